What follows belongs to an exercise in optimizing a design on an open flow for small area; a production flow would make more cautious choices.
Function was checked by simulation only, so behaviour that the tests miss may differ from the original.
Order is by start time. A run may have started before the one above it ended, and the first run may already hold edits.
The series may have gaps, and a smaller design here may also do less where the tests do not look.

File: design.v
`timescale 1ns / 1ps
module matCalc(clk, reset,sel,c, MatrixIn,MatrixIn1,MatrixOut, determinant);
input clk, reset; 
input [2:0] sel; 
input [31:0] c; 
input [287:0] MatrixIn, MatrixIn1; 
output reg [31:0] determinant; 
output reg [287:0] MatrixOut; 
reg [31:0] X; 
reg [31:0] Y; 
reg [31:0] Z; 
always @(posedge reset, posedge clk) begin 
    if (reset) begin 
        determinant <= 16'b0;
        MatrixOut <= 288'b0; 
        X <= 32'b0;
        Y <= 32'b0;
        Z <= 32'b0;
    end 
    else begin 
        if (sel == 0) begin 
            MatrixOut[287:256] <= MatrixIn[287:256];  
            MatrixOut[255:224] <=  MatrixIn[191:160];  
            MatrixOut[223:192] <= MatrixIn[95:64];  
            MatrixOut[191:160] <= MatrixIn[255:224];  
            MatrixOut[159:128] <= MatrixIn[159:128];  
            MatrixOut[127:96] <= MatrixIn[63:32];  
            MatrixOut[95:64] <= MatrixIn[223:192];  
            MatrixOut[63:32] <= MatrixIn[127:96];   
            MatrixOut[31:0] <= MatrixIn[31:0];    
        end 
        else if (sel == 1) begin 
            MatrixOut[287:256] <= MatrixIn[287:256]+MatrixIn1[287:256]; 
            MatrixOut[255:224] <=  MatrixIn[255:224]+MatrixIn1[255:224]; 
            MatrixOut[223:192] <= MatrixIn[223:192]+MatrixIn1[223:192]; 
            MatrixOut[191:160] <= MatrixIn[191:160]+MatrixIn1[191:160]; 
            MatrixOut[159:128] <= MatrixIn[159:128]+MatrixIn1[159:128]; 
            MatrixOut[127:96] <= MatrixIn[127:96]+MatrixIn1[127:96]; 
            MatrixOut[95:64] <= MatrixIn[95:64]+MatrixIn1[95:64]; 
            MatrixOut[63:32] <= MatrixIn[63:32]+MatrixIn1[63:32];  
            MatrixOut[31:0] <= MatrixIn[31:0]+MatrixIn1[31:0];   
        end 
        else if (sel == 2) begin 
            MatrixOut[287:256] <= MatrixIn[287:256]-MatrixIn1[287:256]; 
            MatrixOut[255:224] <=  MatrixIn[255:224]-MatrixIn1[255:224]; 
            MatrixOut[223:192] <= MatrixIn[223:192]-MatrixIn1[223:192]; 
            MatrixOut[191:160] <= MatrixIn[191:160]-MatrixIn1[191:160]; 
            MatrixOut[159:128] <= MatrixIn[159:128]-MatrixIn1[159:128]; 
            MatrixOut[127:96] <= MatrixIn[127:96]-MatrixIn1[127:96]; 
            MatrixOut[95:64] <= MatrixIn[95:64]-MatrixIn1[95:64]; 
            MatrixOut[63:32] <= MatrixIn[63:32]-MatrixIn1[63:32];  
            MatrixOut[31:0] <= MatrixIn[31:0]-MatrixIn1[31:0]; 
        end 
        else if (sel == 3) begin 
            MatrixOut[287:256] <= c*MatrixIn[287:256]; 
            MatrixOut[255:224] <= c*MatrixIn[255:224]; 
            MatrixOut[223:192] <= c*MatrixIn[223:192]; 
            MatrixOut[191:160] <= c*MatrixIn[191:160]; 
            MatrixOut[159:128] <= c*MatrixIn[159:128]; 
            MatrixOut[127:96] <= c*MatrixIn[127:96]; 
            MatrixOut[95:64] <= c*MatrixIn[95:64]; 
            MatrixOut[63:32] <= c*MatrixIn[63:32];  
            MatrixOut[31:0] <= c*MatrixIn[31:0]; 
        end 
        else begin 
            X <= MatrixIn[287:256]*((MatrixIn[159:128]*MatrixIn[31:0])- (MatrixIn[63:32]*MatrixIn[127:96]));
            Y <= MatrixIn[255:224]*((MatrixIn[191:160]*MatrixIn[31:0])-(MatrixIn[95:64]*MatrixIn[127:96]));
            Z <= MatrixIn[223:192]*((MatrixIn[191:160]*MatrixIn[63:32])-(MatrixIn[95:64]*MatrixIn[159:128]));
            determinant <= X-Y+Z;
        end 
    end
 end 
endmodule
`timescale 1ns / 1ps
module DeterminantTopModule(clk, reset, SW, LED,sel,
                             c, 
                             E00, E01, E02, 
                             E10, E11, E12, 
                             E20, E21, E22, 
                             F00, F01, F02, 
                             F10, F11, F12, 
                             F20, F21, F22, 
                             G00, G01, G02, 
                             G10, G11, G12, 
                             G20, G21, G22, 
                             determinant);
input clk, reset; 
input [2:0] sel;
input [2:0] SW; 
input [31:0] c;
input [31:0] E00, E01, E02, 
             E10, E11, E12, 
             E20, E21, E22;
input [31:0]  F00, F01, F02, 
              F10, F11, F12, 
              F20, F21, F22; 
output [31:0] G00, G01, G02, 
              G10, G11, G12, 
              G20, G21, G22; 
output  wire  [15:0] LED;
output wire [31:0] determinant;
matCalc one (.clk (clk), .reset(reset), .c(c),.sel(sel),
             .MatrixIn({E00, E01, E02, E10, E11, E12, E20, E21,E22}), 
             .MatrixIn1({F00, F01, F02, F10, F11, F12, F20, F21,F22}),
             .MatrixOut({G00, G01, G02, G10, G11, G12, G20, G21,G22}),
             .determinant(determinant));
assign LED = E02[15:0];
endmodule
File: run.sh
#!/bin/bash
# synth_recipe.tcl (not shown) runs the flow's synth.tcl, then flattens the netlist and writes it again
# the make line also repeats each setting of config.mk as NAME=value (left out here)
make -C /OpenROAD-flow-scripts/flow DESIGN_CONFIG=/design/flow/config.mk WORK_HOME=/design/flow/orfs CLKGATE_MAP_FILE= SYNTH_SCRIPT=/design/flow/synth_recipe.tcl finish
File: config.mk
export PLATFORM = sky130hd
export DESIGN_NAME = DeterminantTopModule
export DESIGN_NICKNAME = DeterminantTopModule
export VERILOG_FILES = /design/flow/design.v
export SDC_FILE = /design/flow/constraint.sdc
export NUM_CORES = 8
export LEC_CHECK = 0
export CAP_MARGIN = 20
export CORE_MARGIN = 2
export CORE_UTILIZATION = 40
export SLEW_MARGIN = 20
File: constraint.sdc
create_clock -name core_clock -period 23.0 [get_ports {clk}]
set_input_delay 4.6000 -clock core_clock [delete_from_list [all_inputs] [get_ports {clk}]]
set_output_delay 4.6000 -clock core_clock [all_outputs]
set_load 0.01 [all_outputs]
==> results of run 1 <==
[worst max-delay path: cells and delay by family]
family	cells	cell delay [ps]
adders and majority gates	19	8180
AOI/OAI and AO/OA	19	3240
xor gates and xnor gates	14	3440
buffers and inverters	8	1120
and+or+nand+nor	13	1810
[path summary, 6_finish.rpt]
check	slack, ps	to	start
max	1240	one.X[31]	E12[0]
min	470	one.MatrixOut[13]	one.MatrixOut[13]
max reg2reg	15800	one.determinant[31]	one.Z[1]
min reg2reg	470	one.MatrixOut[13]	one.MatrixOut[13]
max in group asynchronous	15260	one.MatrixOut[49]	reset
min in group asynchronous	4190	one.determinant[4]	reset
[sequential cells by signal (all words and copies together) (netlist names)]
name	flops
one.determinant	32
one.X	32
one.Z	32
one.MatrixOut	288
one.Y	32
[cell type report]
cell class | count | area [um^2] | area share [%]
repair buffers | 1885 | 16230 | 4.589
clock inverters | 33 | 446.7 | 0.1263
flip-flops and latches | 416 | 10410 | 2.943
clock buffers | 90 | 1949 | 0.5511
well taps | 10890 | 13620 | 3.851
multi-input cells | 26560 | 275000 | 77.75
inverters | 9393 | 35280 | 9.974
diodes | 306 | 765.7 | 0.2165
[kinds of logic (layout without fill, tap and decap cells)]
family,count (synthesis),after routing,synth area share (%)
buffers and inverters,11720,11400,13.39
adder cells (fa/ha/maj),10480,10480,57.13
XOR/XNOR,1605,1605,4.275
AO/OA/AOI/OAI,3194,3194,6.048
flip-flops,416,416,3.164
multiplexers,80,80,0.2677
AND/OR/NAND/NOR,11200,11200,15.73
other,0,306,0
[stage by stage]
stage | std cells | cell area [um^2]
after global routing | 49430 | 353400
after global placement | 49130 | 350400
after CTS | 49260 | 352900
final | 49570 | 353700
after floorplan | 38690 | 329000
after detailed placement | 49130 | 350500
[cell usage in the layout (no fill, tap or decap), types with 595 or more instances in the layout]
cell                              netlist  final
sky130_fd_sc_hd__inv_1               9391   9389
sky130_fd_sc_hd__fa_1                7576   7576
sky130_fd_sc_hd__nand2_1             6649   6637
sky130_fd_sc_hd__and2_1              3309   3309
sky130_fd_sc_hd__ha_1                2900   2900
sky130_fd_sc_hd__xnor2_1             1301   1281
sky130_fd_sc_hd__a21oi_1             1002    998
sky130_fd_sc_hd__buf_4                 18    973
sky130_fd_sc_hd__clkdlybuf4s50_1        0    700
sky130_fd_sc_hd__o21ai_0              664    651
sky130_fd_sc_hd__nor2_1               607    595
[metal layers]
metal  part of all wire, %  global-route usage [%]
met1                    36                   40.12
met2                    43                   49.74
met3                    11                   10.37
met4                    10                   26.83
met5                 0.069                       0
==> flow_summary.yaml, run 1 <==
status:
  outcome: "finished clean"
timing:
  fin_tns_setup_ps: 0
  hold_slack_ps: 474.7
  slew_headroom_pct: 9.172
  timing.final.hold_violations: 0
  finalSetupViolCount: 0
  finalCritPeriodShare_pct: 94.60
  grt_setup_unrepaired: "false"
  period_needed_ps: 21760
  timing.final.ws_setup_ps: 1241
  worst_slew_pin_slew_ps: 1353
  finalClockSkew_ps: 95.29
  final_max_slew_violation_count: 0
  fmax_ghz: 0.04596
cts:
  cts_tree: "done"
  clock_tree.root_cell: "sky130_fd_sc_hd__clkbuf_16"
  ctsResizeCount: 0
  htree_num_levels: 3
  tritoncts.num_buffers: 72
  cts.sinks: 416
  clk_pin_slew_worst_paths_ps: 80
  post_cts_buffers: 0
  insertion_delay_to_the_later_sink_of_the_worst_skew_pair_ps: 960
  clk_path_buf_depth: 4
  cts_hold_buf: 0
floorplanning:
  dieWidth_um: 910.9
  die_outline_area_mm2: 0.8298
  io_pins: 952
  start_util_pct: 40.08
  floorplan.rows: 333
  core_mm2: 0.8208
  die-height_um: 910.9
placed_design:
  place.port_buffers: 948
  gpl.final_weighted_congestion: 0.9848
  place_hpwl_um: 1110000
  detailedPlace.worstSlack_ps: 594.5
finish:
  total_nets_final: 49420
  layout-area-overhead-vs-synth_pct: 7.504
  layout-drive-gt1-share_pct: 3.891
  final_util_pct: 43.09
  layout.filler_cells: 81270
worst_setup_path:
  critPathMaxStageDelay_ps: 900
  worstSetupStartpointType: "input pin"
  setup.worst_path.end_class: "flip-flop"
  critPathArrivalTime_ps: 22570
  cp_max_fanout: 32
  crit_type: "input pin to flip-flop"
  worst-r2r-cell-count: 34
  cp_slowest_cell: "sky130_fd_sc_hd__xnor2_1"
  worstPathRequired_ps: 23810
min_path:
  worstHoldPathCells: 2
  holdCritPathClass: "flip-flop to flip-flop"
run:
  max_cap_viol_count: 0
yosys:
  netlist_area_mm2: 0.3290
  avgSynthCellArea_um2: 8.504
  synth.area.top_cells: "sky130_fd_sc_hd__fa_1 (46%), sky130_fd_sc_hd__ha_1 (11%), sky130_fd_sc_hd__inv_1 (11%)"
  yosys.cell_count.top_type: "sky130_fd_sc_hd__inv_1"
  post-synth-top-area-cell: "sky130_fd_sc_hd__fa_1"
  sequential_element_share_of_the_synthesized_area_pct: 3.164
  synth_edf_count: 0
  yosysTopAreaCellShare_pct: 46.10
  synthArstFlopShare_pct: 100.0
  postSynthRegisterBits: 416
  synthFlopType: "sky130_fd_sc_hd__dfrtp_1"
  synth_commonest_cells: "sky130_fd_sc_hd__inv_1 (9391), sky130_fd_sc_hd__fa_1 (7576), sky130_fd_sc_hd__nand2_1 (6649)"
  synthDistinctLibCells: 88
  syn_nets: 49780
  synth.yosys.warnings: 1
  cells_after_synthesis: 38690
global_routing:
  number_of_global_route_vias_before_repair: 283800
  grt_pass1_wl_um: 2009000
  grt_usage_pct: 33.45
  grt_max_degree: 151
  gr-total-overflow: 0
  grt_antenna_before_repair: 307
routing:
  drt_wl_total_um: 1389000
  drt-vias-per-instance: 5.444
  drt-pass1-iter-count: 14
  drt-wirelength-per-cell_um: 28.03
  drcViolationCount: 0
  route.vias.total: 269800
  detail-route-antenna-nets: 0
  drtIter0Drc: 25160
Power of run 1 is not shown: default switching activity piles up to over one toggle a cycle in this logic, so the estimate is an artifact.
==> run 2: changes to the inputs <==
==> design.v (replaced) <==
`timescale 1ns / 1ps
module matCalc(clk, reset,sel,c, MatrixIn,MatrixIn1,MatrixOut, determinant);
input clk, reset;
input [2:0] sel;
input [31:0] c;
input [287:0] MatrixIn, MatrixIn1;
output reg [31:0] determinant;
output reg [287:0] MatrixOut;
reg [31:0] D;
wire [31:0] E00 = MatrixIn[287:256], E01 = MatrixIn[255:224], E02 = MatrixIn[223:192];
wire [31:0] E10 = MatrixIn[191:160], E11 = MatrixIn[159:128], E12 = MatrixIn[127:96];
wire [31:0] E20 = MatrixIn[95:64],   E21 = MatrixIn[63:32],   E22 = MatrixIn[31:0];
wire det = sel[2];
wire [31:0] p11 = E11 * (det ? E22 : c);
wire [31:0] p21 = E21 * (det ? E12 : c);
wire [31:0] p12 = E12 * (det ? E20 : c);
wire [31:0] p22 = E22 * (det ? E10 : c);
wire [31:0] p10 = E10 * (det ? E21 : c);
wire [31:0] p20 = E20 * (det ? E11 : c);
wire [31:0] m0 = p11 - p21;    
wire [31:0] m1 = p12 - p22;    
wire [31:0] m2 = p10 - p20;    
wire [31:0] p00 = E00 * (det ? m0 : c);
wire [31:0] p01 = E01 * (det ? m1 : c);
wire [31:0] p02 = E02 * (det ? m2 : c);
wire [31:0] dnew = p00 + p01 + p02;
wire [287:0] prod = {p00, p01, p02, p10, p11, p12, p20, p21, p22};
wire [287:0] trans = {E00, E10, E20, E01, E11, E21, E02, E12, E22};
reg [287:0] gnext;
integer i;
always @* begin
    for (i = 0; i < 9; i = i + 1) begin
        case (sel[1:0])
            2'd0: gnext[32*i +: 32] = trans[32*i +: 32];
            2'd1: gnext[32*i +: 32] = MatrixIn[32*i +: 32] + MatrixIn1[32*i +: 32];
            2'd2: gnext[32*i +: 32] = MatrixIn[32*i +: 32] - MatrixIn1[32*i +: 32];
            default: gnext[32*i +: 32] = prod[32*i +: 32];
        endcase
    end
end
always @(posedge reset, posedge clk) begin
    if (reset) begin
        determinant <= 32'b0;
        MatrixOut <= 288'b0;
        D <= 32'b0;
    end
    else if (det) begin
        determinant <= D;
        D <= dnew;
    end
    else begin
        MatrixOut <= gnext;
    end
end
endmodule
`timescale 1ns / 1ps
module DeterminantTopModule(clk, reset, SW, LED,sel,
                             c, 
                             E00, E01, E02, 
                             E10, E11, E12, 
                             E20, E21, E22, 
                             F00, F01, F02, 
                             F10, F11, F12, 
                             F20, F21, F22, 
                             G00, G01, G02, 
                             G10, G11, G12, 
                             G20, G21, G22, 
                             determinant);
input clk, reset; 
input [2:0] sel;
input [2:0] SW; 
input [31:0] c;
input [31:0] E00, E01, E02, 
             E10, E11, E12, 
             E20, E21, E22;
input [31:0]  F00, F01, F02, 
              F10, F11, F12, 
              F20, F21, F22; 
output [31:0] G00, G01, G02, 
              G10, G11, G12, 
              G20, G21, G22; 
output  wire  [15:0] LED;
output wire [31:0] determinant;
matCalc one (.clk (clk), .reset(reset), .c(c),.sel(sel),
             .MatrixIn({E00, E01, E02, E10, E11, E12, E20, E21,E22}), 
             .MatrixIn1({F00, F01, F02, F10, F11, F12, F20, F21,F22}),
             .MatrixOut({G00, G01, G02, G10, G11, G12, G20, G21,G22}),
             .determinant(determinant));
assign LED = E02[15:0];
endmodule
==> run 2 against run 1 <==
Against the previous run: still clean; first-iteration DRC count fell by 35%; via count fell by 39%; critical path depth rose by 8; sequential cell count fell by 64; cell count fell by 39%; sequential share of layout area rose by 1.1 points; clock skew fell by 23 ps; synthesized area fell by 44%; routed wire length fell by 35%; non-clock buffer count rose by 1214; critical path type unchanged.
==> flow_summary.yaml, run 2 <==
yosys:
  synthFlopType: "sky130_fd_sc_hd__dfrtp_1"
  synthSimpleGateAreaFrac_pct: 16.43
  synth_compound_area_share_pct: 9.137
  yosys.cell_count.top_type: "sky130_fd_sc_hd__inv_1"
  synthDistinctLibCells: 86
  syn_nets: 27550
  synthArstFlopShare_pct: 100.0
  post-synth-top-area-cell: "sky130_fd_sc_hd__fa_1"
  post_synth_xor_area_fraction_pct: 6.540
  postSynthRegisterBits: 352
  synth_commonest_cells: "sky130_fd_sc_hd__inv_1 (4549), sky130_fd_sc_hd__fa_1 (3716), sky130_fd_sc_hd__nand2_1 (3598)"
  synthMuxAreaShare_pct: 0.4735
  yosysTopAreaCellShare_pct: 40.57
  netlist_area_mm2: 0.1834
  sequential_element_share_of_the_synthesized_area_pct: 4.804
  avgSynthCellArea_um2: 8.448
  synth_edf_count: 0
  cells_after_synthesis: 21710
  adder_and_majority_gate_portion_of_the_synthesized_area_pct: 50.92
  synth.yosys.warnings: 1
  combinational_family_with_the_most_area_after_synthesis: "adder cells"
  synth.area.top_cells: "sky130_fd_sc_hd__fa_1 (41%), sky130_fd_sc_hd__ha_1 (10%), sky130_fd_sc_hd__inv_1 (9.3%)"
timing:
  timing.final.ws_setup_ps: 354.1
  period_needed_ps: 22650
  finalSetupViolCount: 0
  fmax_ghz: 0.04416
  timing.final.hold_violations: 0
  finalClockSkew_ps: 72.59
  finalCritPeriodShare_pct: 98.46
  slew_headroom_pct: 3.091
  grt_setup_unrepaired: "true"
  final_max_slew_violation_count: 0
  worst_slew_pin_slew_ps: 1444
worst_setup_path:
  cp_max_fanout: 19
  setup.worst_path.end_class: "flip-flop"
  worstPathRequired_ps: 23690
  worstSetupStartpointType: "input pin"
  critPathArrivalTime_ps: 23330
  crit_type: "input pin to flip-flop"
  cp_slowest_cell: "sky130_fd_sc_hd__fa_1"
  crit_top_cell: "sky130_fd_sc_hd__fa_1"
  reg2reg_slack_ps: 22030
  critPathMaxStageDelay_ps: 590
cts:
  tritoncts.num_buffers: 52
  cts.sinks: 352
  insertion_delay_to_the_later_sink_of_the_worst_skew_pair_ps: 870
  clk_pin_slew_worst_paths_ps: 70
  clk_path_buf_depth: 3
  clock_tree.root_cell: "sky130_fd_sc_hd__clkbuf_16"
  htree_num_levels: 2
  cts_tree: "done"
finish:
  layout.filler_cells: 44600
  registers_with_the_most_flip_flops: "one.MatrixOut: 288 flops, one.D: 32 flops, one.determinant: 32 flops"
  postLayoutCellArea_mm2: 0.2181
  most_common_cell_after_layout_fill_and_taps_aside: "sky130_fd_sc_hd__inv_1"
  largest_register_ff_count: 288
  commonest_non_fill_non_tap_cells_in_the_layout: "sky130_fd_sc_hd__inv_1 (4539), sky130_fd_sc_hd__fa_1 (3710), sky130_fd_sc_hd__nand2_1 (3597)"
  total_nets_final: 29560
  layout-area-overhead-vs-synth_pct: 18.92
  registers.top_by_ff_count: "one.MatrixOut"
  final_util_pct: 47.78
  instances_no_fill: 30020
  layout-drive-gt1-share_pct: 11.07
floorplanning:
  core_mm2: 0.4564
  die-height_um: 681.1
  io_pins: 952
  dieWidth_um: 681.1
  floorplan.rows: 248
  start_util_pct: 40.17
  die_outline_area_mm2: 0.4639
placed_design:
  detailedPlace.worstSlack_ps: -1696
  place_hpwl_um: 760600
  placedInstanceArea_mm2: 0.2148
  place.port_buffers: 948
  placed_cells_incl_taps: 29760
  gpl.final_weighted_congestion: 1.092
global_routing:
  gr-total-overflow: 0
  grt_antenna_before_repair: 195
  grt_pass1_wl_um: 1267000
  grt_max_degree: 101
  number_of_global_route_vias_before_repair: 166300
  grt_usage_pct: 38.95
routing:
  drtIter0Drc: 16310
  route.vias.total: 164400
  drt_wl_total_um: 901200
  drt-vias-per-instance: 5.476
  drt-wirelength-per-cell_um: 30.02
  detail-route-antenna-nets: 0
  drcViolationCount: 0
  drt-pass1-iter-count: 6
min_path:
  holdCritPathClass: "flip-flop to flip-flop"
status:
  outcome: "finished clean"
run:
  max_cap_viol_count: 0
[run 2: changes by cell type after synthesis, sizes merged, moves of 370 or more]
cell    delta
ha      -1389
clkbuf  -1122
inv     -4842
nand2   -3051
and2    -1784
fa      -3860
a21oi    -370
[run 2: metal layers]
metal  track usage, %  share of wire (%)  vias up
li1                 -                  -    69930
met1            46.24                 36    83450
met2            56.95                 42     8604
met3            9.847                9.4     2341
met4            37.81                 12       66
met5                0              0.052        -
[run 2: what timing repair did]
item	in CTS	in global routing
setup buffers	3	22
setup endpoints to repair	2	4
gates resized for setup	29	175
hold buffers	0	0
pin swaps	17	127
[run 2: final cells by class]
cell class                 count  area, um^2  area share, %
multi-input combinational  15660      154500          70.83
timing repair buffer        3099       27920          12.80
inverter                    4552       17110          7.845
sequential                   352        8808          4.039
tap                         6125        7664          3.514
clock buffer                  71        1443         0.6615
antenna                      133       332.8         0.1526
clock inverter                27       329.1         0.1509
[run 2: cell families after synthesis]
family                     count (synthesis)
AOI/OAI and AO/OA                       2484
xor gates and xnor gates                1341
adders and majority gates               5235
buffers and inverters                   5693
DFF                                      352
muxes                                     79
and+or+nand+nor                         6522
[run 2: critical path: cells and delay by family]
kind | cells | cell delay, ps
xor+xnor | 24 | 4560
buf+inv | 14 | 1480
mux | 1 | 260
simple gates | 7 | 1530
fa+ha+maj | 18 | 7540
compound gates | 17 | 3280
[run 2: through the flow]
stage,TNS (ps),hold WS [ps]
2_1_floorplan,0,446.2
3_3_place_gp,-4666,462.4
3_5_place_dp,-5066,467.4
4_1_cts,0,480.8
5_1_grt,-465.6,493.8
6_report,0,479.3
[run 2: final timing paths]
check	startpoint	to	cells after the start
max reg2reg	one.D[28]	one.determinant[28]	1
min reg2reg	one.MatrixOut[73]	one.MatrixOut[73]	1
max	sel[2]	one.D[31]	81
max in group asynchronous	reset	one.MatrixOut[96]	4
min in group asynchronous	reset	one.MatrixOut[68]	2
min	one.MatrixOut[73]	one.MatrixOut[73]	1
Power of run 2 is left out for the same reason.
==> run 3: changes to the inputs <==
==> design.v (replaced) <==
`timescale 1ns / 1ps
module matCalc(clk, reset,sel,c, MatrixIn,MatrixIn1,MatrixOut, determinant);
input clk, reset;
input [2:0] sel;
input [31:0] c;
input [287:0] MatrixIn, MatrixIn1;
output reg [31:0] determinant;
output reg [287:0] MatrixOut;
reg [31:0] ep0, ep1, ep2;
reg [31:0] mn0, mn1, mn2;
wire [31:0] E00 = MatrixIn[287:256], E01 = MatrixIn[255:224], E02 = MatrixIn[223:192];
wire [31:0] E10 = MatrixIn[191:160], E11 = MatrixIn[159:128], E12 = MatrixIn[127:96];
wire [31:0] E20 = MatrixIn[95:64],   E21 = MatrixIn[63:32],   E22 = MatrixIn[31:0];
wire [31:0] F00 = MatrixIn1[287:256], F01 = MatrixIn1[255:224], F02 = MatrixIn1[223:192];
wire [31:0] F10 = MatrixIn1[191:160], F11 = MatrixIn1[159:128], F12 = MatrixIn1[127:96];
wire [31:0] F20 = MatrixIn1[95:64],   F21 = MatrixIn1[63:32],   F22 = MatrixIn1[31:0];
wire det = sel[2];
wire op0 = (sel == 3'd0);
wire op1 = (sel == 3'd1);
wire op2 = (sel == 3'd2);
wire op3 = (sel == 3'd3);
wire [15:0] c1, c2, c3;
rdec dc (.B(c), .s1(c1), .s2(c2), .s3(c3));
wire [15:0] g1o = {c1[15:1] & {15{op3}}, (c1[0] & op3) | op1 | op2};
wire [15:0] g1d = {c1[15:1] & {15{op3}}, (c1[0] & op3) | op1 | op2 | op0};
wire [15:0] g2 = c2 & {16{op3}};
wire [15:0] g3 = c3 & {16{op3}};
wire [31:0] vop0 = {32{op0}}, vop1 = {32{op1}}, vop2 = {32{op2}};
wire [31:0] r00 = (vop1 & F00) | (vop2 & ~F00);
wire [31:0] r01 = (vop1 & F01) | (vop2 & ~F01) | (vop0 & E10);
wire [31:0] r02 = (vop1 & F02) | (vop2 & ~F02) | (vop0 & E20);
wire [31:0] r10 = (vop1 & F10) | (vop2 & ~F10) | (vop0 & E01);
wire [31:0] r11 = (vop1 & F11) | (vop2 & ~F11);
wire [31:0] r12 = (vop1 & F12) | (vop2 & ~F12) | (vop0 & E21);
wire [31:0] r20 = (vop1 & F20) | (vop2 & ~F20) | (vop0 & E02);
wire [31:0] r21 = (vop1 & F21) | (vop2 & ~F21) | (vop0 & E12);
wire [31:0] r22 = (vop1 & F22) | (vop2 & ~F22);
wire [31:0] p00, p01, p02, p10, p11, p12, p20, p21, p22;
unitE u11 (.det(det), .A(E11), .Bd(E22), .g1(g1d), .g2(g2), .g3(g3), .R(r11), .cin(op2), .P(p11));
unitE u21 (.det(det), .A(E21), .Bd(E12), .g1(g1o), .g2(g2), .g3(g3), .R(r21), .cin(op2), .P(p21));
unitE u12 (.det(det), .A(E12), .Bd(E20), .g1(g1o), .g2(g2), .g3(g3), .R(r12), .cin(op2), .P(p12));
unitE u22 (.det(det), .A(E22), .Bd(E10), .g1(g1d), .g2(g2), .g3(g3), .R(r22), .cin(op2), .P(p22));
unitE u10 (.det(det), .A(E10), .Bd(E21), .g1(g1o), .g2(g2), .g3(g3), .R(r10), .cin(op2), .P(p10));
unitE u20 (.det(det), .A(E20), .Bd(E11), .g1(g1o), .g2(g2), .g3(g3), .R(r20), .cin(op2), .P(p20));
wire [31:0] m0, m1, m2;
add2 s0 (.X0(p11), .X1(~p21), .cin(1'b1), .Y(m0));    
add2 s1 (.X0(p12), .X1(~p22), .cin(1'b1), .Y(m1));    
add2 s2 (.X0(p10), .X1(~p20), .cin(1'b1), .Y(m2));    
unitE u00 (.det(det), .A(det ? ep0 : E00), .Bd(mn0), .g1(g1d), .g2(g2), .g3(g3), .R(r00), .cin(op2), .P(p00));
unitE u01 (.det(det), .A(det ? ep1 : E01), .Bd(mn1), .g1(g1o), .g2(g2), .g3(g3), .R(r01), .cin(op2), .P(p01));
unitE u02 (.det(det), .A(det ? ep2 : E02), .Bd(mn2), .g1(g1o), .g2(g2), .g3(g3), .R(r02), .cin(op2), .P(p02));
wire [31:0] dsum;
add3 s3 (.X0(p00), .X1(p01), .X2(p02), .cin(1'b0), .Y(dsum));
always @(posedge reset, posedge clk) begin
    if (reset) begin
        determinant <= 32'b0;
        MatrixOut <= 288'b0;
        ep0 <= 32'b0; ep1 <= 32'b0; ep2 <= 32'b0;
        mn0 <= 32'b0; mn1 <= 32'b0; mn2 <= 32'b0;
    end
    else if (det) begin
        determinant <= dsum;
        ep0 <= E00; ep1 <= E01; ep2 <= E02;
        mn0 <= m0; mn1 <= m1; mn2 <= m2;
    end
    else begin
        MatrixOut <= {p00, p01, p02, p10, p11, p12, p20, p21, p22};
    end
end
endmodule
module rdec(B, s1, s2, s3);
input [31:0] B;
output [15:0] s1, s2, s3;
genvar k;
generate for (k = 0; k < 16; k = k + 1) begin : d
    assign s1[k] = ~B[2*k+1] & B[2*k];
    assign s2[k] = B[2*k+1] & ~B[2*k];
    assign s3[k] = B[2*k+1] & B[2*k];
end endgenerate
endmodule
module unitE(det, A, Bd, g1, g2, g3, R, cin, P);
input det;
input [31:0] A, Bd;
input [15:0] g1, g2, g3;
input [31:0] R;
input cin;
output [31:0] P;
wire [15:0] d1, d2, d3;
rdec db (.B(Bd), .s1(d1), .s2(d2), .s3(d3));
mulunit mu (.A(A), .s1(det ? d1 : g1), .s2(det ? d2 : g2), .s3(det ? d3 : g3),
            .R(R), .cin(cin), .P(P));
endmodule
module mulunit(A, s1, s2, s3, R, cin, P);
input [31:0] A;
input [15:0] s1, s2, s3;
input [31:0] R;
input cin;
output [31:0] P;
    wire ts1 = A[1] ^ A[0];
    wire tc2 = A[1] & A[0];
    wire ts3 = A[2] ^ A[1] ^ tc2;
    wire tc4 = (A[2] & A[1]) | (tc2 & (A[2] | A[1]));
    wire ts5 = A[3] ^ A[2] ^ tc4;
    wire tc6 = (A[3] & A[2]) | (tc4 & (A[3] | A[2]));
    wire ts7 = A[4] ^ A[3] ^ tc6;
    wire tc8 = (A[4] & A[3]) | (tc6 & (A[4] | A[3]));
    wire ts9 = A[5] ^ A[4] ^ tc8;
    wire tc10 = (A[5] & A[4]) | (tc8 & (A[5] | A[4]));
    wire ts11 = A[6] ^ A[5] ^ tc10;
    wire tc12 = (A[6] & A[5]) | (tc10 & (A[6] | A[5]));
    wire ts13 = A[7] ^ A[6] ^ tc12;
    wire tc14 = (A[7] & A[6]) | (tc12 & (A[7] | A[6]));
    wire ts15 = A[8] ^ A[7] ^ tc14;
    wire tc16 = (A[8] & A[7]) | (tc14 & (A[8] | A[7]));
    wire ts17 = A[9] ^ A[8] ^ tc16;
    wire tc18 = (A[9] & A[8]) | (tc16 & (A[9] | A[8]));
    wire ts19 = A[10] ^ A[9] ^ tc18;
    wire tc20 = (A[10] & A[9]) | (tc18 & (A[10] | A[9]));
    wire ts21 = A[11] ^ A[10] ^ tc20;
    wire tc22 = (A[11] & A[10]) | (tc20 & (A[11] | A[10]));
    wire ts23 = A[12] ^ A[11] ^ tc22;
    wire tc24 = (A[12] & A[11]) | (tc22 & (A[12] | A[11]));
    wire ts25 = A[13] ^ A[12] ^ tc24;
    wire tc26 = (A[13] & A[12]) | (tc24 & (A[13] | A[12]));
    wire ts27 = A[14] ^ A[13] ^ tc26;
    wire tc28 = (A[14] & A[13]) | (tc26 & (A[14] | A[13]));
    wire ts29 = A[15] ^ A[14] ^ tc28;
    wire tc30 = (A[15] & A[14]) | (tc28 & (A[15] | A[14]));
    wire ts31 = A[16] ^ A[15] ^ tc30;
    wire tc32 = (A[16] & A[15]) | (tc30 & (A[16] | A[15]));
    wire ts33 = A[17] ^ A[16] ^ tc32;
    wire tc34 = (A[17] & A[16]) | (tc32 & (A[17] | A[16]));
    wire ts35 = A[18] ^ A[17] ^ tc34;
    wire tc36 = (A[18] & A[17]) | (tc34 & (A[18] | A[17]));
    wire ts37 = A[19] ^ A[18] ^ tc36;
    wire tc38 = (A[19] & A[18]) | (tc36 & (A[19] | A[18]));
    wire ts39 = A[20] ^ A[19] ^ tc38;
    wire tc40 = (A[20] & A[19]) | (tc38 & (A[20] | A[19]));
    wire ts41 = A[21] ^ A[20] ^ tc40;
    wire tc42 = (A[21] & A[20]) | (tc40 & (A[21] | A[20]));
    wire ts43 = A[22] ^ A[21] ^ tc42;
    wire tc44 = (A[22] & A[21]) | (tc42 & (A[22] | A[21]));
    wire ts45 = A[23] ^ A[22] ^ tc44;
    wire tc46 = (A[23] & A[22]) | (tc44 & (A[23] | A[22]));
    wire ts47 = A[24] ^ A[23] ^ tc46;
    wire tc48 = (A[24] & A[23]) | (tc46 & (A[24] | A[23]));
    wire ts49 = A[25] ^ A[24] ^ tc48;
    wire tc50 = (A[25] & A[24]) | (tc48 & (A[25] | A[24]));
    wire ts51 = A[26] ^ A[25] ^ tc50;
    wire tc52 = (A[26] & A[25]) | (tc50 & (A[26] | A[25]));
    wire ts53 = A[27] ^ A[26] ^ tc52;
    wire tc54 = (A[27] & A[26]) | (tc52 & (A[27] | A[26]));
    wire ts55 = A[28] ^ A[27] ^ tc54;
    wire tc56 = (A[28] & A[27]) | (tc54 & (A[28] | A[27]));
    wire ts57 = A[29] ^ A[28] ^ tc56;
    wire tc58 = (A[29] & A[28]) | (tc56 & (A[29] | A[28]));
    wire ts59 = A[30] ^ A[29] ^ tc58;
    wire tc60 = (A[30] & A[29]) | (tc58 & (A[30] | A[29]));
    wire ts61 = A[31] ^ A[30] ^ tc60;
    wire [31:0] A3 = {ts61, ts59, ts57, ts55, ts53, ts51, ts49, ts47, ts45, ts43, ts41, ts39, ts37, ts35, ts33, ts31, ts29, ts27, ts25, ts23, ts21, ts19, ts17, ts15, ts13, ts11, ts9, ts7, ts5, ts3, ts1, A[0]};
    wire pp0_0 = (s1[0] & A[0]) | (s3[0] & A3[0]);
    wire pp0_1 = (s1[0] & A[1]) | (s2[0] & A[0]) | (s3[0] & A3[1]);
    wire pp0_2 = (s1[0] & A[2]) | (s2[0] & A[1]) | (s3[0] & A3[2]);
    wire pp0_3 = (s1[0] & A[3]) | (s2[0] & A[2]) | (s3[0] & A3[3]);
    wire pp0_4 = (s1[0] & A[4]) | (s2[0] & A[3]) | (s3[0] & A3[4]);
    wire pp0_5 = (s1[0] & A[5]) | (s2[0] & A[4]) | (s3[0] & A3[5]);
    wire pp0_6 = (s1[0] & A[6]) | (s2[0] & A[5]) | (s3[0] & A3[6]);
    wire pp0_7 = (s1[0] & A[7]) | (s2[0] & A[6]) | (s3[0] & A3[7]);
    wire pp0_8 = (s1[0] & A[8]) | (s2[0] & A[7]) | (s3[0] & A3[8]);
    wire pp0_9 = (s1[0] & A[9]) | (s2[0] & A[8]) | (s3[0] & A3[9]);
    wire pp0_10 = (s1[0] & A[10]) | (s2[0] & A[9]) | (s3[0] & A3[10]);
    wire pp0_11 = (s1[0] & A[11]) | (s2[0] & A[10]) | (s3[0] & A3[11]);
    wire pp0_12 = (s1[0] & A[12]) | (s2[0] & A[11]) | (s3[0] & A3[12]);
    wire pp0_13 = (s1[0] & A[13]) | (s2[0] & A[12]) | (s3[0] & A3[13]);
    wire pp0_14 = (s1[0] & A[14]) | (s2[0] & A[13]) | (s3[0] & A3[14]);
    wire pp0_15 = (s1[0] & A[15]) | (s2[0] & A[14]) | (s3[0] & A3[15]);
    wire pp0_16 = (s1[0] & A[16]) | (s2[0] & A[15]) | (s3[0] & A3[16]);
    wire pp0_17 = (s1[0] & A[17]) | (s2[0] & A[16]) | (s3[0] & A3[17]);
    wire pp0_18 = (s1[0] & A[18]) | (s2[0] & A[17]) | (s3[0] & A3[18]);
    wire pp0_19 = (s1[0] & A[19]) | (s2[0] & A[18]) | (s3[0] & A3[19]);
    wire pp0_20 = (s1[0] & A[20]) | (s2[0] & A[19]) | (s3[0] & A3[20]);
    wire pp0_21 = (s1[0] & A[21]) | (s2[0] & A[20]) | (s3[0] & A3[21]);
    wire pp0_22 = (s1[0] & A[22]) | (s2[0] & A[21]) | (s3[0] & A3[22]);
    wire pp0_23 = (s1[0] & A[23]) | (s2[0] & A[22]) | (s3[0] & A3[23]);
    wire pp0_24 = (s1[0] & A[24]) | (s2[0] & A[23]) | (s3[0] & A3[24]);
    wire pp0_25 = (s1[0] & A[25]) | (s2[0] & A[24]) | (s3[0] & A3[25]);
    wire pp0_26 = (s1[0] & A[26]) | (s2[0] & A[25]) | (s3[0] & A3[26]);
    wire pp0_27 = (s1[0] & A[27]) | (s2[0] & A[26]) | (s3[0] & A3[27]);
    wire pp0_28 = (s1[0] & A[28]) | (s2[0] & A[27]) | (s3[0] & A3[28]);
    wire pp0_29 = (s1[0] & A[29]) | (s2[0] & A[28]) | (s3[0] & A3[29]);
    wire pp0_30 = (s1[0] & A[30]) | (s2[0] & A[29]) | (s3[0] & A3[30]);
    wire pp0_31 = (s1[0] & A[31]) | (s2[0] & A[30]) | (s3[0] & A3[31]);
    wire pp1_2 = (s1[1] & A[0]) | (s3[1] & A3[0]);
    wire pp1_3 = (s1[1] & A[1]) | (s2[1] & A[0]) | (s3[1] & A3[1]);
    wire pp1_4 = (s1[1] & A[2]) | (s2[1] & A[1]) | (s3[1] & A3[2]);
    wire pp1_5 = (s1[1] & A[3]) | (s2[1] & A[2]) | (s3[1] & A3[3]);
    wire pp1_6 = (s1[1] & A[4]) | (s2[1] & A[3]) | (s3[1] & A3[4]);
    wire pp1_7 = (s1[1] & A[5]) | (s2[1] & A[4]) | (s3[1] & A3[5]);
    wire pp1_8 = (s1[1] & A[6]) | (s2[1] & A[5]) | (s3[1] & A3[6]);
    wire pp1_9 = (s1[1] & A[7]) | (s2[1] & A[6]) | (s3[1] & A3[7]);
    wire pp1_10 = (s1[1] & A[8]) | (s2[1] & A[7]) | (s3[1] & A3[8]);
    wire pp1_11 = (s1[1] & A[9]) | (s2[1] & A[8]) | (s3[1] & A3[9]);
    wire pp1_12 = (s1[1] & A[10]) | (s2[1] & A[9]) | (s3[1] & A3[10]);
    wire pp1_13 = (s1[1] & A[11]) | (s2[1] & A[10]) | (s3[1] & A3[11]);
    wire pp1_14 = (s1[1] & A[12]) | (s2[1] & A[11]) | (s3[1] & A3[12]);
    wire pp1_15 = (s1[1] & A[13]) | (s2[1] & A[12]) | (s3[1] & A3[13]);
    wire pp1_16 = (s1[1] & A[14]) | (s2[1] & A[13]) | (s3[1] & A3[14]);
    wire pp1_17 = (s1[1] & A[15]) | (s2[1] & A[14]) | (s3[1] & A3[15]);
    wire pp1_18 = (s1[1] & A[16]) | (s2[1] & A[15]) | (s3[1] & A3[16]);
    wire pp1_19 = (s1[1] & A[17]) | (s2[1] & A[16]) | (s3[1] & A3[17]);
    wire pp1_20 = (s1[1] & A[18]) | (s2[1] & A[17]) | (s3[1] & A3[18]);
    wire pp1_21 = (s1[1] & A[19]) | (s2[1] & A[18]) | (s3[1] & A3[19]);
    wire pp1_22 = (s1[1] & A[20]) | (s2[1] & A[19]) | (s3[1] & A3[20]);
    wire pp1_23 = (s1[1] & A[21]) | (s2[1] & A[20]) | (s3[1] & A3[21]);
    wire pp1_24 = (s1[1] & A[22]) | (s2[1] & A[21]) | (s3[1] & A3[22]);
    wire pp1_25 = (s1[1] & A[23]) | (s2[1] & A[22]) | (s3[1] & A3[23]);
    wire pp1_26 = (s1[1] & A[24]) | (s2[1] & A[23]) | (s3[1] & A3[24]);
    wire pp1_27 = (s1[1] & A[25]) | (s2[1] & A[24]) | (s3[1] & A3[25]);
    wire pp1_28 = (s1[1] & A[26]) | (s2[1] & A[25]) | (s3[1] & A3[26]);
    wire pp1_29 = (s1[1] & A[27]) | (s2[1] & A[26]) | (s3[1] & A3[27]);
    wire pp1_30 = (s1[1] & A[28]) | (s2[1] & A[27]) | (s3[1] & A3[28]);
    wire pp1_31 = (s1[1] & A[29]) | (s2[1] & A[28]) | (s3[1] & A3[29]);
    wire pp2_4 = (s1[2] & A[0]) | (s3[2] & A3[0]);
    wire pp2_5 = (s1[2] & A[1]) | (s2[2] & A[0]) | (s3[2] & A3[1]);
    wire pp2_6 = (s1[2] & A[2]) | (s2[2] & A[1]) | (s3[2] & A3[2]);
    wire pp2_7 = (s1[2] & A[3]) | (s2[2] & A[2]) | (s3[2] & A3[3]);
    wire pp2_8 = (s1[2] & A[4]) | (s2[2] & A[3]) | (s3[2] & A3[4]);
    wire pp2_9 = (s1[2] & A[5]) | (s2[2] & A[4]) | (s3[2] & A3[5]);
    wire pp2_10 = (s1[2] & A[6]) | (s2[2] & A[5]) | (s3[2] & A3[6]);
    wire pp2_11 = (s1[2] & A[7]) | (s2[2] & A[6]) | (s3[2] & A3[7]);
    wire pp2_12 = (s1[2] & A[8]) | (s2[2] & A[7]) | (s3[2] & A3[8]);
    wire pp2_13 = (s1[2] & A[9]) | (s2[2] & A[8]) | (s3[2] & A3[9]);
    wire pp2_14 = (s1[2] & A[10]) | (s2[2] & A[9]) | (s3[2] & A3[10]);
    wire pp2_15 = (s1[2] & A[11]) | (s2[2] & A[10]) | (s3[2] & A3[11]);
    wire pp2_16 = (s1[2] & A[12]) | (s2[2] & A[11]) | (s3[2] & A3[12]);
    wire pp2_17 = (s1[2] & A[13]) | (s2[2] & A[12]) | (s3[2] & A3[13]);
    wire pp2_18 = (s1[2] & A[14]) | (s2[2] & A[13]) | (s3[2] & A3[14]);
    wire pp2_19 = (s1[2] & A[15]) | (s2[2] & A[14]) | (s3[2] & A3[15]);
    wire pp2_20 = (s1[2] & A[16]) | (s2[2] & A[15]) | (s3[2] & A3[16]);
    wire pp2_21 = (s1[2] & A[17]) | (s2[2] & A[16]) | (s3[2] & A3[17]);
    wire pp2_22 = (s1[2] & A[18]) | (s2[2] & A[17]) | (s3[2] & A3[18]);
    wire pp2_23 = (s1[2] & A[19]) | (s2[2] & A[18]) | (s3[2] & A3[19]);
    wire pp2_24 = (s1[2] & A[20]) | (s2[2] & A[19]) | (s3[2] & A3[20]);
    wire pp2_25 = (s1[2] & A[21]) | (s2[2] & A[20]) | (s3[2] & A3[21]);
    wire pp2_26 = (s1[2] & A[22]) | (s2[2] & A[21]) | (s3[2] & A3[22]);
    wire pp2_27 = (s1[2] & A[23]) | (s2[2] & A[22]) | (s3[2] & A3[23]);
    wire pp2_28 = (s1[2] & A[24]) | (s2[2] & A[23]) | (s3[2] & A3[24]);
    wire pp2_29 = (s1[2] & A[25]) | (s2[2] & A[24]) | (s3[2] & A3[25]);
    wire pp2_30 = (s1[2] & A[26]) | (s2[2] & A[25]) | (s3[2] & A3[26]);
    wire pp2_31 = (s1[2] & A[27]) | (s2[2] & A[26]) | (s3[2] & A3[27]);
    wire pp3_6 = (s1[3] & A[0]) | (s3[3] & A3[0]);
    wire pp3_7 = (s1[3] & A[1]) | (s2[3] & A[0]) | (s3[3] & A3[1]);
    wire pp3_8 = (s1[3] & A[2]) | (s2[3] & A[1]) | (s3[3] & A3[2]);
    wire pp3_9 = (s1[3] & A[3]) | (s2[3] & A[2]) | (s3[3] & A3[3]);
    wire pp3_10 = (s1[3] & A[4]) | (s2[3] & A[3]) | (s3[3] & A3[4]);
    wire pp3_11 = (s1[3] & A[5]) | (s2[3] & A[4]) | (s3[3] & A3[5]);
    wire pp3_12 = (s1[3] & A[6]) | (s2[3] & A[5]) | (s3[3] & A3[6]);
    wire pp3_13 = (s1[3] & A[7]) | (s2[3] & A[6]) | (s3[3] & A3[7]);
    wire pp3_14 = (s1[3] & A[8]) | (s2[3] & A[7]) | (s3[3] & A3[8]);
    wire pp3_15 = (s1[3] & A[9]) | (s2[3] & A[8]) | (s3[3] & A3[9]);
    wire pp3_16 = (s1[3] & A[10]) | (s2[3] & A[9]) | (s3[3] & A3[10]);
    wire pp3_17 = (s1[3] & A[11]) | (s2[3] & A[10]) | (s3[3] & A3[11]);
    wire pp3_18 = (s1[3] & A[12]) | (s2[3] & A[11]) | (s3[3] & A3[12]);
    wire pp3_19 = (s1[3] & A[13]) | (s2[3] & A[12]) | (s3[3] & A3[13]);
    wire pp3_20 = (s1[3] & A[14]) | (s2[3] & A[13]) | (s3[3] & A3[14]);
    wire pp3_21 = (s1[3] & A[15]) | (s2[3] & A[14]) | (s3[3] & A3[15]);
    wire pp3_22 = (s1[3] & A[16]) | (s2[3] & A[15]) | (s3[3] & A3[16]);
    wire pp3_23 = (s1[3] & A[17]) | (s2[3] & A[16]) | (s3[3] & A3[17]);
    wire pp3_24 = (s1[3] & A[18]) | (s2[3] & A[17]) | (s3[3] & A3[18]);
    wire pp3_25 = (s1[3] & A[19]) | (s2[3] & A[18]) | (s3[3] & A3[19]);
    wire pp3_26 = (s1[3] & A[20]) | (s2[3] & A[19]) | (s3[3] & A3[20]);
    wire pp3_27 = (s1[3] & A[21]) | (s2[3] & A[20]) | (s3[3] & A3[21]);
    wire pp3_28 = (s1[3] & A[22]) | (s2[3] & A[21]) | (s3[3] & A3[22]);
    wire pp3_29 = (s1[3] & A[23]) | (s2[3] & A[22]) | (s3[3] & A3[23]);
    wire pp3_30 = (s1[3] & A[24]) | (s2[3] & A[23]) | (s3[3] & A3[24]);
    wire pp3_31 = (s1[3] & A[25]) | (s2[3] & A[24]) | (s3[3] & A3[25]);
    wire pp4_8 = (s1[4] & A[0]) | (s3[4] & A3[0]);
    wire pp4_9 = (s1[4] & A[1]) | (s2[4] & A[0]) | (s3[4] & A3[1]);
    wire pp4_10 = (s1[4] & A[2]) | (s2[4] & A[1]) | (s3[4] & A3[2]);
    wire pp4_11 = (s1[4] & A[3]) | (s2[4] & A[2]) | (s3[4] & A3[3]);
    wire pp4_12 = (s1[4] & A[4]) | (s2[4] & A[3]) | (s3[4] & A3[4]);
    wire pp4_13 = (s1[4] & A[5]) | (s2[4] & A[4]) | (s3[4] & A3[5]);
    wire pp4_14 = (s1[4] & A[6]) | (s2[4] & A[5]) | (s3[4] & A3[6]);
    wire pp4_15 = (s1[4] & A[7]) | (s2[4] & A[6]) | (s3[4] & A3[7]);
    wire pp4_16 = (s1[4] & A[8]) | (s2[4] & A[7]) | (s3[4] & A3[8]);
    wire pp4_17 = (s1[4] & A[9]) | (s2[4] & A[8]) | (s3[4] & A3[9]);
    wire pp4_18 = (s1[4] & A[10]) | (s2[4] & A[9]) | (s3[4] & A3[10]);
    wire pp4_19 = (s1[4] & A[11]) | (s2[4] & A[10]) | (s3[4] & A3[11]);
    wire pp4_20 = (s1[4] & A[12]) | (s2[4] & A[11]) | (s3[4] & A3[12]);
    wire pp4_21 = (s1[4] & A[13]) | (s2[4] & A[12]) | (s3[4] & A3[13]);
    wire pp4_22 = (s1[4] & A[14]) | (s2[4] & A[13]) | (s3[4] & A3[14]);
    wire pp4_23 = (s1[4] & A[15]) | (s2[4] & A[14]) | (s3[4] & A3[15]);
    wire pp4_24 = (s1[4] & A[16]) | (s2[4] & A[15]) | (s3[4] & A3[16]);
    wire pp4_25 = (s1[4] & A[17]) | (s2[4] & A[16]) | (s3[4] & A3[17]);
    wire pp4_26 = (s1[4] & A[18]) | (s2[4] & A[17]) | (s3[4] & A3[18]);
    wire pp4_27 = (s1[4] & A[19]) | (s2[4] & A[18]) | (s3[4] & A3[19]);
    wire pp4_28 = (s1[4] & A[20]) | (s2[4] & A[19]) | (s3[4] & A3[20]);
    wire pp4_29 = (s1[4] & A[21]) | (s2[4] & A[20]) | (s3[4] & A3[21]);
    wire pp4_30 = (s1[4] & A[22]) | (s2[4] & A[21]) | (s3[4] & A3[22]);
    wire pp4_31 = (s1[4] & A[23]) | (s2[4] & A[22]) | (s3[4] & A3[23]);
    wire pp5_10 = (s1[5] & A[0]) | (s3[5] & A3[0]);
    wire pp5_11 = (s1[5] & A[1]) | (s2[5] & A[0]) | (s3[5] & A3[1]);
    wire pp5_12 = (s1[5] & A[2]) | (s2[5] & A[1]) | (s3[5] & A3[2]);
    wire pp5_13 = (s1[5] & A[3]) | (s2[5] & A[2]) | (s3[5] & A3[3]);
    wire pp5_14 = (s1[5] & A[4]) | (s2[5] & A[3]) | (s3[5] & A3[4]);
    wire pp5_15 = (s1[5] & A[5]) | (s2[5] & A[4]) | (s3[5] & A3[5]);
    wire pp5_16 = (s1[5] & A[6]) | (s2[5] & A[5]) | (s3[5] & A3[6]);
    wire pp5_17 = (s1[5] & A[7]) | (s2[5] & A[6]) | (s3[5] & A3[7]);
    wire pp5_18 = (s1[5] & A[8]) | (s2[5] & A[7]) | (s3[5] & A3[8]);
    wire pp5_19 = (s1[5] & A[9]) | (s2[5] & A[8]) | (s3[5] & A3[9]);
    wire pp5_20 = (s1[5] & A[10]) | (s2[5] & A[9]) | (s3[5] & A3[10]);
    wire pp5_21 = (s1[5] & A[11]) | (s2[5] & A[10]) | (s3[5] & A3[11]);
    wire pp5_22 = (s1[5] & A[12]) | (s2[5] & A[11]) | (s3[5] & A3[12]);
    wire pp5_23 = (s1[5] & A[13]) | (s2[5] & A[12]) | (s3[5] & A3[13]);
    wire pp5_24 = (s1[5] & A[14]) | (s2[5] & A[13]) | (s3[5] & A3[14]);
    wire pp5_25 = (s1[5] & A[15]) | (s2[5] & A[14]) | (s3[5] & A3[15]);
    wire pp5_26 = (s1[5] & A[16]) | (s2[5] & A[15]) | (s3[5] & A3[16]);
    wire pp5_27 = (s1[5] & A[17]) | (s2[5] & A[16]) | (s3[5] & A3[17]);
    wire pp5_28 = (s1[5] & A[18]) | (s2[5] & A[17]) | (s3[5] & A3[18]);
    wire pp5_29 = (s1[5] & A[19]) | (s2[5] & A[18]) | (s3[5] & A3[19]);
    wire pp5_30 = (s1[5] & A[20]) | (s2[5] & A[19]) | (s3[5] & A3[20]);
    wire pp5_31 = (s1[5] & A[21]) | (s2[5] & A[20]) | (s3[5] & A3[21]);
    wire pp6_12 = (s1[6] & A[0]) | (s3[6] & A3[0]);
    wire pp6_13 = (s1[6] & A[1]) | (s2[6] & A[0]) | (s3[6] & A3[1]);
    wire pp6_14 = (s1[6] & A[2]) | (s2[6] & A[1]) | (s3[6] & A3[2]);
    wire pp6_15 = (s1[6] & A[3]) | (s2[6] & A[2]) | (s3[6] & A3[3]);
    wire pp6_16 = (s1[6] & A[4]) | (s2[6] & A[3]) | (s3[6] & A3[4]);
    wire pp6_17 = (s1[6] & A[5]) | (s2[6] & A[4]) | (s3[6] & A3[5]);
    wire pp6_18 = (s1[6] & A[6]) | (s2[6] & A[5]) | (s3[6] & A3[6]);
    wire pp6_19 = (s1[6] & A[7]) | (s2[6] & A[6]) | (s3[6] & A3[7]);
    wire pp6_20 = (s1[6] & A[8]) | (s2[6] & A[7]) | (s3[6] & A3[8]);
    wire pp6_21 = (s1[6] & A[9]) | (s2[6] & A[8]) | (s3[6] & A3[9]);
    wire pp6_22 = (s1[6] & A[10]) | (s2[6] & A[9]) | (s3[6] & A3[10]);
    wire pp6_23 = (s1[6] & A[11]) | (s2[6] & A[10]) | (s3[6] & A3[11]);
    wire pp6_24 = (s1[6] & A[12]) | (s2[6] & A[11]) | (s3[6] & A3[12]);
    wire pp6_25 = (s1[6] & A[13]) | (s2[6] & A[12]) | (s3[6] & A3[13]);
    wire pp6_26 = (s1[6] & A[14]) | (s2[6] & A[13]) | (s3[6] & A3[14]);
    wire pp6_27 = (s1[6] & A[15]) | (s2[6] & A[14]) | (s3[6] & A3[15]);
    wire pp6_28 = (s1[6] & A[16]) | (s2[6] & A[15]) | (s3[6] & A3[16]);
    wire pp6_29 = (s1[6] & A[17]) | (s2[6] & A[16]) | (s3[6] & A3[17]);
    wire pp6_30 = (s1[6] & A[18]) | (s2[6] & A[17]) | (s3[6] & A3[18]);
    wire pp6_31 = (s1[6] & A[19]) | (s2[6] & A[18]) | (s3[6] & A3[19]);
    wire pp7_14 = (s1[7] & A[0]) | (s3[7] & A3[0]);
    wire pp7_15 = (s1[7] & A[1]) | (s2[7] & A[0]) | (s3[7] & A3[1]);
    wire pp7_16 = (s1[7] & A[2]) | (s2[7] & A[1]) | (s3[7] & A3[2]);
    wire pp7_17 = (s1[7] & A[3]) | (s2[7] & A[2]) | (s3[7] & A3[3]);
    wire pp7_18 = (s1[7] & A[4]) | (s2[7] & A[3]) | (s3[7] & A3[4]);
    wire pp7_19 = (s1[7] & A[5]) | (s2[7] & A[4]) | (s3[7] & A3[5]);
    wire pp7_20 = (s1[7] & A[6]) | (s2[7] & A[5]) | (s3[7] & A3[6]);
    wire pp7_21 = (s1[7] & A[7]) | (s2[7] & A[6]) | (s3[7] & A3[7]);
    wire pp7_22 = (s1[7] & A[8]) | (s2[7] & A[7]) | (s3[7] & A3[8]);
    wire pp7_23 = (s1[7] & A[9]) | (s2[7] & A[8]) | (s3[7] & A3[9]);
    wire pp7_24 = (s1[7] & A[10]) | (s2[7] & A[9]) | (s3[7] & A3[10]);
    wire pp7_25 = (s1[7] & A[11]) | (s2[7] & A[10]) | (s3[7] & A3[11]);
    wire pp7_26 = (s1[7] & A[12]) | (s2[7] & A[11]) | (s3[7] & A3[12]);
    wire pp7_27 = (s1[7] & A[13]) | (s2[7] & A[12]) | (s3[7] & A3[13]);
    wire pp7_28 = (s1[7] & A[14]) | (s2[7] & A[13]) | (s3[7] & A3[14]);
    wire pp7_29 = (s1[7] & A[15]) | (s2[7] & A[14]) | (s3[7] & A3[15]);
    wire pp7_30 = (s1[7] & A[16]) | (s2[7] & A[15]) | (s3[7] & A3[16]);
    wire pp7_31 = (s1[7] & A[17]) | (s2[7] & A[16]) | (s3[7] & A3[17]);
    wire pp8_16 = (s1[8] & A[0]) | (s3[8] & A3[0]);
    wire pp8_17 = (s1[8] & A[1]) | (s2[8] & A[0]) | (s3[8] & A3[1]);
    wire pp8_18 = (s1[8] & A[2]) | (s2[8] & A[1]) | (s3[8] & A3[2]);
    wire pp8_19 = (s1[8] & A[3]) | (s2[8] & A[2]) | (s3[8] & A3[3]);
    wire pp8_20 = (s1[8] & A[4]) | (s2[8] & A[3]) | (s3[8] & A3[4]);
    wire pp8_21 = (s1[8] & A[5]) | (s2[8] & A[4]) | (s3[8] & A3[5]);
    wire pp8_22 = (s1[8] & A[6]) | (s2[8] & A[5]) | (s3[8] & A3[6]);
    wire pp8_23 = (s1[8] & A[7]) | (s2[8] & A[6]) | (s3[8] & A3[7]);
    wire pp8_24 = (s1[8] & A[8]) | (s2[8] & A[7]) | (s3[8] & A3[8]);
    wire pp8_25 = (s1[8] & A[9]) | (s2[8] & A[8]) | (s3[8] & A3[9]);
    wire pp8_26 = (s1[8] & A[10]) | (s2[8] & A[9]) | (s3[8] & A3[10]);
    wire pp8_27 = (s1[8] & A[11]) | (s2[8] & A[10]) | (s3[8] & A3[11]);
    wire pp8_28 = (s1[8] & A[12]) | (s2[8] & A[11]) | (s3[8] & A3[12]);
    wire pp8_29 = (s1[8] & A[13]) | (s2[8] & A[12]) | (s3[8] & A3[13]);
    wire pp8_30 = (s1[8] & A[14]) | (s2[8] & A[13]) | (s3[8] & A3[14]);
    wire pp8_31 = (s1[8] & A[15]) | (s2[8] & A[14]) | (s3[8] & A3[15]);
    wire pp9_18 = (s1[9] & A[0]) | (s3[9] & A3[0]);
    wire pp9_19 = (s1[9] & A[1]) | (s2[9] & A[0]) | (s3[9] & A3[1]);
    wire pp9_20 = (s1[9] & A[2]) | (s2[9] & A[1]) | (s3[9] & A3[2]);
    wire pp9_21 = (s1[9] & A[3]) | (s2[9] & A[2]) | (s3[9] & A3[3]);
    wire pp9_22 = (s1[9] & A[4]) | (s2[9] & A[3]) | (s3[9] & A3[4]);
    wire pp9_23 = (s1[9] & A[5]) | (s2[9] & A[4]) | (s3[9] & A3[5]);
    wire pp9_24 = (s1[9] & A[6]) | (s2[9] & A[5]) | (s3[9] & A3[6]);
    wire pp9_25 = (s1[9] & A[7]) | (s2[9] & A[6]) | (s3[9] & A3[7]);
    wire pp9_26 = (s1[9] & A[8]) | (s2[9] & A[7]) | (s3[9] & A3[8]);
    wire pp9_27 = (s1[9] & A[9]) | (s2[9] & A[8]) | (s3[9] & A3[9]);
    wire pp9_28 = (s1[9] & A[10]) | (s2[9] & A[9]) | (s3[9] & A3[10]);
    wire pp9_29 = (s1[9] & A[11]) | (s2[9] & A[10]) | (s3[9] & A3[11]);
    wire pp9_30 = (s1[9] & A[12]) | (s2[9] & A[11]) | (s3[9] & A3[12]);
    wire pp9_31 = (s1[9] & A[13]) | (s2[9] & A[12]) | (s3[9] & A3[13]);
    wire pp10_20 = (s1[10] & A[0]) | (s3[10] & A3[0]);
    wire pp10_21 = (s1[10] & A[1]) | (s2[10] & A[0]) | (s3[10] & A3[1]);
    wire pp10_22 = (s1[10] & A[2]) | (s2[10] & A[1]) | (s3[10] & A3[2]);
    wire pp10_23 = (s1[10] & A[3]) | (s2[10] & A[2]) | (s3[10] & A3[3]);
    wire pp10_24 = (s1[10] & A[4]) | (s2[10] & A[3]) | (s3[10] & A3[4]);
    wire pp10_25 = (s1[10] & A[5]) | (s2[10] & A[4]) | (s3[10] & A3[5]);
    wire pp10_26 = (s1[10] & A[6]) | (s2[10] & A[5]) | (s3[10] & A3[6]);
    wire pp10_27 = (s1[10] & A[7]) | (s2[10] & A[6]) | (s3[10] & A3[7]);
    wire pp10_28 = (s1[10] & A[8]) | (s2[10] & A[7]) | (s3[10] & A3[8]);
    wire pp10_29 = (s1[10] & A[9]) | (s2[10] & A[8]) | (s3[10] & A3[9]);
    wire pp10_30 = (s1[10] & A[10]) | (s2[10] & A[9]) | (s3[10] & A3[10]);
    wire pp10_31 = (s1[10] & A[11]) | (s2[10] & A[10]) | (s3[10] & A3[11]);
    wire pp11_22 = (s1[11] & A[0]) | (s3[11] & A3[0]);
    wire pp11_23 = (s1[11] & A[1]) | (s2[11] & A[0]) | (s3[11] & A3[1]);
    wire pp11_24 = (s1[11] & A[2]) | (s2[11] & A[1]) | (s3[11] & A3[2]);
    wire pp11_25 = (s1[11] & A[3]) | (s2[11] & A[2]) | (s3[11] & A3[3]);
    wire pp11_26 = (s1[11] & A[4]) | (s2[11] & A[3]) | (s3[11] & A3[4]);
    wire pp11_27 = (s1[11] & A[5]) | (s2[11] & A[4]) | (s3[11] & A3[5]);
    wire pp11_28 = (s1[11] & A[6]) | (s2[11] & A[5]) | (s3[11] & A3[6]);
    wire pp11_29 = (s1[11] & A[7]) | (s2[11] & A[6]) | (s3[11] & A3[7]);
    wire pp11_30 = (s1[11] & A[8]) | (s2[11] & A[7]) | (s3[11] & A3[8]);
    wire pp11_31 = (s1[11] & A[9]) | (s2[11] & A[8]) | (s3[11] & A3[9]);
    wire pp12_24 = (s1[12] & A[0]) | (s3[12] & A3[0]);
    wire pp12_25 = (s1[12] & A[1]) | (s2[12] & A[0]) | (s3[12] & A3[1]);
    wire pp12_26 = (s1[12] & A[2]) | (s2[12] & A[1]) | (s3[12] & A3[2]);
    wire pp12_27 = (s1[12] & A[3]) | (s2[12] & A[2]) | (s3[12] & A3[3]);
    wire pp12_28 = (s1[12] & A[4]) | (s2[12] & A[3]) | (s3[12] & A3[4]);
    wire pp12_29 = (s1[12] & A[5]) | (s2[12] & A[4]) | (s3[12] & A3[5]);
    wire pp12_30 = (s1[12] & A[6]) | (s2[12] & A[5]) | (s3[12] & A3[6]);
    wire pp12_31 = (s1[12] & A[7]) | (s2[12] & A[6]) | (s3[12] & A3[7]);
    wire pp13_26 = (s1[13] & A[0]) | (s3[13] & A3[0]);
    wire pp13_27 = (s1[13] & A[1]) | (s2[13] & A[0]) | (s3[13] & A3[1]);
    wire pp13_28 = (s1[13] & A[2]) | (s2[13] & A[1]) | (s3[13] & A3[2]);
    wire pp13_29 = (s1[13] & A[3]) | (s2[13] & A[2]) | (s3[13] & A3[3]);
    wire pp13_30 = (s1[13] & A[4]) | (s2[13] & A[3]) | (s3[13] & A3[4]);
    wire pp13_31 = (s1[13] & A[5]) | (s2[13] & A[4]) | (s3[13] & A3[5]);
    wire pp14_28 = (s1[14] & A[0]) | (s3[14] & A3[0]);
    wire pp14_29 = (s1[14] & A[1]) | (s2[14] & A[0]) | (s3[14] & A3[1]);
    wire pp14_30 = (s1[14] & A[2]) | (s2[14] & A[1]) | (s3[14] & A3[2]);
    wire pp14_31 = (s1[14] & A[3]) | (s2[14] & A[2]) | (s3[14] & A3[3]);
    wire pp15_30 = (s1[15] & A[0]) | (s3[15] & A3[0]);
    wire pp15_31 = (s1[15] & A[1]) | (s2[15] & A[0]) | (s3[15] & A3[1]);
    wire ms62 = R[0] ^ cin ^ pp0_0;
    wire mc63 = (R[0] & cin) | (pp0_0 & (R[0] | cin));
    wire ms64 = R[1] ^ pp0_1 ^ mc63;
    wire mc65 = (R[1] & pp0_1) | (mc63 & (R[1] | pp0_1));
    wire ms66 = R[2] ^ pp1_2 ^ pp0_2;
    wire mc67 = (R[2] & pp1_2) | (pp0_2 & (R[2] | pp1_2));
    wire ms68 = mc65 ^ ms66;
    wire mc69 = mc65 & ms66;
    wire ms70 = R[3] ^ pp1_3 ^ pp0_3;
    wire mc71 = (R[3] & pp1_3) | (pp0_3 & (R[3] | pp1_3));
    wire ms72 = mc67 ^ mc69 ^ ms70;
    wire mc73 = (mc67 & mc69) | (ms70 & (mc67 | mc69));
    wire ms74 = R[4] ^ pp2_4 ^ pp1_4;
    wire mc75 = (R[4] & pp2_4) | (pp1_4 & (R[4] | pp2_4));
    wire ms76 = ms74 ^ pp0_4 ^ mc71;
    wire mc77 = (ms74 & pp0_4) | (mc71 & (ms74 | pp0_4));
    wire ms78 = mc73 ^ ms76;
    wire mc79 = mc73 & ms76;
    wire ms80 = R[5] ^ pp2_5 ^ pp1_5;
    wire mc81 = (R[5] & pp2_5) | (pp1_5 & (R[5] | pp2_5));
    wire ms82 = mc75 ^ ms80 ^ pp0_5;
    wire mc83 = (mc75 & ms80) | (pp0_5 & (mc75 | ms80));
    wire ms84 = mc77 ^ mc79 ^ ms82;
    wire mc85 = (mc77 & mc79) | (ms82 & (mc77 | mc79));
    wire ms86 = R[6] ^ pp3_6 ^ pp2_6;
    wire mc87 = (R[6] & pp3_6) | (pp2_6 & (R[6] | pp3_6));
    wire ms88 = ms86 ^ pp1_6 ^ mc81;
    wire mc89 = (ms86 & pp1_6) | (mc81 & (ms86 | pp1_6));
    wire ms90 = ms88 ^ mc83 ^ pp0_6;
    wire mc91 = (ms88 & mc83) | (pp0_6 & (ms88 | mc83));
    wire ms92 = mc85 ^ ms90;
    wire mc93 = mc85 & ms90;
    wire ms94 = R[7] ^ pp3_7 ^ pp2_7;
    wire mc95 = (R[7] & pp3_7) | (pp2_7 & (R[7] | pp3_7));
    wire ms96 = mc87 ^ ms94 ^ pp1_7;
    wire mc97 = (mc87 & ms94) | (pp1_7 & (mc87 | ms94));
    wire ms98 = mc89 ^ ms96 ^ pp0_7;
    wire mc99 = (mc89 & ms96) | (pp0_7 & (mc89 | ms96));
    wire ms100 = mc91 ^ mc93 ^ ms98;
    wire mc101 = (mc91 & mc93) | (ms98 & (mc91 | mc93));
    wire ms102 = R[8] ^ pp4_8 ^ pp3_8;
    wire mc103 = (R[8] & pp4_8) | (pp3_8 & (R[8] | pp4_8));
    wire ms104 = ms102 ^ pp2_8 ^ mc95;
    wire mc105 = (ms102 & pp2_8) | (mc95 & (ms102 | pp2_8));
    wire ms106 = ms104 ^ mc97 ^ pp1_8;
    wire mc107 = (ms104 & mc97) | (pp1_8 & (ms104 | mc97));
    wire ms108 = ms106 ^ pp0_8 ^ mc99;
    wire mc109 = (ms106 & pp0_8) | (mc99 & (ms106 | pp0_8));
    wire ms110 = mc101 ^ ms108;
    wire mc111 = mc101 & ms108;
    wire ms112 = R[9] ^ pp4_9 ^ pp3_9;
    wire mc113 = (R[9] & pp4_9) | (pp3_9 & (R[9] | pp4_9));
    wire ms114 = mc103 ^ ms112 ^ pp2_9;
    wire mc115 = (mc103 & ms112) | (pp2_9 & (mc103 | ms112));
    wire ms116 = mc105 ^ ms114 ^ pp1_9;
    wire mc117 = (mc105 & ms114) | (pp1_9 & (mc105 | ms114));
    wire ms118 = mc107 ^ ms116 ^ pp0_9;
    wire mc119 = (mc107 & ms116) | (pp0_9 & (mc107 | ms116));
    wire ms120 = mc109 ^ mc111 ^ ms118;
    wire mc121 = (mc109 & mc111) | (ms118 & (mc109 | mc111));
    wire ms122 = R[10] ^ pp5_10 ^ pp4_10;
    wire mc123 = (R[10] & pp5_10) | (pp4_10 & (R[10] | pp5_10));
    wire ms124 = ms122 ^ pp3_10 ^ mc113;
    wire mc125 = (ms122 & pp3_10) | (mc113 & (ms122 | pp3_10));
    wire ms126 = ms124 ^ mc115 ^ pp2_10;
    wire mc127 = (ms124 & mc115) | (pp2_10 & (ms124 | mc115));
    wire ms128 = ms126 ^ pp1_10 ^ mc117;
    wire mc129 = (ms126 & pp1_10) | (mc117 & (ms126 | pp1_10));
    wire ms130 = ms128 ^ pp0_10 ^ mc119;
    wire mc131 = (ms128 & pp0_10) | (mc119 & (ms128 | pp0_10));
    wire ms132 = mc121 ^ ms130;
    wire mc133 = mc121 & ms130;
    wire ms134 = R[11] ^ pp5_11 ^ pp4_11;
    wire mc135 = (R[11] & pp5_11) | (pp4_11 & (R[11] | pp5_11));
    wire ms136 = mc123 ^ ms134 ^ pp3_11;
    wire mc137 = (mc123 & ms134) | (pp3_11 & (mc123 | ms134));
    wire ms138 = mc125 ^ ms136 ^ pp2_11;
    wire mc139 = (mc125 & ms136) | (pp2_11 & (mc125 | ms136));
    wire ms140 = mc127 ^ ms138 ^ pp1_11;
    wire mc141 = (mc127 & ms138) | (pp1_11 & (mc127 | ms138));
    wire ms142 = mc129 ^ ms140 ^ pp0_11;
    wire mc143 = (mc129 & ms140) | (pp0_11 & (mc129 | ms140));
    wire ms144 = mc131 ^ mc133 ^ ms142;
    wire mc145 = (mc131 & mc133) | (ms142 & (mc131 | mc133));
    wire ms146 = R[12] ^ pp6_12 ^ pp5_12;
    wire mc147 = (R[12] & pp6_12) | (pp5_12 & (R[12] | pp6_12));
    wire ms148 = ms146 ^ pp4_12 ^ mc135;
    wire mc149 = (ms146 & pp4_12) | (mc135 & (ms146 | pp4_12));
    wire ms150 = ms148 ^ mc137 ^ pp3_12;
    wire mc151 = (ms148 & mc137) | (pp3_12 & (ms148 | mc137));
    wire ms152 = ms150 ^ pp2_12 ^ mc139;
    wire mc153 = (ms150 & pp2_12) | (mc139 & (ms150 | pp2_12));
    wire ms154 = ms152 ^ pp1_12 ^ mc141;
    wire mc155 = (ms152 & pp1_12) | (mc141 & (ms152 | pp1_12));
    wire ms156 = ms154 ^ pp0_12 ^ mc143;
    wire mc157 = (ms154 & pp0_12) | (mc143 & (ms154 | pp0_12));
    wire ms158 = mc145 ^ ms156;
    wire mc159 = mc145 & ms156;
    wire ms160 = R[13] ^ pp6_13 ^ pp5_13;
    wire mc161 = (R[13] & pp6_13) | (pp5_13 & (R[13] | pp6_13));
    wire ms162 = mc147 ^ ms160 ^ pp4_13;
    wire mc163 = (mc147 & ms160) | (pp4_13 & (mc147 | ms160));
    wire ms164 = mc149 ^ ms162 ^ pp3_13;
    wire mc165 = (mc149 & ms162) | (pp3_13 & (mc149 | ms162));
    wire ms166 = mc151 ^ ms164 ^ pp2_13;
    wire mc167 = (mc151 & ms164) | (pp2_13 & (mc151 | ms164));
    wire ms168 = mc153 ^ ms166 ^ pp1_13;
    wire mc169 = (mc153 & ms166) | (pp1_13 & (mc153 | ms166));
    wire ms170 = mc155 ^ ms168 ^ pp0_13;
    wire mc171 = (mc155 & ms168) | (pp0_13 & (mc155 | ms168));
    wire ms172 = mc157 ^ mc159 ^ ms170;
    wire mc173 = (mc157 & mc159) | (ms170 & (mc157 | mc159));
    wire ms174 = R[14] ^ pp7_14 ^ pp6_14;
    wire mc175 = (R[14] & pp7_14) | (pp6_14 & (R[14] | pp7_14));
    wire ms176 = ms174 ^ pp5_14 ^ mc161;
    wire mc177 = (ms174 & pp5_14) | (mc161 & (ms174 | pp5_14));
    wire ms178 = ms176 ^ mc163 ^ pp4_14;
    wire mc179 = (ms176 & mc163) | (pp4_14 & (ms176 | mc163));
    wire ms180 = ms178 ^ pp3_14 ^ mc165;
    wire mc181 = (ms178 & pp3_14) | (mc165 & (ms178 | pp3_14));
    wire ms182 = ms180 ^ pp2_14 ^ mc167;
    wire mc183 = (ms180 & pp2_14) | (mc167 & (ms180 | pp2_14));
    wire ms184 = ms182 ^ pp1_14 ^ mc169;
    wire mc185 = (ms182 & pp1_14) | (mc169 & (ms182 | pp1_14));
    wire ms186 = ms184 ^ pp0_14 ^ mc171;
    wire mc187 = (ms184 & pp0_14) | (mc171 & (ms184 | pp0_14));
    wire ms188 = mc173 ^ ms186;
    wire mc189 = mc173 & ms186;
    wire ms190 = R[15] ^ pp7_15 ^ pp6_15;
    wire mc191 = (R[15] & pp7_15) | (pp6_15 & (R[15] | pp7_15));
    wire ms192 = mc175 ^ ms190 ^ pp5_15;
    wire mc193 = (mc175 & ms190) | (pp5_15 & (mc175 | ms190));
    wire ms194 = mc177 ^ ms192 ^ pp4_15;
    wire mc195 = (mc177 & ms192) | (pp4_15 & (mc177 | ms192));
    wire ms196 = mc179 ^ ms194 ^ pp3_15;
    wire mc197 = (mc179 & ms194) | (pp3_15 & (mc179 | ms194));
    wire ms198 = mc181 ^ ms196 ^ pp2_15;
    wire mc199 = (mc181 & ms196) | (pp2_15 & (mc181 | ms196));
    wire ms200 = mc183 ^ ms198 ^ pp1_15;
    wire mc201 = (mc183 & ms198) | (pp1_15 & (mc183 | ms198));
    wire ms202 = mc185 ^ ms200 ^ pp0_15;
    wire mc203 = (mc185 & ms200) | (pp0_15 & (mc185 | ms200));
    wire ms204 = mc187 ^ mc189 ^ ms202;
    wire mc205 = (mc187 & mc189) | (ms202 & (mc187 | mc189));
    wire ms206 = R[16] ^ pp8_16 ^ pp7_16;
    wire mc207 = (R[16] & pp8_16) | (pp7_16 & (R[16] | pp8_16));
    wire ms208 = ms206 ^ pp6_16 ^ mc191;
    wire mc209 = (ms206 & pp6_16) | (mc191 & (ms206 | pp6_16));
    wire ms210 = ms208 ^ mc193 ^ pp5_16;
    wire mc211 = (ms208 & mc193) | (pp5_16 & (ms208 | mc193));
    wire ms212 = ms210 ^ pp4_16 ^ mc195;
    wire mc213 = (ms210 & pp4_16) | (mc195 & (ms210 | pp4_16));
    wire ms214 = ms212 ^ pp3_16 ^ mc197;
    wire mc215 = (ms212 & pp3_16) | (mc197 & (ms212 | pp3_16));
    wire ms216 = ms214 ^ pp2_16 ^ mc199;
    wire mc217 = (ms214 & pp2_16) | (mc199 & (ms214 | pp2_16));
    wire ms218 = ms216 ^ pp1_16 ^ mc201;
    wire mc219 = (ms216 & pp1_16) | (mc201 & (ms216 | pp1_16));
    wire ms220 = ms218 ^ pp0_16 ^ mc203;
    wire mc221 = (ms218 & pp0_16) | (mc203 & (ms218 | pp0_16));
    wire ms222 = mc205 ^ ms220;
    wire mc223 = mc205 & ms220;
    wire ms224 = R[17] ^ pp8_17 ^ pp7_17;
    wire mc225 = (R[17] & pp8_17) | (pp7_17 & (R[17] | pp8_17));
    wire ms226 = mc207 ^ ms224 ^ pp6_17;
    wire mc227 = (mc207 & ms224) | (pp6_17 & (mc207 | ms224));
    wire ms228 = mc209 ^ ms226 ^ pp5_17;
    wire mc229 = (mc209 & ms226) | (pp5_17 & (mc209 | ms226));
    wire ms230 = mc211 ^ ms228 ^ pp4_17;
    wire mc231 = (mc211 & ms228) | (pp4_17 & (mc211 | ms228));
    wire ms232 = mc213 ^ ms230 ^ pp3_17;
    wire mc233 = (mc213 & ms230) | (pp3_17 & (mc213 | ms230));
    wire ms234 = mc215 ^ ms232 ^ pp2_17;
    wire mc235 = (mc215 & ms232) | (pp2_17 & (mc215 | ms232));
    wire ms236 = mc217 ^ ms234 ^ pp1_17;
    wire mc237 = (mc217 & ms234) | (pp1_17 & (mc217 | ms234));
    wire ms238 = mc219 ^ ms236 ^ pp0_17;
    wire mc239 = (mc219 & ms236) | (pp0_17 & (mc219 | ms236));
    wire ms240 = mc221 ^ mc223 ^ ms238;
    wire mc241 = (mc221 & mc223) | (ms238 & (mc221 | mc223));
    wire ms242 = R[18] ^ pp9_18 ^ pp8_18;
    wire mc243 = (R[18] & pp9_18) | (pp8_18 & (R[18] | pp9_18));
    wire ms244 = ms242 ^ pp7_18 ^ mc225;
    wire mc245 = (ms242 & pp7_18) | (mc225 & (ms242 | pp7_18));
    wire ms246 = ms244 ^ mc227 ^ pp6_18;
    wire mc247 = (ms244 & mc227) | (pp6_18 & (ms244 | mc227));
    wire ms248 = ms246 ^ pp5_18 ^ mc229;
    wire mc249 = (ms246 & pp5_18) | (mc229 & (ms246 | pp5_18));
    wire ms250 = ms248 ^ pp4_18 ^ mc231;
    wire mc251 = (ms248 & pp4_18) | (mc231 & (ms248 | pp4_18));
    wire ms252 = ms250 ^ pp3_18 ^ mc233;
    wire mc253 = (ms250 & pp3_18) | (mc233 & (ms250 | pp3_18));
    wire ms254 = ms252 ^ pp2_18 ^ mc235;
    wire mc255 = (ms252 & pp2_18) | (mc235 & (ms252 | pp2_18));
    wire ms256 = ms254 ^ pp1_18 ^ mc237;
    wire mc257 = (ms254 & pp1_18) | (mc237 & (ms254 | pp1_18));
    wire ms258 = ms256 ^ pp0_18 ^ mc239;
    wire mc259 = (ms256 & pp0_18) | (mc239 & (ms256 | pp0_18));
    wire ms260 = mc241 ^ ms258;
    wire mc261 = mc241 & ms258;
    wire ms262 = R[19] ^ pp9_19 ^ pp8_19;
    wire mc263 = (R[19] & pp9_19) | (pp8_19 & (R[19] | pp9_19));
    wire ms264 = mc243 ^ ms262 ^ pp7_19;
    wire mc265 = (mc243 & ms262) | (pp7_19 & (mc243 | ms262));
    wire ms266 = mc245 ^ ms264 ^ pp6_19;
    wire mc267 = (mc245 & ms264) | (pp6_19 & (mc245 | ms264));
    wire ms268 = mc247 ^ ms266 ^ pp5_19;
    wire mc269 = (mc247 & ms266) | (pp5_19 & (mc247 | ms266));
    wire ms270 = mc249 ^ ms268 ^ pp4_19;
    wire mc271 = (mc249 & ms268) | (pp4_19 & (mc249 | ms268));
    wire ms272 = mc251 ^ ms270 ^ pp3_19;
    wire mc273 = (mc251 & ms270) | (pp3_19 & (mc251 | ms270));
    wire ms274 = mc253 ^ ms272 ^ pp2_19;
    wire mc275 = (mc253 & ms272) | (pp2_19 & (mc253 | ms272));
    wire ms276 = mc255 ^ ms274 ^ pp1_19;
    wire mc277 = (mc255 & ms274) | (pp1_19 & (mc255 | ms274));
    wire ms278 = mc257 ^ ms276 ^ pp0_19;
    wire mc279 = (mc257 & ms276) | (pp0_19 & (mc257 | ms276));
    wire ms280 = mc259 ^ mc261 ^ ms278;
    wire mc281 = (mc259 & mc261) | (ms278 & (mc259 | mc261));
    wire ms282 = R[20] ^ pp10_20 ^ pp9_20;
    wire mc283 = (R[20] & pp10_20) | (pp9_20 & (R[20] | pp10_20));
    wire ms284 = ms282 ^ pp8_20 ^ mc263;
    wire mc285 = (ms282 & pp8_20) | (mc263 & (ms282 | pp8_20));
    wire ms286 = ms284 ^ mc265 ^ pp7_20;
    wire mc287 = (ms284 & mc265) | (pp7_20 & (ms284 | mc265));
    wire ms288 = ms286 ^ pp6_20 ^ mc267;
    wire mc289 = (ms286 & pp6_20) | (mc267 & (ms286 | pp6_20));
    wire ms290 = ms288 ^ pp5_20 ^ mc269;
    wire mc291 = (ms288 & pp5_20) | (mc269 & (ms288 | pp5_20));
    wire ms292 = ms290 ^ pp4_20 ^ mc271;
    wire mc293 = (ms290 & pp4_20) | (mc271 & (ms290 | pp4_20));
    wire ms294 = ms292 ^ pp3_20 ^ mc273;
    wire mc295 = (ms292 & pp3_20) | (mc273 & (ms292 | pp3_20));
    wire ms296 = ms294 ^ pp2_20 ^ mc275;
    wire mc297 = (ms294 & pp2_20) | (mc275 & (ms294 | pp2_20));
    wire ms298 = ms296 ^ pp1_20 ^ mc277;
    wire mc299 = (ms296 & pp1_20) | (mc277 & (ms296 | pp1_20));
    wire ms300 = ms298 ^ pp0_20 ^ mc279;
    wire mc301 = (ms298 & pp0_20) | (mc279 & (ms298 | pp0_20));
    wire ms302 = mc281 ^ ms300;
    wire mc303 = mc281 & ms300;
    wire ms304 = R[21] ^ pp10_21 ^ pp9_21;
    wire mc305 = (R[21] & pp10_21) | (pp9_21 & (R[21] | pp10_21));
    wire ms306 = mc283 ^ ms304 ^ pp8_21;
    wire mc307 = (mc283 & ms304) | (pp8_21 & (mc283 | ms304));
    wire ms308 = mc285 ^ ms306 ^ pp7_21;
    wire mc309 = (mc285 & ms306) | (pp7_21 & (mc285 | ms306));
    wire ms310 = mc287 ^ ms308 ^ pp6_21;
    wire mc311 = (mc287 & ms308) | (pp6_21 & (mc287 | ms308));
    wire ms312 = mc289 ^ ms310 ^ pp5_21;
    wire mc313 = (mc289 & ms310) | (pp5_21 & (mc289 | ms310));
    wire ms314 = mc291 ^ ms312 ^ pp4_21;
    wire mc315 = (mc291 & ms312) | (pp4_21 & (mc291 | ms312));
    wire ms316 = mc293 ^ ms314 ^ pp3_21;
    wire mc317 = (mc293 & ms314) | (pp3_21 & (mc293 | ms314));
    wire ms318 = mc295 ^ ms316 ^ pp2_21;
    wire mc319 = (mc295 & ms316) | (pp2_21 & (mc295 | ms316));
    wire ms320 = mc297 ^ ms318 ^ pp1_21;
    wire mc321 = (mc297 & ms318) | (pp1_21 & (mc297 | ms318));
    wire ms322 = mc299 ^ ms320 ^ pp0_21;
    wire mc323 = (mc299 & ms320) | (pp0_21 & (mc299 | ms320));
    wire ms324 = mc301 ^ mc303 ^ ms322;
    wire mc325 = (mc301 & mc303) | (ms322 & (mc301 | mc303));
    wire ms326 = R[22] ^ pp11_22 ^ pp10_22;
    wire mc327 = (R[22] & pp11_22) | (pp10_22 & (R[22] | pp11_22));
    wire ms328 = ms326 ^ pp9_22 ^ mc305;
    wire mc329 = (ms326 & pp9_22) | (mc305 & (ms326 | pp9_22));
    wire ms330 = ms328 ^ mc307 ^ pp8_22;
    wire mc331 = (ms328 & mc307) | (pp8_22 & (ms328 | mc307));
    wire ms332 = ms330 ^ pp7_22 ^ mc309;
    wire mc333 = (ms330 & pp7_22) | (mc309 & (ms330 | pp7_22));
    wire ms334 = ms332 ^ pp6_22 ^ mc311;
    wire mc335 = (ms332 & pp6_22) | (mc311 & (ms332 | pp6_22));
    wire ms336 = ms334 ^ pp5_22 ^ mc313;
    wire mc337 = (ms334 & pp5_22) | (mc313 & (ms334 | pp5_22));
    wire ms338 = ms336 ^ pp4_22 ^ mc315;
    wire mc339 = (ms336 & pp4_22) | (mc315 & (ms336 | pp4_22));
    wire ms340 = ms338 ^ pp3_22 ^ mc317;
    wire mc341 = (ms338 & pp3_22) | (mc317 & (ms338 | pp3_22));
    wire ms342 = ms340 ^ pp2_22 ^ mc319;
    wire mc343 = (ms340 & pp2_22) | (mc319 & (ms340 | pp2_22));
    wire ms344 = ms342 ^ pp1_22 ^ mc321;
    wire mc345 = (ms342 & pp1_22) | (mc321 & (ms342 | pp1_22));
    wire ms346 = ms344 ^ pp0_22 ^ mc323;
    wire mc347 = (ms344 & pp0_22) | (mc323 & (ms344 | pp0_22));
    wire ms348 = mc325 ^ ms346;
    wire mc349 = mc325 & ms346;
    wire ms350 = R[23] ^ pp11_23 ^ pp10_23;
    wire mc351 = (R[23] & pp11_23) | (pp10_23 & (R[23] | pp11_23));
    wire ms352 = mc327 ^ ms350 ^ pp9_23;
    wire mc353 = (mc327 & ms350) | (pp9_23 & (mc327 | ms350));
    wire ms354 = mc329 ^ ms352 ^ pp8_23;
    wire mc355 = (mc329 & ms352) | (pp8_23 & (mc329 | ms352));
    wire ms356 = mc331 ^ ms354 ^ pp7_23;
    wire mc357 = (mc331 & ms354) | (pp7_23 & (mc331 | ms354));
    wire ms358 = mc333 ^ ms356 ^ pp6_23;
    wire mc359 = (mc333 & ms356) | (pp6_23 & (mc333 | ms356));
    wire ms360 = mc335 ^ ms358 ^ pp5_23;
    wire mc361 = (mc335 & ms358) | (pp5_23 & (mc335 | ms358));
    wire ms362 = mc337 ^ ms360 ^ pp4_23;
    wire mc363 = (mc337 & ms360) | (pp4_23 & (mc337 | ms360));
    wire ms364 = mc339 ^ ms362 ^ pp3_23;
    wire mc365 = (mc339 & ms362) | (pp3_23 & (mc339 | ms362));
    wire ms366 = mc341 ^ ms364 ^ pp2_23;
    wire mc367 = (mc341 & ms364) | (pp2_23 & (mc341 | ms364));
    wire ms368 = mc343 ^ ms366 ^ pp1_23;
    wire mc369 = (mc343 & ms366) | (pp1_23 & (mc343 | ms366));
    wire ms370 = mc345 ^ ms368 ^ pp0_23;
    wire mc371 = (mc345 & ms368) | (pp0_23 & (mc345 | ms368));
    wire ms372 = mc347 ^ mc349 ^ ms370;
    wire mc373 = (mc347 & mc349) | (ms370 & (mc347 | mc349));
    wire ms374 = R[24] ^ pp12_24 ^ pp11_24;
    wire mc375 = (R[24] & pp12_24) | (pp11_24 & (R[24] | pp12_24));
    wire ms376 = ms374 ^ pp10_24 ^ mc351;
    wire mc377 = (ms374 & pp10_24) | (mc351 & (ms374 | pp10_24));
    wire ms378 = ms376 ^ mc353 ^ pp9_24;
    wire mc379 = (ms376 & mc353) | (pp9_24 & (ms376 | mc353));
    wire ms380 = ms378 ^ pp8_24 ^ mc355;
    wire mc381 = (ms378 & pp8_24) | (mc355 & (ms378 | pp8_24));
    wire ms382 = ms380 ^ pp7_24 ^ mc357;
    wire mc383 = (ms380 & pp7_24) | (mc357 & (ms380 | pp7_24));
    wire ms384 = ms382 ^ pp6_24 ^ mc359;
    wire mc385 = (ms382 & pp6_24) | (mc359 & (ms382 | pp6_24));
    wire ms386 = ms384 ^ pp5_24 ^ mc361;
    wire mc387 = (ms384 & pp5_24) | (mc361 & (ms384 | pp5_24));
    wire ms388 = ms386 ^ pp4_24 ^ mc363;
    wire mc389 = (ms386 & pp4_24) | (mc363 & (ms386 | pp4_24));
    wire ms390 = ms388 ^ pp3_24 ^ mc365;
    wire mc391 = (ms388 & pp3_24) | (mc365 & (ms388 | pp3_24));
    wire ms392 = ms390 ^ pp2_24 ^ mc367;
    wire mc393 = (ms390 & pp2_24) | (mc367 & (ms390 | pp2_24));
    wire ms394 = ms392 ^ pp1_24 ^ mc369;
    wire mc395 = (ms392 & pp1_24) | (mc369 & (ms392 | pp1_24));
    wire ms396 = ms394 ^ pp0_24 ^ mc371;
    wire mc397 = (ms394 & pp0_24) | (mc371 & (ms394 | pp0_24));
    wire ms398 = mc373 ^ ms396;
    wire mc399 = mc373 & ms396;
    wire ms400 = R[25] ^ pp12_25 ^ pp11_25;
    wire mc401 = (R[25] & pp12_25) | (pp11_25 & (R[25] | pp12_25));
    wire ms402 = mc375 ^ ms400 ^ pp10_25;
    wire mc403 = (mc375 & ms400) | (pp10_25 & (mc375 | ms400));
    wire ms404 = mc377 ^ ms402 ^ pp9_25;
    wire mc405 = (mc377 & ms402) | (pp9_25 & (mc377 | ms402));
    wire ms406 = mc379 ^ ms404 ^ pp8_25;
    wire mc407 = (mc379 & ms404) | (pp8_25 & (mc379 | ms404));
    wire ms408 = mc381 ^ ms406 ^ pp7_25;
    wire mc409 = (mc381 & ms406) | (pp7_25 & (mc381 | ms406));
    wire ms410 = mc383 ^ ms408 ^ pp6_25;
    wire mc411 = (mc383 & ms408) | (pp6_25 & (mc383 | ms408));
    wire ms412 = mc385 ^ ms410 ^ pp5_25;
    wire mc413 = (mc385 & ms410) | (pp5_25 & (mc385 | ms410));
    wire ms414 = mc387 ^ ms412 ^ pp4_25;
    wire mc415 = (mc387 & ms412) | (pp4_25 & (mc387 | ms412));
    wire ms416 = mc389 ^ ms414 ^ pp3_25;
    wire mc417 = (mc389 & ms414) | (pp3_25 & (mc389 | ms414));
    wire ms418 = mc391 ^ ms416 ^ pp2_25;
    wire mc419 = (mc391 & ms416) | (pp2_25 & (mc391 | ms416));
    wire ms420 = mc393 ^ ms418 ^ pp1_25;
    wire mc421 = (mc393 & ms418) | (pp1_25 & (mc393 | ms418));
    wire ms422 = mc395 ^ ms420 ^ pp0_25;
    wire mc423 = (mc395 & ms420) | (pp0_25 & (mc395 | ms420));
    wire ms424 = mc397 ^ mc399 ^ ms422;
    wire mc425 = (mc397 & mc399) | (ms422 & (mc397 | mc399));
    wire ms426 = R[26] ^ pp13_26 ^ pp12_26;
    wire mc427 = (R[26] & pp13_26) | (pp12_26 & (R[26] | pp13_26));
    wire ms428 = ms426 ^ pp11_26 ^ mc401;
    wire mc429 = (ms426 & pp11_26) | (mc401 & (ms426 | pp11_26));
    wire ms430 = ms428 ^ mc403 ^ pp10_26;
    wire mc431 = (ms428 & mc403) | (pp10_26 & (ms428 | mc403));
    wire ms432 = ms430 ^ pp9_26 ^ mc405;
    wire mc433 = (ms430 & pp9_26) | (mc405 & (ms430 | pp9_26));
    wire ms434 = ms432 ^ pp8_26 ^ mc407;
    wire mc435 = (ms432 & pp8_26) | (mc407 & (ms432 | pp8_26));
    wire ms436 = ms434 ^ pp7_26 ^ mc409;
    wire mc437 = (ms434 & pp7_26) | (mc409 & (ms434 | pp7_26));
    wire ms438 = ms436 ^ pp6_26 ^ mc411;
    wire mc439 = (ms436 & pp6_26) | (mc411 & (ms436 | pp6_26));
    wire ms440 = ms438 ^ pp5_26 ^ mc413;
    wire mc441 = (ms438 & pp5_26) | (mc413 & (ms438 | pp5_26));
    wire ms442 = ms440 ^ pp4_26 ^ mc415;
    wire mc443 = (ms440 & pp4_26) | (mc415 & (ms440 | pp4_26));
    wire ms444 = ms442 ^ pp3_26 ^ mc417;
    wire mc445 = (ms442 & pp3_26) | (mc417 & (ms442 | pp3_26));
    wire ms446 = ms444 ^ pp2_26 ^ mc419;
    wire mc447 = (ms444 & pp2_26) | (mc419 & (ms444 | pp2_26));
    wire ms448 = ms446 ^ pp1_26 ^ mc421;
    wire mc449 = (ms446 & pp1_26) | (mc421 & (ms446 | pp1_26));
    wire ms450 = ms448 ^ pp0_26 ^ mc423;
    wire mc451 = (ms448 & pp0_26) | (mc423 & (ms448 | pp0_26));
    wire ms452 = mc425 ^ ms450;
    wire mc453 = mc425 & ms450;
    wire ms454 = R[27] ^ pp13_27 ^ pp12_27;
    wire mc455 = (R[27] & pp13_27) | (pp12_27 & (R[27] | pp13_27));
    wire ms456 = mc427 ^ ms454 ^ pp11_27;
    wire mc457 = (mc427 & ms454) | (pp11_27 & (mc427 | ms454));
    wire ms458 = mc429 ^ ms456 ^ pp10_27;
    wire mc459 = (mc429 & ms456) | (pp10_27 & (mc429 | ms456));
    wire ms460 = mc431 ^ ms458 ^ pp9_27;
    wire mc461 = (mc431 & ms458) | (pp9_27 & (mc431 | ms458));
    wire ms462 = mc433 ^ ms460 ^ pp8_27;
    wire mc463 = (mc433 & ms460) | (pp8_27 & (mc433 | ms460));
    wire ms464 = mc435 ^ ms462 ^ pp7_27;
    wire mc465 = (mc435 & ms462) | (pp7_27 & (mc435 | ms462));
    wire ms466 = mc437 ^ ms464 ^ pp6_27;
    wire mc467 = (mc437 & ms464) | (pp6_27 & (mc437 | ms464));
    wire ms468 = mc439 ^ ms466 ^ pp5_27;
    wire mc469 = (mc439 & ms466) | (pp5_27 & (mc439 | ms466));
    wire ms470 = mc441 ^ ms468 ^ pp4_27;
    wire mc471 = (mc441 & ms468) | (pp4_27 & (mc441 | ms468));
    wire ms472 = mc443 ^ ms470 ^ pp3_27;
    wire mc473 = (mc443 & ms470) | (pp3_27 & (mc443 | ms470));
    wire ms474 = mc445 ^ ms472 ^ pp2_27;
    wire mc475 = (mc445 & ms472) | (pp2_27 & (mc445 | ms472));
    wire ms476 = mc447 ^ ms474 ^ pp1_27;
    wire mc477 = (mc447 & ms474) | (pp1_27 & (mc447 | ms474));
    wire ms478 = mc449 ^ ms476 ^ pp0_27;
    wire mc479 = (mc449 & ms476) | (pp0_27 & (mc449 | ms476));
    wire ms480 = mc451 ^ mc453 ^ ms478;
    wire mc481 = (mc451 & mc453) | (ms478 & (mc451 | mc453));
    wire ms482 = R[28] ^ pp14_28 ^ pp13_28;
    wire mc483 = (R[28] & pp14_28) | (pp13_28 & (R[28] | pp14_28));
    wire ms484 = ms482 ^ pp12_28 ^ mc455;
    wire mc485 = (ms482 & pp12_28) | (mc455 & (ms482 | pp12_28));
    wire ms486 = ms484 ^ mc457 ^ pp11_28;
    wire mc487 = (ms484 & mc457) | (pp11_28 & (ms484 | mc457));
    wire ms488 = ms486 ^ pp10_28 ^ mc459;
    wire mc489 = (ms486 & pp10_28) | (mc459 & (ms486 | pp10_28));
    wire ms490 = ms488 ^ pp9_28 ^ mc461;
    wire mc491 = (ms488 & pp9_28) | (mc461 & (ms488 | pp9_28));
    wire ms492 = ms490 ^ pp8_28 ^ mc463;
    wire mc493 = (ms490 & pp8_28) | (mc463 & (ms490 | pp8_28));
    wire ms494 = ms492 ^ pp7_28 ^ mc465;
    wire mc495 = (ms492 & pp7_28) | (mc465 & (ms492 | pp7_28));
    wire ms496 = ms494 ^ pp6_28 ^ mc467;
    wire mc497 = (ms494 & pp6_28) | (mc467 & (ms494 | pp6_28));
    wire ms498 = ms496 ^ pp5_28 ^ mc469;
    wire mc499 = (ms496 & pp5_28) | (mc469 & (ms496 | pp5_28));
    wire ms500 = ms498 ^ pp4_28 ^ mc471;
    wire mc501 = (ms498 & pp4_28) | (mc471 & (ms498 | pp4_28));
    wire ms502 = ms500 ^ pp3_28 ^ mc473;
    wire mc503 = (ms500 & pp3_28) | (mc473 & (ms500 | pp3_28));
    wire ms504 = ms502 ^ pp2_28 ^ mc475;
    wire mc505 = (ms502 & pp2_28) | (mc475 & (ms502 | pp2_28));
    wire ms506 = ms504 ^ pp1_28 ^ mc477;
    wire mc507 = (ms504 & pp1_28) | (mc477 & (ms504 | pp1_28));
    wire ms508 = ms506 ^ pp0_28 ^ mc479;
    wire mc509 = (ms506 & pp0_28) | (mc479 & (ms506 | pp0_28));
    wire ms510 = mc481 ^ ms508;
    wire mc511 = mc481 & ms508;
    wire ms512 = R[29] ^ pp14_29 ^ pp13_29;
    wire mc513 = (R[29] & pp14_29) | (pp13_29 & (R[29] | pp14_29));
    wire ms514 = mc483 ^ ms512 ^ pp12_29;
    wire mc515 = (mc483 & ms512) | (pp12_29 & (mc483 | ms512));
    wire ms516 = mc485 ^ ms514 ^ pp11_29;
    wire mc517 = (mc485 & ms514) | (pp11_29 & (mc485 | ms514));
    wire ms518 = mc487 ^ ms516 ^ pp10_29;
    wire mc519 = (mc487 & ms516) | (pp10_29 & (mc487 | ms516));
    wire ms520 = mc489 ^ ms518 ^ pp9_29;
    wire mc521 = (mc489 & ms518) | (pp9_29 & (mc489 | ms518));
    wire ms522 = mc491 ^ ms520 ^ pp8_29;
    wire mc523 = (mc491 & ms520) | (pp8_29 & (mc491 | ms520));
    wire ms524 = mc493 ^ ms522 ^ pp7_29;
    wire mc525 = (mc493 & ms522) | (pp7_29 & (mc493 | ms522));
    wire ms526 = mc495 ^ ms524 ^ pp6_29;
    wire mc527 = (mc495 & ms524) | (pp6_29 & (mc495 | ms524));
    wire ms528 = mc497 ^ ms526 ^ pp5_29;
    wire mc529 = (mc497 & ms526) | (pp5_29 & (mc497 | ms526));
    wire ms530 = mc499 ^ ms528 ^ pp4_29;
    wire mc531 = (mc499 & ms528) | (pp4_29 & (mc499 | ms528));
    wire ms532 = mc501 ^ ms530 ^ pp3_29;
    wire mc533 = (mc501 & ms530) | (pp3_29 & (mc501 | ms530));
    wire ms534 = mc503 ^ ms532 ^ pp2_29;
    wire mc535 = (mc503 & ms532) | (pp2_29 & (mc503 | ms532));
    wire ms536 = mc505 ^ ms534 ^ pp1_29;
    wire mc537 = (mc505 & ms534) | (pp1_29 & (mc505 | ms534));
    wire ms538 = mc507 ^ ms536 ^ pp0_29;
    wire mc539 = (mc507 & ms536) | (pp0_29 & (mc507 | ms536));
    wire ms540 = mc509 ^ mc511 ^ ms538;
    wire mc541 = (mc509 & mc511) | (ms538 & (mc509 | mc511));
    wire ms542 = R[30] ^ pp15_30 ^ pp14_30;
    wire mc543 = (R[30] & pp15_30) | (pp14_30 & (R[30] | pp15_30));
    wire ms544 = ms542 ^ pp13_30 ^ mc513;
    wire mc545 = (ms542 & pp13_30) | (mc513 & (ms542 | pp13_30));
    wire ms546 = ms544 ^ mc515 ^ pp12_30;
    wire mc547 = (ms544 & mc515) | (pp12_30 & (ms544 | mc515));
    wire ms548 = ms546 ^ pp11_30 ^ mc517;
    wire mc549 = (ms546 & pp11_30) | (mc517 & (ms546 | pp11_30));
    wire ms550 = ms548 ^ pp10_30 ^ mc519;
    wire mc551 = (ms548 & pp10_30) | (mc519 & (ms548 | pp10_30));
    wire ms552 = ms550 ^ pp9_30 ^ mc521;
    wire mc553 = (ms550 & pp9_30) | (mc521 & (ms550 | pp9_30));
    wire ms554 = ms552 ^ pp8_30 ^ mc523;
    wire mc555 = (ms552 & pp8_30) | (mc523 & (ms552 | pp8_30));
    wire ms556 = ms554 ^ pp7_30 ^ mc525;
    wire mc557 = (ms554 & pp7_30) | (mc525 & (ms554 | pp7_30));
    wire ms558 = ms556 ^ pp6_30 ^ mc527;
    wire mc559 = (ms556 & pp6_30) | (mc527 & (ms556 | pp6_30));
    wire ms560 = ms558 ^ pp5_30 ^ mc529;
    wire mc561 = (ms558 & pp5_30) | (mc529 & (ms558 | pp5_30));
    wire ms562 = ms560 ^ pp4_30 ^ mc531;
    wire mc563 = (ms560 & pp4_30) | (mc531 & (ms560 | pp4_30));
    wire ms564 = ms562 ^ pp3_30 ^ mc533;
    wire mc565 = (ms562 & pp3_30) | (mc533 & (ms562 | pp3_30));
    wire ms566 = ms564 ^ pp2_30 ^ mc535;
    wire mc567 = (ms564 & pp2_30) | (mc535 & (ms564 | pp2_30));
    wire ms568 = ms566 ^ pp1_30 ^ mc537;
    wire mc569 = (ms566 & pp1_30) | (mc537 & (ms566 | pp1_30));
    wire ms570 = ms568 ^ pp0_30 ^ mc539;
    wire mc571 = (ms568 & pp0_30) | (mc539 & (ms568 | pp0_30));
    wire ms572 = mc541 ^ ms570;
    wire mc573 = mc541 & ms570;
    wire ms574 = R[31] ^ pp15_31 ^ pp14_31;
    wire ms575 = mc543 ^ ms574 ^ pp13_31;
    wire ms576 = mc545 ^ ms575 ^ pp12_31;
    wire ms577 = mc547 ^ ms576 ^ pp11_31;
    wire ms578 = mc549 ^ ms577 ^ pp10_31;
    wire ms579 = mc551 ^ ms578 ^ pp9_31;
    wire ms580 = mc553 ^ ms579 ^ pp8_31;
    wire ms581 = mc555 ^ ms580 ^ pp7_31;
    wire ms582 = mc557 ^ ms581 ^ pp6_31;
    wire ms583 = mc559 ^ ms582 ^ pp5_31;
    wire ms584 = mc561 ^ ms583 ^ pp4_31;
    wire ms585 = mc563 ^ ms584 ^ pp3_31;
    wire ms586 = mc565 ^ ms585 ^ pp2_31;
    wire ms587 = mc567 ^ ms586 ^ pp1_31;
    wire ms588 = mc569 ^ ms587 ^ pp0_31;
    wire ms589 = mc571 ^ mc573 ^ ms588;
    assign P = {ms589, ms572, ms540, ms510, ms480, ms452, ms424, ms398, ms372, ms348, ms324, ms302, ms280, ms260, ms240, ms222, ms204, ms188, ms172, ms158, ms144, ms132, ms120, ms110, ms100, ms92, ms84, ms78, ms72, ms68, ms64, ms62};
endmodule
module add2(X0, X1, cin, Y);
input [31:0] X0, X1;
input cin;
output [31:0] Y;
    wire as1 = X0[0] ^ X1[0] ^ cin;
    wire ac2 = (X0[0] & X1[0]) | (cin & (X0[0] | X1[0]));
    wire as3 = X0[1] ^ X1[1] ^ ac2;
    wire ac4 = (X0[1] & X1[1]) | (ac2 & (X0[1] | X1[1]));
    wire as5 = X0[2] ^ X1[2] ^ ac4;
    wire ac6 = (X0[2] & X1[2]) | (ac4 & (X0[2] | X1[2]));
    wire as7 = X0[3] ^ X1[3] ^ ac6;
    wire ac8 = (X0[3] & X1[3]) | (ac6 & (X0[3] | X1[3]));
    wire as9 = X0[4] ^ X1[4] ^ ac8;
    wire ac10 = (X0[4] & X1[4]) | (ac8 & (X0[4] | X1[4]));
    wire as11 = X0[5] ^ X1[5] ^ ac10;
    wire ac12 = (X0[5] & X1[5]) | (ac10 & (X0[5] | X1[5]));
    wire as13 = X0[6] ^ X1[6] ^ ac12;
    wire ac14 = (X0[6] & X1[6]) | (ac12 & (X0[6] | X1[6]));
    wire as15 = X0[7] ^ X1[7] ^ ac14;
    wire ac16 = (X0[7] & X1[7]) | (ac14 & (X0[7] | X1[7]));
    wire as17 = X0[8] ^ X1[8] ^ ac16;
    wire ac18 = (X0[8] & X1[8]) | (ac16 & (X0[8] | X1[8]));
    wire as19 = X0[9] ^ X1[9] ^ ac18;
    wire ac20 = (X0[9] & X1[9]) | (ac18 & (X0[9] | X1[9]));
    wire as21 = X0[10] ^ X1[10] ^ ac20;
    wire ac22 = (X0[10] & X1[10]) | (ac20 & (X0[10] | X1[10]));
    wire as23 = X0[11] ^ X1[11] ^ ac22;
    wire ac24 = (X0[11] & X1[11]) | (ac22 & (X0[11] | X1[11]));
    wire as25 = X0[12] ^ X1[12] ^ ac24;
    wire ac26 = (X0[12] & X1[12]) | (ac24 & (X0[12] | X1[12]));
    wire as27 = X0[13] ^ X1[13] ^ ac26;
    wire ac28 = (X0[13] & X1[13]) | (ac26 & (X0[13] | X1[13]));
    wire as29 = X0[14] ^ X1[14] ^ ac28;
    wire ac30 = (X0[14] & X1[14]) | (ac28 & (X0[14] | X1[14]));
    wire as31 = X0[15] ^ X1[15] ^ ac30;
    wire ac32 = (X0[15] & X1[15]) | (ac30 & (X0[15] | X1[15]));
    wire as33 = X0[16] ^ X1[16] ^ ac32;
    wire ac34 = (X0[16] & X1[16]) | (ac32 & (X0[16] | X1[16]));
    wire as35 = X0[17] ^ X1[17] ^ ac34;
    wire ac36 = (X0[17] & X1[17]) | (ac34 & (X0[17] | X1[17]));
    wire as37 = X0[18] ^ X1[18] ^ ac36;
    wire ac38 = (X0[18] & X1[18]) | (ac36 & (X0[18] | X1[18]));
    wire as39 = X0[19] ^ X1[19] ^ ac38;
    wire ac40 = (X0[19] & X1[19]) | (ac38 & (X0[19] | X1[19]));
    wire as41 = X0[20] ^ X1[20] ^ ac40;
    wire ac42 = (X0[20] & X1[20]) | (ac40 & (X0[20] | X1[20]));
    wire as43 = X0[21] ^ X1[21] ^ ac42;
    wire ac44 = (X0[21] & X1[21]) | (ac42 & (X0[21] | X1[21]));
    wire as45 = X0[22] ^ X1[22] ^ ac44;
    wire ac46 = (X0[22] & X1[22]) | (ac44 & (X0[22] | X1[22]));
    wire as47 = X0[23] ^ X1[23] ^ ac46;
    wire ac48 = (X0[23] & X1[23]) | (ac46 & (X0[23] | X1[23]));
    wire as49 = X0[24] ^ X1[24] ^ ac48;
    wire ac50 = (X0[24] & X1[24]) | (ac48 & (X0[24] | X1[24]));
    wire as51 = X0[25] ^ X1[25] ^ ac50;
    wire ac52 = (X0[25] & X1[25]) | (ac50 & (X0[25] | X1[25]));
    wire as53 = X0[26] ^ X1[26] ^ ac52;
    wire ac54 = (X0[26] & X1[26]) | (ac52 & (X0[26] | X1[26]));
    wire as55 = X0[27] ^ X1[27] ^ ac54;
    wire ac56 = (X0[27] & X1[27]) | (ac54 & (X0[27] | X1[27]));
    wire as57 = X0[28] ^ X1[28] ^ ac56;
    wire ac58 = (X0[28] & X1[28]) | (ac56 & (X0[28] | X1[28]));
    wire as59 = X0[29] ^ X1[29] ^ ac58;
    wire ac60 = (X0[29] & X1[29]) | (ac58 & (X0[29] | X1[29]));
    wire as61 = X0[30] ^ X1[30] ^ ac60;
    wire ac62 = (X0[30] & X1[30]) | (ac60 & (X0[30] | X1[30]));
    wire as63 = X0[31] ^ X1[31] ^ ac62;
    assign Y = {as63, as61, as59, as57, as55, as53, as51, as49, as47, as45, as43, as41, as39, as37, as35, as33, as31, as29, as27, as25, as23, as21, as19, as17, as15, as13, as11, as9, as7, as5, as3, as1};
endmodule
module add3(X0, X1, X2, cin, Y);
input [31:0] X0, X1, X2;
input cin;
output [31:0] Y;
    wire as1 = X0[0] ^ X1[0] ^ X2[0];
    wire ac2 = (X0[0] & X1[0]) | (X2[0] & (X0[0] | X1[0]));
    wire as3 = cin ^ as1;
    wire ac4 = cin & as1;
    wire as5 = X0[1] ^ X1[1] ^ X2[1];
    wire ac6 = (X0[1] & X1[1]) | (X2[1] & (X0[1] | X1[1]));
    wire as7 = ac2 ^ as5 ^ ac4;
    wire ac8 = (ac2 & as5) | (ac4 & (ac2 | as5));
    wire as9 = X0[2] ^ X1[2] ^ X2[2];
    wire ac10 = (X0[2] & X1[2]) | (X2[2] & (X0[2] | X1[2]));
    wire as11 = ac6 ^ as9 ^ ac8;
    wire ac12 = (ac6 & as9) | (ac8 & (ac6 | as9));
    wire as13 = X0[3] ^ X1[3] ^ X2[3];
    wire ac14 = (X0[3] & X1[3]) | (X2[3] & (X0[3] | X1[3]));
    wire as15 = ac10 ^ as13 ^ ac12;
    wire ac16 = (ac10 & as13) | (ac12 & (ac10 | as13));
    wire as17 = X0[4] ^ X1[4] ^ X2[4];
    wire ac18 = (X0[4] & X1[4]) | (X2[4] & (X0[4] | X1[4]));
    wire as19 = ac14 ^ as17 ^ ac16;
    wire ac20 = (ac14 & as17) | (ac16 & (ac14 | as17));
    wire as21 = X0[5] ^ X1[5] ^ X2[5];
    wire ac22 = (X0[5] & X1[5]) | (X2[5] & (X0[5] | X1[5]));
    wire as23 = ac18 ^ as21 ^ ac20;
    wire ac24 = (ac18 & as21) | (ac20 & (ac18 | as21));
    wire as25 = X0[6] ^ X1[6] ^ X2[6];
    wire ac26 = (X0[6] & X1[6]) | (X2[6] & (X0[6] | X1[6]));
    wire as27 = ac22 ^ as25 ^ ac24;
    wire ac28 = (ac22 & as25) | (ac24 & (ac22 | as25));
    wire as29 = X0[7] ^ X1[7] ^ X2[7];
    wire ac30 = (X0[7] & X1[7]) | (X2[7] & (X0[7] | X1[7]));
    wire as31 = ac26 ^ as29 ^ ac28;
    wire ac32 = (ac26 & as29) | (ac28 & (ac26 | as29));
    wire as33 = X0[8] ^ X1[8] ^ X2[8];
    wire ac34 = (X0[8] & X1[8]) | (X2[8] & (X0[8] | X1[8]));
    wire as35 = ac30 ^ as33 ^ ac32;
    wire ac36 = (ac30 & as33) | (ac32 & (ac30 | as33));
    wire as37 = X0[9] ^ X1[9] ^ X2[9];
    wire ac38 = (X0[9] & X1[9]) | (X2[9] & (X0[9] | X1[9]));
    wire as39 = ac34 ^ as37 ^ ac36;
    wire ac40 = (ac34 & as37) | (ac36 & (ac34 | as37));
    wire as41 = X0[10] ^ X1[10] ^ X2[10];
    wire ac42 = (X0[10] & X1[10]) | (X2[10] & (X0[10] | X1[10]));
    wire as43 = ac38 ^ as41 ^ ac40;
    wire ac44 = (ac38 & as41) | (ac40 & (ac38 | as41));
    wire as45 = X0[11] ^ X1[11] ^ X2[11];
    wire ac46 = (X0[11] & X1[11]) | (X2[11] & (X0[11] | X1[11]));
    wire as47 = ac42 ^ as45 ^ ac44;
    wire ac48 = (ac42 & as45) | (ac44 & (ac42 | as45));
    wire as49 = X0[12] ^ X1[12] ^ X2[12];
    wire ac50 = (X0[12] & X1[12]) | (X2[12] & (X0[12] | X1[12]));
    wire as51 = ac46 ^ as49 ^ ac48;
    wire ac52 = (ac46 & as49) | (ac48 & (ac46 | as49));
    wire as53 = X0[13] ^ X1[13] ^ X2[13];
    wire ac54 = (X0[13] & X1[13]) | (X2[13] & (X0[13] | X1[13]));
    wire as55 = ac50 ^ as53 ^ ac52;
    wire ac56 = (ac50 & as53) | (ac52 & (ac50 | as53));
    wire as57 = X0[14] ^ X1[14] ^ X2[14];
    wire ac58 = (X0[14] & X1[14]) | (X2[14] & (X0[14] | X1[14]));
    wire as59 = ac54 ^ as57 ^ ac56;
    wire ac60 = (ac54 & as57) | (ac56 & (ac54 | as57));
    wire as61 = X0[15] ^ X1[15] ^ X2[15];
    wire ac62 = (X0[15] & X1[15]) | (X2[15] & (X0[15] | X1[15]));
    wire as63 = ac58 ^ as61 ^ ac60;
    wire ac64 = (ac58 & as61) | (ac60 & (ac58 | as61));
    wire as65 = X0[16] ^ X1[16] ^ X2[16];
    wire ac66 = (X0[16] & X1[16]) | (X2[16] & (X0[16] | X1[16]));
    wire as67 = ac62 ^ as65 ^ ac64;
    wire ac68 = (ac62 & as65) | (ac64 & (ac62 | as65));
    wire as69 = X0[17] ^ X1[17] ^ X2[17];
    wire ac70 = (X0[17] & X1[17]) | (X2[17] & (X0[17] | X1[17]));
    wire as71 = ac66 ^ as69 ^ ac68;
    wire ac72 = (ac66 & as69) | (ac68 & (ac66 | as69));
    wire as73 = X0[18] ^ X1[18] ^ X2[18];
    wire ac74 = (X0[18] & X1[18]) | (X2[18] & (X0[18] | X1[18]));
    wire as75 = ac70 ^ as73 ^ ac72;
    wire ac76 = (ac70 & as73) | (ac72 & (ac70 | as73));
    wire as77 = X0[19] ^ X1[19] ^ X2[19];
    wire ac78 = (X0[19] & X1[19]) | (X2[19] & (X0[19] | X1[19]));
    wire as79 = ac74 ^ as77 ^ ac76;
    wire ac80 = (ac74 & as77) | (ac76 & (ac74 | as77));
    wire as81 = X0[20] ^ X1[20] ^ X2[20];
    wire ac82 = (X0[20] & X1[20]) | (X2[20] & (X0[20] | X1[20]));
    wire as83 = ac78 ^ as81 ^ ac80;
    wire ac84 = (ac78 & as81) | (ac80 & (ac78 | as81));
    wire as85 = X0[21] ^ X1[21] ^ X2[21];
    wire ac86 = (X0[21] & X1[21]) | (X2[21] & (X0[21] | X1[21]));
    wire as87 = ac82 ^ as85 ^ ac84;
    wire ac88 = (ac82 & as85) | (ac84 & (ac82 | as85));
    wire as89 = X0[22] ^ X1[22] ^ X2[22];
    wire ac90 = (X0[22] & X1[22]) | (X2[22] & (X0[22] | X1[22]));
    wire as91 = ac86 ^ as89 ^ ac88;
    wire ac92 = (ac86 & as89) | (ac88 & (ac86 | as89));
    wire as93 = X0[23] ^ X1[23] ^ X2[23];
    wire ac94 = (X0[23] & X1[23]) | (X2[23] & (X0[23] | X1[23]));
    wire as95 = ac90 ^ as93 ^ ac92;
    wire ac96 = (ac90 & as93) | (ac92 & (ac90 | as93));
    wire as97 = X0[24] ^ X1[24] ^ X2[24];
    wire ac98 = (X0[24] & X1[24]) | (X2[24] & (X0[24] | X1[24]));
    wire as99 = ac94 ^ as97 ^ ac96;
    wire ac100 = (ac94 & as97) | (ac96 & (ac94 | as97));
    wire as101 = X0[25] ^ X1[25] ^ X2[25];
    wire ac102 = (X0[25] & X1[25]) | (X2[25] & (X0[25] | X1[25]));
    wire as103 = ac98 ^ as101 ^ ac100;
    wire ac104 = (ac98 & as101) | (ac100 & (ac98 | as101));
    wire as105 = X0[26] ^ X1[26] ^ X2[26];
    wire ac106 = (X0[26] & X1[26]) | (X2[26] & (X0[26] | X1[26]));
    wire as107 = ac102 ^ as105 ^ ac104;
    wire ac108 = (ac102 & as105) | (ac104 & (ac102 | as105));
    wire as109 = X0[27] ^ X1[27] ^ X2[27];
    wire ac110 = (X0[27] & X1[27]) | (X2[27] & (X0[27] | X1[27]));
    wire as111 = ac106 ^ as109 ^ ac108;
    wire ac112 = (ac106 & as109) | (ac108 & (ac106 | as109));
    wire as113 = X0[28] ^ X1[28] ^ X2[28];
    wire ac114 = (X0[28] & X1[28]) | (X2[28] & (X0[28] | X1[28]));
    wire as115 = ac110 ^ as113 ^ ac112;
    wire ac116 = (ac110 & as113) | (ac112 & (ac110 | as113));
    wire as117 = X0[29] ^ X1[29] ^ X2[29];
    wire ac118 = (X0[29] & X1[29]) | (X2[29] & (X0[29] | X1[29]));
    wire as119 = ac114 ^ as117 ^ ac116;
    wire ac120 = (ac114 & as117) | (ac116 & (ac114 | as117));
    wire as121 = X0[30] ^ X1[30] ^ X2[30];
    wire ac122 = (X0[30] & X1[30]) | (X2[30] & (X0[30] | X1[30]));
    wire as123 = ac118 ^ as121 ^ ac120;
    wire ac124 = (ac118 & as121) | (ac120 & (ac118 | as121));
    wire as125 = X0[31] ^ X1[31] ^ X2[31];
    wire as126 = ac122 ^ as125 ^ ac124;
    assign Y = {as126, as123, as119, as115, as111, as107, as103, as99, as95, as91, as87, as83, as79, as75, as71, as67, as63, as59, as55, as51, as47, as43, as39, as35, as31, as27, as23, as19, as15, as11, as7, as3};
endmodule
`timescale 1ns / 1ps
module DeterminantTopModule(clk, reset, SW, LED,sel,
                             c, 
                             E00, E01, E02, 
                             E10, E11, E12, 
                             E20, E21, E22, 
                             F00, F01, F02, 
                             F10, F11, F12, 
                             F20, F21, F22, 
                             G00, G01, G02, 
                             G10, G11, G12, 
                             G20, G21, G22, 
                             determinant);
input clk, reset; 
input [2:0] sel;
input [2:0] SW; 
input [31:0] c;
input [31:0] E00, E01, E02, 
             E10, E11, E12, 
             E20, E21, E22;
input [31:0]  F00, F01, F02, 
              F10, F11, F12, 
              F20, F21, F22; 
output [31:0] G00, G01, G02, 
              G10, G11, G12, 
              G20, G21, G22; 
output  wire  [15:0] LED;
output wire [31:0] determinant;
matCalc one (.clk (clk), .reset(reset), .c(c),.sel(sel),
             .MatrixIn({E00, E01, E02, E10, E11, E12, E20, E21,E22}), 
             .MatrixIn1({F00, F01, F02, F10, F11, F12, F20, F21,F22}),
             .MatrixOut({G00, G01, G02, G10, G11, G12, G20, G21,G22}),
             .determinant(determinant));
assign LED = E02[15:0];
endmodule
==> run 3 against run 2 <==
Against the previous run: still clean on timing, DRC and antenna; sequential share of layout area is 4.7 points higher; die area fell by 30%; first-iteration DRC count is 46% higher; register-to-register slack lost 16000 ps; via count down 25%; global-route usage is 4.4 points higher; fmax rose by 7.9%; design area down 33%; cell count shrank 39%; clock skew shrank 7.5 ps; worst setup slack gained 1700 ps; largest cell class unchanged.
==> flow_summary.yaml, run 3 <==
status:
  outcome: "finished clean"
min_path:
  holdCritPathClass: "flip-flop to flip-flop"
timing:
  fin_tns_setup_ps: 0
  finalClockSkew_ps: 65.12
  slew_headroom_pct: 8.605
  period_needed_ps: 20990
  worst_slew_pin_slew_ps: 1354
  finalCritPeriodShare_pct: 91.27
  finalSetupViolCount: 0
  fmax_ghz: 0.04764
  final_max_slew_violation_count: 0
  grt_setup_unrepaired: "false"
  timing.final.hold_violations: 0
yosys:
  avgSynthCellArea_um2: 9.653
  post-synth-top-area-cell: "sky130_fd_sc_hd__fa_1"
  synth_commonest_cells: "sky130_fd_sc_hd__fa_1 (2548), sky130_fd_sc_hd__inv_1 (1534), sky130_fd_sc_hd__nor2_1 (1325)"
  synthFlopType: "sky130_fd_sc_hd__dfrtp_1"
  synth.yosys.warnings: 1
  syn_nets: 16940
  cells_after_synthesis: 13340
  yosysTopAreaCellShare_pct: 39.62
  sequential_element_share_of_the_synthesized_area_pct: 9.952
  netlist_area_mm2: 0.1287
  postSynthRegisterBits: 512
  synth.area.top_cells: "sky130_fd_sc_hd__fa_1 (40%), sky130_fd_sc_hd__dfrtp_1 (10%), sky130_fd_sc_hd__a222oi_1 (6.7%)"
  yosys.cell_count.top_type: "sky130_fd_sc_hd__fa_1"
  synth_edf_count: 0
  synthDistinctLibCells: 81
  synthArstFlopShare_pct: 100.0
worst_setup_path:
  setup.worst_path.end_class: "flip-flop"
  cpLargestDelayFamily: "adder cells"
  critPathArrivalTime_ps: 21630
  cp_slowest_cell: "sky130_fd_sc_hd__fa_1"
  worstPathRequired_ps: 23640
  worstSetupStartpointType: "input pin"
  critical_path.n_buffers_inverters: 5
  critPathMaxStageDelay_ps: 1030
  crit_top_cell: "sky130_fd_sc_hd__fa_1"
  cp_max_fanout: 34
  crit_type: "input pin to flip-flop"
finish:
  layout-drive-gt1-share_pct: 9.888
  layout-area-overhead-vs-synth_pct: 14.00
  most_common_cell_after_layout_fill_and_taps_aside: "sky130_fd_sc_hd__fa_1"
  registers.top_by_ff_count: "one.MatrixOut"
  total_nets_final: 17300
  largest_register_ff_count: 288
  commonest_non_fill_non_tap_cells_in_the_layout: "sky130_fd_sc_hd__fa_1 (2548), sky130_fd_sc_hd__inv_1 (1533), sky130_fd_sc_hd__nor2_1 (1318)"
global_routing:
  number_of_global_route_vias_before_repair: 119800
  gr-total-overflow: 0
  grt_antenna_before_repair: 163
  grt_pass1_wl_um: 987500
  grt_max_degree: 135
  grt_usage_pct: 43.31
cts:
  clock_tree.root_cell: "sky130_fd_sc_hd__clkbuf_16"
  cts_tree: "done"
  cts_hold_buf: 0
  insertion_delay_to_the_later_sink_of_the_worst_skew_pair_ps: 810
  ctsResizeCount: 0
  clk_pin_slew_worst_paths_ps: 60
  clk_path_buf_depth: 4
  htree_num_levels: 3
  cts.sinks: 512
  post_cts_buffers: 0
  tritoncts.num_buffers: 74
routing:
  drt-wirelength-per-cell_um: 39.55
  drtIter0Drc: 23770
  drt-pass1-iter-count: 21
  drt_wl_total_um: 718800
  route.vias.total: 124000
  drt-vias-per-instance: 6.823
  detail-route-antenna-nets: 0
  drcViolationCount: 0
floorplanning:
  die_outline_area_mm2: 0.3264
  io_pins: 952
  core_mm2: 0.3206
  dieWidth_um: 571.3
  start_util_pct: 40.15
  floorplan.rows: 208
  die-height_um: 571.3
placed_design:
  place_hpwl_um: 575500
  place.port_buffers: 948
  gpl.final_weighted_congestion: 1.062
run:
  max_cap_viol_count: 0
-- run 3: changes by cell type after synthesis, moves of 753 or more --
cell / before / now
sky130_fd_sc_hd__nand2_1: 3598 / 451
sky130_fd_sc_hd__ha_1: 1511 / 435
sky130_fd_sc_hd__and2_1: 1525 / 26
sky130_fd_sc_hd__xnor2_1: 1070 / 236
sky130_fd_sc_hd__nor2_1: 572 / 1325
sky130_fd_sc_hd__a222oi_1: 0 / 856
sky130_fd_sc_hd__inv_1: 4549 / 1534
sky130_fd_sc_hd__fa_1: 3716 / 2548
-- run 3: area by class of cell --
| cell class | instances | area, um^2 |
|---|---|---|
| fillers | 31190 | 173900 |
| well taps | 4305 | 5386 |
| clock buffers | 90 | 2023 |
| multi-input cells | 9876 | 104900 |
| flip-flops and latches | 512 | 12810 |
| repair buffers | 1679 | 15060 |
| inverters | 1562 | 5881 |
| clock inverters | 35 | 394.1 |
| diodes | 115 | 287.8 |
-- run 3: stage by stage --
step / util, % / cell area, um^2 / hold WS (ps) / std cells / setup slack (ps)
3_3_place_gp: 44.90 / 144000 / 465.7 / 17930 / 1434
6_report: 45.77 / 146800 / 482.5 / 18170 / 2009
4_1_cts: 45.67 / 146400 / 485.4 / 18060 / 2197
3_5_place_dp: 44.92 / 144000 / 471.8 / 17930 / 1410
2_1_floorplan: - / 128700 / 474.6 / 13340 / 2127
5_1_grt: 45.72 / 146600 / 499.8 / 18100 / 1633
-- run 3: tightest hold or removal path, cell delays in order (launching register included) --
cell,delay [ps]
sky130_fd_sc_hd__dfrtp_1,340
sky130_fd_sc_hd__nand2_1,50
sky130_fd_sc_hd__o21ai_0,60
-- run 3: kinds of logic (layout without fill, tap and decap cells) --
kind of cell / count (synthesis) / count (layout) / synth area share [%]
buffers and inverters: 2949 / 3366 / 8.938
adders and majority gates: 2998 / 2998 / 43.97
other: 0 / 115 / 0
and+or+nand+nor: 2019 / 2019 / 6.429
muxes: 597 / 597 / 4.991
xor gates and xnor gates: 329 / 329 / 2.690
AOI/OAI and AO/OA: 3933 / 3933 / 23.03
DFF: 512 / 512 / 9.952
-- run 3: final timing paths --
check | to | slack, ps | start | cells past startpoint
setup reg to reg | one.determinant[31] | 6020 | one.ep1[1] | 45
setup / recovery | one.determinant[31] | 2010 | sel[2] | 46
hold / removal | one.determinant[19] | 480 | one.determinant[19] | 2
hold reg to reg | one.determinant[19] | 480 | one.determinant[19] | 2
max in group asynchronous | one.ep2[23] | 15780 | reset | 5
min in group asynchronous | one.ep0[25] | 4300 | reset | 2
-- run 3: routing by layer --
metal	up-vias	wire length (um)	global-route usage [%]
met1	63050	252100	52.43
met4	98	69470	34.28
li1	48320	-	-
met2	10310	286900	58.82
met3	2235	109000	19.90
met5	-	1273	1.455
Power of run 3 is left out for the same reason.
## Run 4: large edit since run 3, in outline
design.v: 1198 -> 2072 lines; modules unchanged: 1
  matCalc: edited, 69 -> 54 lines
  unitD: new, 877 lines, not shown
  unitO: new, 877 lines, shown in part
  sub2: new, 69 lines
  add3n: new, 131 lines
  fa: new, 6 lines
  ha: new, 6 lines
  hai: new, 6 lines
  xnr2: new, 5 lines
  or2m: new, 5 lines
  removed: rdec, unitE, mulunit, add2, add3
==> module matCalc as of run 4 <==
module matCalc(clk, reset,sel,c, MatrixIn,MatrixIn1,MatrixOut, determinant);
input clk, reset;
input [2:0] sel;
input [31:0] c;
input [287:0] MatrixIn, MatrixIn1;
output reg [31:0] determinant;
output reg [287:0] MatrixOut;
reg [31:0] ep0, ep1, ep2;
reg [31:0] mn0, mn1, mn2;
wire [31:0] E00 = MatrixIn[287:256], E01 = MatrixIn[255:224], E02 = MatrixIn[223:192];
wire [31:0] E10 = MatrixIn[191:160], E11 = MatrixIn[159:128], E12 = MatrixIn[127:96];
wire [31:0] E20 = MatrixIn[95:64],   E21 = MatrixIn[63:32],   E22 = MatrixIn[31:0];
wire [31:0] F00 = MatrixIn1[287:256], F01 = MatrixIn1[255:224], F02 = MatrixIn1[223:192];
wire [31:0] F10 = MatrixIn1[191:160], F11 = MatrixIn1[159:128], F12 = MatrixIn1[127:96];
wire [31:0] F20 = MatrixIn1[95:64],   F21 = MatrixIn1[63:32],   F22 = MatrixIn1[31:0];
wire det = sel[2];
wire op0 = (sel == 3'd0);
wire op1 = (sel == 3'd1);
wire op2 = (sel == 3'd2);
wire op3 = (sel == 3'd3);
wire [31:0] cg = c & {32{op3}};
wire [31:0] np00, np01, np02, np10, np11, np12, np20, np21, np22;
unitD u11 (.det(det), .op0(op0), .op1(op1), .op2(op2), .A(E11), .Bd(E22), .cg(cg), .F(F11), .nP(np11));
unitO u21 (.det(det), .op0(op0), .op1(op1), .op2(op2), .A(E21), .Bd(E12), .cg(cg), .F(F21), .T(E12), .nP(np21));
unitO u12 (.det(det), .op0(op0), .op1(op1), .op2(op2), .A(E12), .Bd(E20), .cg(cg), .F(F12), .T(E21), .nP(np12));
unitD u22 (.det(det), .op0(op0), .op1(op1), .op2(op2), .A(E22), .Bd(E10), .cg(cg), .F(F22), .nP(np22));
unitO u10 (.det(det), .op0(op0), .op1(op1), .op2(op2), .A(E10), .Bd(E21), .cg(cg), .F(F10), .T(E01), .nP(np10));
unitO u20 (.det(det), .op0(op0), .op1(op1), .op2(op2), .A(E20), .Bd(E11), .cg(cg), .F(F20), .T(E02), .nP(np20));
wire [31:0] m0, m1, m2;
sub2 s0 (.X0(~np11), .X1(np21), .Y(m0));    
sub2 s1 (.X0(~np12), .X1(np22), .Y(m1));    
sub2 s2 (.X0(~np10), .X1(np20), .Y(m2));    
unitD u00 (.det(det), .op0(op0), .op1(op1), .op2(op2), .A(det ? ep0 : E00), .Bd(mn0), .cg(cg), .F(F00), .nP(np00));
unitO u01 (.det(det), .op0(op0), .op1(op1), .op2(op2), .A(det ? ep1 : E01), .Bd(mn1), .cg(cg), .F(F01), .T(E10), .nP(np01));
unitO u02 (.det(det), .op0(op0), .op1(op1), .op2(op2), .A(det ? ep2 : E02), .Bd(mn2), .cg(cg), .F(F02), .T(E20), .nP(np02));
wire [31:0] ndsum;
add3n s3 (.X0(np00), .X1(np01), .X2(np02), .Y(ndsum));
always @(posedge reset, posedge clk) begin
    if (reset) begin
        determinant <= 32'b0;
        MatrixOut <= 288'b0;
        ep0 <= 32'b0; ep1 <= 32'b0; ep2 <= 32'b0;
        mn0 <= 32'b0; mn1 <= 32'b0; mn2 <= 32'b0;
    end
    else if (det) begin
        determinant <= ~ndsum;
        ep0 <= E00; ep1 <= E01; ep2 <= E02;
        mn0 <= m0; mn1 <= m1; mn2 <= m2;
    end
    else begin
        MatrixOut <= ~{np00, np01, np02, np10, np11, np12, np20, np21, np22};
    end
end
endmodule
==> module unitO as of run 4, first 50 of 877 lines <==
module unitO(det, op0, op1, op2, A, Bd, cg, F, T, nP);
input det, op0, op1, op2;
input [31:0] A, Bd, cg, F, T;
output [31:0] nP;
    wire [31:0] B = det ? Bd : cg;
    wire [15:0] s1, s2, s3;
    assign s1[0] = (~B[1] & B[0]) | op1 | op2;
    assign s2[0] = B[1] & ~B[0];
    assign s3[0] = (B[1] & B[0]);
    assign s1[1] = (~B[3] & B[2]);
    assign s2[1] = B[3] & ~B[2];
    assign s3[1] = (B[3] & B[2]) | op0 | op1 | op2;
    assign s1[2] = (~B[5] & B[4]);
    assign s2[2] = B[5] & ~B[4];
    assign s3[2] = (B[5] & B[4]);
    assign s1[3] = (~B[7] & B[6]);
    assign s2[3] = B[7] & ~B[6];
    assign s3[3] = (B[7] & B[6]);
    assign s1[4] = (~B[9] & B[8]);
    assign s2[4] = B[9] & ~B[8];
    assign s3[4] = (B[9] & B[8]);
    assign s1[5] = (~B[11] & B[10]);
    assign s2[5] = B[11] & ~B[10];
    assign s3[5] = (B[11] & B[10]);
    assign s1[6] = (~B[13] & B[12]);
    assign s2[6] = B[13] & ~B[12];
    assign s3[6] = (B[13] & B[12]);
    assign s1[7] = (~B[15] & B[14]);
    assign s2[7] = B[15] & ~B[14];
    assign s3[7] = (B[15] & B[14]);
    assign s1[8] = (~B[17] & B[16]);
    assign s2[8] = B[17] & ~B[16];
    assign s3[8] = (B[17] & B[16]);
    assign s1[9] = (~B[19] & B[18]);
    assign s2[9] = B[19] & ~B[18];
    assign s3[9] = (B[19] & B[18]);
    assign s1[10] = (~B[21] & B[20]);
    assign s2[10] = B[21] & ~B[20];
    assign s3[10] = (B[21] & B[20]);
    assign s1[11] = (~B[23] & B[22]);
    assign s2[11] = B[23] & ~B[22];
    assign s3[11] = (B[23] & B[22]);
    assign s1[12] = (~B[25] & B[24]);
    assign s2[12] = B[25] & ~B[24];
    assign s3[12] = (B[25] & B[24]);
    assign s1[13] = (~B[27] & B[26]);
    assign s2[13] = B[27] & ~B[26];
    assign s3[13] = (B[27] & B[26]);
    assign s1[14] = (~B[29] & B[28]);
    assign s2[14] = B[29] & ~B[28];
==> module sub2 as of run 4 <==
module sub2(X0, X1, Y);
input [31:0] X0, X1;
output [31:0] Y;
    wire as1, ac2;
    hai aias1 (.a(X0[0]), .b(X1[0]), .s(as1), .co(ac2));
    wire as3, ac4;
    fa afas3 (.a(X0[1]), .b(X1[1]), .c(ac2), .s(as3), .co(ac4));
    wire as5, ac6;
    fa afas5 (.a(X0[2]), .b(X1[2]), .c(ac4), .s(as5), .co(ac6));
    wire as7, ac8;
    fa afas7 (.a(X0[3]), .b(X1[3]), .c(ac6), .s(as7), .co(ac8));
    wire as9, ac10;
    fa afas9 (.a(X0[4]), .b(X1[4]), .c(ac8), .s(as9), .co(ac10));
    wire as11, ac12;
    fa afas11 (.a(X0[5]), .b(X1[5]), .c(ac10), .s(as11), .co(ac12));
    wire as13, ac14;
    fa afas13 (.a(X0[6]), .b(X1[6]), .c(ac12), .s(as13), .co(ac14));
    wire as15, ac16;
    fa afas15 (.a(X0[7]), .b(X1[7]), .c(ac14), .s(as15), .co(ac16));
    wire as17, ac18;
    fa afas17 (.a(X0[8]), .b(X1[8]), .c(ac16), .s(as17), .co(ac18));
    wire as19, ac20;
    fa afas19 (.a(X0[9]), .b(X1[9]), .c(ac18), .s(as19), .co(ac20));
    wire as21, ac22;
    fa afas21 (.a(X0[10]), .b(X1[10]), .c(ac20), .s(as21), .co(ac22));
    wire as23, ac24;
    fa afas23 (.a(X0[11]), .b(X1[11]), .c(ac22), .s(as23), .co(ac24));
    wire as25, ac26;
    fa afas25 (.a(X0[12]), .b(X1[12]), .c(ac24), .s(as25), .co(ac26));
    wire as27, ac28;
    fa afas27 (.a(X0[13]), .b(X1[13]), .c(ac26), .s(as27), .co(ac28));
    wire as29, ac30;
    fa afas29 (.a(X0[14]), .b(X1[14]), .c(ac28), .s(as29), .co(ac30));
    wire as31, ac32;
    fa afas31 (.a(X0[15]), .b(X1[15]), .c(ac30), .s(as31), .co(ac32));
    wire as33, ac34;
    fa afas33 (.a(X0[16]), .b(X1[16]), .c(ac32), .s(as33), .co(ac34));
    wire as35, ac36;
    fa afas35 (.a(X0[17]), .b(X1[17]), .c(ac34), .s(as35), .co(ac36));
    wire as37, ac38;
    fa afas37 (.a(X0[18]), .b(X1[18]), .c(ac36), .s(as37), .co(ac38));
    wire as39, ac40;
    fa afas39 (.a(X0[19]), .b(X1[19]), .c(ac38), .s(as39), .co(ac40));
    wire as41, ac42;
    fa afas41 (.a(X0[20]), .b(X1[20]), .c(ac40), .s(as41), .co(ac42));
    wire as43, ac44;
    fa afas43 (.a(X0[21]), .b(X1[21]), .c(ac42), .s(as43), .co(ac44));
    wire as45, ac46;
    fa afas45 (.a(X0[22]), .b(X1[22]), .c(ac44), .s(as45), .co(ac46));
    wire as47, ac48;
    fa afas47 (.a(X0[23]), .b(X1[23]), .c(ac46), .s(as47), .co(ac48));
    wire as49, ac50;
    fa afas49 (.a(X0[24]), .b(X1[24]), .c(ac48), .s(as49), .co(ac50));
    wire as51, ac52;
    fa afas51 (.a(X0[25]), .b(X1[25]), .c(ac50), .s(as51), .co(ac52));
    wire as53, ac54;
    fa afas53 (.a(X0[26]), .b(X1[26]), .c(ac52), .s(as53), .co(ac54));
    wire as55, ac56;
    fa afas55 (.a(X0[27]), .b(X1[27]), .c(ac54), .s(as55), .co(ac56));
    wire as57, ac58;
    fa afas57 (.a(X0[28]), .b(X1[28]), .c(ac56), .s(as57), .co(ac58));
    wire as59, ac60;
    fa afas59 (.a(X0[29]), .b(X1[29]), .c(ac58), .s(as59), .co(ac60));
    wire as61, ac62;
    fa afas61 (.a(X0[30]), .b(X1[30]), .c(ac60), .s(as61), .co(ac62));
    wire as63, ac64;
    assign as63 = X0[31] ^ X1[31] ^ ac62;
    assign Y = {as63, as61, as59, as57, as55, as53, as51, as49, as47, as45, as43, as41, as39, as37, as35, as33, as31, as29, as27, as25, as23, as21, as19, as17, as15, as13, as11, as9, as7, as5, as3, as1};
endmodule
==> module add3n as of run 4 <==
module add3n(X0, X1, X2, Y);
input [31:0] X0, X1, X2;
output [31:0] Y;
    wire as1, ac2;
    fa afas1 (.a(X0[0]), .b(X1[0]), .c(X2[0]), .s(as1), .co(ac2));
    wire as3, ac4;
    fa afas3 (.a(X0[1]), .b(X1[1]), .c(X2[1]), .s(as3), .co(ac4));
    wire as5, ac6;
    hai ahas5 (.a(ac2), .b(as3), .s(as5), .co(ac6));
    wire as7, ac8;
    fa afas7 (.a(X0[2]), .b(X1[2]), .c(X2[2]), .s(as7), .co(ac8));
    wire as9, ac10;
    fa afas9 (.a(ac4), .b(as7), .c(ac6), .s(as9), .co(ac10));
    wire as11, ac12;
    fa afas11 (.a(X0[3]), .b(X1[3]), .c(X2[3]), .s(as11), .co(ac12));
    wire as13, ac14;
    fa afas13 (.a(ac8), .b(as11), .c(ac10), .s(as13), .co(ac14));
    wire as15, ac16;
    fa afas15 (.a(X0[4]), .b(X1[4]), .c(X2[4]), .s(as15), .co(ac16));
    wire as17, ac18;
    fa afas17 (.a(ac12), .b(as15), .c(ac14), .s(as17), .co(ac18));
    wire as19, ac20;
    fa afas19 (.a(X0[5]), .b(X1[5]), .c(X2[5]), .s(as19), .co(ac20));
    wire as21, ac22;
    fa afas21 (.a(ac16), .b(as19), .c(ac18), .s(as21), .co(ac22));
    wire as23, ac24;
    fa afas23 (.a(X0[6]), .b(X1[6]), .c(X2[6]), .s(as23), .co(ac24));
    wire as25, ac26;
    fa afas25 (.a(ac20), .b(as23), .c(ac22), .s(as25), .co(ac26));
    wire as27, ac28;
    fa afas27 (.a(X0[7]), .b(X1[7]), .c(X2[7]), .s(as27), .co(ac28));
    wire as29, ac30;
    fa afas29 (.a(ac24), .b(as27), .c(ac26), .s(as29), .co(ac30));
    wire as31, ac32;
    fa afas31 (.a(X0[8]), .b(X1[8]), .c(X2[8]), .s(as31), .co(ac32));
    wire as33, ac34;
    fa afas33 (.a(ac28), .b(as31), .c(ac30), .s(as33), .co(ac34));
    wire as35, ac36;
    fa afas35 (.a(X0[9]), .b(X1[9]), .c(X2[9]), .s(as35), .co(ac36));
    wire as37, ac38;
    fa afas37 (.a(ac32), .b(as35), .c(ac34), .s(as37), .co(ac38));
    wire as39, ac40;
    fa afas39 (.a(X0[10]), .b(X1[10]), .c(X2[10]), .s(as39), .co(ac40));
    wire as41, ac42;
    fa afas41 (.a(ac36), .b(as39), .c(ac38), .s(as41), .co(ac42));
    wire as43, ac44;
    fa afas43 (.a(X0[11]), .b(X1[11]), .c(X2[11]), .s(as43), .co(ac44));
    wire as45, ac46;
    fa afas45 (.a(ac40), .b(as43), .c(ac42), .s(as45), .co(ac46));
    wire as47, ac48;
    fa afas47 (.a(X0[12]), .b(X1[12]), .c(X2[12]), .s(as47), .co(ac48));
    wire as49, ac50;
    fa afas49 (.a(ac44), .b(as47), .c(ac46), .s(as49), .co(ac50));
    wire as51, ac52;
    fa afas51 (.a(X0[13]), .b(X1[13]), .c(X2[13]), .s(as51), .co(ac52));
    wire as53, ac54;
    fa afas53 (.a(ac48), .b(as51), .c(ac50), .s(as53), .co(ac54));
    wire as55, ac56;
    fa afas55 (.a(X0[14]), .b(X1[14]), .c(X2[14]), .s(as55), .co(ac56));
    wire as57, ac58;
    fa afas57 (.a(ac52), .b(as55), .c(ac54), .s(as57), .co(ac58));
    wire as59, ac60;
    fa afas59 (.a(X0[15]), .b(X1[15]), .c(X2[15]), .s(as59), .co(ac60));
    wire as61, ac62;
    fa afas61 (.a(ac56), .b(as59), .c(ac58), .s(as61), .co(ac62));
    wire as63, ac64;
    fa afas63 (.a(X0[16]), .b(X1[16]), .c(X2[16]), .s(as63), .co(ac64));
    wire as65, ac66;
    fa afas65 (.a(ac60), .b(as63), .c(ac62), .s(as65), .co(ac66));
    wire as67, ac68;
    fa afas67 (.a(X0[17]), .b(X1[17]), .c(X2[17]), .s(as67), .co(ac68));
    wire as69, ac70;
    fa afas69 (.a(ac64), .b(as67), .c(ac66), .s(as69), .co(ac70));
    wire as71, ac72;
    fa afas71 (.a(X0[18]), .b(X1[18]), .c(X2[18]), .s(as71), .co(ac72));
    wire as73, ac74;
    fa afas73 (.a(ac68), .b(as71), .c(ac70), .s(as73), .co(ac74));
    wire as75, ac76;
    fa afas75 (.a(X0[19]), .b(X1[19]), .c(X2[19]), .s(as75), .co(ac76));
    wire as77, ac78;
    fa afas77 (.a(ac72), .b(as75), .c(ac74), .s(as77), .co(ac78));
    wire as79, ac80;
    fa afas79 (.a(X0[20]), .b(X1[20]), .c(X2[20]), .s(as79), .co(ac80));
    wire as81, ac82;
    fa afas81 (.a(ac76), .b(as79), .c(ac78), .s(as81), .co(ac82));
    wire as83, ac84;
    fa afas83 (.a(X0[21]), .b(X1[21]), .c(X2[21]), .s(as83), .co(ac84));
    wire as85, ac86;
    fa afas85 (.a(ac80), .b(as83), .c(ac82), .s(as85), .co(ac86));
    wire as87, ac88;
    fa afas87 (.a(X0[22]), .b(X1[22]), .c(X2[22]), .s(as87), .co(ac88));
    wire as89, ac90;
    fa afas89 (.a(ac84), .b(as87), .c(ac86), .s(as89), .co(ac90));
    wire as91, ac92;
    fa afas91 (.a(X0[23]), .b(X1[23]), .c(X2[23]), .s(as91), .co(ac92));
    wire as93, ac94;
    fa afas93 (.a(ac88), .b(as91), .c(ac90), .s(as93), .co(ac94));
    wire as95, ac96;
    fa afas95 (.a(X0[24]), .b(X1[24]), .c(X2[24]), .s(as95), .co(ac96));
    wire as97, ac98;
    fa afas97 (.a(ac92), .b(as95), .c(ac94), .s(as97), .co(ac98));
    wire as99, ac100;
    fa afas99 (.a(X0[25]), .b(X1[25]), .c(X2[25]), .s(as99), .co(ac100));
    wire as101, ac102;
    fa afas101 (.a(ac96), .b(as99), .c(ac98), .s(as101), .co(ac102));
    wire as103, ac104;
    fa afas103 (.a(X0[26]), .b(X1[26]), .c(X2[26]), .s(as103), .co(ac104));
    wire as105, ac106;
    fa afas105 (.a(ac100), .b(as103), .c(ac102), .s(as105), .co(ac106));
    wire as107, ac108;
    fa afas107 (.a(X0[27]), .b(X1[27]), .c(X2[27]), .s(as107), .co(ac108));
    wire as109, ac110;
    fa afas109 (.a(ac104), .b(as107), .c(ac106), .s(as109), .co(ac110));
    wire as111, ac112;
    fa afas111 (.a(X0[28]), .b(X1[28]), .c(X2[28]), .s(as111), .co(ac112));
    wire as113, ac114;
    fa afas113 (.a(ac108), .b(as111), .c(ac110), .s(as113), .co(ac114));
    wire as115, ac116;
    fa afas115 (.a(X0[29]), .b(X1[29]), .c(X2[29]), .s(as115), .co(ac116));
    wire as117, ac118;
    fa afas117 (.a(ac112), .b(as115), .c(ac114), .s(as117), .co(ac118));
    wire as119, ac120;
    fa afas119 (.a(X0[30]), .b(X1[30]), .c(X2[30]), .s(as119), .co(ac120));
    wire as121, ac122;
    fa afas121 (.a(ac116), .b(as119), .c(ac118), .s(as121), .co(ac122));
    wire as123, ac124;
    assign as123 = X0[31] ^ X1[31] ^ X2[31];
    wire as125, ac126;
    assign as125 = ac120 ^ as123 ^ ac122;
    assign Y = {as125, as121, as117, as113, as109, as105, as101, as97, as93, as89, as85, as81, as77, as73, as69, as65, as61, as57, as53, as49, as45, as41, as37, as33, as29, as25, as21, as17, as13, as9, as5, as1};
endmodule
==> module fa as of run 4 <==
module fa(a, b, c, s, co);
input a, b, c;
output s, co;
assign s = a ^ b ^ c;
assign co = (a & b) | (c & (a | b));
endmodule
==> module ha as of run 4 <==
module ha(a, b, s, co);
input a, b;
output s, co;
assign s = a ^ b;
assign co = a & b;
endmodule
==> module hai as of run 4 <==
module hai(a, b, s, co);
input a, b;
output s, co;
xnr2 x (.a(a), .b(b), .y(s));
or2m o (.a(a), .b(b), .y(co));
endmodule
==> module xnr2 as of run 4 <==
module xnr2(a, b, y);
input a, b;
output y;
assign y = ~(a ^ b);
endmodule
==> module or2m as of run 4 <==
module or2m(a, b, y);
input a, b;
output y;
assign y = a | b;
endmodule
--- a/config.mk
+++ b/config.mk
@@ -9,3 +9,5 @@
 export CORE_MARGIN = 2
 export CORE_UTILIZATION = 40
 export SLEW_MARGIN = 20
+export SYNTH_HIERARCHICAL = 1
+export SYNTH_MINIMUM_KEEP_SIZE = 0
==> run 4 against run 3 <==
Against the previous run: the layout now fails its checks (max-capacitance violations, max-slew violations); register-to-register slack lost 250 ps; utilization down 1.3 points; synthesized cell count decreased by 18%; clock-buffer cell count did not move; worst hold slack improved by 10 ps.
==> flow_summary.yaml, run 4 <==
status:
  outcome: "complete, but fails checks"
  check.faults: "max-capacitance violations, max-slew violations"
routing:
  detail-route-antenna-nets: 0
  drt-wirelength-per-cell_um: 40.38
  drt-pass1-iter-count: 22
  drt_wl_total_um: 597400
  drcViolationCount: 0
  drtIter0Drc: 27780
  drt-vias-per-instance: 7.556
  route.vias.total: 111800
timing:
  finalSetupViolCount: 0
  worst_slew_pin_slew_ps: 1519
  finalCritPeriodShare_pct: 92.92
  timing.final.hold_violations: 0
  fmax_ghz: 0.04679
  slew_headroom_pct: -1.990
  period_needed_ps: 21370
  finalClockSkew_ps: 73.95
  final_max_slew_violation_count: 2
  grt_setup_unrepaired: "false"
  fin_tns_setup_ps: 0
worst_setup_path:
  critPathArrivalTime_ps: 22040
  worstPathRequired_ps: 23670
  crit_top_cell: "sky130_fd_sc_hd__fa_1"
  cp_max_fanout: 18
  critPathMaxStageDelay_ps: 990
  setup.worst_path.end_class: "flip-flop"
  worstSetupStartpointType: "input pin"
  crit_type: "input pin to flip-flop"
  cp_slowest_cell: "sky130_fd_sc_hd__clkdlybuf4s50_1"
cts:
  cts_hold_buf: 0
  cts.sinks: 512
  ctsResizeCount: 0
  tritoncts.num_buffers: 74
  clk_path_buf_depth: 4
  htree_num_levels: 3
  post_cts_buffers: 0
  clk_pin_slew_worst_paths_ps: 60
  clock_tree.root_cell: "sky130_fd_sc_hd__clkbuf_16"
  insertion_delay_to_the_later_sink_of_the_worst_skew_pair_ps: 830
  cts_tree: "done"
floorplanning:
  core_mm2: 0.2993
  dieWidth_um: 552.0
  floorplan.rows: 201
  start_util_pct: 40.14
  io_pins: 952
  die-height_um: 552.0
  die_outline_area_mm2: 0.3047
placed_design:
  gpl.final_weighted_congestion: 0.9968
  placed_cells_incl_taps: 14600
  place_hpwl_um: 448300
  place.port_buffers: 948
yosys:
  cells_after_synthesis: 11000
  synth.area.top_cells: "sky130_fd_sc_hd__fa_1 (39%), sky130_fd_sc_hd__a222oi_1 (17%), sky130_fd_sc_hd__dfrtp_1 (11%)"
  yosysTopAreaCellShare_pct: 38.79
  synth_edf_count: 0
  synthDistinctLibCells: 61
  avgSynthCellArea_um2: 10.92
  syn_nets: 13950
  sequential_element_share_of_the_synthesized_area_pct: 10.67
  synthArstFlopShare_pct: 100.0
  synth_commonest_cells: "sky130_fd_sc_hd__fa_1 (2328), sky130_fd_sc_hd__a222oi_1 (2070), sky130_fd_sc_hd__clkbuf_1 (1153)"
  yosys.cell_count.top_type: "sky130_fd_sc_hd__fa_1"
  post-synth-top-area-cell: "sky130_fd_sc_hd__fa_1"
  postSynthRegisterBits: 512
  synthFlopType: "sky130_fd_sc_hd__dfrtp_1"
  synth.yosys.warnings: 7
  netlist_area_mm2: 0.1201
finish:
  most_common_cell_after_layout_fill_and_taps_aside: "sky130_fd_sc_hd__fa_1"
  commonest_non_fill_non_tap_cells_in_the_layout: "sky130_fd_sc_hd__fa_1 (2328), sky130_fd_sc_hd__a222oi_1 (2070), sky130_fd_sc_hd__clkdlybuf4s50_1 (922)"
  layout-area-overhead-vs-synth_pct: 10.84
  layout.filler_cells: 27870
  total_nets_final: 13670
  registers.top_by_ff_count: "one.MatrixOut"
  layout-drive-gt1-share_pct: 14.15
  largest_register_ff_count: 288
  instances_no_fill: 14790
min_path:
  holdCritPathClass: "flip-flop to flip-flop"
global_routing:
  grt_antenna_before_repair: 85
  grt_usage_pct: 37.86
  grt_max_degree: 166
  number_of_global_route_vias_before_repair: 111400
  gr-total-overflow: 0
  grt_pass1_wl_um: 845400
run:
  max_cap_viol_count: 1
## run 4: changes by cell type after synthesis, moves of 469 or more
cell	delta
sky130_fd_sc_hd__inv_1	-1119
sky130_fd_sc_hd__buf_4	+469
sky130_fd_sc_hd__o22ai_1	-518
sky130_fd_sc_hd__nor2_1	-976
sky130_fd_sc_hd__a221oi_1	-501
sky130_fd_sc_hd__a222oi_1	+1214
## run 4: logic make-up (layout without fill, tap and decap cells)
| logic type | after synthesis | after routing | synth area share (%) |
|---|---|---|---|
| mux | 919 | 919 | 8.255 |
| simple gates | 1271 | 1271 | 4.985 |
| compound gates | 3280 | 3280 | 24.54 |
| xor+xnor | 370 | 370 | 3.390 |
| other cells | 0 | 64 | 0 |
| flops | 512 | 512 | 10.67 |
| fa+ha+maj | 2337 | 2337 | 38.89 |
| buf+inv | 2310 | 2083 | 9.275 |
## run 4: path summary, 6_finish.rpt
kind,start,endpoint,slack (ps),cells after the start
worst max-delay path,sel[1],one.mn1[31],1630,50
worst min-delay path,one.MatrixOut[85],one.MatrixOut[85],490,2
worst max register to register,one.ep1[2],one.determinant[31],5770,43
worst min register to register,one.MatrixOut[85],one.MatrixOut[85],490,2
max in group asynchronous,reset,one.MatrixOut[172],16180,6
min in group asynchronous,reset,one.ep0[17],4240,2
## run 4: routing by layer
metal / GRT usage, % / up-vias / wire length [um]
met5: 0 / - / 263
met3: 13.61 / 1714 / 85490
met2: 54.46 / 10080 / 251000
li1: - / 42220 / -
met1: 47.92 / 57730 / 214600
met4: 24.53 / 40 / 46010
## run 4: cell type report
cell class	instances	area (um^2)	share of cell area, %
Inverter	415	1565	1.175
Clock buffer	90	2002	1.503
Antenna cell	64	160.2	0.1203
Tap cell	3958	4952	3.719
Sequential cell	512	12810	9.622
Clock inverter	37	412.9	0.3101
Multi-Input combinational cell	8177	97230	73.02
Timing Repair Buffer	1541	14020	10.53
## run 4: per-module statistics from Yosys, one instance, submodules excluded, a selection
module                cell area, um^2  cells  times used  flip-flops and latches
ha                              12.51      1           9                       0
sub2                            264.0     33           3                       0
DeterminantTopModule            120.1     16           1                       0
or2m                            6.256      1         130                       0
fa                              20.02      1        2328                       0
unitD                            5379    738           3                       0
matCalc                         20940   1580           1                     512
add3n                           280.3     35           1                       0
## run 4: through the flow
step                hold WS [ps]  setup WS [ps]  util (%)  area [um^2]
finish                     492.5           1627     44.49       133200
global route               511.3           1298     44.47       133100
floorplan                  474.9          831.2         -       120100
detailed placement         476.2           1075     43.59       130400
global placement           472.7           1054     43.55       130300
CTS                        494.8           1908     44.39       132900
## run 4: worst max-delay path, delay by kind of cell
family          cells  cell delay [ps]
mux                 1              270
compound gates      2              400
xor+xnor            7             2230
fa+ha+maj          17             7410
simple gates       16             4380
buf+inv             7             2650
Power of run 4 is left out for the same reason.
==> run 5: changes to the inputs <==
--- a/design.v
+++ b/design.v
@@ -6,8 +6,10 @@
 input [287:0] MatrixIn, MatrixIn1;
 output reg [31:0] determinant;
 output reg [287:0] MatrixOut;
-reg [31:0] ep0, ep1, ep2;
+reg [31:0] nep0, nep1, nep2;
 reg [31:0] mn0, mn1, mn2;
+reg dval;
+wire dv = det & dval;
 wire [31:0] E00 = MatrixIn[287:256], E01 = MatrixIn[255:224], E02 = MatrixIn[223:192];
 wire [31:0] E10 = MatrixIn[191:160], E11 = MatrixIn[159:128], E12 = MatrixIn[127:96];
 wire [31:0] E20 = MatrixIn[95:64],   E21 = MatrixIn[63:32],   E22 = MatrixIn[31:0];
@@ -19,94 +21,125 @@
 wire op1 = (sel == 3'd1);
 wire op2 = (sel == 3'd2);
 wire op3 = (sel == 3'd3);
-wire [31:0] cg = c & {32{op3}};
+wire [15:0] c1, c2, c3;
+genvar k;
+generate for (k = 0; k < 16; k = k + 1) begin : cd
+    assign c1[k] = op3 & ~c[2*k+1] & c[2*k];
+    assign c2[k] = op3 & c[2*k+1] & ~c[2*k];
+    assign c3[k] = op3 & c[2*k+1] & c[2*k];
+end endgenerate
+wire opr = op0 | op1 | op2;
+wire [15:0] g1o = {c1[15:1], c1[0] | op1 | op2};
+wire [15:0] g1d = {c1[15:1], c1[0] | opr};
+wire [15:0] g3 = {c3[15:2], c3[1] | opr, c3[0]};
 wire [31:0] np00, np01, np02, np10, np11, np12, np20, np21, np22;
-unitD u11 (.det(det), .op0(op0), .op1(op1), .op2(op2), .A(E11), .Bd(E22), .cg(cg), .F(F11), .nP(np11));
-unitO u21 (.det(det), .op0(op0), .op1(op1), .op2(op2), .A(E21), .Bd(E12), .cg(cg), .F(F21), .T(E12), .nP(np21));
-unitO u12 (.det(det), .op0(op0), .op1(op1), .op2(op2), .A(E12), .Bd(E20), .cg(cg), .F(F12), .T(E21), .nP(np12));
-unitD u22 (.det(det), .op0(op0), .op1(op1), .op2(op2), .A(E22), .Bd(E10), .cg(cg), .F(F22), .nP(np22));
-unitO u10 (.det(det), .op0(op0), .op1(op1), .op2(op2), .A(E10), .Bd(E21), .cg(cg), .F(F10), .T(E01), .nP(np10));
-unitO u20 (.det(det), .op0(op0), .op1(op1), .op2(op2), .A(E20), .Bd(E11), .cg(cg), .F(F20), .T(E02), .nP(np20));
-wire [31:0] m0, m1, m2;
-sub2 s0 (.X0(~np11), .X1(np21), .Y(m0));    
-sub2 s1 (.X0(~np12), .X1(np22), .Y(m1));    
-sub2 s2 (.X0(~np10), .X1(np20), .Y(m2));    
-unitD u00 (.det(det), .op0(op0), .op1(op1), .op2(op2), .A(det ? ep0 : E00), .Bd(mn0), .cg(cg), .F(F00), .nP(np00));
-unitO u01 (.det(det), .op0(op0), .op1(op1), .op2(op2), .A(det ? ep1 : E01), .Bd(mn1), .cg(cg), .F(F01), .T(E10), .nP(np01));
-unitO u02 (.det(det), .op0(op0), .op1(op1), .op2(op2), .A(det ? ep2 : E02), .Bd(mn2), .cg(cg), .F(F02), .T(E20), .nP(np02));
+unitD u11 (.det(det), .op0(op0), .op1(op1), .op2(op2), .A(E11), .Bd(E22), .g1(g1d), .g2(c2), .g3(g3), .F(F11), .nP(np11));
+unitO u21 (.det(det), .op0(op0), .op1(op1), .op2(op2), .A(E21), .Bd(E12), .g1(g1o), .g2(c2), .g3(g3), .F(F21), .T(E12), .nP(np21));
+unitO u12 (.det(det), .op0(op0), .op1(op1), .op2(op2), .A(E12), .Bd(E20), .g1(g1o), .g2(c2), .g3(g3), .F(F12), .T(E21), .nP(np12));
+unitD u22 (.det(det), .op0(op0), .op1(op1), .op2(op2), .A(E22), .Bd(E10), .g1(g1d), .g2(c2), .g3(g3), .F(F22), .nP(np22));
+unitO u10 (.det(det), .op0(op0), .op1(op1), .op2(op2), .A(E10), .Bd(E21), .g1(g1o), .g2(c2), .g3(g3), .F(F10), .T(E01), .nP(np10));
+unitO u20 (.det(det), .op0(op0), .op1(op1), .op2(op2), .A(E20), .Bd(E11), .g1(g1o), .g2(c2), .g3(g3), .F(F20), .T(E02), .nP(np20));
+wire [31:0] nm0, nm1, nm2;
+add2 s0 (.X0(~np21), .X1(np11), .Y(nm0));    
+add2 s1 (.X0(~np22), .X1(np12), .Y(nm1));    
+add2 s2 (.X0(~np20), .X1(np10), .Y(nm2));    
+wire ndet = ~det;
+wire [31:0] a00, a01, a02;
+hldn ha0[31:0] (.s(ndet), .g(E00), .n(nep0), .y(a00));
+hldn ha1[31:0] (.s(ndet), .g(E01), .n(nep1), .y(a01));
+hldn ha2[31:0] (.s(ndet), .g(E02), .n(nep2), .y(a02));
+unitD u00 (.det(dv), .op0(op0), .op1(op1), .op2(op2), .A(a00), .Bd(mn0), .g1(g1d), .g2(c2), .g3(g3), .F(F00), .nP(np00));
+unitO u01 (.det(dv), .op0(op0), .op1(op1), .op2(op2), .A(a01), .Bd(mn1), .g1(g1o), .g2(c2), .g3(g3), .F(F01), .T(E10), .nP(np01));
+unitO u02 (.det(dv), .op0(op0), .op1(op1), .op2(op2), .A(a02), .Bd(mn2), .g1(g1o), .g2(c2), .g3(g3), .F(F02), .T(E20), .nP(np02));
 wire [31:0] ndsum;
 add3n s3 (.X0(np00), .X1(np01), .X2(np02), .Y(ndsum));
+wire [287:0] gnext;
+wire [31:0] dnext;
+wire [31:0] nepn0, nepn1, nepn2, mnn0, mnn1, mnn2;
+hldn hg[287:0] (.s(det), .g(MatrixOut), .n({np00, np01, np02, np10, np11, np12, np20, np21, np22}), .y(gnext));
+hldn hd[31:0] (.s(ndet), .g(determinant), .n(ndsum), .y(dnext));
+hldn he0[31:0] (.s(ndet), .g(nep0), .n(E00), .y(nepn0));
+hldn he1[31:0] (.s(ndet), .g(nep1), .n(E01), .y(nepn1));
+hldn he2[31:0] (.s(ndet), .g(nep2), .n(E02), .y(nepn2));
+hldn hm0[31:0] (.s(ndet), .g(mn0), .n(nm0), .y(mnn0));
+hldn hm1[31:0] (.s(ndet), .g(mn1), .n(nm1), .y(mnn1));
+hldn hm2[31:0] (.s(ndet), .g(mn2), .n(nm2), .y(mnn2));
 always @(posedge reset, posedge clk) begin
     if (reset) begin
         determinant <= 32'b0;
         MatrixOut <= 288'b0;
-        ep0 <= 32'b0; ep1 <= 32'b0; ep2 <= 32'b0;
-        mn0 <= 32'b0; mn1 <= 32'b0; mn2 <= 32'b0;
-    end
-    else if (det) begin
-        determinant <= ~ndsum;
-        ep0 <= E00; ep1 <= E01; ep2 <= E02;
-        mn0 <= m0; mn1 <= m1; mn2 <= m2;
+        dval <= 1'b0;
     end
     else begin
-        MatrixOut <= ~{np00, np01, np02, np10, np11, np12, np20, np21, np22};
+        determinant <= dnext;
+        MatrixOut <= gnext;
+        dval <= dval | det;
     end
 end
+always @(posedge clk) begin
+    nep0 <= nepn0; nep1 <= nepn1; nep2 <= nepn2;
+    mn0 <= mnn0; mn1 <= mnn1; mn2 <= mnn2;
+end
+endmodule
+module hldn(s, g, n, y);
+input s, g, n;
+output y;
+assign y = s ? g : ~n;
 endmodule
-module unitD(det, op0, op1, op2, A, Bd, cg, F, nP);
+module unitD(det, op0, op1, op2, A, Bd, g1, g2, g3, F, nP);
 input det, op0, op1, op2;
-input [31:0] A, Bd, cg, F;
+input [31:0] A, Bd, F;
+input [15:0] g1, g2, g3;
 output [31:0] nP;
-    wire [31:0] B = det ? Bd : cg;
     wire [15:0] s1, s2, s3;
-    assign s1[0] = (~B[1] & B[0]) | op1 | op2 | op0;
-    assign s2[0] = B[1] & ~B[0];
-    assign s3[0] = (B[1] & B[0]);
-    assign s1[1] = (~B[3] & B[2]);
-    assign s2[1] = B[3] & ~B[2];
-    assign s3[1] = (B[3] & B[2]) | op0 | op1 | op2;
-    assign s1[2] = (~B[5] & B[4]);
-    assign s2[2] = B[5] & ~B[4];
-    assign s3[2] = (B[5] & B[4]);
-    assign s1[3] = (~B[7] & B[6]);
-    assign s2[3] = B[7] & ~B[6];
-    assign s3[3] = (B[7] & B[6]);
-    assign s1[4] = (~B[9] & B[8]);
-    assign s2[4] = B[9] & ~B[8];
-    assign s3[4] = (B[9] & B[8]);
-    assign s1[5] = (~B[11] & B[10]);
-    assign s2[5] = B[11] & ~B[10];
-    assign s3[5] = (B[11] & B[10]);
-    assign s1[6] = (~B[13] & B[12]);
-    assign s2[6] = B[13] & ~B[12];
-    assign s3[6] = (B[13] & B[12]);
-    assign s1[7] = (~B[15] & B[14]);
-    assign s2[7] = B[15] & ~B[14];
-    assign s3[7] = (B[15] & B[14]);
-    assign s1[8] = (~B[17] & B[16]);
-    assign s2[8] = B[17] & ~B[16];
-    assign s3[8] = (B[17] & B[16]);
-    assign s1[9] = (~B[19] & B[18]);
-    assign s2[9] = B[19] & ~B[18];
-    assign s3[9] = (B[19] & B[18]);
-    assign s1[10] = (~B[21] & B[20]);
-    assign s2[10] = B[21] & ~B[20];
-    assign s3[10] = (B[21] & B[20]);
-    assign s1[11] = (~B[23] & B[22]);
-    assign s2[11] = B[23] & ~B[22];
-    assign s3[11] = (B[23] & B[22]);
-    assign s1[12] = (~B[25] & B[24]);
-    assign s2[12] = B[25] & ~B[24];
-    assign s3[12] = (B[25] & B[24]);
-    assign s1[13] = (~B[27] & B[26]);
-    assign s2[13] = B[27] & ~B[26];
-    assign s3[13] = (B[27] & B[26]);
-    assign s1[14] = (~B[29] & B[28]);
-    assign s2[14] = B[29] & ~B[28];
-    assign s3[14] = (B[29] & B[28]);
-    assign s1[15] = (~B[31] & B[30]);
-    assign s2[15] = B[31] & ~B[30];
-    assign s3[15] = (B[31] & B[30]);
+    assign s1[0] = (det & ~Bd[1] & Bd[0]) | g1[0];
+    assign s2[0] = (det & Bd[1] & ~Bd[0]) | g2[0];
+    assign s3[0] = (det & Bd[1] & Bd[0]) | g3[0];
+    assign s1[1] = (det & ~Bd[3] & Bd[2]) | g1[1];
+    assign s2[1] = (det & Bd[3] & ~Bd[2]) | g2[1];
+    assign s3[1] = (det & Bd[3] & Bd[2]) | g3[1];
+    assign s1[2] = (det & ~Bd[5] & Bd[4]) | g1[2];
+    assign s2[2] = (det & Bd[5] & ~Bd[4]) | g2[2];
+    assign s3[2] = (det & Bd[5] & Bd[4]) | g3[2];
+    assign s1[3] = (det & ~Bd[7] & Bd[6]) | g1[3];
+    assign s2[3] = (det & Bd[7] & ~Bd[6]) | g2[3];
+    assign s3[3] = (det & Bd[7] & Bd[6]) | g3[3];
+    assign s1[4] = (det & ~Bd[9] & Bd[8]) | g1[4];
+    assign s2[4] = (det & Bd[9] & ~Bd[8]) | g2[4];
+    assign s3[4] = (det & Bd[9] & Bd[8]) | g3[4];
+    assign s1[5] = (det & ~Bd[11] & Bd[10]) | g1[5];
+    assign s2[5] = (det & Bd[11] & ~Bd[10]) | g2[5];
+    assign s3[5] = (det & Bd[11] & Bd[10]) | g3[5];
+    assign s1[6] = (det & ~Bd[13] & Bd[12]) | g1[6];
+    assign s2[6] = (det & Bd[13] & ~Bd[12]) | g2[6];
+    assign s3[6] = (det & Bd[13] & Bd[12]) | g3[6];
+    assign s1[7] = (det & ~Bd[15] & Bd[14]) | g1[7];
+    assign s2[7] = (det & Bd[15] & ~Bd[14]) | g2[7];
+    assign s3[7] = (det & Bd[15] & Bd[14]) | g3[7];
+    assign s1[8] = (det & ~Bd[17] & Bd[16]) | g1[8];
+    assign s2[8] = (det & Bd[17] & ~Bd[16]) | g2[8];
+    assign s3[8] = (det & Bd[17] & Bd[16]) | g3[8];
+    assign s1[9] = (det & ~Bd[19] & Bd[18]) | g1[9];
+    assign s2[9] = (det & Bd[19] & ~Bd[18]) | g2[9];
+    assign s3[9] = (det & Bd[19] & Bd[18]) | g3[9];
+    assign s1[10] = (det & ~Bd[21] & Bd[20]) | g1[10];
+    assign s2[10] = (det & Bd[21] & ~Bd[20]) | g2[10];
+    assign s3[10] = (det & Bd[21] & Bd[20]) | g3[10];
+    assign s1[11] = (det & ~Bd[23] & Bd[22]) | g1[11];
+    assign s2[11] = (det & Bd[23] & ~Bd[22]) | g2[11];
+    assign s3[11] = (det & Bd[23] & Bd[22]) | g3[11];
+    assign s1[12] = (det & ~Bd[25] & Bd[24]) | g1[12];
+    assign s2[12] = (det & Bd[25] & ~Bd[24]) | g2[12];
+    assign s3[12] = (det & Bd[25] & Bd[24]) | g3[12];
+    assign s1[13] = (det & ~Bd[27] & Bd[26]) | g1[13];
+    assign s2[13] = (det & Bd[27] & ~Bd[26]) | g2[13];
+    assign s3[13] = (det & Bd[27] & Bd[26]) | g3[13];
+    assign s1[14] = (det & ~Bd[29] & Bd[28]) | g1[14];
+    assign s2[14] = (det & Bd[29] & ~Bd[28]) | g2[14];
+    assign s3[14] = (det & Bd[29] & Bd[28]) | g3[14];
+    assign s1[15] = (det & ~Bd[31] & Bd[30]) | g1[15];
+    assign s2[15] = (det & Bd[31] & ~Bd[30]) | g2[15];
+    assign s3[15] = (det & Bd[31] & Bd[30]) | g3[15];
     wire [31:0] R = (F & {32{op1}}) | (~F & {32{op2}});
     wire ts1, tc2;
     ha thts1 (.a(A[1]), .b(A[0]), .s(ts1), .co(tc2));
@@ -930,60 +963,60 @@
     assign ms545 = mc514 ^ mc516 ^ ms543;
     assign nP = {ms545, ms515, ms485, ms457, ms429, ms403, ms377, ms353, ms329, ms307, ms285, ms265, ms245, ms227, ms209, ms193, ms177, ms163, ms149, ms137, ms125, ms115, ms105, ms97, ms89, ms83, ms77, ms73, ms69, ms67, ms65, ms63};
 endmodule
-module unitO(det, op0, op1, op2, A, Bd, cg, F, T, nP);
+module unitO(det, op0, op1, op2, A, Bd, g1, g2, g3, F, T, nP);
 input det, op0, op1, op2;
-input [31:0] A, Bd, cg, F, T;
+input [31:0] A, Bd, F, T;
+input [15:0] g1, g2, g3;
 output [31:0] nP;
-    wire [31:0] B = det ? Bd : cg;
     wire [15:0] s1, s2, s3;
-    assign s1[0] = (~B[1] & B[0]) | op1 | op2;
-    assign s2[0] = B[1] & ~B[0];
-    assign s3[0] = (B[1] & B[0]);
-    assign s1[1] = (~B[3] & B[2]);
-    assign s2[1] = B[3] & ~B[2];
-    assign s3[1] = (B[3] & B[2]) | op0 | op1 | op2;
-    assign s1[2] = (~B[5] & B[4]);
-    assign s2[2] = B[5] & ~B[4];
-    assign s3[2] = (B[5] & B[4]);
-    assign s1[3] = (~B[7] & B[6]);
-    assign s2[3] = B[7] & ~B[6];
-    assign s3[3] = (B[7] & B[6]);
-    assign s1[4] = (~B[9] & B[8]);
-    assign s2[4] = B[9] & ~B[8];
-    assign s3[4] = (B[9] & B[8]);
-    assign s1[5] = (~B[11] & B[10]);
-    assign s2[5] = B[11] & ~B[10];
-    assign s3[5] = (B[11] & B[10]);
-    assign s1[6] = (~B[13] & B[12]);
-    assign s2[6] = B[13] & ~B[12];
-    assign s3[6] = (B[13] & B[12]);
-    assign s1[7] = (~B[15] & B[14]);
-    assign s2[7] = B[15] & ~B[14];
-    assign s3[7] = (B[15] & B[14]);
-    assign s1[8] = (~B[17] & B[16]);
-    assign s2[8] = B[17] & ~B[16];
-    assign s3[8] = (B[17] & B[16]);
-    assign s1[9] = (~B[19] & B[18]);
-    assign s2[9] = B[19] & ~B[18];
-    assign s3[9] = (B[19] & B[18]);
-    assign s1[10] = (~B[21] & B[20]);
-    assign s2[10] = B[21] & ~B[20];
-    assign s3[10] = (B[21] & B[20]);
-    assign s1[11] = (~B[23] & B[22]);
-    assign s2[11] = B[23] & ~B[22];
-    assign s3[11] = (B[23] & B[22]);
-    assign s1[12] = (~B[25] & B[24]);
-    assign s2[12] = B[25] & ~B[24];
-    assign s3[12] = (B[25] & B[24]);
-    assign s1[13] = (~B[27] & B[26]);
-    assign s2[13] = B[27] & ~B[26];
-    assign s3[13] = (B[27] & B[26]);
-    assign s1[14] = (~B[29] & B[28]);
-    assign s2[14] = B[29] & ~B[28];
-    assign s3[14] = (B[29] & B[28]);
-    assign s1[15] = (~B[31] & B[30]);
-    assign s2[15] = B[31] & ~B[30];
-    assign s3[15] = (B[31] & B[30]);
+    assign s1[0] = (det & ~Bd[1] & Bd[0]) | g1[0];
+    assign s2[0] = (det & Bd[1] & ~Bd[0]) | g2[0];
+    assign s3[0] = (det & Bd[1] & Bd[0]) | g3[0];
+    assign s1[1] = (det & ~Bd[3] & Bd[2]) | g1[1];
+    assign s2[1] = (det & Bd[3] & ~Bd[2]) | g2[1];
+    assign s3[1] = (det & Bd[3] & Bd[2]) | g3[1];
+    assign s1[2] = (det & ~Bd[5] & Bd[4]) | g1[2];
+    assign s2[2] = (det & Bd[5] & ~Bd[4]) | g2[2];
+    assign s3[2] = (det & Bd[5] & Bd[4]) | g3[2];
+    assign s1[3] = (det & ~Bd[7] & Bd[6]) | g1[3];
+    assign s2[3] = (det & Bd[7] & ~Bd[6]) | g2[3];
+    assign s3[3] = (det & Bd[7] & Bd[6]) | g3[3];
+    assign s1[4] = (det & ~Bd[9] & Bd[8]) | g1[4];
+    assign s2[4] = (det & Bd[9] & ~Bd[8]) | g2[4];
+    assign s3[4] = (det & Bd[9] & Bd[8]) | g3[4];
+    assign s1[5] = (det & ~Bd[11] & Bd[10]) | g1[5];
+    assign s2[5] = (det & Bd[11] & ~Bd[10]) | g2[5];
+    assign s3[5] = (det & Bd[11] & Bd[10]) | g3[5];
+    assign s1[6] = (det & ~Bd[13] & Bd[12]) | g1[6];
+    assign s2[6] = (det & Bd[13] & ~Bd[12]) | g2[6];
+    assign s3[6] = (det & Bd[13] & Bd[12]) | g3[6];
+    assign s1[7] = (det & ~Bd[15] & Bd[14]) | g1[7];
+    assign s2[7] = (det & Bd[15] & ~Bd[14]) | g2[7];
+    assign s3[7] = (det & Bd[15] & Bd[14]) | g3[7];
+    assign s1[8] = (det & ~Bd[17] & Bd[16]) | g1[8];
+    assign s2[8] = (det & Bd[17] & ~Bd[16]) | g2[8];
+    assign s3[8] = (det & Bd[17] & Bd[16]) | g3[8];
+    assign s1[9] = (det & ~Bd[19] & Bd[18]) | g1[9];
+    assign s2[9] = (det & Bd[19] & ~Bd[18]) | g2[9];
+    assign s3[9] = (det & Bd[19] & Bd[18]) | g3[9];
+    assign s1[10] = (det & ~Bd[21] & Bd[20]) | g1[10];
+    assign s2[10] = (det & Bd[21] & ~Bd[20]) | g2[10];
+    assign s3[10] = (det & Bd[21] & Bd[20]) | g3[10];
+    assign s1[11] = (det & ~Bd[23] & Bd[22]) | g1[11];
+    assign s2[11] = (det & Bd[23] & ~Bd[22]) | g2[11];
+    assign s3[11] = (det & Bd[23] & Bd[22]) | g3[11];
+    assign s1[12] = (det & ~Bd[25] & Bd[24]) | g1[12];
+    assign s2[12] = (det & Bd[25] & ~Bd[24]) | g2[12];
+    assign s3[12] = (det & Bd[25] & Bd[24]) | g3[12];
+    assign s1[13] = (det & ~Bd[27] & Bd[26]) | g1[13];
+    assign s2[13] = (det & Bd[27] & ~Bd[26]) | g2[13];
+    assign s3[13] = (det & Bd[27] & Bd[26]) | g3[13];
+    assign s1[14] = (det & ~Bd[29] & Bd[28]) | g1[14];
+    assign s2[14] = (det & Bd[29] & ~Bd[28]) | g2[14];
+    assign s3[14] = (det & Bd[29] & Bd[28]) | g3[14];
+    assign s1[15] = (det & ~Bd[31] & Bd[30]) | g1[15];
+    assign s2[15] = (det & Bd[31] & ~Bd[30]) | g2[15];
+    assign s3[15] = (det & Bd[31] & Bd[30]) | g3[15];
     wire [31:0] R = (F & {32{op1}}) | (~F & {32{op2}}) | (T & {32{op0}});
     wire ts1, tc2;
     ha thts1 (.a(A[1]), .b(A[0]), .s(ts1), .co(tc2));
@@ -1807,11 +1840,11 @@
     assign ms545 = mc514 ^ mc516 ^ ms543;
     assign nP = {ms545, ms515, ms485, ms457, ms429, ms403, ms377, ms353, ms329, ms307, ms285, ms265, ms245, ms227, ms209, ms193, ms177, ms163, ms149, ms137, ms125, ms115, ms105, ms97, ms89, ms83, ms77, ms73, ms69, ms67, ms65, ms63};
 endmodule
-module sub2(X0, X1, Y);
+module add2(X0, X1, Y);
 input [31:0] X0, X1;
 output [31:0] Y;
     wire as1, ac2;
-    hai aias1 (.a(X0[0]), .b(X1[0]), .s(as1), .co(ac2));
+    ha ahas1 (.a(X0[0]), .b(X1[0]), .s(as1), .co(ac2));
     wire as3, ac4;
     fa afas3 (.a(X0[1]), .b(X1[1]), .c(ac2), .s(as3), .co(ac4));
     wire as5, ac6;
--- a/config.mk
+++ b/config.mk
@@ -5,9 +5,9 @@
 export SDC_FILE = /design/flow/constraint.sdc
 export NUM_CORES = 8
 export LEC_CHECK = 0
-export CAP_MARGIN = 20
+export CAP_MARGIN = 40
 export CORE_MARGIN = 2
 export CORE_UTILIZATION = 40
-export SLEW_MARGIN = 20
+export SLEW_MARGIN = 40
 export SYNTH_HIERARCHICAL = 1
 export SYNTH_MINIMUM_KEEP_SIZE = 0
==> run 5 against run 4 <==
Against the previous run: now clean on timing, DRC and antenna; routed wire length shrank 3.0%; via count shrank 1.7%; highest routed layer unchanged; synthesized cell count down 5.0%; design area fell by 5.3%; worst setup slack gained 170 ps; first-iteration DRC count grew 3.5%; critical path depth decreased by 11.
==> flow_summary.yaml, run 5 <==
placed_design:
  place.port_buffers: 948
  detailedPlace.worstSlack_ps: 1477
  gpl.final_weighted_congestion: 1.016
  placedInstanceArea_mm2: 0.1233
  place_hpwl_um: 426700
  placed_cells_incl_taps: 13910
yosys:
  synthArstFlopShare_pct: 62.57
  synth_commonest_cells: "sky130_fd_sc_hd__fa_1 (2328), sky130_fd_sc_hd__a222oi_1 (2289), sky130_fd_sc_hd__clkbuf_1 (1128)"
  synthMuxAreaShare_pct: 0.3545
  syn_nets: 13410
  synth.yosys.warnings: 7
  postSynthRegisterBits: 513
  synth_edf_count: 0
  post-synth-top-area-cell: "sky130_fd_sc_hd__fa_1"
  netlist_area_mm2: 0.1122
  cells_after_synthesis: 10450
  synthDistinctLibCells: 49
  sequential_element_share_of_the_synthesized_area_pct: 10.58
  synth_compound_area_share_pct: 30.70
  yosys.cell_count.top_type: "sky130_fd_sc_hd__fa_1"
  synth.area.top_cells: "sky130_fd_sc_hd__fa_1 (42%), sky130_fd_sc_hd__a222oi_1 (20%), sky130_fd_sc_hd__dfrtp_1 (7.2%)"
  yosysTopAreaCellShare_pct: 41.53
  synthSimpleGateAreaFrac_pct: 5.123
  avgSynthCellArea_um2: 10.73
  combinational_family_with_the_most_area_after_synthesis: "adder cells"
  synthFlopType: "sky130_fd_sc_hd__dfrtp_1"
  adder_and_majority_gate_portion_of_the_synthesized_area_pct: 41.66
  post_synth_xor_area_fraction_pct: 3.499
finish:
  layout-drive-gt1-share_pct: 12.24
  registers.top_by_ff_count: "one.MatrixOut"
  postLayoutCellArea_mm2: 0.1261
  largest_register_ff_count: 288
  instances_no_fill: 14110
  layout.filler_cells: 26090
  multi_input_comb_area_mm2: 0.09268
  seq_area_mm2: 0.01188
  commonest_non_fill_non_tap_cells_in_the_layout: "sky130_fd_sc_hd__a222oi_1 (2289), sky130_fd_sc_hd__fa_1 (2195), sky130_fd_sc_hd__nand2_1 (975)"
  total_nets_final: 13210
  layout-area-overhead-vs-synth_pct: 12.32
  most_common_cell_after_layout_fill_and_taps_aside: "sky130_fd_sc_hd__a222oi_1"
min_path:
  holdCritPathClass: "flip-flop to flip-flop"
  holdPathEnd: "one.nep1[27]"
  hp-start: "one.nep1[27]"
  worstHoldPathCells: 2
worst_setup_path:
  worstSetupStartpointType: "input pin"
  critPathMaxStageDelay_ps: 780
  worst-r2r-cell-count: 44
  setup.worst_path.end_class: "flip-flop"
  reg2reg_slack_ps: 7750
  crit_top_cell: "sky130_fd_sc_hd__fa_1"
  regToRegStartpoint: "one.nep0[0]"
  worstPathRequired_ps: 23590
  cp_slowest_cell: "sky130_fd_sc_hd__clkdlybuf4s50_1"
  crit_type: "input pin to flip-flop"
  critPathArrivalTime_ps: 21790
  cp_max_fanout: 32
  endpoint_of_the_worst_slack_reg_to_reg_timing_path: "one.determinant[31]"
routing:
  route.vias.total: 109900
  drtIter0Drc: 28750
  drcViolationCount: 0
  drt-wirelength-per-cell_um: 41.09
  drt-pass1-iter-count: 23
  drt-vias-per-instance: 7.792
  drt_wl_total_um: 579700
  detail-route-antenna-nets: 0
run:
  max_cap_viol_count: 0
floorplanning:
  die-height_um: 533.7
  core_mm2: 0.2791
  io_pins: 952
  start_util_pct: 40.20
  dieWidth_um: 533.7
  floorplan.rows: 194
  die_outline_area_mm2: 0.2848
timing:
  finalSetupViolCount: 0
  period_needed_ps: 21200
  slew_headroom_pct: 30.14
  finalCritPeriodShare_pct: 92.17
  timing.final.ws_setup_ps: 1801
  final_max_slew_violation_count: 0
  grt_setup_unrepaired: "false"
  worst_slew_pin_slew_ps: 1048
  fin_tns_setup_ps: 0
  timing.final.hold_violations: 0
  finalClockSkew_ps: 24.52
  fmax_ghz: 0.04717
cts:
  cts.sinks: 513
  post_cts_buffers: 0
  cts_hold_buf: 0
  ctsResizeCount: 0
  clock_tree.root_cell: "sky130_fd_sc_hd__clkbuf_16"
  insertion_delay_to_the_later_sink_of_the_worst_skew_pair_ps: 750
  htree_num_levels: 3
  clk_path_buf_depth: 3
  tritoncts.num_buffers: 68
  clk_pin_slew_worst_paths_ps: 60
  cts_tree: "done"
global_routing:
  grt_usage_pct: 39.39
  grt_pass1_wl_um: 822300
  gr-total-overflow: 0
  grt_max_degree: 172
  number_of_global_route_vias_before_repair: 108600
  grt_antenna_before_repair: 86
status:
  outcome: "finished clean"
## run 5: cell count changes in the layout (fill, tap and decap cells not counted), moves of 243 or more
cell                      change
sky130_fd_sc_hd__inv_1      -243
sky130_fd_sc_hd__o21ai_1    +488
sky130_fd_sc_hd__mux2i_1    -361
sky130_fd_sc_hd__nand2_1    +549
sky130_fd_sc_hd__mux2_2     -532
sky130_fd_sc_hd__nor2_1     -289
## run 5: how the worst max path moves through the flow
stage,startpoint,end,slack (ps),cells past startpoint
2_1_floorplan,sel[2],one.determinant[31],-2520,45
3_3_place_gp,sel[0],one.mn1[31],1610,41
3_5_place_dp,sel[0],one.mn1[31],1480,39
4_1_cts,sel[0],one.mn1[31],2210,39
5_1_grt,sel[1],one.mn1[31],1600,39
6_report,sel[0],one.mn1[31],1800,39
## run 5: final cells by class
type | count | area share (%)
multi-input combinational | 8009 | 73.53
timing repair buffer | 1485 | 10.73
sequential | 513 | 9.422
tap | 3724 | 3.697
clock buffer | 95 | 1.600
inverter | 176 | 0.5370
clock inverter | 29 | 0.3385
antenna | 78 | 0.1548
## run 5: routing by layer
metal	track usage [%]	share of wire, %	vias to the layer above
li1	-	-	41370
met1	48.38	35	56220
met2	54.52	41	10450
met3	17.62	16	1846
met4	28.35	8.6	64
met5	0	0.086	-
## run 5: metrics by stage
stage,util [%],hold WS (ps)
after CTS,45.05,449.9
after floorplan,-,429.5
after global routing,45.11,466.8
after global placement,44.05,437.5
after detailed placement,44.18,441.9
final,45.16,447.6
## run 5: kinds of logic (layout without fill, tap and decap cells)
logic type	Yosys count	count (layout)
AOI/OAI and AO/OA	3948	3948
xor gates and xnor gates	394	394
adders and majority gates	2340	2340
muxes	36	36
and+or+nand+nor	1291	1291
buffers and inverters	1932	1785
DFF	513	513
other	0	78
## run 5: per-module statistics from Yosys, one instance, submodules excluded, excerpt
module	times used	cells
matCalc	1	677
unitO	6	649
unitD	3	641
add3n	1	35
add2	3	33
DeterminantTopModule	1	16
fa	2328	1
ha	12	1
hldn	608	2
xnr2	127	1
or2m	127	1
## run 5: critical path: cells and delay by family
family                     cells  cell delay, ps
and+or+nand+nor                2            1180
xor gates and xnor gates       1             490
buffers and inverters          1             780
adders and majority gates     32           13570
AOI/OAI and AO/OA              3            1100
Power of run 5 is left out for the same reason.

what the ideal ports hide:
The results above use ideal ports. As a check the final layouts listed here were re-extracted and re-timed, cells and wires unchanged. Step 1, drivers: a clkbuf_16 drives clk and a buf_2 each remaining input, both assumed. Step 2 adds t to the input delays and takes it off the output delays; t is the mean of the earliest and latest rising clock arrival at the registers after step 1. Input paths then give back, and output paths get back, about the clock's delay inside the block. Three values: ideal, step 1, step 2; two values: the first two.
run	t, ns	setup slack, ns	latest minus earliest clock arrival (ns)	slew at the worst register clock pin (ns)
run 1	1.026	1.241 / 1.183 / 0.157	0.136 / 0.135	0.09 / 0.09
run 2	0.943	0.354 / 0.327 / -0.616	0.105 / 0.105	0.09 / 0.09
run 3	0.897	2.009 / 2.074 / 1.177	0.066 / 0.067	0.07 / 0.07
run 4	0.897	1.627 / 1.705 / 0.808	0.093 / 0.093	0.09 / 0.09
run 5	0.830	1.801 / 1.705 / 0.875	0.039 / 0.039	0.08 / 0.08
Met with ideal ports but missed after step 2: setup timing in run 2. The setup slack of run 1, which loses most, moves by -0.058 ns with the drivers and by -1.084 ns with both steps.
